This design comes from an exercise in tuning for small area on the open sky130 flow, not from production work.
At most, simulation tests tie the RTL to the original design; equivalence was not proved.
Runs are listed by start time; runs that overlapped did not see each other's results, and the first one shown may already differ from the original design.
Not every run is shown, and edits may drop behaviour that the tests do not exercise.
Function not checked in runs 1, 4, 5, 12 and 18: the RTL went through the layout flow alone.
Power figures rest on the tool's default switching activity, not on a simulated workload.

[flow/design.v]
module flex_counter
#(
	parameter NUM_CNT_BITS = 4
)
(
	input wire n_rst, clear, count_enable, clk,
	input wire [NUM_CNT_BITS-1:0] rollover_val,
	output wire [NUM_CNT_BITS-1:0] count_out,
	output wire rollover_flag
);
reg [NUM_CNT_BITS-1:0] count_reg;
reg [NUM_CNT_BITS-1:0] next_cnt;
reg roll_reg, next_roll;
always_ff @(posedge clk, negedge n_rst)
begin
	if (n_rst == 1'b0) begin
		count_reg <= '0;
	end
	else begin
		count_reg <= next_cnt;
	end
end
always_ff @(posedge clk, negedge n_rst)
begin
	if (n_rst == 1'b0) begin
		roll_reg <= '0;
	end
	else begin
		roll_reg <= next_roll;
	end
end
always_comb begin
	next_roll = rollover_flag;
	next_cnt = count_out;
	if (clear == 1'b1) begin
		next_cnt = '0;
		next_roll = '0;
	end
	else if (count_enable == 1'b1) begin
		if (count_out == rollover_val - 1) begin
			next_roll = 1'b1;
		end
		else begin
			next_roll = 1'b0;
		end
		if (count_out == rollover_val) begin
			next_cnt = 1'b1;
		end
		else begin
			next_cnt = next_cnt + 1;
		end
	end
	else 
	begin
		if (count_out == rollover_val) begin
			next_roll = 1'b1;
		end
		else begin
			next_roll = 1'b0;
		end
	end
end
assign count_out = count_reg;
assign rollover_flag = roll_reg;
endmodule
module flex_stp_sr
#(
	parameter NUM_BITS = 4,
	parameter SHIFT_MSB = 1
)
(
	input wire clk,
	input wire n_rst,
	input wire shift_enable,
	input wire serial_in,
	output reg [NUM_BITS-1:0] parallel_out
);
reg [NUM_BITS-1:0] next_out;
always_ff @(posedge clk, negedge n_rst)
begin
	if (n_rst == 1'b0) begin
		parallel_out <= '1;
	end
	else begin
		parallel_out <= next_out;
	end
end
always_comb begin
	if (shift_enable == 1'b1) begin
		if (SHIFT_MSB == 1'b1) begin
			next_out = {parallel_out[NUM_BITS-2:0],serial_in};
		end
		else begin
			next_out = {serial_in ,parallel_out[NUM_BITS-1:1]};
		end
	end
	else begin
		next_out = parallel_out;
	end
end
endmodule 
module avalonMasterFSM(
	input wire clk, n_rst,   
	input wire [31:0] readdata,
	input wire readen, writen,
	input [31:0] wdata,
	input [31:0] outaddr,  
	input [31:0] inaddr,  
	output reg read, write, dataready,
	output reg [31:0] address, writedata
);
typedef enum bit [2:0] {IDLE,READ,READDATA1,READDATA2,WRITE,WRITEDATA} stateType;
stateType current;
stateType next;
always_ff @ (posedge clk, negedge n_rst)
begin
	if( n_rst == 1'b0)
        begin
		current <= IDLE;
	end
	else
	begin	
		current <= next;
	end
end
always_comb
begin
	next = current;
	case(current)
	IDLE:
	begin
		if (readen)
		begin
			next = READ;
		end
		else if (writen)
		begin	
			next = WRITE;
		end
	end
	WRITE:
		begin
			next = WRITEDATA;
		end
	READ:
		begin
			next = READDATA1;
		end
	READDATA1:
		begin
			next = READDATA2;
		end
	READDATA2:
		begin
			next = IDLE;
		end
	WRITEDATA:
		begin
			next = IDLE;
		end	
	endcase
end
always_comb
begin
	read = 0;
	write = 0;
	writedata = 0;
	address = 0;
	dataready = 0;
	case(current)
	WRITE:
	begin
		write = 1;
		writedata = wdata;
		address = outaddr;
	end
	READ:
	begin
		read = 1;
		address = inaddr;
	end
	READDATA1:
	begin
		read = 1;
		address = inaddr;
	end
	READDATA2:
	begin
		dataready = 1;
		address = inaddr;
	end
	WRITEDATA:
	begin
		write = 1;
		writedata = wdata;
		address = outaddr;
	end
	endcase
end
endmodule
module avalonSlaveFSM(
	input wire clk, read, write, n_rst,   
	input wire [31:0] address, writedata,
	output reg [31:0] readdata,
	output reg [31:0] startpixel,  
	output reg [31:0] endpixel,   
	output reg [31:0] status,    
	output reg [31:0] control   
);
typedef enum bit [1:0] {IDLE,READ,WRITE} stateType;
stateType current;
stateType next;
reg [31:0] nextstart, nextend;
reg nextstatus, nextcontrol;
always_ff @ (posedge clk, negedge n_rst)
begin
	if( n_rst == 1'b0)
        begin
		current <= IDLE;
		startpixel <= 0;
		endpixel <= 0;
		status <= 0;
		control <= 0;	
	end
	else
	begin	
		current <= next;
		startpixel <= nextstart;
		endpixel <= nextend;
		status <= nextstatus;
		control <= nextcontrol;	
	end
end
always_comb
begin
	next = current;
	case(current)
	IDLE:
		if (write && address == 32'd1)
		begin
			next = WRITE;
		end
		else if (write && address == 32'd2)
		begin
			next = WRITE;
		end
		else if (read && address == 32'd3)
		begin
			next = READ;
		end
		else if (write && address == 32'd3)
		begin
			next = WRITE;
		end
		else if (write && address == 32'd4)
		begin
			next = WRITE;
		end
	WRITE:
		begin
			next = IDLE;
		end
	READ:
		begin
			if (read && address == 32'd3)
			begin
				next = READ;
			end
			else begin
				next = IDLE;
			end
		end
	endcase
end
always_comb
begin
	nextstart = startpixel;
	nextend = endpixel;
	nextcontrol = control;
	nextstatus = status;
	readdata = 0;
	case(current)
	WRITE:
	begin
		if (address == 32'd1)
		begin
			nextstart = writedata;
		end
		else if (address == 32'd2)
		begin	
			nextend = writedata;
		end
		else if (address == 32'd4)
		begin
	 		nextcontrol = writedata;
		end
		else if (address == 32'd3)
		begin
			nextstatus = writedata;
		end
	end
	READ:
	begin
		if (address == 32'd3)
		begin
			readdata = nextstatus;
		end
	end
	endcase
end
endmodule
module preGrayScale 
(
	input wire clk,
	input wire n_rst,
	input wire [31:0]  read_word,
	input wire start_en,
	input wire store_en,
	output reg [3:0][23:0] out_pixels,
	output reg gray_en
);
reg [3:0][23:0] in_pixels;
reg [7:0] temp1, next_temp1;
reg [15:0] temp2, next_temp2;
typedef enum bit [1:0] {IDLE, EXTRACT1, EXTRACT2, EXTRACT3} stateType;
stateType state;
stateType next_state;
always_ff @ (posedge clk, negedge n_rst) begin
	if (n_rst == 1'b0) begin
		state <= IDLE;
		in_pixels <= {24'd0, 24'd0, 24'd0, 24'd0};
		temp1 <= 0;
		temp2 <= 0;
	end
	else begin
		state <= next_state;
		in_pixels <= out_pixels;
		temp1 <= next_temp1;
		temp2 <= next_temp2;
	end
end
always_comb begin
	next_state = state;
	out_pixels = in_pixels;
	gray_en = 0;
	next_temp1 = temp1;
	next_temp2 = temp2;
	case (state) 
		IDLE: begin
			if (start_en == 1) begin
				next_state = EXTRACT1;
			end
		end
		EXTRACT1: begin
			if (store_en == 1) begin
				out_pixels[3] = read_word[31:8];
				next_temp1 = read_word[7:0];
				next_state = EXTRACT2;
			end
		end
		EXTRACT2: begin
			if (store_en == 1) begin
				out_pixels[2] = {next_temp1, read_word[31:16]};
				next_temp2 = read_word[15:0];
				next_state = EXTRACT3;
			end
		end
		EXTRACT3: begin
			if (store_en == 1) begin
				out_pixels[1] = {next_temp2, read_word[31:24]};
				out_pixels[0] = read_word[23:0];
				gray_en = 1;
				next_state = EXTRACT1;
			end
		end
	endcase
end
endmodule
module grayscale
(
	input wire clk,    
	input wire n_rst, 
	input wire [3:0][23:0] in_pixel_buffer,
	input wire gray_en,
	output reg [3:0][7:0] gray_pixel,
	output reg gray_done
);
	typedef enum bit [2:0] {IDLE, GRAY_1, GRAY_2, GRAY_3, GRAY_4, DONE} stateType;
	stateType state;
	stateType nxt_state;
	reg [7:0] gray_pixel_r, gray_pixel_g, gray_pixel_b, gray_1, gray_2;
	reg [8:0] grayscaled_value;
	reg [31:0] tmp_gray_pixel, tmp_gray_pixel_q;
	always_ff @ (posedge clk, negedge n_rst) begin : REG_LOGIC	
		if(n_rst == 1'b0) begin
			state <= IDLE;
			tmp_gray_pixel_q <= 32'd0;
		end else begin
			state <= nxt_state;
			tmp_gray_pixel_q <= tmp_gray_pixel;
		end
	end
	always_comb begin : NXT_LOGIC
		tmp_gray_pixel = tmp_gray_pixel_q;
		gray_pixel = 32'd0;
		gray_done = 1'b0;
		nxt_state = state;
		gray_pixel_r = 8'd0;
		gray_pixel_g = 8'd0;
		gray_pixel_b = 8'd0;
		gray_1 = 8'd0;
		gray_2 = 8'd0;
		grayscaled_value = 9'd0;
		case(state) IDLE: begin
			if(gray_en == 1'b1) begin
				nxt_state = GRAY_1;
				gray_done = 1'b0;
				gray_pixel = 8'd0;
			end else begin
				gray_done = 1'b0;
				gray_pixel = 8'd0;
				nxt_state = IDLE;
			end
			end GRAY_1: begin
				gray_pixel_r = {2'b00, in_pixel_buffer[3][23:18]};   
				gray_pixel_g = {2'b00, in_pixel_buffer[3][15:10]};   
				gray_pixel_b = {4'b0000, in_pixel_buffer[3][7:4]};   
				gray_1 = gray_pixel_r + {gray_pixel_g[6:0], 1'b0};   
				gray_2 = gray_pixel_b + gray_pixel_g;		     
				grayscaled_value = gray_1 + gray_2;		     
				if(grayscaled_value[8] == 1'b1)
					tmp_gray_pixel[31:24] = 8'd255;
				else
					tmp_gray_pixel[31:24] = grayscaled_value[7:0];
				gray_done = 1'b0;
				nxt_state = GRAY_2;
			end GRAY_2: begin
				gray_pixel_r = {2'b00, in_pixel_buffer[2][23:18]};   
				gray_pixel_g = {2'b00, in_pixel_buffer[2][15:10]};   
				gray_pixel_b = {4'b0000, in_pixel_buffer[2][7:4]};   
				gray_1 = gray_pixel_r + {gray_pixel_g[6:0], 1'b0};   
				gray_2 = gray_pixel_b + gray_pixel_g;		     
				grayscaled_value = gray_1 + gray_2;		     
				if(grayscaled_value[8] == 1'b1)
					tmp_gray_pixel[23:16] = 8'd255;
				else
					tmp_gray_pixel[23:16] = grayscaled_value[7:0];
				gray_done = 1'b0;
				nxt_state = GRAY_3;
			end GRAY_3: begin
				gray_pixel_r = {2'b00, in_pixel_buffer[1][23:18]};   
				gray_pixel_g = {2'b00, in_pixel_buffer[1][15:10]};   
				gray_pixel_b = {4'b0000, in_pixel_buffer[1][7:4]};   
				gray_1 = gray_pixel_r + {gray_pixel_g[6:0], 1'b0};   
				gray_2 = gray_pixel_b + gray_pixel_g;		     
				grayscaled_value = gray_1 + gray_2;		     
				if(grayscaled_value[8] == 1'b1)
					tmp_gray_pixel[15:8] = 8'd255;
				else
					tmp_gray_pixel[15:8] = grayscaled_value[7:0];
				gray_done = 1'b0;
				nxt_state = GRAY_4;
			end GRAY_4: begin
				gray_pixel_r = {2'b00, in_pixel_buffer[0][23:18]};   
				gray_pixel_g = {2'b00, in_pixel_buffer[0][15:10]};   
				gray_pixel_b = {4'b0000, in_pixel_buffer[0][7:4]};   
				gray_1 = gray_pixel_r + {gray_pixel_g[6:0], 1'b0};   
				gray_2 = gray_pixel_b + gray_pixel_g;		     
				grayscaled_value = gray_1 + gray_2;		     
				if(grayscaled_value[8] == 1'b1)
					tmp_gray_pixel[7:0] = 8'd255;
				else
					tmp_gray_pixel[7:0] = grayscaled_value[7:0];
				gray_done = 1'b0;
				nxt_state = DONE;
			end DONE: begin
				gray_pixel= tmp_gray_pixel;
				gray_done = 1'b1;
				nxt_state = IDLE;
			end
		endcase
	end
endmodule
module calculateCompBuffer(
	input wire clk,
	input wire n_rst,
	input wire grayed_done,
	input wire [3:0][7:0] grayed_pixels,
	input wire edge_detected,
	input wire getMatrix,
	output reg computeSobel,
	output reg [2:0][7:0][7:0] out_buffer,
	output reg fill,
	output reg [2:0] next_counter
);
typedef enum bit [3:0] {IDLE, FILL1, FILL2, FILL3, FILL4, FILL5, FILL6, FILL7, FILL8, INC, DEC, SHIFT, SHIFTCOMPUTE} stateType;
stateType state;
stateType next_state;
reg shift_en, incdec, next_shift_en, next_incdec, edge_found, next_edge_found;
reg [2:0] counter;
reg [2:0][7:0][7:0] in_buffer;
reg computeSobel_prev;
reg shift_done, next_shift_done;
always_ff @ (posedge clk, negedge n_rst) begin : REG_LOGIC	
	if(n_rst == 1'b0) begin
		state <= IDLE;
		counter <= 0;
		shift_en <= 0;
		incdec <= 1;
		edge_found <= 0;
		shift_done <= 0;
		in_buffer  <= 		   {{8'd0, 8'd0, 8'd0, 8'd0, 8'd0, 8'd0, 8'd0, 8'd0},
					    {8'd0, 8'd0, 8'd0, 8'd0, 8'd0, 8'd0, 8'd0, 8'd0},
					    {8'd0, 8'd0, 8'd0, 8'd0, 8'd0, 8'd0, 8'd0, 8'd0}};
		computeSobel_prev <= 0;
	end else begin
		state <= next_state;
		counter <= next_counter;
		shift_en <= next_shift_en;
		incdec <= next_incdec;
		edge_found <= next_edge_found;
		in_buffer <= out_buffer;
		computeSobel_prev <= computeSobel;
		shift_done <= next_shift_done;
	end
end
always_comb begin: NXT_LOGIC
	next_state = state;
	computeSobel = computeSobel_prev;
	out_buffer  =  in_buffer;
	next_shift_done = shift_done;
 	next_edge_found = edge_found;
	next_counter = counter;
	next_shift_en = shift_en;
	next_incdec = incdec;
	fill = 0;
	case(state)
		IDLE: begin
			next_state = FILL1;
		end
		FILL1: begin	
			computeSobel = 0;
			if (grayed_done == 1) begin
				out_buffer[2][7:4] = grayed_pixels;
				next_state = FILL2;
			end
			else begin
				next_state = FILL1;
			end
		end
		FILL2: begin
			if (grayed_done == 1) begin
				out_buffer[1][7:4] = grayed_pixels;
				next_state = FILL3;
			end
			else begin 
				next_state = FILL2;
			end
		end
		FILL3: begin
			if (grayed_done == 1) begin
				out_buffer[0][7:4] = grayed_pixels;
				if (incdec == 1 && shift_en == 0) 
					next_state = INC;
				else if (incdec == 0 && shift_en == 0) 
					next_state = DEC;
				else if (shift_en == 1) begin
					next_state = FILL6;
				end
				if (edge_detected == 1)
					next_edge_found = 1;
			end
		end
		INC: begin
			if(computeSobel_prev == 1'b1)
				computeSobel = 0;
			else begin
				if (getMatrix == 1) begin
					computeSobel = 1;
					if (counter == 7) 
						next_counter = 0;
					else
						next_counter = counter + 1;
					if(next_counter == 1 && shift_done == 0) begin
						fill = 1;
						next_state = FILL4;
					end else if (next_counter == 5 && edge_found == 0) begin
						fill = 1;
						next_state = FILL1;
					end else if (next_counter == 5 && edge_found== 1) begin
						next_edge_found = 0;
						next_state = SHIFT;
					end else if (shift_done == 1) 
						next_shift_done = 0;
				end
			end
		end
		FILL4: begin
			computeSobel = 0;
			if (grayed_done == 1) begin
				out_buffer[2][3:0] = grayed_pixels;
				next_state = FILL5;
			end
		end
		FILL5: begin
			if (grayed_done == 1) begin
				out_buffer[1][3:0] = grayed_pixels;
				next_state = FILL6;
			end
		end
		FILL6: begin
			if (grayed_done == 1) begin
				out_buffer[0][3:0] = grayed_pixels;
				if (shift_en == 1) begin		
					next_shift_en = 0;
					next_state = SHIFTCOMPUTE;	
				end
				if (edge_detected == 1) 
					next_edge_found = 1;
				if (incdec == 1 && shift_en == 0) 
					next_state = INC;
				else if (incdec == 0 && shift_en == 0) 
					next_state = DEC;
			end
		end
		SHIFTCOMPUTE: begin
			computeSobel = 1;
			next_shift_done = 1;
			if (incdec == 1) 
				next_state = INC;
			else if (incdec == 0) 
				next_state = DEC;
		end
		DEC: begin
			if(computeSobel_prev == 1'b1)
				computeSobel = 0;
			else begin
				if (getMatrix == 1) begin
					computeSobel = 1;
					if (counter == 0) 
						next_counter = 7;
					else
						next_counter = counter - 1;
					if (next_counter == 4 && shift_done == 0) begin
						fill = 1;
						next_state = FILL1;
					end else if (next_counter == 0 && edge_detected == 0) begin
						fill = 1;
						next_state = FILL4;
					end
					else if (next_counter == 0 && edge_detected == 1) begin
						next_state = SHIFT;
						next_edge_found = 0;
					end
					else if (shift_done == 1)
						next_shift_done = 0;
				end		
			end
		end
		SHIFT: begin
			computeSobel = 0;
			next_shift_en = 1;
			fill = 1;
			next_state = FILL3;
			out_buffer[2] = in_buffer[1];
			out_buffer[1] = in_buffer[0];
			if (incdec == 1) begin
				next_incdec = 0;
			end
			else begin
				next_incdec = 1;
			end
		end
	endcase
end
endmodule
module sobel_controller
(
	input wire clk,
	input wire n_rst,
	input wire [2:0] option,
	input wire [2:0][7:0][7:0] in_buffer,
	input wire computeSobel,
	output reg [2:0][2:0][7:0] sobel_matrix,
	output reg sobel_ready
);
typedef enum bit [3:0] {IDLE, COMP_1, COMP_2, COMP_3, COMP_4, COMP_5, COMP_6, COMP_7, COMP_8} stateType;
stateType state;
stateType next_state;
always_ff @ (posedge clk, negedge n_rst) begin : REG_LOGIC	
	if(n_rst == 1'b0) begin
		state <= IDLE;
	end else begin
		state <= next_state;
	end
end
always_comb begin: NXT_LOGIC
	next_state = state;
	sobel_ready = 0;
	sobel_matrix = '0;
	case(state) 
		IDLE: begin
			if (option == 0 && computeSobel == 1)
				next_state = COMP_1;
			else if (option == 1 && computeSobel == 1)
				next_state = COMP_2;
			else if (option == 2 && computeSobel == 1) 
				next_state = COMP_3;
			else if (option == 3 && computeSobel == 1) 
				next_state = COMP_4;
			else if (option == 4 && computeSobel == 1) 
				next_state = COMP_5;
			else if (option == 5 && computeSobel == 1) 
				next_state = COMP_6;
			else if (option == 6 && computeSobel == 1)
				next_state = COMP_7;
			else if (option == 7 && computeSobel == 1) 
				next_state = COMP_8;
		end
		COMP_1: begin
			sobel_matrix[2][2] = in_buffer[2][7];
			sobel_matrix[2][1] = in_buffer[2][6];
			sobel_matrix[2][0] = in_buffer[2][5];
			sobel_matrix[1][2] = in_buffer[1][7];
			sobel_matrix[1][1] = in_buffer[1][6];
			sobel_matrix[1][0] = in_buffer[1][5];
			sobel_matrix[0][2] = in_buffer[0][7];
			sobel_matrix[0][1] = in_buffer[0][6];
			sobel_matrix[0][0] = in_buffer[0][5];
			sobel_ready = 1;
			next_state = IDLE;
		end
		COMP_2: begin
			sobel_matrix[2][2] = in_buffer[2][6];
			sobel_matrix[2][1] = in_buffer[2][5];
			sobel_matrix[2][0] = in_buffer[2][4];
			sobel_matrix[1][2] = in_buffer[1][6];
			sobel_matrix[1][1] = in_buffer[1][5];
			sobel_matrix[1][0] = in_buffer[1][4];
			sobel_matrix[0][2] = in_buffer[0][6];
			sobel_matrix[0][1] = in_buffer[0][5];
			sobel_matrix[0][0] = in_buffer[0][4];
			sobel_ready = 1;
			next_state = IDLE;
		end
		COMP_3: begin
			sobel_matrix[2][2] = in_buffer[2][5];
			sobel_matrix[2][1] = in_buffer[2][4];
			sobel_matrix[2][0] = in_buffer[2][3];
			sobel_matrix[1][2] = in_buffer[1][5];
			sobel_matrix[1][1] = in_buffer[1][4];
			sobel_matrix[1][0] = in_buffer[1][3];
			sobel_matrix[0][2] = in_buffer[0][5];
			sobel_matrix[0][1] = in_buffer[0][4];
			sobel_matrix[0][0] = in_buffer[0][3];
			sobel_ready = 1;
			next_state = IDLE;
		end
		COMP_4: begin
			sobel_matrix[2][2] = in_buffer[2][4];
			sobel_matrix[2][1] = in_buffer[2][3];
			sobel_matrix[2][0] = in_buffer[2][2];
			sobel_matrix[1][2] = in_buffer[1][4];
			sobel_matrix[1][1] = in_buffer[1][3];
			sobel_matrix[1][0] = in_buffer[1][2];
			sobel_matrix[0][2] = in_buffer[0][4];
			sobel_matrix[0][1] = in_buffer[0][3];
			sobel_matrix[0][0] = in_buffer[0][2];
			sobel_ready = 1;
			next_state = IDLE;
		end
		COMP_5: begin
			sobel_matrix[2][2] = in_buffer[2][3];
			sobel_matrix[2][1] = in_buffer[2][2];
			sobel_matrix[2][0] = in_buffer[2][1];
			sobel_matrix[1][2] = in_buffer[1][3];
			sobel_matrix[1][1] = in_buffer[1][2];
			sobel_matrix[1][0] = in_buffer[1][1];
			sobel_matrix[0][2] = in_buffer[0][3];
			sobel_matrix[0][1] = in_buffer[0][2];
			sobel_matrix[0][0] = in_buffer[0][1];
			sobel_ready = 1;
			next_state = IDLE;
		end
		COMP_6: begin
			sobel_matrix[2][2] = in_buffer[2][2];
			sobel_matrix[2][1] = in_buffer[2][1];
			sobel_matrix[2][0] = in_buffer[2][0];
			sobel_matrix[1][2] = in_buffer[1][2];
			sobel_matrix[1][1] = in_buffer[1][1];
			sobel_matrix[1][0] = in_buffer[1][0];
			sobel_matrix[0][2] = in_buffer[0][2];
			sobel_matrix[0][1] = in_buffer[0][1];
			sobel_matrix[0][0] = in_buffer[0][0];
			sobel_ready = 1;
			next_state = IDLE;
		end
		COMP_7: begin
			sobel_matrix[2][2] = in_buffer[2][1];
			sobel_matrix[2][1] = in_buffer[2][0];
			sobel_matrix[2][0] = in_buffer[2][7];
			sobel_matrix[1][2] = in_buffer[1][1];
			sobel_matrix[1][1] = in_buffer[1][0];
			sobel_matrix[1][0] = in_buffer[1][7];
			sobel_matrix[0][2] = in_buffer[0][1];
			sobel_matrix[0][1] = in_buffer[0][0];
			sobel_matrix[0][0] = in_buffer[0][7];
			sobel_ready = 1;
			next_state = IDLE;
		end
		COMP_8: begin
			sobel_matrix[2][2] = in_buffer[2][0];
			sobel_matrix[2][1] = in_buffer[2][7];
			sobel_matrix[2][0] = in_buffer[2][6];
			sobel_matrix[1][2] = in_buffer[1][0];
			sobel_matrix[1][1] = in_buffer[1][7];
			sobel_matrix[1][0] = in_buffer[1][6];
			sobel_matrix[0][2] = in_buffer[0][0];
			sobel_matrix[0][1] = in_buffer[0][7];
			sobel_matrix[0][0] = in_buffer[0][6];
			sobel_ready = 1;
			next_state = IDLE;
		end
	endcase
end
endmodule
module sobel_edge
(
	input wire sobel_en,
	input wire [2:0][2:0][7:0] comp_matrix,
	output reg output_pixel,
	output wire sobel_done
);
	reg signed[15:0] f1_x, f2_x, f3_x, f4_x;
	reg signed [15:0] f1_y, f2_y, f3_y, f4_y;
	reg signed [15:0] g1_x, g2_x, g3_x;
 	reg unsigned [15:0] g_x;
	reg signed [15:0] g1_y, g2_y, g3_y;
	reg unsigned [15:0] g_y;
	reg signed [15:0] gradient;
	reg tmp_done;
	always_comb begin	
		tmp_done = 1'b0;
		f1_x = (comp_matrix[2][0] ^ 16'b1111111111111111) + 1'b1;  
		f2_x = {7'b0000000, comp_matrix[1][2], 1'b0};	 
		f3_x = {7'b0000000, comp_matrix[1][0], 1'b0};	 
		f3_x = (f3_x[15:0] ^ 16'b1111111111111111) + 1'b1;
		f4_x = (comp_matrix[0][0] ^ 16'b1111111111111111) + 1'b1;  
		f1_y = {7'b0000000, comp_matrix[2][1], 1'b0};     
		f2_y = ({8'b00000000, comp_matrix[0][2]} ^ 16'b1111111111111111) + 1'b1;  
		f3_y = {7'b0000000, comp_matrix[0][1], 1'b0};	 
		f3_y = (f3_y[15:0] ^ 16'b1111111111111111) + 1'b1;
		f4_y = ({8'b00000000, comp_matrix[0][0]} ^ 16'b1111111111111111) + 1'b1;  
		g1_x = f1_x + f2_x;
		g2_x = f3_x + f4_x;
		g3_x = comp_matrix[2][2] + comp_matrix[0][2];
		g_x = g1_x + g2_x + g3_x;				 
		if (g_x[15] == 1'b1)
			g_x = (g_x[15:0] ^ 16'b1111111111111111) + 1'b1;
		else
			g_x = g_x[15:0];
		g1_y = f1_y + f2_y;
		g2_y = f3_y + f4_y;
		g3_y = comp_matrix[2][0] + comp_matrix[2][2];
		g_y = g1_y + g2_y + g3_y;				 
		if (g_y[15] == 1'b1)
			g_y = (g_y[15:0] ^ 16'b1111111111111111) + 1'b1;
		else
			g_y = g_y[15:0];
		gradient = g_x + g_y;	
		if (gradient[15] == 1'b1)
			gradient = (gradient[15:0] ^ 16'b1111111111111111) + 1'b1;
		else
			gradient = gradient[15:0];
		if(gradient > 16'd127) begin
			output_pixel = 1'b1;
			tmp_done = 1;
		end else begin
			output_pixel = 1'b0;
			tmp_done = 1;
		end
	end
	assign sobel_done = tmp_done;
endmodule
module window_slider(
	input wire clk,
	input wire n_rst,
	input wire nx_pixel_en,
	input wire [31:0] image_start_addr,
	output reg next_edge_detected,
	output reg addr_done,
	output reg [31:0] next_calc_address,
	output reg next_last_pix_read
);
	reg [7:0] col_cnt;
	reg [8:0] row_cnt;
	reg [1:0] matrix_cnt;
	reg [31:0] calc_address;
	reg [7:0] next_col_cnt;
	reg [8:0] next_row_cnt;
	reg [1:0] next_matrix_cnt;
	typedef enum bit [4:0] {IDLE, CALC1, DONE1, CALC2, DONE2, CALC3, DONE3, INCDEC_COL, DONEINCDEC, NEW_ROW1, DONEN1, NEW_ROW2, DONEN2, INC_ROW, DONEINC_ROW, DONE, ENDDONE} stateType;
	stateType state;
	stateType next_state;
	reg incdec;  
	reg next_incdec;
	reg addr_done_prev;
	reg [31:0] calc_tmp1, calc_tmp2, calc_tmp3, calc_tmp4;
	reg edge_detected, last_pix_read;
	reg getAddr, next_getAddr;
	always_ff @ (posedge clk, negedge n_rst) begin : REG_LOGIC	
		if(n_rst == 1'b0) begin
			state <= IDLE;
			col_cnt <= 0;
			row_cnt <= 0;
			matrix_cnt <= 0;
			calc_address <= 0;
			edge_detected <= 0;
			incdec <= 0;
			last_pix_read <= 0;
			addr_done_prev <= 0;
			getAddr <= 0;
		end else begin
			state <= next_state;
		        col_cnt <= next_col_cnt;
			row_cnt <= next_row_cnt;
			matrix_cnt <= next_matrix_cnt;
			calc_address <= next_calc_address;
			edge_detected <= next_edge_detected;
			incdec <= next_incdec;
			last_pix_read <= next_last_pix_read;
			addr_done_prev <= addr_done;
			getAddr <= next_getAddr;
		end
	end
	always_comb begin: NXT_LOGIC
		next_getAddr = getAddr;
		next_state = state;
		next_col_cnt = col_cnt;
		next_row_cnt = row_cnt;
		next_matrix_cnt = matrix_cnt;
		next_calc_address = calc_address;
		calc_tmp1 = 0;
		calc_tmp2 = 0;
		calc_tmp3 = 0;
		calc_tmp4 = 0;
		addr_done = addr_done_prev;
		next_edge_detected = edge_detected;
		next_incdec = incdec;
		next_last_pix_read = last_pix_read;
		case(state)
			IDLE: begin 	
				if(nx_pixel_en == 1 && edge_detected == 0 ) begin
					next_state = CALC1;
					next_getAddr = 1;
				end else if(nx_pixel_en == 1 && edge_detected == 1) begin
					next_state = NEW_ROW1;
					next_edge_detected = 0;
					next_getAddr = 1;
				end else begin
					next_getAddr = 0;
					next_state = IDLE;
				end
			end CALC1: begin	
				if(addr_done_prev == 1'b1)
					addr_done = 0;
				else if (nx_pixel_en == 1 || getAddr == 1) begin
					next_getAddr = 0;	
					if(matrix_cnt == 0) begin  
						calc_tmp1 = 32'h000001E0 * row_cnt;  
						calc_tmp2 = 32'h00000003 * col_cnt;
						calc_tmp3 = image_start_addr + calc_tmp1;
						next_calc_address = calc_tmp2 + calc_tmp3;
						next_matrix_cnt = matrix_cnt + 2'b01;
						next_state = DONE1;
					end else if(matrix_cnt == 2) begin  
						next_calc_address = calc_address + 32'h00000001;
						next_matrix_cnt = 2'b00;
						next_state = DONE2;
					end else begin  
						next_calc_address = calc_address + 32'h00000001;
						next_matrix_cnt = matrix_cnt + 2'b01;
						next_state = DONE1;
					end				
				end
			end DONE1: begin
				addr_done = 1;
				next_state = CALC1;
			end DONE2: begin
				addr_done = 1;
				next_state = CALC2;
			end DONE3: begin
				addr_done = 1;
				next_state = CALC3;
			end DONEINCDEC: begin
				addr_done = 1;
				next_state = INCDEC_COL;
			end DONEN1: begin
				addr_done = 1;
				next_state = NEW_ROW1;
			end DONEN2: begin
				addr_done = 1;
				next_state = NEW_ROW2;
			end DONEINC_ROW: begin
				addr_done = 1;
				next_state = INC_ROW;
			end CALC2: begin
				if(addr_done_prev == 1'b1)
					addr_done = 1'b0;	
				else if (nx_pixel_en == 1) begin
					if(matrix_cnt == 0) begin  
						next_calc_address = calc_address + 32'd478;
						next_matrix_cnt = matrix_cnt + 2'b01;
						next_state = DONE2;
					end else if(matrix_cnt == 2) begin  
						next_calc_address = calc_address + 32'h00000001;
						next_matrix_cnt = 2'b00;
						next_state = DONE3;
					end else begin  
						next_calc_address = calc_address + 32'h00000001;
						next_matrix_cnt = matrix_cnt + 2'b01;
						next_state = DONE2;
					end
				end	
			end CALC3: begin
				if(addr_done_prev == 1'b1)
					addr_done = 1'b0;
				else if (nx_pixel_en == 1) begin	
					if(matrix_cnt == 0) begin  
						next_calc_address = calc_address + 32'd478;
						next_matrix_cnt = matrix_cnt + 2'b01;
						next_state = DONE3;
					end else if(matrix_cnt == 2) begin  
						next_calc_address = calc_address + 32'h00000001;
						next_matrix_cnt = 2'b00;
						next_state = DONEINCDEC;
					end else begin  
						next_calc_address = calc_address + 32'h00000001;
						next_matrix_cnt = matrix_cnt + 2'b01;
						next_state = DONE3;
					end 
					if(row_cnt == 477 && col_cnt == 0 && matrix_cnt == 2) begin  
						next_state = ENDDONE;
					end
				end	
			end INCDEC_COL: begin
				if (addr_done_prev == 1'b1) 
					addr_done = 1'b0;
				else if(incdec == 0) begin  
					if(col_cnt == 159) begin  
						next_col_cnt = 157; 
						next_incdec = 1;
						next_edge_detected = 1;
						next_state = IDLE;
					end else begin
						next_col_cnt = col_cnt + 1;  
						next_state = IDLE;
					end
				end else begin  
					if(col_cnt == 0) begin   
						next_col_cnt = 2;
						next_incdec = 0;
						next_edge_detected = 1;
						next_state = IDLE;
					end else begin
						next_col_cnt = col_cnt - 1;  
						next_state = IDLE;
					end
				end
			end NEW_ROW1: begin
				if(addr_done_prev == 1'b1)
					addr_done = 1'b0;
				else if (nx_pixel_en == 1 || getAddr == 1) begin	
					next_getAddr = 0;
					if(matrix_cnt == 0 && incdec == 1) begin  
						next_calc_address = calc_address + 32'd475;
						next_matrix_cnt = matrix_cnt + 2'b01;
						next_state = DONEN1;
					end else if(matrix_cnt == 0 && incdec == 0) begin  
						next_calc_address = calc_address + 32'd478;
						next_matrix_cnt = matrix_cnt + 2'b01;
						next_state = DONEN1;
					end else if(matrix_cnt == 2) begin  
						next_calc_address = calc_address + 32'h00000001;
						next_matrix_cnt = 2'b00;
						next_state = DONEN2;
					end else begin  
						next_calc_address = calc_address + 32'h00000001;
						next_matrix_cnt = matrix_cnt + 2'b01;
						next_state = DONEN1;
					end	
				end
			end NEW_ROW2: begin
				if(addr_done_prev == 1'b1)
					addr_done = 1'b0;
				else if (nx_pixel_en == 1) begin	
					if(matrix_cnt == 0) begin  
						next_calc_address = calc_address + 32'd1;
						next_matrix_cnt = matrix_cnt + 2'b01;
						next_state = DONEN2;
					end else if(matrix_cnt == 2) begin  
						next_calc_address = calc_address + 32'h00000001;
						next_matrix_cnt = 2'b00;
						next_state = DONEINC_ROW;
					end else begin  
						next_calc_address = calc_address + 32'h00000001;
						next_matrix_cnt = matrix_cnt + 2'b01;
						next_state = DONEN2;
					end
				end	
			end INC_ROW: begin
				if (addr_done_prev == 1'b1) 
					addr_done = 1'b0;
				else begin	
					next_row_cnt = row_cnt + 1;
					next_state = IDLE;
				end
			end ENDDONE: begin
				addr_done = 1;
				next_last_pix_read = 1;
				next_state = DONE;
			end DONE: begin
				if (addr_done_prev == 1) 
					addr_done = 0;
				next_last_pix_read = 1;
			end
		endcase
	end
endmodule
module outputBuffer(
	input wire clk, n_rst, edge_pixel, out_en, write_out_enable, img_done,
	output reg out_empty, out_full,
	input wire [31:0] endpixel,
	output reg [31:0] out_pixel,
	output wire [31:0] write_addr
);
typedef enum bit [2:0] {IDLE, CHECK_FULL, FULL, WRITE_OUT, DONE} stateType;
stateType current;
stateType next;
reg [5:0] count;
reg full;
reg nextcol;
reg [31:0] currpixel;
reg [5:0] buffcnt;
reg [4:0] ccnt;
reg [8:0] rcnt;
reg [31:0] next_out_pixel;
reg [31:0] next_write_addr;
reg [31:0] curr_addr;
reg [31:0] out_pixel_q;
always_ff @ (posedge clk, negedge n_rst)
begin
	if( n_rst == 1'b0)
        begin
		current <= IDLE;
		curr_addr <= 32'd0;
		out_pixel_q <= 32'd0;
	end
	else
	begin	
		current <= next;
		curr_addr <= next_write_addr;
		out_pixel_q <= out_pixel;
	end
end
flex_stp_sr #(32,0) TXSR(.clk(clk), .n_rst(n_rst), .shift_enable(out_en), .serial_in(edge_pixel), .parallel_out(next_out_pixel));
flex_counter #(6) buffcounter (.clk(clk), .n_rst(n_rst), .clear(1'b0), .count_enable(out_en), .rollover_val(6'd32), .rollover_flag(full), .count_out(buffcnt));
flex_counter #(5) colcnt (.clk(clk), .n_rst(n_rst), .clear(out_en & nextcol), .count_enable(write_out_enable), .rollover_val(5'd19), .rollover_flag(nextcol), .count_out(ccnt));
flex_counter #(9) rowcnt (.clk(clk), .n_rst(n_rst), .clear(1'b0), .count_enable(nextcol), .rollover_val(9'd0), .count_out(rcnt));
always_comb
begin
	next = current;
	case(current)
	IDLE:
	begin
		if (out_en)
		begin
			next = CHECK_FULL;
		end
		if (img_done)
		begin
			next = DONE;
		end
	end
	CHECK_FULL:
	begin
		if (full)
		begin
			next = FULL;
		end
		else
		begin
			next = IDLE;
		end
	end
	FULL:
	begin
		if (write_out_enable)
		begin
			next = WRITE_OUT;
		end
	end
	WRITE_OUT:
	begin
		next = IDLE;
	end
	endcase
end
always_comb
begin
	out_full = 0;
	out_empty = 0;
	out_pixel = out_pixel_q;
	case(current)
	FULL:
	begin
		out_full = 1'b1;
	end
	WRITE_OUT:
	begin
		out_empty = 1'b1;
		if (ccnt <= 18)
		begin
			out_pixel = next_out_pixel;
		end
		else
		begin
			if (rcnt % 2 == 0)
			begin
				out_pixel = {next_out_pixel[31:2], 2'b0};
			end
			else begin
				out_pixel={2'b0, next_out_pixel[29:0]};
			end		
		end
	end
	DONE:
	begin
		out_pixel = 32'd1;
	end
	endcase
end
always_comb
begin
	next_write_addr = curr_addr;
	if (rcnt % 2 == 0 && write_out_enable && !img_done)
	begin
		next_write_addr = endpixel + (ccnt*4) + (rcnt*20);
	end
	else if (rcnt % 2 == 1 && write_out_enable && !img_done)
	begin
		next_write_addr = curr_addr + 20 - (ccnt*4);
	end
end
assign write_addr = img_done ? 32'd4 : curr_addr;
endmodule
module controller(
	input wire clk,
	input wire n_rst,
	input wire start,       
	input wire addr_done, 
	input wire gray_en,
	input wire gray_done,
	input wire computeSobel,
	input wire sobel_ready,
	input wire image_done,
	input wire out_full,
	input wire out_empty,
	input wire data_ready,    
	input wire sobel_pixel,
	input wire compBufferFill,
	output reg getMatrix,
	output reg sobel_complete,
	output reg nx_pixel_en,
	output reg read_enable,  
	output reg pre_gray_start_en,
	output reg pre_gray_store_en,
	output reg out_pixel,
	output reg out_en,
	output reg write_out_enable  
);
	typedef enum bit [4:0] {IDLE, GET_PIX_ADDR, FETCH_DATA, PRE_WAIT, STORE_PIX, WAIT, GRAYSCALE, CALC_BUFF, 
				WAIT2, GET_SOBEL_MATRIX, SOBEL_COMP, WAIT3, WAIT4, CHECK_OUT, STORE_OUT, CHECK_DONE, DONE, ENDDONE} stateType;
	stateType state;
	stateType next_state;
	reg storeOutPixel, storeOutPixel_q;
	reg needFill, needFill_q;
	always_ff @ (posedge clk, negedge n_rst) begin : REG_LOGIC	
		if(n_rst == 1'b0) begin
			state <= IDLE;
			storeOutPixel_q <= 1'b0;
			needFill_q <= 1'b0;
		end else begin
		state <= next_state;
			storeOutPixel_q <= storeOutPixel;
			needFill_q <= needFill;
		end
	end
	always_comb begin: NXT_LOGIC
		next_state = state;
		nx_pixel_en = 1'b0;
		read_enable = 1'b0;
		pre_gray_start_en = 1'b0;
		pre_gray_store_en = 1'b0;
		out_en = 1'b0;
		sobel_complete = 1'b0;
		write_out_enable = 1'b0;
		out_pixel = 0;
		getMatrix = 0;
		storeOutPixel = storeOutPixel_q;
		needFill = needFill_q;
		case(state)
			IDLE: begin
				if(start == 1'b1) 
					next_state = GET_PIX_ADDR;
			end GET_PIX_ADDR: begin
				nx_pixel_en = 1'b1;
				next_state = FETCH_DATA;
			end FETCH_DATA: begin
				if (addr_done == 1'b1) begin
					read_enable = 1'b1;
					pre_gray_start_en = 1;
					next_state = PRE_WAIT;
				end
			end PRE_WAIT: begin
				next_state = STORE_PIX;
			end STORE_PIX: begin
				if (data_ready == 1) begin
					pre_gray_store_en = 1'b1;				
					if(gray_en == 1'b1) 
						next_state = GRAYSCALE;
					else if(gray_en == 1'b0)
						next_state = GET_PIX_ADDR;
				end
			end WAIT: begin
				if(gray_en == 1'b1) 
					next_state = GRAYSCALE;
				else if(gray_en == 1'b0)
					next_state = GET_PIX_ADDR;
			end GRAYSCALE: begin
				if (gray_done == 1'b1) begin
					next_state = WAIT2; 
				end
			end CALC_BUFF: begin 
				next_state = WAIT2;
			end WAIT2: begin
				getMatrix = 1;
				needFill = compBufferFill;
				if(computeSobel == 1'd1)
					next_state = GET_SOBEL_MATRIX;
				else if(computeSobel == 1'b0)
					next_state = GET_PIX_ADDR;
			end GET_SOBEL_MATRIX: begin
				if(sobel_ready == 1'b1)
					storeOutPixel = sobel_pixel; 
					next_state = CHECK_OUT; 
			end SOBEL_COMP: begin
				next_state = WAIT3;
			end WAIT3: begin
				next_state = WAIT4;
			end WAIT4: begin
				next_state = CHECK_OUT;
			end CHECK_OUT: begin
				if (out_full == 0) begin 
					out_en = 1;
					out_pixel = storeOutPixel;
					next_state = CHECK_DONE;
				end
				else begin
					write_out_enable = 1;
					next_state = STORE_OUT;
				end
			end STORE_OUT: begin
				if (out_empty == 1) begin
					out_en = 1;
					out_pixel = storeOutPixel;
					next_state = CHECK_DONE;
				end
			end CHECK_DONE: begin
				if(image_done == 1'b0 && needFill == 1)
					next_state = GET_PIX_ADDR;
				else if (needFill == 0) begin
					next_state = WAIT2;
				end
				if(image_done == 1'b1)
					next_state = DONE;
			end DONE: begin
				if (out_empty == 1) 
					sobel_complete = 1;
				else 
					write_out_enable = 1;
					next_state = ENDDONE;
			end ENDDONE: begin
				sobel_complete = 1;
				if (out_empty == 1) 
					write_out_enable = 1;
			end
		endcase
	end
endmodule
module sobel_edge_detection
(
	input wire clk, 	
	input wire n_rst,
	input wire start,	 
	input wire data_ready,
	input wire [31:0] read_word,	         
	input wire [31:0] image_start_addr,	 
	input wire [31:0] out_start_addr,	 
	output reg [31:0] sobel_pixel,		 
	output reg [31:0] pixAddress,		 
	output wire [31:0] writeAddress,	 
	output reg read_enable,				 
	output reg write_out_enable,		 
	output reg sobel_complete
);
reg start_en;
reg store_en;
reg [3:0][23:0] pixelsBuffer;
reg gray_en;
reg [3:0][7:0] grayedBuffer;
reg gray_done;
reg edge_detected;
reg computeSobel;
reg [2:0][7:0][7:0] computationBuffer;
reg [2:0] counter;
reg [2:0][2:0][7:0] sobel_matrix;
reg sobel_ready;
reg sobel_done;
reg nx_pixel_en;
reg addr_done;
reg image_done;
reg out_en;
reg out_empty;
reg out_full;
reg out_pixel;
reg tempSobel_pixel;
reg fill;
reg getMatrix;
preGrayScale fillBuffer (.clk(clk), .n_rst(n_rst), .read_word(read_word), .start_en(start_en), .store_en(store_en), .out_pixels(pixelsBuffer), .gray_en(gray_en));
grayscale grayBuffer (.clk(clk), .n_rst(n_rst), .in_pixel_buffer(pixelsBuffer), .gray_en(gray_en), .gray_pixel(grayedBuffer), .gray_done(gray_done));
calculateCompBuffer fillCompBuffer (.clk(clk), .n_rst(n_rst), .grayed_done(gray_done), .grayed_pixels(grayedBuffer), .edge_detected(edge_detected), .getMatrix(getMatrix), .computeSobel(computeSobel), .out_buffer(computationBuffer), .fill(fill), .next_counter(counter));
sobel_controller getSobelMatrix (.clk(clk), .n_rst(n_rst), .option(counter), .in_buffer(computationBuffer), .computeSobel(computeSobel), .sobel_matrix(sobel_matrix), .sobel_ready(sobel_ready));
sobel_edge sobelCalc (.sobel_en(sobel_ready), .comp_matrix(sobel_matrix), .output_pixel(out_pixel), .sobel_done(sobel_done));
window_slider window (.clk(clk), .n_rst(n_rst), .nx_pixel_en(nx_pixel_en), .image_start_addr(image_start_addr), .next_edge_detected(edge_detected), .addr_done(addr_done), .next_calc_address(pixAddress), .next_last_pix_read(image_done));
outputBuffer outData (.clk(clk), .n_rst(n_rst), .edge_pixel(tempSobel_pixel), .out_en(out_en), .write_out_enable(write_out_enable), .img_done(sobel_complete), .out_empty(out_empty), .out_full(out_full), .endpixel(out_start_addr), .out_pixel(sobel_pixel), .write_addr(writeAddress));
controller controlUnit (.clk(clk), .n_rst(n_rst), .start(start), .addr_done(addr_done), .gray_en(gray_en), .gray_done(gray_done), .computeSobel(computeSobel), .sobel_ready(sobel_ready), .image_done(image_done), .sobel_complete(sobel_complete), .nx_pixel_en(nx_pixel_en), .read_enable(read_enable), .pre_gray_start_en(start_en), .pre_gray_store_en(store_en), .out_pixel(tempSobel_pixel), .out_en(out_en), .out_full(out_full), .out_empty(out_empty), .data_ready(data_ready), .sobel_pixel(out_pixel), .compBufferFill(fill), .getMatrix(getMatrix), .write_out_enable(write_out_enable));
endmodule
module avalonBus
(
	input wire clk,
	input wire n_rst,
	input wire slave_read,
	input wire slave_write,
	input wire [31:0] slave_writedata,
	input wire [31:0] slave_addr,
	output reg [31:0] slave_readdata,
	input wire [31:0] master_readdata,
	output reg master_read,
	output reg master_write,
	output reg [31:0] master_addr,
	output reg [31:0] master_writedata,
	output reg sobel_complete
);
reg [31:0] startpixel;  
reg [31:0] endpixel;    
reg [31:0] status;     
reg [31:0] control;    
reg dataready;
reg read_en;
reg write_out_en;
reg [31:0] inaddr;
wire [31:0] outaddr;
reg [31:0] sobel_pixel;
avalonMasterFSM master (.clk(clk), .n_rst(n_rst), .readdata(master_readdata), .readen(read_en), .writen(write_out_en), .wdata(sobel_pixel), .inaddr(inaddr), .outaddr(outaddr), .read(master_read), .write(master_write), .dataready(dataready), .address(master_addr), .writedata(master_writedata));
avalonSlaveFSM slave (.clk(clk), .n_rst(n_rst), .read(slave_read), .write(slave_write), .address(slave_addr), .writedata(slave_writedata), .readdata(slave_readdata), .startpixel(startpixel), .endpixel(endpixel), .status(status), .control(control));
sobel_edge_detection sobel (.clk(clk), .n_rst(n_rst), .start(control[0]), .data_ready(dataready), .read_word(master_readdata), .image_start_addr(startpixel), .out_start_addr(endpixel), .sobel_pixel(sobel_pixel), .pixAddress(inaddr), .writeAddress(outaddr), .read_enable(read_en), .write_out_enable(write_out_en), .sobel_complete(sobel_complete)); 
endmodule
[flow/run.sh]
#!/bin/bash
# synth_recipe.tcl (not shown) runs the flow's synth.tcl, then flattens the netlist and writes it again
# the make line also repeats each setting of config.mk as NAME=value (left out here)
make -C /OpenROAD-flow-scripts/flow DESIGN_CONFIG=/design/flow/config.mk WORK_HOME=/design/flow/orfs CLKGATE_MAP_FILE= SYNTH_SCRIPT=/design/flow/synth_recipe.tcl finish
[flow/config.mk]
export PLATFORM = sky130hd
export DESIGN_NAME = avalonBus
export DESIGN_NICKNAME = avalonBus
export VERILOG_FILES = /design/flow/design.v
export SDC_FILE = /design/flow/constraint.sdc
export NUM_CORES = 4
export LEC_CHECK = 0
export CAP_MARGIN = 20
export CORE_MARGIN = 2
export CORE_UTILIZATION = 40
export PLACE_DENSITY = 0.6
export SLEW_MARGIN = 20
[flow/constraint.sdc]
create_clock -name core_clock -period 12.0 [get_ports {clk}]
set_input_delay 2.4000 -clock core_clock [delete_from_list [all_inputs] [get_ports {clk}]]
set_output_delay 2.4000 -clock core_clock [all_outputs]
set_load 0.01 [all_outputs]
==> summary.md, run 1 <==
| Metric | Value |
|---|---|
| Top post-synthesis cells by count | 554 x dfrtp_1, 535 x nand2_1, 468 x inv_1 |
| Worst stage delay on the critical path | 0.64 ns |
| Setup TNS | 0 ns |
| Num CTS Buffers | 74 |
| #FFs+latches synth | 587 |
| Min cycle time layout | 11.34 ns |
| Met1 wire length | 60200 µm |
| Reg area | 14700 µm² |
| Metal2 WL | 65500 µm |
| WS Path Type | reg2reg |
| RSZ-0062 raised after global routing | no |
| Initial Utilization | 40.4% |
| EDFF count, synth | 0 |
| Yosys warnings | 14 |
| Worst Path Required | 12.57 ns |
| Worst skew pair latency | 0.64 ns |
| Core Area | 111000 µm² |
| Cell Rows | 122 |
| Die area | 115000 µm² |
| Post-route insts no fill | 6678 |
| Period utilization | 94.5% |
| Grt total ovfl | 0 |
| Largest regs | sobel.fillCompBuffer.in_buffer: 192 flops, sobel.fillBuffer.in_pixels: 64 flops |
| Number of port buffers | 159 |
| Critical path's top delay family | simple AND/OR/NAND/NOR gates |
| Avg WL per Cell | 21.5 µm |
| Largest register by flop count | sobel.fillCompBuffer.in_buffer |
| CTS tree | done |
| Run status | finished clean |
| Top Layer Used | met4 |
| Pwr Density | 89.8 nW/µm² |
| Max-cap viol count | 0 |
| Crit path DAT | 11.91 ns |
| IO Pins | 199 |
| Clock skew | 0.0155 ns |
| Startpoint types | register |
| Post-route ant nets | 0 |
| Final setup viols | 0 |
| Slew @ Worst Pin | 1.14 ns |
| Synth top area share | 30.9% |
| Initial antenna violation count | 0 |
| Slew margin rel. | 24.1% |
| DR vias | 39000 |
| Drt pass-1 iters | 8 |
| Vias in the first global route | 38400 |
| Worst hold path class | reg2reg |
| Final HPWL DP | 103000 µm |
| Area contributors post-synth | dfrtp_1 31%, ha_1 7.5%, fa_1 5.5%, nand2_1 4.5%, inv_1 3.9% |
| Most common cell in the netlist | dfrtp_1 |
| Mean Syn Cell Area | 8.83 µm² |
| Max reg flops | 192 |
| VDD IR max | 0.109 mV |
| Post-synth top area cell | dfrtp_1 |
| Buffers & Inverters on Critical Path | 2 |
| Pleak | 24.3 nW |
| Area of the multi-input gates | 27200 µm² |
| Routed met3 length | 10000 µm |
| CTS root buffer | clkbuf_16 |
| Clk buf depth | 3 |
| Seq/Total Area, Yosys | 32.9% |
| Final #Nets | 5625 |
| CTS sink count | 587 |
| FFs w/ async S/R, synth | 100% |
| Ys flop type | dfrtp_1 |
| Crit-path slowest cell | or4_1 |
| Synthesized netlist cell count | 5077 |
| Clock transition at the registers of the reported paths | 0.07 ns |
| Crit-path max FO | 14 |
| Vias per std cell | 5.84 |
| Die width | 339 µm |
| Placer Congestion | 0.978 |
| Largest net degree at the start of global routing | 172 |
| Post-Syn Area | 44800 µm² |
| Die Y | 339 µm |
| Cell variety after synth | 103 |
| First-pass GRT wire length | 223000 µm |
| CTS Hold Bufs | 0 |
| GRT Total Usage | 24.5% |
| Pins Over Slew Limit | 0 |
| Post-placement cell count | 6538 |
| Endpoints failing hold | 0 |
| Initial drt markers | 3755 |
| CP Capture Type | register |
| DRC violations left | 0 |
| Layout cell share with drive strength beyond 1 | 9.66% |
| F_max | 0.0882 GHz |
| H-tree depth | 3 |
| WL final | 143000 µm |
| # fillers | 10800 |
| Layout area overhead | 12.7% |
report_power, final:
part	switching (mW)	internal [mW]	total (mW)	leakage (nW)
clock network	0.951	1.37	2.32	1.23
logic	0.132	0.0898	0.222	15.2
registers	0.00331	1.99	1.99	7.82
path summary, 6_finish.rpt:
path	startpoint	to	slack, ns	cells past startpoint
max reg2reg	sobel.grayBuffer.state[1]	sobel.controlUnit.storeOutPixel_q	0.66	42
min in group asynchronous	n_rst	slave.current[0]	1.82	1
max	sobel.grayBuffer.state[1]	sobel.controlUnit.storeOutPixel_q	0.66	42
max in group asynchronous	n_rst	sobel.outData.out_pixel_q[6]	7.81	3
min	sobel.outData.TXSR.parallel_out[30]	sobel.outData.TXSR.parallel_out[29]	0.46	2
min reg2reg	sobel.outData.TXSR.parallel_out[30]	sobel.outData.TXSR.parallel_out[29]	0.46	2
cells in the final DEF, fill, tap and decap left out, types with 95 or more instances in the layout:
master | netlist | routed
a22o_1 | 100 | 100
inv_1 | 468 | 468
o22ai_1 | 107 | 107
o21ai_0 | 251 | 250
dfrtp_1 | 554 | 551
nor3_1 | 103 | 95
a21oi_1 | 296 | 294
nand3_1 | 105 | 105
xnor2_1 | 183 | 183
nand2_1 | 535 | 534
clkdlybuf4s50_1 | 0 | 158
mux2_2 | 145 | 145
a22oi_1 | 118 | 118
ha_1 | 270 | 270
buf_4 | 34 | 111
fa_1 | 124 | 124
nor2_1 | 277 | 270
cells by family after synthesis:
| group | synth area share [%] |
|---|---|
| AND/OR/NAND/NOR | 14.8 |
| AO/OA/AOI/OAI | 21.0 |
| flip-flops | 32.9 |
| adder cells (fa/ha/maj) | 13.4 |
| other | 0.00837 |
| XOR/XNOR | 5.38 |
| buffers and inverters | 7.06 |
| multiplexers | 5.45 |
worst register-to-register path: cells and delay by family (launching register included):
family,cells,cell delay (ns)
XOR/XNOR,5,0.96
flip-flops,1,0.46
adder cells (fa/ha/maj),8,2.75
buffers and inverters,2,0.27
AND/OR/NAND/NOR,13,3.57
AO/OA/AOI/OAI,13,3.20
multiplexers,1,0.08
final cells by class:
| type | instances | area share (%) |
|---|---|---|
| timing repair buffer | 273 | 4.91 |
| sequential | 587 | 29.2 |
| clock buffer | 96 | 4.07 |
| tap | 1488 | 3.68 |
| inverter | 473 | 3.52 |
| antenna | 1 | 0.00495 |
| clock inverter | 38 | 0.849 |
| multi-input combinational | 3722 | 53.8 |
per-layer routing:
metal  vias up  global-route usage [%]
met1     19000                    31.5
met3       355                    4.13
met2      1519                    39.9
met4         0                    12.4
met5         -                       0
li1      18100                       -
metrics by stage:
stage	worst slack, ns	cell area, µm²	hold slack [ns]	util (%)	power, mW
6_report	0.663	50500	0.458	45.5	4.54
5_1_grt	0.0306	50500	0.475	45.5	4.69
4_1_cts	0.235	50400	0.461	45.5	4.59
3_5_place_dp	0.317	48000	0.451	43.2	2.26
3_3_place_gp	0.494	48000	0.448	43.2	2.25
2_1_floorplan	1.30	44900	0.438	-	2.15
timing repair:
| action | CTS | global route |
|---|---|---|
| gates resized for setup | 0 | 11 |
| setup endpoints to repair | 0 | 1 |
| buffers inserted | 0 | 2 |
| endpoints found under the hold margin | 0 | 0 |
==> run 2, diff against run 1 <==
==> flow/design.v (replaced) <==
module avalonBus
(
	input wire clk,
	input wire n_rst,
	input wire slave_read,
	input wire slave_write,
	input wire [31:0] slave_writedata,
	input wire [31:0] slave_addr,
	output reg [31:0] slave_readdata,
	input wire [31:0] master_readdata,
	output reg master_read,
	output reg master_write,
	output reg [31:0] master_addr,
	output reg [31:0] master_writedata,
	output reg sobel_complete
);
function automatic [31:0] add32(input [31:0] x, input [31:0] y, input ci);
	integer i;
	reg c;
	begin
		c = ci;
		for (i = 0; i < 32; i = i + 1) begin
			add32[i] = x[i] ^ y[i] ^ c;
			c = (x[i] & y[i]) | (c & (x[i] ^ y[i]));
		end
	end
endfunction
localparam [1:0] S_IDLE = 2'd0, S_READ = 2'd1, S_WRITE = 2'd2;
reg [1:0] s_state;
reg [31:0] startpixel, endpixel;
reg status, control;
wire a_hi0 = (slave_addr[31:3] == 29'd0);
wire a1 = a_hi0 && slave_addr[2:0] == 3'd1;
wire a2 = a_hi0 && slave_addr[2:0] == 3'd2;
wire a3 = a_hi0 && slave_addr[2:0] == 3'd3;
wire a4 = a_hi0 && slave_addr[2:0] == 3'd4;
always_ff @(posedge clk, negedge n_rst) begin
	if (!n_rst) begin
		s_state <= S_IDLE;
		startpixel <= 32'd0;
		endpixel <= 32'd0;
		status <= 1'b0;
		control <= 1'b0;
	end else begin
		case (s_state)
		S_IDLE: begin
			if (slave_write && (a1 || a2 || a4)) s_state <= S_WRITE;
			else if (slave_read && a3) s_state <= S_READ;
			else if (slave_write && a3) s_state <= S_WRITE;
		end
		S_READ: if (!(slave_read && a3)) s_state <= S_IDLE;
		default: s_state <= S_IDLE;
		endcase
		if (s_state == S_WRITE) begin
			if (a1) startpixel <= slave_writedata;
			if (a2) endpixel <= slave_writedata;
			if (a3) status <= slave_writedata[0];
			if (a4) control <= slave_writedata[0];
		end
	end
end
always_comb begin
	slave_readdata = 32'd0;
	slave_readdata[0] = (s_state == S_READ) && a3 && status;
end
localparam [3:0] C_IDLE = 4'd0, C_GPA = 4'd1, C_FETCH = 4'd2, C_PREWAIT = 4'd3,
	C_STORE = 4'd4, C_GRAY = 4'd5, C_WAIT2 = 4'd6, C_GSM = 4'd7, C_CHKOUT = 4'd8,
	C_STOREOUT = 4'd9, C_CHKDONE = 4'd10, C_DONE = 4'd11, C_ENDDONE = 4'd12;
reg [3:0] c_state;
reg store_out_pix;
reg need_fill;
localparam [2:0] M_IDLE = 3'd0, M_READ = 3'd1, M_RD1 = 3'd2, M_RD2 = 3'd3, M_WRITE = 3'd4, M_WD = 3'd5;
reg [2:0] m_state;
wire data_ready = (m_state == M_RD2);
wire addr_done;
wire image_done;
wire gray_en;
wire gray_done;
wire compute_sobel;
wire fill;
wire sobel_pixel;
wire out_full, out_empty;
wire nx_pixel_en = (c_state == C_GPA);
wire read_enable = (c_state == C_FETCH) && addr_done;
wire store_en = (c_state == C_STORE) && data_ready;
wire get_matrix = (c_state == C_WAIT2);
wire out_en = ((c_state == C_CHKOUT) && !out_full) || ((c_state == C_STOREOUT) && out_empty);
wire write_out_enable = ((c_state == C_CHKOUT) && out_full) || ((c_state == C_DONE) && !out_empty)
	|| ((c_state == C_ENDDONE) && out_empty);
wire img_done = ((c_state == C_DONE) && out_empty) || (c_state == C_ENDDONE);
always_comb sobel_complete = img_done;
always_ff @(posedge clk, negedge n_rst) begin
	if (!n_rst) begin
		c_state <= C_IDLE;
		store_out_pix <= 1'b0;
		need_fill <= 1'b0;
	end else begin
		case (c_state)
		C_IDLE: if (control) c_state <= C_GPA;
		C_GPA: c_state <= C_FETCH;
		C_FETCH: if (addr_done) c_state <= C_PREWAIT;
		C_PREWAIT: c_state <= C_STORE;
		C_STORE: if (data_ready) c_state <= gray_en ? C_GRAY : C_GPA;
		C_GRAY: if (gray_done) c_state <= C_WAIT2;
		C_WAIT2: begin
			need_fill <= fill;
			c_state <= compute_sobel ? C_GSM : C_GPA;
		end
		C_GSM: begin
			store_out_pix <= sobel_pixel;
			c_state <= C_CHKOUT;
		end
		C_CHKOUT: c_state <= out_full ? C_STOREOUT : C_CHKDONE;
		C_STOREOUT: if (out_empty) c_state <= C_CHKDONE;
		C_CHKDONE: begin
			if (image_done) c_state <= C_DONE;
			else if (need_fill) c_state <= C_GPA;
			else c_state <= C_WAIT2;
		end
		C_DONE: c_state <= C_ENDDONE;
		default: c_state <= C_ENDDONE;
		endcase
	end
end
always_ff @(posedge clk, negedge n_rst) begin
	if (!n_rst) m_state <= M_IDLE;
	else begin
		case (m_state)
		M_IDLE: if (read_enable) m_state <= M_READ; else if (write_out_enable) m_state <= M_WRITE;
		M_READ: m_state <= M_RD1;
		M_RD1: m_state <= M_RD2;
		M_WRITE: m_state <= M_WD;
		default: m_state <= M_IDLE;
		endcase
	end
end
wire [31:0] calc_address;
wire [31:0] write_addr;
wire [31:0] out_pixel;
wire m_rd = (m_state == M_READ) || (m_state == M_RD1) || (m_state == M_RD2);
wire m_wr = (m_state == M_WRITE) || (m_state == M_WD);
always_comb begin
	master_read = (m_state == M_READ) || (m_state == M_RD1);
	master_write = m_wr;
	master_addr = m_rd ? calc_address : (m_wr ? write_addr : 32'd0);
	master_writedata = m_wr ? out_pixel : 32'd0;
end
localparam [4:0] W_IDLE = 5'd0, W_CALC1 = 5'd1, W_DONE1 = 5'd2, W_CALC2 = 5'd3, W_DONE2 = 5'd4,
	W_CALC3 = 5'd5, W_DONE3 = 5'd6, W_INCDEC = 5'd7, W_DONEINCDEC = 5'd8, W_NR1 = 5'd9,
	W_DONEN1 = 5'd10, W_NR2 = 5'd11, W_DONEN2 = 5'd12, W_INCROW = 5'd13, W_DONEINCROW = 5'd14,
	W_DONE = 5'd15, W_ENDDONE = 5'd16;
reg [4:0] w_state;
reg [7:0] col_cnt;
reg [8:0] row_cnt;
reg [1:0] matrix_cnt;
reg [31:0] calc_q;
reg w_edge;
reg w_incdec;
reg w_adp;
reg get_addr;
wire w_is_done = (w_state == W_DONE1) || (w_state == W_DONE2) || (w_state == W_DONE3) ||
	(w_state == W_DONEINCDEC) || (w_state == W_DONEN1) || (w_state == W_DONEN2) ||
	(w_state == W_DONEINCROW) || (w_state == W_ENDDONE);
assign addr_done = w_is_done || ((w_state == W_IDLE) && w_adp);
assign image_done = (w_state == W_ENDDONE) || (w_state == W_DONE);
reg next_edge;
always_comb begin
	next_edge = w_edge;
	if (w_state == W_IDLE && nx_pixel_en && w_edge) next_edge = 1'b0;
	if (w_state == W_INCDEC && !w_adp) begin
		if (!w_incdec && col_cnt == 8'd159) next_edge = 1'b1;
		if (w_incdec && col_cnt == 8'd0) next_edge = 1'b1;
	end
end
wire trig = nx_pixel_en || get_addr;
wire upd = !w_adp && (((w_state == W_CALC1 || w_state == W_NR1) && trig) ||
	((w_state == W_CALC2 || w_state == W_CALC3 || w_state == W_NR2) && nx_pixel_en));
wire m0 = (matrix_cnt == 2'd0);
wire first = (w_state == W_CALC1) && m0;
wire big = m0 && (w_state == W_CALC2 || w_state == W_CALC3 || w_state == W_NR1);
wire [31:0] row15 = add32({19'd0, row_cnt, 4'd0}, ~{23'd0, row_cnt}, 1'b1);
wire [31:0] col3 = add32({23'd0, col_cnt, 1'b0}, {24'd0, col_cnt}, 1'b0);
wire [31:0] offs_w = add32({14'd0, row15[12:0], 5'd0}, {22'd0, col3[9:0]}, 1'b0);
wire [17:0] offs = offs_w[17:0];
wire [17:0] incv = big ? ((w_state == W_NR1 && w_incdec) ? 18'd475 : 18'd478) : 18'd1;
wire [31:0] add_a = first ? startpixel : calc_q;
wire [17:0] add_b = first ? offs : incv;
wire [31:0] add_s = add32(add_a, {14'd0, add_b}, 1'b0);
assign calc_address = calc_q;
always_ff @(posedge clk, negedge n_rst) begin
	if (!n_rst) begin
		w_state <= W_IDLE;
		col_cnt <= 8'd0;
		row_cnt <= 9'd0;
		matrix_cnt <= 2'd0;
		calc_q <= 32'd0;
		w_edge <= 1'b0;
		w_incdec <= 1'b0;
		w_adp <= 1'b0;
		get_addr <= 1'b0;
	end else begin
		w_adp <= addr_done;
		w_edge <= next_edge;
		if (upd) begin
			calc_q <= add_s;
			matrix_cnt <= (matrix_cnt == 2'd2) ? 2'd0 : matrix_cnt + 2'd1;
		end
		case (w_state)
		W_IDLE: begin
			if (nx_pixel_en) begin
				w_state <= w_edge ? W_NR1 : W_CALC1;
				get_addr <= 1'b1;
			end else get_addr <= 1'b0;
		end
		W_CALC1: if (upd) begin
			get_addr <= 1'b0;
			w_state <= (matrix_cnt == 2'd2) ? W_DONE2 : W_DONE1;
		end
		W_CALC2: if (upd) w_state <= (matrix_cnt == 2'd2) ? W_DONE3 : W_DONE2;
		W_CALC3: if (upd) begin
			if (row_cnt == 9'd477 && col_cnt == 8'd0 && matrix_cnt == 2'd2) w_state <= W_ENDDONE;
			else w_state <= (matrix_cnt == 2'd2) ? W_DONEINCDEC : W_DONE3;
		end
		W_NR1: if (upd) begin
			get_addr <= 1'b0;
			w_state <= (matrix_cnt == 2'd2) ? W_DONEN2 : W_DONEN1;
		end
		W_NR2: if (upd) w_state <= (matrix_cnt == 2'd2) ? W_DONEINCROW : W_DONEN2;
		W_INCDEC: if (!w_adp) begin
			w_state <= W_IDLE;
			if (!w_incdec) begin
				if (col_cnt == 8'd159) begin col_cnt <= 8'd157; w_incdec <= 1'b1; end
				else col_cnt <= col_cnt + 8'd1;
			end else begin
				if (col_cnt == 8'd0) begin col_cnt <= 8'd2; w_incdec <= 1'b0; end
				else col_cnt <= col_cnt - 8'd1;
			end
		end
		W_INCROW: if (!w_adp) begin
			row_cnt <= row_cnt + 9'd1;
			w_state <= W_IDLE;
		end
		W_DONE1: w_state <= W_CALC1;
		W_DONE2: w_state <= W_CALC2;
		W_DONE3: w_state <= W_CALC3;
		W_DONEINCDEC: w_state <= W_INCDEC;
		W_DONEN1: w_state <= W_NR1;
		W_DONEN2: w_state <= W_NR2;
		W_DONEINCROW: w_state <= W_INCROW;
		W_ENDDONE: w_state <= W_DONE;
		default: ;
		endcase
	end
end
reg [1:0] word_ph;        
reg [7:0] carry;          
reg [2:0] g_cnt;          
assign gray_en = store_en && (word_ph == 2'd2);
assign gray_done = (g_cnt == 3'd5);
wire [31:0] rw = master_readdata;
reg [5:0] gx_r, gx_g;
reg [3:0] gx_b;
always_comb begin
	case (word_ph)
	2'd0: begin gx_r = rw[31:26]; gx_g = rw[23:18]; gx_b = rw[15:12]; end
	2'd1: begin gx_r = carry[5:0]; gx_g = rw[31:26]; gx_b = rw[23:20]; end
	default: begin gx_r = rw[23:18]; gx_g = rw[15:10]; gx_b = rw[7:4]; end
	endcase
end
wire [31:0] g3 = add32({25'd0, gx_g, 1'b0}, {26'd0, gx_g}, 1'b0);
wire [31:0] grb = add32({26'd0, gx_r}, {28'd0, gx_b}, 1'b0);
wire [31:0] gsw = add32({24'd0, g3[7:0]}, {25'd0, grb[6:0]}, 1'b0);
wire [8:0] gsum = gsw[8:0];
wire [7:0] gray_a = gsum[8] ? 8'hFF : gsum[7:0];
wire [31:0] csw = add32({24'd0, carry}, {28'd0, rw[31:28]}, 1'b0);
wire [8:0] csum = csw[8:0];
wire [7:0] gray_c = csum[8] ? 8'hFF : csum[7:0];
wire [31:0] p3 = add32({25'd0, rw[7:2], 1'b0}, {26'd0, rw[7:2]}, 1'b0);
wire [31:0] p1w = add32({24'd0, p3[7:0]}, {26'd0, rw[15:10]}, 1'b0);
wire [7:0] p1 = p1w[7:0];
always_ff @(posedge clk, negedge n_rst) begin
	if (!n_rst) begin
		word_ph <= 2'd0;
		g_cnt <= 3'd0;
	end else begin
		if (store_en) word_ph <= (word_ph == 2'd2) ? 2'd0 : word_ph + 2'd1;
		if (g_cnt == 3'd5) g_cnt <= 3'd0;
		else if (g_cnt != 3'd0 || gray_en) g_cnt <= g_cnt + 3'd1;
	end
end
always_ff @(posedge clk) begin
	if (store_en) begin
		if (word_ph == 2'd0) carry <= {2'b00, rw[7:2]};
		else if (word_ph == 2'd1) carry <= p1;
	end
end
localparam [3:0] B_IDLE = 4'd0, B_FILL1 = 4'd1, B_FILL2 = 4'd2, B_FILL3 = 4'd3, B_FILL4 = 4'd4,
	B_FILL5 = 4'd5, B_FILL6 = 4'd6, B_INC = 4'd7, B_DEC = 4'd8, B_SHIFT = 4'd9, B_SHIFTC = 4'd10;
reg [3:0] b_state;
reg [2:0] counter;
reg shift_en, b_incdec, edge_found, shift_done, cs_prev;
reg cs;
reg fill_r;
reg [3:0] b_next;
reg [2:0] n_counter;
reg n_shift_en, n_incdec, n_edge_found, n_shift_done;
assign compute_sobel = cs;
assign fill = fill_r;
always_comb begin
	b_next = b_state;
	cs = cs_prev;
	n_counter = counter;
	n_shift_en = shift_en;
	n_incdec = b_incdec;
	n_edge_found = edge_found;
	n_shift_done = shift_done;
	fill_r = 1'b0;
	case (b_state)
	B_IDLE: b_next = B_FILL1;
	B_FILL1: begin
		cs = 1'b0;
		if (gray_done) b_next = B_FILL2;
	end
	B_FILL2: if (gray_done) b_next = B_FILL3;
	B_FILL3: if (gray_done) begin
		if (b_incdec && !shift_en) b_next = B_INC;
		else if (!b_incdec && !shift_en) b_next = B_DEC;
		else b_next = B_FILL6;
		if (next_edge) n_edge_found = 1'b1;
	end
	B_INC: begin
		if (cs_prev) cs = 1'b0;
		else if (get_matrix) begin
			cs = 1'b1;
			n_counter = counter + 3'd1;
			if (n_counter == 3'd1 && !shift_done) begin fill_r = 1'b1; b_next = B_FILL4; end
			else if (n_counter == 3'd5 && !edge_found) begin fill_r = 1'b1; b_next = B_FILL1; end
			else if (n_counter == 3'd5 && edge_found) begin n_edge_found = 1'b0; b_next = B_SHIFT; end
			else if (shift_done) n_shift_done = 1'b0;
		end
	end
	B_FILL4: begin
		cs = 1'b0;
		if (gray_done) b_next = B_FILL5;
	end
	B_FILL5: if (gray_done) b_next = B_FILL6;
	B_FILL6: if (gray_done) begin
		if (shift_en) begin n_shift_en = 1'b0; b_next = B_SHIFTC; end
		if (next_edge) n_edge_found = 1'b1;
		if (b_incdec && !shift_en) b_next = B_INC;
		else if (!b_incdec && !shift_en) b_next = B_DEC;
	end
	B_SHIFTC: begin
		cs = 1'b1;
		n_shift_done = 1'b1;
		b_next = b_incdec ? B_INC : B_DEC;
	end
	B_DEC: begin
		if (cs_prev) cs = 1'b0;
		else if (get_matrix) begin
			cs = 1'b1;
			n_counter = counter - 3'd1;
			if (n_counter == 3'd4 && !shift_done) begin fill_r = 1'b1; b_next = B_FILL1; end
			else if (n_counter == 3'd0 && !next_edge) begin fill_r = 1'b1; b_next = B_FILL4; end
			else if (n_counter == 3'd0 && next_edge) begin b_next = B_SHIFT; n_edge_found = 1'b0; end
			else if (shift_done) n_shift_done = 1'b0;
		end
	end
	B_SHIFT: begin
		cs = 1'b0;
		n_shift_en = 1'b1;
		fill_r = 1'b1;
		b_next = B_FILL3;
		n_incdec = !b_incdec;
	end
	default: ;
	endcase
end
always_ff @(posedge clk, negedge n_rst) begin
	if (!n_rst) begin
		b_state <= B_IDLE;
		counter <= 3'd0;
		shift_en <= 1'b0;
		b_incdec <= 1'b1;
		edge_found <= 1'b0;
		shift_done <= 1'b0;
		cs_prev <= 1'b0;
	end else begin
		b_state <= b_next;
		counter <= n_counter;
		shift_en <= n_shift_en;
		b_incdec <= n_incdec;
		edge_found <= n_edge_found;
		shift_done <= n_shift_done;
		cs_prev <= cs;
	end
end
wire [2:0][7:0][7:0] cb;
wire fill_hi = (b_state == B_FILL1) || (b_state == B_FILL2) || (b_state == B_FILL3);
wire fill_lo = (b_state == B_FILL4) || (b_state == B_FILL5) || (b_state == B_FILL6);
wire [2:0] fill_row;
assign fill_row[2] = (b_state == B_FILL1) || (b_state == B_FILL4);
assign fill_row[1] = (b_state == B_FILL2) || (b_state == B_FILL5);
assign fill_row[0] = (b_state == B_FILL3) || (b_state == B_FILL6);
wire do_shift = (b_state == B_SHIFT);
genvar gr, gc;
generate
for (gr = 0; gr < 3; gr = gr + 1) begin : g_row
	for (gc = 0; gc < 8; gc = gc + 1) begin : g_col
		wire half_ok = (gc >= 4) ? fill_hi : fill_lo;
		wire [1:0] ph = (gc % 4 == 3) ? 2'd0 : (gc % 4 == 2) ? 2'd1 : 2'd2;
		wire we = store_en && fill_row[gr] && half_ok && (word_ph == ph);
		wire [7:0] din = (gc % 4 == 1) ? gray_c : gray_a;
		reg [7:0] px;
		always_ff @(posedge clk) begin
			if (gr > 0 && do_shift) px <= cb[(gr > 0) ? gr - 1 : 0][gc];
			else if (we) px <= din;
		end
		assign cb[gr][gc] = px;
	end
end
endgenerate
wire [2:0] c2 = 3'd7 - counter;
wire [2:0] c1 = 3'd6 - counter;
wire [2:0] c0 = 3'd5 - counter;
wire [7:0] r12 = cb[1][c2], r11 = cb[1][c1], r10 = cb[1][c0];
wire [7:0] m02 = cb[0][c2], m01 = cb[0][c1], m00 = cb[0][c0];
wire [7:0] m22 = do_shift ? r12 : cb[2][c2];
wire [7:0] m21 = do_shift ? r11 : cb[2][c1];
wire [7:0] m20 = do_shift ? r10 : cb[2][c0];
wire [7:0] m12 = do_shift ? m02 : r12;
wire [7:0] m10 = do_shift ? m00 : r10;
function automatic [9:0] sum3(input [7:0] x, input [7:0] y, input [7:0] z);
	reg [31:0] t1, t2;
	begin
		t1 = add32({24'd0, x}, {24'd0, y}, 1'b0);
		t2 = add32({23'd0, t1[8:0]}, {24'd0, z}, 1'b0);
		sum3 = t2[9:0];
	end
endfunction
function automatic outside63(input [10:0] x);
	outside63 = !((x[10:6] == 5'd0) || ((x[10:6] == 5'b11111) && (x[5:0] != 6'd0)));
endfunction
wire [9:0] su_p = sum3(m22, m12, m21);
wire [9:0] su_n = sum3(m10, m01, m00);
wire [9:0] sv_p = sum3(m12, m02, m01);
wire [9:0] sv_n = sum3(m20, m10, m21);
wire [31:0] uw = add32({22'd0, su_p}, ~{22'd0, su_n}, 1'b1);
wire [31:0] vw = add32({22'd0, sv_p}, ~{22'd0, sv_n}, 1'b1);
assign sobel_pixel = outside63(uw[10:0]) || outside63(vw[10:0]);
localparam [2:0] O_IDLE = 3'd0, O_CHECK = 3'd1, O_FULL = 3'd2, O_WRITE = 3'd3, O_DONE = 3'd4;
reg [2:0] o_state;
reg [31:0] sr;
reg [5:0] buffcnt;
reg [4:0] ccnt;
reg [8:0] rcnt;
reg [31:0] curr_addr;
reg [31:0] opix_q;
wire full = (buffcnt == 6'd32);
wire nextcol = (ccnt == 5'd19);
wire odd = rcnt[0];
wire [31:0] r5 = add32({21'd0, rcnt, 2'b00}, {23'd0, rcnt}, 1'b0);
wire [31:0] evw = add32({20'd0, r5[11:0]}, {27'd0, ccnt}, 1'b0);
wire [31:0] odw = add32(32'd5, ~{27'd0, ccnt}, 1'b1);
wire [29:0] ob = odd ? odw[29:0] : {18'd0, evw[11:0]};
wire [31:0] oa = odd ? curr_addr : endpixel;
wire [31:0] osw = add32({2'b00, oa[31:2]}, {2'b00, ob}, 1'b0);
wire [31:0] oadd_s = {osw[29:0], oa[1:0]};
assign out_full = (o_state == O_FULL);
assign out_empty = (o_state == O_WRITE);
always_ff @(posedge clk, negedge n_rst) begin
	if (!n_rst) begin
		o_state <= O_IDLE;
		sr <= 32'hFFFFFFFF;
		buffcnt <= 6'd0;
		ccnt <= 5'd0;
		rcnt <= 9'd0;
		curr_addr <= 32'd0;
	end else begin
		case (o_state)
		O_IDLE: begin
			if (img_done) o_state <= O_DONE;
			else if (out_en) o_state <= O_CHECK;
		end
		O_CHECK: o_state <= full ? O_FULL : O_IDLE;
		O_FULL: if (write_out_enable) o_state <= O_WRITE;
		O_WRITE: o_state <= O_IDLE;
		default: ;
		endcase
		if (out_en) begin
			sr <= {store_out_pix, sr[31:1]};
			buffcnt <= full ? 6'd1 : buffcnt + 6'd1;
		end
		if (out_en && nextcol) ccnt <= 5'd0;
		else if (write_out_enable) ccnt <= nextcol ? 5'd1 : ccnt + 5'd1;
		if (nextcol) rcnt <= rcnt + 9'd1;
		if (write_out_enable && !img_done) curr_addr <= oadd_s;
	end
end
reg [31:0] opix;
always_comb begin
	opix = opix_q;
	if (o_state == O_WRITE) begin
		if (ccnt <= 5'd18) opix = sr;
		else if (!odd) opix = {sr[31:2], 2'b00};
		else opix = {2'b00, sr[29:0]};
	end else if (o_state == O_DONE) opix = 32'd1;
end
always_ff @(posedge clk) opix_q <= opix;
assign out_pixel = opix;
assign write_addr = img_done ? 32'd4 : curr_addr;
endmodule
==> summary.md, run 2 <==
| Metric | Value |
|---|---|
| Startpoint types | register |
| Cell variety after synth | 87 (-16%) |
| Slew margin rel. | 27.3% (+3.3 points) |
| Min cycle time layout | 11.56 ns (+0.225 ns) |
| GRT Total Usage | 19.4% (-5.2 points) |
| Yosys warnings | 1 (-13) |
| Worst Hold Slack | 0.457 ns (-0.000583 ns) |
| WL final | 76200 µm (-47%) |
| Pins Over Slew Limit | 0 (unchanged) |
| #FFs+latches synth | 473 (-19%) |
| Max-cap viol count | 0 (unchanged) |
| Synth top area share | 19.4% (-12 points) |
| F_max | 0.0865 GHz (-1.9%) |
| Cell Rows | 102 (-16%) |
| Top post-synthesis cells by count | 343 x nor2_1, 286 x nand2_1, 208 x dfrtp_1 |
| Crit-path max FO | 5 (-9) |
| Seq/Total Area, Yosys | 41.0% (+8.2 points) |
| FFs w/ async S/R, synth | 51.0% (-49 points) |
| Final HPWL DP | 54300 µm (-47%) |
| Worst hold path class | reg2reg |
| Clk buf depth | 3 (unchanged) |
| Layout cell share with drive strength beyond 1 | 16.4% (+6.8 points) |
| H-tree depth | 2 (-1) |
| Max reg flops | 192 (unchanged) |
| Number of setup buffers added after CTS | 0 (unchanged) |
| Drt pass-1 iters | 7 (-1) |
| Clock skew | 0.0148 ns (-0.000681 ns) |
| Post-route insts no fill | 3928 (-41%) |
| Cell area after layout | 35200 µm² (-30%) |
| Avg WL per Cell | 19.4 µm (-9.7%) |
| DR vias | 21200 (-46%) |
| Ys flop type | dfrtp_1 |
| Final core occ | 45.7% (+0.16 points) |
| Slew @ Worst Pin | 1.09 ns (-0.0458 ns) |
| Pwr Density | 106 nW/µm² (+18%) |
| Placed inst area | 33400 µm² (-30%) |
| Worst skew pair latency | 0.60 ns (-0.04 ns) |
| CTS sink count | 473 (-19%) |
| Layout area overhead | 13.6% |
| Endpoints failing hold | 0 (unchanged) |
| Clock transition at the registers of the reported paths | 0.06 ns (about the same) |
| Initial drt markers | 1536 (-59%) |
| Die area | 79800 µm² (-31%) |
| CTS root buffer | clkbuf_16 |
| EDFF count, synth | 200 (+200) |
| Setup TNS | 0 ns (unchanged) |
| Final #Nets | 3214 (-43%) |
| Area contributors post-synth | edfxtp_1 19%, dfrtp_1 17%, fa_1 11%, mux4_2 8.0%, mux2_2 5.7% |
| Fin worst setup slack | 0.438 ns (-0.225 ns) |
| Worst stage delay on the critical path | 0.49 ns (-0.15 ns) |
| Post-place setup slack | 0.455 ns (+0.138 ns) |
| Pleak | 14.2 nW (-41%) |
| Placer Congestion | 0.864 (-12%) |
| Post-synth top area cell | edfxtp_1 |
| VDD IR max | 0.0921 mV (-16%) |
| Number of port buffers | 159 (unchanged) |
| WS Path Type | reg2reg |
| Largest net degree at the start of global routing | 126 (-27%) |
| Power, Total | 3.74 mW (-18%) |
| Die Y | 282 µm (-17%) |
| Worst Path Required | 12.49 ns (-0.08 ns) |
| Mean Syn Cell Area | 11.2 µm² (+27%) |
| Post-placement cell count | 3832 (-41%) |
| CTS tree | done |
| DRC violations left | 0 (unchanged) |
| Post-route ant nets | 0 (unchanged) |
| Crit path DAT | 12.05 ns (+0.14 ns) |
| Initial Utilization | 40.2% (-0.17 points) |
| Core Area | 77100 µm² (-31%) |
| Final setup viols | 0 (unchanged) |
| Die width | 282 µm (-17%) |
| Post-Syn Area | 31000 µm² (-31%) |
| CP Capture Type | register |
| Commonest non-fill, non-tap cell in the layout | nor2_1 |
| Run status | finished clean |
| Grt total ovfl | 0 (unchanged) |
| Synthesized netlist cell count | 2759 (-46%) |
| RSZ-0062 raised after global routing | no |
| Vias in the first global route | 21900 (-43%) |
| Period utilization | 96.4% (+1.9 points) |
| Crit-path slowest cell | fa_1 |
| Largest register by flop count | g_row.g_col.px |
| Most frequent cells in the layout | 340 x nor2_1, 286 x nand2_1, 204 x dfrtp_1 |
| Num CTS Buffers | 51 (-31%) |
| Crit-path most repeated cell | fa_1 |
| Initial antenna violation count | 1 (+1) |
| Vias per std cell | 5.39 (-7.7%) |
| First-pass GRT wire length | 121000 µm (-46%) |
| Most common cell in the netlist | nor2_1 |
| IO Pins | 199 (unchanged) |
## run 2: changes by cell type after synthesis, sizes merged, moves of 109 or more
| cell | delta |
|---|---|
| mux4 | +109 |
| a22oi | -117 |
| nand2 | -248 |
| a21oi | -199 |
| dfrtp | -346 |
| clkbuf | -155 |
| edfxtp | +200 |
| xnor2 | -156 |
| inv | -285 |
| o21ai | -153 |
| ha | -173 |
## run 2: final cells by class
cell class,count,area [µm²]
fillers,7122,41900
multi-input cells,1934,16700
flip-flops and latches,473,12700
repair buffers,199,1920
clock buffers,71,1530
well taps,1040,1300
inverters,187,702
clock inverters,23,308
diodes,1,2.50
## run 2: path summary, 6_finish.rpt
check / from / end / slack, ns / cells past startpoint
worst max-delay path: rcnt[2] / curr_addr[31] / 0.44 / 37
worst min-delay path: opix_q[3] / opix_q[3] / 0.46 / 2
worst max register to register: rcnt[2] / curr_addr[31] / 0.44 / 37
worst min register to register: opix_q[3] / opix_q[3] / 0.46 / 2
max in group asynchronous: n_rst / startpixel[19] / 8.75 / 3
min in group asynchronous: n_rst / store_out_pix / 1.67 / 1
## run 2: cell families (layout without fill, tap and decap cells)
| group | Yosys count | count (layout) | synth area share [%] |
|---|---|---|---|
| AND/OR/NAND/NOR | 852 | 852 | 12.3 |
| other | 1 | 32 | 0.0121 |
| adder cells (fa/ha/maj) | 268 | 268 | 15.0 |
| flip-flops | 473 | 473 | 41.0 |
| buffers and inverters | 382 | 480 | 5.56 |
| multiplexers | 374 | 374 | 17.2 |
| XOR/XNOR | 31 | 31 | 0.936 |
| AO/OA/AOI/OAI | 378 | 378 | 8.01 |
## run 2: metal layers
metal,track usage (%),share of wire [%]
met1,25.0,41
met2,34.1,51
met3,2.70,5.3
met4,5.05,2.3
met5,0,0
## run 2: power breakdown
group,switching (mW),internal [mW]
sequential,0.0000466,1.75
clock,0.671,1.04
combinational,0.168,0.103
total,0.839,2.90
## run 2: timing repair
action	CTS	global route
hold endpoints to repair	0	0
gates resized for setup	0	3
setup endpoints to repair	0	1
hold buffers	0	0
## run 2: worst max-delay path: cells and delay by family (launching register included)
| family | cells | cell delay (ns) |
|---|---|---|
| adder cells (fa/ha/maj) | 29 | 10.22 |
| AND/OR/NAND/NOR | 2 | 0.13 |
| XOR/XNOR | 1 | 0.16 |
| flip-flops | 1 | 0.44 |
| buffers and inverters | 3 | 0.16 |
| AO/OA/AOI/OAI | 2 | 0.34 |
==> run 3, diff against run 2 <==
--- a/flow/design.v
+++ b/flow/design.v
@@ -108,7 +108,7 @@
 		end
-		C_GSM: begin
+		C_GSM: c_state <= C_CHKOUT;
+		C_CHKOUT: begin
 			store_out_pix <= sobel_pixel;
-			c_state <= C_CHKOUT;
+			c_state <= out_full ? C_STOREOUT : C_CHKDONE;
 		end
-		C_CHKOUT: c_state <= out_full ? C_STOREOUT : C_CHKDONE;
 		C_STOREOUT: if (out_empty) c_state <= C_CHKDONE;
@@ -189,2 +189,3 @@
 assign calc_address = calc_q;
+always_ff @(posedge clk) if (upd) calc_q <= add_s;
 always_ff @(posedge clk, negedge n_rst) begin
@@ -195,3 +196,2 @@
 		matrix_cnt <= 2'd0;
-		calc_q <= 32'd0;
 		w_edge <= 1'b0;
@@ -204,3 +204,2 @@
 		if (upd) begin
-			calc_q <= add_s;
 			matrix_cnt <= (matrix_cnt == 2'd2) ? 2'd0 : matrix_cnt + 2'd1;
@@ -398,2 +397,5 @@
 wire [2:0][7:0][7:0] cb;
+reg [1:0] rot;
+reg sv_q;
+wire [1:0] rot_dec = (rot == 2'd0) ? 2'd2 : rot - 2'd1;
 wire fill_hi = (b_state == B_FILL1) || (b_state == B_FILL2) || (b_state == B_FILL3);
@@ -405,2 +407,15 @@
 wire do_shift = (b_state == B_SHIFT);
+always_ff @(posedge clk, negedge n_rst) begin
+	if (!n_rst) begin
+		rot <= 2'd0;
+		sv_q <= 1'b0;
+	end else begin
+		sv_q <= do_shift;
+		if (sv_q) rot <= rot_dec;
+	end
+end
+wire [2:0] fill_phys;
+assign fill_phys[0] = (rot == 2'd0) ? fill_row[0] : (rot == 2'd1) ? fill_row[2] : fill_row[1];
+assign fill_phys[1] = (rot == 2'd0) ? fill_row[1] : (rot == 2'd1) ? fill_row[0] : fill_row[2];
+assign fill_phys[2] = (rot == 2'd0) ? fill_row[2] : (rot == 2'd1) ? fill_row[1] : fill_row[0];
 genvar gr, gc;
@@ -411,3 +426,3 @@
 		wire [1:0] ph = (gc % 4 == 3) ? 2'd0 : (gc % 4 == 2) ? 2'd1 : 2'd2;
-		wire we = store_en && fill_row[gr] && half_ok && (word_ph == ph);
+		wire we = store_en && fill_phys[gr] && half_ok && (word_ph == ph);
 		wire [7:0] din = (gc % 4 == 1) ? gray_c : gray_a;
@@ -415,4 +430,3 @@
 		always_ff @(posedge clk) begin
-			if (gr > 0 && do_shift) px <= cb[(gr > 0) ? gr - 1 : 0][gc];
-			else if (we) px <= din;
+			if (we) px <= din;
 		end
@@ -422,20 +436,40 @@
 endgenerate
-wire [2:0] c2 = 3'd7 - counter;
-wire [2:0] c1 = 3'd6 - counter;
-wire [2:0] c0 = 3'd5 - counter;
-wire [7:0] r12 = cb[1][c2], r11 = cb[1][c1], r10 = cb[1][c0];
-wire [7:0] m02 = cb[0][c2], m01 = cb[0][c1], m00 = cb[0][c0];
-wire [7:0] m22 = do_shift ? r12 : cb[2][c2];
-wire [7:0] m21 = do_shift ? r11 : cb[2][c1];
-wire [7:0] m20 = do_shift ? r10 : cb[2][c0];
-wire [7:0] m12 = do_shift ? m02 : r12;
-wire [7:0] m10 = do_shift ? m00 : r10;
-function automatic [9:0] sum3(input [7:0] x, input [7:0] y, input [7:0] z);
-	reg [31:0] t1, t2;
-	begin
-		t1 = add32({24'd0, x}, {24'd0, y}, 1'b0);
-		t2 = add32({23'd0, t1[8:0]}, {24'd0, z}, 1'b0);
-		sum3 = t2[9:0];
-	end
+wire j0 = (c_state == C_WAIT2);
+wire j1 = (c_state == C_GSM);
+wire j2 = !j0 && !j1;
+wire [2:0] wcol = ~n_counter - {1'b0, j2, j1};
+wire vs = (b_next == B_SHIFT) || (b_state == B_SHIFT) || sv_q;
+wire [2:0] l2, l1, l0;
+assign l2 = vs ? ((rot == 2'd0) ? 3'b010 : (rot == 2'd1) ? 3'b100 : 3'b001)
+               : ((rot == 2'd0) ? 3'b100 : (rot == 2'd1) ? 3'b001 : 3'b010);
+assign l0 = (rot == 2'd0) ? 3'b001 : (rot == 2'd1) ? 3'b010 : 3'b100;
+assign l1 = vs ? l0 : ((rot == 2'd0) ? 3'b010 : (rot == 2'd1) ? 3'b100 : 3'b001);
+wire [2:0][7:0] yq;
+genvar gp;
+generate
+for (gp = 0; gp < 3; gp = gp + 1) begin : g_phys
+	assign yq[gp] = cb[gp][wcol];
+end
+endgenerate
+function automatic [7:0] pick(input [2:0] s, input [2:0][7:0] q);
+	pick = ({8{s[0]}} & q[0]) | ({8{s[1]}} & q[1]) | ({8{s[2]}} & q[2]);
 endfunction
+wire [7:0] x2 = pick(l2, yq), x1 = pick(l1, yq), x0 = pick(l0, yq);
+wire [31:0] pw = add32({24'd0, x2}, {24'd0, x1}, 1'b0);
+wire [31:0] qw = add32({24'd0, x1}, {24'd0, x0}, 1'b0);
+wire [31:0] dw = add32({24'd0, x2}, ~{24'd0, x0}, 1'b1);
+wire [10:0] cp = {2'b00, pw[8:0]};
+wire [10:0] cq = {2'b00, qw[8:0]};
+wire [10:0] cd = {{2{dw[8]}}, dw[8:0]};
+wire [10:0] xu = j0 ? cp : (j1 ? cd : cq);
+wire [10:0] xv = j0 ? cq : (j1 ? cd : cp);
+wire nu = j2;
+wire nv = !j0;
+reg [10:0] acc_u, acc_v;
+wire [31:0] su = add32({21'd0, j0 ? 11'd0 : acc_u}, {21'd0, xu ^ {11{nu}}}, nu);
+wire [31:0] sv = add32({21'd0, j0 ? 11'd0 : acc_v}, {21'd0, xv ^ {11{nv}}}, nv);
+always_ff @(posedge clk) begin
+	acc_u <= su[10:0];
+	acc_v <= sv[10:0];
+end
 function automatic outside63(input [10:0] x);
@@ -443,9 +477,3 @@
 endfunction
-wire [9:0] su_p = sum3(m22, m12, m21);
-wire [9:0] su_n = sum3(m10, m01, m00);
-wire [9:0] sv_p = sum3(m12, m02, m01);
-wire [9:0] sv_n = sum3(m20, m10, m21);
-wire [31:0] uw = add32({22'd0, su_p}, ~{22'd0, su_n}, 1'b1);
-wire [31:0] vw = add32({22'd0, sv_p}, ~{22'd0, sv_n}, 1'b1);
-assign sobel_pixel = outside63(uw[10:0]) || outside63(vw[10:0]);
+assign sobel_pixel = outside63(su[10:0]) || outside63(sv[10:0]);
 localparam [2:0] O_IDLE = 3'd0, O_CHECK = 3'd1, O_FULL = 3'd2, O_WRITE = 3'd3, O_DONE = 3'd4;
@@ -457,3 +485,2 @@
 reg [31:0] curr_addr;
-reg [31:0] opix_q;
 wire full = (buffcnt == 6'd32);
@@ -473,3 +500,2 @@
 		o_state <= O_IDLE;
-		sr <= 32'hFFFFFFFF;
 		buffcnt <= 6'd0;
@@ -477,3 +503,2 @@
 		rcnt <= 9'd0;
-		curr_addr <= 32'd0;
 	end else begin
@@ -490,3 +515,2 @@
 		if (out_en) begin
-			sr <= {store_out_pix, sr[31:1]};
 			buffcnt <= full ? 6'd1 : buffcnt + 6'd1;
@@ -496,15 +520,28 @@
 		if (nextcol) rcnt <= rcnt + 9'd1;
-		if (write_out_enable && !img_done) curr_addr <= oadd_s;
 	end
 end
+always_ff @(posedge clk) begin
+	if (out_en) sr <= {(c_state == C_CHKOUT) ? sobel_pixel : store_out_pix, sr[31:1]};
+	if (write_out_enable && !img_done) curr_addr <= oadd_s;
+end
+wire in_wo = (o_state == O_WRITE);
+reg wo_shift, wo_lost, wo_keep, wo_odd;
+always_ff @(posedge clk) begin
+	if (in_wo) begin
+		wo_shift <= out_en;
+		wo_lost <= sr[0];
+		wo_keep <= (ccnt <= 5'd18);
+		wo_odd <= odd;
+	end
+end
+wire [31:0] obase = (!in_wo && wo_shift) ? {sr[30:0], wo_lost} : sr;
+wire okeep = in_wo ? (ccnt <= 5'd18) : wo_keep;
+wire oodd = in_wo ? odd : wo_odd;
 reg [31:0] opix;
 always_comb begin
-	opix = opix_q;
-	if (o_state == O_WRITE) begin
-		if (ccnt <= 5'd18) opix = sr;
-		else if (!odd) opix = {sr[31:2], 2'b00};
-		else opix = {2'b00, sr[29:0]};
-	end else if (o_state == O_DONE) opix = 32'd1;
+	if (o_state == O_DONE) opix = 32'd1;
+	else if (okeep) opix = obase;
+	else if (!oodd) opix = {obase[31:2], 2'b00};
+	else opix = {2'b00, obase[29:0]};
 end
-always_ff @(posedge clk) opix_q <= opix;
 assign out_pixel = opix;
==> summary.md, run 3 <==
| Metric | Value |
|---|---|
| Cell Rows | 95 (-6.9%) |
| Most frequent cells in the layout | 298 x edfxtp_1, 285 x nand2_1, 182 x inv_1 |
| CTS tree | done |
| Commonest non-fill, non-tap cell in the layout | edfxtp_1 |
| Die width | 264 µm (-6.5%) |
| Mean Syn Cell Area | 12.0 µm² (+6.6%) |
| Synthesized netlist cell count | 2256 (-18%) |
| F_max | 0.0873 GHz (+0.95%) |
| Num CTS Buffers | 52 (+2.0%) |
| Top post-synthesis cells by count | 298 x edfxtp_1, 285 x nand2_1, 182 x inv_1 |
| Number of port buffers | 159 (unchanged) |
| Pwr Density | 116 nW/µm² (+9.5%) |
| Final HPWL DP | 45000 µm (-17%) |
| Initial Utilization | 40.3% (+0.089 points) |
| Internal | 2.84 mW (-2.0%) |
| Crit path to | curr_addr[31] |
| Slew margin rel. | 28.5% (+1.2 points) |
| Setup TNS | 0 ns (unchanged) |
| Clk pwr share | 45.9% (about the same) |
| Sw Pwr | 780 µW (-7.0%) |
| Switching part of the total power | 21.6% (-0.92 points) |
| Ys flop type | edfxtp_1 |
| Hold path cells | 0 (-2) |
| Crit path DAT | 11.80 ns (-0.25 ns) |
| Placer Congestion | 0.823 (-4.8%) |
| Startpoint types | register |
| Run status | finished clean |
| Hold Startpoint | endpixel[0] |
| CTS Hold Bufs | 0 (unchanged) |
| Post-route ant nets | 0 (unchanged) |
| Post-synth top area cell | edfxtp_1 |
| Reg2Reg Setup Slack | 0.55 ns (+0.11 ns) |
| Cell variety after synth | 86 (-1.1%) |
| Cells on worst reg2reg path | 34 (-8.1%) |
| Crit path launch | rcnt[2] |
| Final setup viols | 0 (unchanged) |
| Post-route insts no fill | 3300 (-16%) |
| Layout area overhead | 15.4% |
| Die area | 69700 µm² (-13%) |
| CP Capture Type | register |
| Clock transition at the registers of the reported paths | 0.06 ns (about the same) |
| Max-cap viol count | 0 (unchanged) |
| GRT Total Usage | 18.1% (-1.3 points) |
| EDFF count, synth | 298 (+49%) |
| Yosys warnings | 1 (unchanged) |
| Layout cell share with drive strength beyond 1 | 12.0% (-4.4 points) |
| FFs w/ async S/R, synth | 31.5% (-19 points) |
| End of the worst register-to-register path | curr_addr[31] |
| Vias in the first global route | 17800 (-19%) |
| Largest register by flop count | g_row.g_col.px |
| DR vias | 17500 (-17%) |
| Sequential share of power | 49.4% (+2.4 points) |
| CTS sink count | 470 (-0.63%) |
| Area contributors post-synth | edfxtp_1 33%, dfrtp_1 14%, fa_1 10%, mux2_2 4.5%, ha_1 4.2% |
| #FFs+latches synth | 470 (-0.63%) |
| Clk buf depth | 3 (unchanged) |
| VDD IR max | 0.0941 mV (+2.2%) |
| Worst hold path class | reg2reg |
| Die Y | 264 µm (-6.5%) |
| Core Area | 67000 µm² (-13%) |
| Vias per std cell | 5.30 (-1.8%) |
| Crit-path max FO | 6 (+1) |
| Period utilization | 95.4% (-0.90 points) |
| Pleak | 12.3 nW (-14%) |
| Comb pwr share | 4.7% (-2.6 points) |
| Clock skew | 0.0395 ns (+0.0248 ns) |
| DRC violations left | 0 (unchanged) |
| RSZ-0062 raised after global routing | no |
| Number of setup buffers added after CTS | 0 (unchanged) |
| R2R Path Start | rcnt[2] |
| Largest net degree at the start of global routing | 97 (-23%) |
| Post-placement cell count | 3203 (-16%) |
| Worst path depth | 34 (-8.1%) |
| Final #Nets | 2712 (-16%) |
| # fillers | 6063 (-15%) |
| IO Pins | 199 (unchanged) |
| Drt pass-1 iters | 5 (-2) |
| Pins Over Slew Limit | 0 (unchanged) |
| WL final | 62500 µm (-18%) |
| Initial drt markers | 1311 (-15%) |
| Crit-path most repeated cell | fa_1 |
| Worst skew pair latency | 0.61 ns (about the same) |
| CTS root buffer | clkbuf_16 |
| Worst stage delay on the critical path | 0.48 ns (about the same) |
| H-tree depth | 2 (unchanged) |
| Min cycle time layout | 11.45 ns (-0.108 ns) |
| First-pass GRT wire length | 100000 µm (-17%) |
| Critical path's top delay family | adder cells |
| Slew @ Worst Pin | 1.07 ns (-0.0174 ns) |
| Grt total ovfl | 0 (unchanged) |
| Post-Syn Area | 27000 µm² (-13%) |
| Crit-path slowest cell | fa_1 |
| Worst Hold Slack | 0.450 ns (-0.00699 ns) |
| Seq/Total Area, Yosys | 48.6% (+7.6 points) |
| Power, Total | 3.62 mW (-3.1%) |
| WS Path Type | reg2reg |
| Buffers & Inverters on Critical Path | 3 (unchanged) |
| Synth top area share | 33.1% (+14 points) |
| Max reg flops | 192 (unchanged) |
| Diodes inserted | 0 (-1) |
| Avg WL per Cell | 19.0 µm (-2.3%) |
| Initial antenna violation count | 0 (-1) |
| Final core occ | 46.5% (+0.81 points) |
| Most common cell in the netlist | edfxtp_1 |
| Worst Path Required | 12.35 ns (-0.14 ns) |
| Post-CTS sizing | 0 (unchanged) |
| Endpoints failing hold | 0 (unchanged) |
run 3: changes by cell type in the layout (fill, tap and decap cells not counted), sizes merged, moves of 27 or more:
cell / delta
nor2: -232
o21a: -27
mux2i: -32
edfxtp: +98
fa: -34
mux2: -50
mux4: -62
dfrtp: -61
dfstp: -32
run 3: how the worst min path moves through the flow:
stage	endpoint
after CTS	curr_addr[0]
after global placement	curr_addr[1]
after detailed placement	curr_addr[0]
after floorplan	curr_addr[0]
after global routing	curr_addr[0]
final	curr_addr[0]
run 3: cells by family (layout without fill, tap and decap cells):
kind of cell,count (synthesis),count (layout),share of synthesized area [%]
multiplexers,230,230,11.3
AND/OR/NAND/NOR,607,607,10.4
buffers and inverters,324,465,5.13
AO/OA/AOI/OAI,355,355,8.78
flip-flops,470,470,48.6
other,1,31,0.0139
adder cells (fa/ha/maj),227,227,14.3
XOR/XNOR,42,42,1.42
run 3: through the flow:
stage               instance area, µm²  worst slack (ns)
finish                           31200             0.546
floorplan                        27100              1.16
detailed placement               29400             0.603
global route                     31200             0.146
CTS                              31200             0.547
global placement                 29400             0.676
run 3: power groups by stage:
stage	registers (mW)	clock network, mW	logic, mW
after floorplan	1.82	0	0.0877
after global placement	1.82	0	0.169
after detailed placement	1.82	0	0.177
after CTS	1.79	1.70	0.178
after global routing	1.79	1.77	0.199
final	1.79	1.66	0.171
run 3: cell type report:
cell class | instances | area [µm²] | share of cell area, %
sequential | 470 | 13100 | 42.1
multi-input combinational | 1492 | 12700 | 40.6
timing repair buffer | 187 | 1810 | 5.81
clock buffer | 72 | 1450 | 4.65
tap | 873 | 1090 | 3.50
inverter | 182 | 683 | 2.19
clock inverter | 24 | 349 | 1.12
run 3: metal layers:
| metal | global-route usage, % | routed length, µm |
|---|---|---|
| met1 | 26.3 | 29500 |
| met2 | 28.5 | 28900 |
| met3 | 2.59 | 3030 |
| met4 | 4.44 | 1140 |
| met5 | 0 | 0 |
==> run 4, diff against run 3 <==
--- a/flow/design.v
+++ b/flow/design.v
@@ -481,2 +481,3 @@
 reg [31:0] sr;
+reg sr_pend, sr_bit;
 reg [5:0] buffcnt;
@@ -523,3 +524,5 @@
 always_ff @(posedge clk) begin
-	if (out_en) sr <= {(c_state == C_CHKOUT) ? sobel_pixel : store_out_pix, sr[31:1]};
+	sr_pend <= out_en;
+	sr_bit <= (c_state == C_CHKOUT) ? sobel_pixel : store_out_pix;
+	if (sr_pend) sr <= {sr_bit, sr[31:1]};
 	if (write_out_enable && !img_done) curr_addr <= oadd_s;
@@ -527,7 +530,5 @@
 wire in_wo = (o_state == O_WRITE);
-reg wo_shift, wo_lost, wo_keep, wo_odd;
+reg wo_keep, wo_odd;
 always_ff @(posedge clk) begin
 	if (in_wo) begin
-		wo_shift <= out_en;
-		wo_lost <= sr[0];
 		wo_keep <= (ccnt <= 5'd18);
@@ -536,3 +537,3 @@
 end
-wire [31:0] obase = (!in_wo && wo_shift) ? {sr[30:0], wo_lost} : sr;
+wire [31:0] obase = sr;
 wire okeep = in_wo ? (ccnt <= 5'd18) : wo_keep;
--- a/flow/config.mk
+++ b/flow/config.mk
@@ -10,2 +10,5 @@
 export CORE_UTILIZATION = 40
+export CTS_BUF_LIST = sky130_fd_sc_hd__clkbuf_8
+export CTS_CLUSTER_DIAMETER = 50
+export CTS_CLUSTER_SIZE = 16
 export PLACE_DENSITY = 0.6
==> summary.md, run 4 <==
| Metric | Value |
|---|---|
| Yosys warnings | 1 (unchanged) |
| GRT Total Usage | 18.1% (about the same) |
| Most frequent cells in the layout | 296 x edfxtp_1, 220 x nand2_1, 180 x inv_1 |
| Setup TNS | 0 ns (unchanged) |
| Placer Congestion | 0.861 (+4.7%) |
| Vias per std cell | 5.26 (-0.72%) |
| IO Pins | 199 (unchanged) |
| Crit-path max FO | 9 (+3) |
| Final setup viols | 0 (unchanged) |
| Num CTS Buffers | 53 (+1.9%) |
| Slew margin rel. | 24.6% (-3.8 points) |
| Worst stage delay on the critical path | 0.49 ns (about the same) |
| Crit-path slowest cell | dfrtp_2 |
| CTS root buffer | clkbuf_8 |
| Initial antenna violation count | 1 (+1) |
| CP Capture Type | register |
| Final core occ | 46.0% (-0.50 points) |
| Layout area overhead | 13.9% |
| Slew @ Worst Pin | 1.13 ns (+0.0577 ns) |
| Run status | finished clean |
| Avg WL per Cell | 18.9 µm (-0.12%) |
| Min cycle time layout | 11.48 ns (+0.0303 ns) |
| Seq/Total Area, Yosys | 49.5% (+0.89 points) |
| First-pass GRT wire length | 96900 µm (-3.2%) |
| Placed inst area | 28900 µm² (-1.5%) |
| RSZ-0062 raised after global routing | no |
| Pins Over Slew Limit | 0 (unchanged) |
| Most common cell in the netlist | edfxtp_1 |
| Max-cap viol count | 0 (unchanged) |
| Synth top area share | 33.5% (+0.43 points) |
| Largest net degree at the start of global routing | 104 (+7.2%) |
| WS Path Type | reg2reg |
| Post-route ant nets | 0 (unchanged) |
| Vias in the first global route | 17400 (-2.2%) |
| Pwr Density | 107 nW/µm² (-8.2%) |
| Final HPWL DP | 43300 µm (-3.7%) |
| Initial Utilization | 40.4% (+0.066 points) |
| CTS tree | done |
| Layout cell share with drive strength beyond 1 | 12.6% (+0.59 points) |
| Endpoints failing hold | 0 (unchanged) |
| Ys flop type | edfxtp_1 |
| Core Area | 65600 µm² (-2.1%) |
| Crit path DAT | 11.88 ns (+0.08 ns) |
| Clock transition at the registers of the reported paths | 0.09 ns (+0.03 ns) |
| Post-synth top area cell | edfxtp_1 |
| Number of port buffers | 159 (unchanged) |
| Cell Rows | 94 (-1.1%) |
| Number of setup buffers added after CTS | 0 (unchanged) |
| Die area | 68300 µm² (-1.9%) |
| Largest register by flop count | g_row.g_col.px |
| Initial drt markers | 1272 (-3.0%) |
| Final #Nets | 2639 (-2.7%) |
| Cell variety after synth | 80 (-7.0%) |
| DRC violations left | 0 (unchanged) |
| Period utilization | 95.7% (+0.25 points) |
| Die width | 261 µm (-0.96%) |
| Drt pass-1 iters | 5 (unchanged) |
| CTS sink count | 470 (unchanged) |
| Commonest non-fill, non-tap cell in the layout | edfxtp_1 |
| VDD IR max | 0.0914 mV (-2.8%) |
| H-tree depth | 2 (unchanged) |
| Pleak | 11.8 nW (-3.6%) |
| Mean Syn Cell Area | 12.2 µm² (+2.0%) |
| #FFs+latches synth | 470 (unchanged) |
| Clock skew | 0.0290 ns (-0.0106 ns) |
| Clk buf depth | 3 (unchanged) |
| Post-Syn Area | 26500 µm² (-1.9%) |
| F_max | 0.0871 GHz (-0.26%) |
| Worst Path Required | 12.40 ns (+0.05 ns) |
| Cell area after layout | 30200 µm² (-3.2%) |
| Worst hold path class | reg2reg |
| Grt total ovfl | 0 (unchanged) |
| Top post-synthesis cells by count | 296 x edfxtp_1, 220 x nand2_1, 177 x inv_1 |
| Area contributors post-synth | edfxtp_1 34%, dfrtp_1 14%, fa_1 10%, mux2_2 4.3%, ha_1 4.2% |
| Post-CTS sizing | 0 (unchanged) |
| Startpoint types | register |
| Max reg flops | 192 (unchanged) |
| Die Y | 261 µm (-0.96%) |
| Worst skew pair latency | 0.65 ns (+0.04 ns) |
| DR vias | 16900 (-3.1%) |
| EDFF count, synth | 296 (-0.67%) |
| Crit-path most repeated cell | fa_1 |
| WL final | 60900 µm (-2.5%) |
| CTS Hold Bufs | 0 (unchanged) |
| FFs w/ async S/R, synth | 31.5% (unchanged) |
| Synthesized netlist cell count | 2168 (-3.9%) |
## run 4: changes by cell type in the layout (fill, tap and decap cells not counted), sizes merged, moves of 6 or more
cell	before	now
a21oi	91	72
mux2	112	101
and2	19	48
clkbuf	72	56
a21o	12	5
nor2	111	126
nand2b	31	39
nand3	28	14
nand2	285	220
inv	183	192
o22ai	15	9
## run 4: cells by family after synthesis
logic type	Yosys count	synth area share, %
AOI/OAI and AO/OA	324	8.11
other	1	0.0142
adders and majority gates	227	14.6
and+or+nand+nor	576	10.4
muxes	222	11.1
xor gates and xnor gates	42	1.39
buffers and inverters	306	4.84
DFF	470	49.5
## run 4: final timing paths
kind / endpoint / slack, ns / cells after the start / startpoint
max in group asynchronous: s_state[0] / 8.98 / 2 / n_rst
min in group asynchronous: row_cnt[8] / 1.86 / 1 / n_rst
hold reg to reg: sr[31] / 0.44 / 0 / sr_bit
hold / removal: sr[31] / 0.44 / 0 / sr_bit
setup reg to reg: curr_addr[31] / 0.52 / 34 / rcnt[0]
setup / recovery: curr_addr[31] / 0.52 / 34 / rcnt[0]
## run 4: layout make-up
type                            count  area, µm²
Antenna cell                        2       5.00
Clock buffer                       55        757
Clock inverter                     42        487
Fill cell                        5972      35400
Inverter                          179        672
Multi-Input combinational cell   1422      12300
Sequential cell                   470      13100
Tap cell                          864       1080
Timing Repair Buffer              186       1800
## run 4: power breakdown
part | switching (mW) | total, mW | internal (mW)
sequential | 0.000139 | 1.78 | 1.78
combinational | 0.131 | 0.185 | 0.0541
clock | 0.658 | 1.25 | 0.593
total | 0.789 | 3.22 | 2.43
## run 4: per-stage QoR
step	cells	setup slack, ns	hold WS (ns)	power [mW]
floorplan	2198	1.05	0.386	1.91
global placement	3121	0.662	0.425	2.00
detailed placement	3121	0.548	0.431	2.01
CTS	3218	0.527	0.453	3.27
global route	3219	0.0865	0.467	3.35
finish	3220	0.516	0.442	3.22
## run 4: routing by layer
| layer | share of wire [%] | up-vias | global-route usage [%] |
|---|---|---|---|
| li1 | - | 7926 | - |
| met1 | 45 | 8477 | 24.9 |
| met2 | 47 | 470 | 30.0 |
| met3 | 5.7 | 68 | 2.79 |
| met4 | 1.7 | 0 | 4.43 |
| met5 | 0 | - | 0 |
## run 4: critical path, delay by kind of cell, from the launching register on
kind | cells | cell delay (ns)
XOR/XNOR | 1 | 0.16
adder cells (fa/ha/maj) | 29 | 10.26
flip-flops | 1 | 0.49
AO/OA/AOI/OAI | 1 | 0.15
buffers and inverters | 3 | 0.18
==> run 5, diff against run 4 <==
==> flow/flow/run.sh (new file) <==
#!/bin/bash
# Standard layout, with the port buffers made from the smallest buffer cell.
set -euo pipefail
bash standard.sh "BUFFER_PORTS_ARGS=-buffer_cell sky130_fd_sc_hd__buf_1" finish > standard_flow.log 2>&1
==> flow/standard.sh (new file) <==
#!/bin/bash
# synth_recipe.tcl (not shown) runs the flow's synth.tcl, then flattens the netlist and writes it again
# the make line also repeats each setting of config.mk as NAME=value (left out here)
make -C /OpenROAD-flow-scripts/flow DESIGN_CONFIG=/design/flow/config.mk WORK_HOME=/design/flow/orfs CLKGATE_MAP_FILE= SYNTH_SCRIPT=/design/flow/synth_recipe.tcl "${@:-finish}"
--- a/flow/config.mk
+++ b/flow/config.mk
@@ -10,5 +10,2 @@
 export CORE_UTILIZATION = 40
-export CTS_BUF_LIST = sky130_fd_sc_hd__clkbuf_8
-export CTS_CLUSTER_DIAMETER = 50
-export CTS_CLUSTER_SIZE = 16
 export PLACE_DENSITY = 0.6
removed: flow/run.sh
==> summary.md, run 5 <==
| Metric | Value |
|---|---|
| Sequential share of power | 51.0% (-4.4 points) |
| Hold Crit Endpoint | sr[10] |
| IO Pins | 199 (unchanged) |
| Clock transition at the registers of the reported paths | 0.06 ns (-0.03 ns) |
| F_max | 0.0874 GHz (+0.42%) |
| Placer Congestion | 0.866 (+0.55%) |
| Vias per std cell | 5.26 (about the same) |
| Cell variety after synth | 80 (unchanged) |
| Setup TNS | 0 ns (unchanged) |
| Vias in the first global route | 17000 (-2.2%) |
| Crit path DAT | 11.77 ns (-0.11 ns) |
| Core Area | 65600 µm² (unchanged) |
| Final setup viols | 0 (unchanged) |
| DR vias | 16900 (-0.28%) |
| CTS tree | done |
| Period utilization | 95.3% (-0.40 points) |
| Crit-path max FO | 16 (+7) |
| CTS Hold Bufs | 0 (unchanged) |
| Post-Syn Area | 26500 µm² (unchanged) |
| VDD IR max | 0.178 mV (+95%) |
| H-tree depth | 2 (unchanged) |
| Slew margin rel. | 31.3% (+6.7 points) |
| Slew @ Worst Pin | 1.00 ns (-0.129 ns) |
| Worst Hold Slack | 0.437 ns (-0.00511 ns) |
| Synthesized netlist cell count | 2168 (unchanged) |
| Post-route insts no fill | 3213 (-0.22%) |
| Mean Syn Cell Area | 12.2 µm² (unchanged) |
| Top post-synthesis cells by count | 296 x edfxtp_1, 220 x nand2_1, 177 x inv_1 |
| Run status | finished clean |
| Min cycle time layout | 11.44 ns (-0.0476 ns) |
| Initial antenna violation count | 0 (-1) |
| Comb pwr share | 4.7% (-1.0 points) |
| Crit-path most repeated cell | fa_1 |
| RSZ-0062 raised after global routing | no |
| Reg2Reg Setup Slack | 0.56 ns (+0.05 ns) |
| End of the worst register-to-register path | curr_addr[31] |
| Die area | 68300 µm² (unchanged) |
| Post-CTS sizing | 0 (unchanged) |
| Largest register by flop count | g_row.g_col.px |
| WL final | 60100 µm (-1.4%) |
| Hold Startpoint | sr[11] |
| Final HPWL DP | 43000 µm (-0.78%) |
| Hold path cells | 0 (unchanged) |
| Startpoint types | register |
| Post-route ant nets | 0 (unchanged) |
| Commonest non-fill, non-tap cell in the layout | edfxtp_1 |
| Clk pwr share | 44.3% (+5.5 points) |
| Post-synth top area cell | edfxtp_1 |
| Pwr Density | 118 nW/µm² (+11%) |
| Clock skew | 0.0298 ns (+0.000792 ns) |
| Pleak | 11.6 nW (-1.9%) |
| Largest net degree at the start of global routing | 62 (-40%) |
| Worst skew pair latency | 0.60 ns (-0.05 ns) |
| Cells on worst reg2reg path | 34 (unchanged) |
| Cell area after layout | 29600 µm² (-2.0%) |
| Worst stage delay on the critical path | 0.53 ns (+0.04 ns) |
| First-pass GRT wire length | 95400 µm (-1.6%) |
| Most frequent cells in the layout | 296 x edfxtp_1, 220 x nand2_1, 177 x inv_1 |
| Yosys warnings | 1 (unchanged) |
| Cell Rows | 94 (unchanged) |
| Most common cell in the netlist | edfxtp_1 |
| Clk buf depth | 3 (unchanged) |
| Crit-path slowest cell | dfrtp_2 |
| Worst Path Required | 12.34 ns (-0.06 ns) |
| Worst hold path class | reg2reg |
| Power, Total | 3.50 mW (+8.8%) |
| Area contributors post-synth | edfxtp_1 34%, dfrtp_1 14%, fa_1 10%, mux2_2 4.3%, ha_1 4.2% |
| EDFF count, synth | 296 (unchanged) |
| Sw Pwr | 776 µW (-1.6%) |
| Max reg flops | 192 (unchanged) |
| Seq/Total Area, Yosys | 49.5% (unchanged) |
| Synth top area share | 33.5% (unchanged) |
| Number of port buffers | 159 (unchanged) |
| Max-cap viol count | 0 (unchanged) |
| DRC violations left | 0 (unchanged) |
| Initial Utilization | 40.4% (unchanged) |
| Post-placement cell count | 3120 (-0.032%) |
| Ys flop type | edfxtp_1 |
| Pins Over Slew Limit | 0 (unchanged) |
| Final #Nets | 2636 (-0.11%) |
| Diodes inserted | 0 (-2) |
| CTS sink count | 470 (unchanged) |
| Layout cell share with drive strength beyond 1 | 11.8% (-0.82 points) |
| WS Path Type | reg2reg |
| Grt total ovfl | 0 (unchanged) |
| Num CTS Buffers | 51 (-3.8%) |
| CTS root buffer | clkbuf_16 |
| GRT Total Usage | 17.8% (-0.22 points) |
| Switching part of the total power | 22.2% (-2.3 points) |
| Placed inst area | 27900 µm² (-3.4%) |
| Internal | 2.73 mW (+12%) |
| Initial drt markers | 1253 (-1.5%) |
| Drt pass-1 iters | 5 (unchanged) |
| #FFs+latches synth | 470 (unchanged) |
| CP Capture Type | register |
| FFs w/ async S/R, synth | 31.5% (unchanged) |
| R2R Path Start | rcnt[0] |
| Die width | 261 µm (unchanged) |
| Die Y | 261 µm (unchanged) |
| Number of setup buffers added after CTS | 0 (unchanged) |
| Layout area overhead | 11.7% |
| Avg WL per Cell | 18.7 µm (-1.2%) |
| Endpoints failing hold | 0 (unchanged) |
-- run 5: worst max-delay path, delay by kind of cell, from the launching register on --
kind	cells	cell delay (ns)
AO/OA/AOI/OAI	1	0.13
XOR/XNOR	1	0.16
adder cells (fa/ha/maj)	29	10.20
buffers and inverters	3	0.17
flip-flops	1	0.53
-- run 5: final cells by class --
class	count	area [µm²]
fill	6039	36000
clock inverter	24	273
inverter	179	672
sequential	470	13100
clock buffer	69	1360
tap	864	1080
multi-input combinational	1422	12300
timing repair buffer	185	808
-- run 5: power by group through the flow --
| stage | Sequential, mW | Combinational [mW] | Clock (mW) |
|---|---|---|---|
| finish | 1.79 | 0.164 | 1.55 |
| detailed placement | 1.82 | 0.168 | 0 |
| global placement | 1.82 | 0.158 | 0 |
| CTS | 1.79 | 0.169 | 1.59 |
| floorplan | 1.82 | 0.0905 | 0 |
| global route | 1.79 | 0.189 | 1.66 |
-- run 5: stage by stage --
stage / utilization [%] / worst slack [ns]
2_1_floorplan: - / 1.05
3_3_place_gp: 42.6 / 0.582
3_5_place_dp: 42.6 / 0.603
4_1_cts: 45.1 / 0.564
5_1_grt: 45.1 / 0.0943
6_report: 45.1 / 0.564
-- run 5: worst max path at each step --
stage / start / to / slack [ns]
2_1_floorplan: rcnt[0] / curr_addr[31] / 1.05
3_3_place_gp: rcnt[0] / curr_addr[31] / 0.58
3_5_place_dp: rcnt[0] / curr_addr[31] / 0.60
4_1_cts: rcnt[0] / curr_addr[31] / 0.56
5_1_grt: rcnt[0] / curr_addr[31] / 0.09
6_report: rcnt[0] / curr_addr[31] / 0.56
-- run 5: logic make-up (layout without fill, tap and decap cells) --
| group | count (synthesis) | count (layout) | synth area share, % |
|---|---|---|---|
| XOR/XNOR | 42 | 42 | 1.39 |
| multiplexers | 222 | 222 | 11.1 |
| buffers and inverters | 306 | 457 | 4.84 |
| other | 1 | 31 | 0.0142 |
| adder cells (fa/ha/maj) | 227 | 227 | 14.6 |
| AO/OA/AOI/OAI | 324 | 324 | 8.11 |
| flip-flops | 470 | 470 | 49.5 |
| AND/OR/NAND/NOR | 576 | 576 | 10.4 |
-- run 5: layer usage --
metal / global-route usage (%) / up-vias / share of wire, %
li1: - / 7918 / -
met1: 24.3 / 8445 / 44
met2: 29.6 / 456 / 48
met3: 3.22 / 75 / 5.8
met4: 4.59 / 0 / 1.9
met5: 0 / - / 0
==> run 6, diff against run 5 <==
--- a/flow/design.v
+++ b/flow/design.v
@@ -457,10 +457,8 @@
 wire [7:0] x2 = pick(l2, yq), x1 = pick(l1, yq), x0 = pick(l0, yq);
-wire [31:0] pw = add32({24'd0, x2}, {24'd0, x1}, 1'b0);
-wire [31:0] qw = add32({24'd0, x1}, {24'd0, x0}, 1'b0);
-wire [31:0] dw = add32({24'd0, x2}, ~{24'd0, x0}, 1'b1);
-wire [10:0] cp = {2'b00, pw[8:0]};
-wire [10:0] cq = {2'b00, qw[8:0]};
-wire [10:0] cd = {{2{dw[8]}}, dw[8:0]};
-wire [10:0] xu = j0 ? cp : (j1 ? cd : cq);
-wire [10:0] xv = j0 ? cq : (j1 ? cd : cp);
+wire [31:0] aw = add32({24'd0, x2}, j1 ? ~{24'd0, x0} : {24'd0, x1}, j1);
+wire [31:0] bw = add32({24'd0, x1}, {24'd0, x0}, 1'b0);
+wire [10:0] ca = aw[10:0];
+wire [10:0] cb2 = {2'b00, bw[8:0]};
+wire [10:0] xu = j2 ? cb2 : ca;
+wire [10:0] xv = j0 ? cb2 : ca;
 wire nu = j2;
==> flow/flow/run.sh (replaced) <==
#!/bin/bash
# Standard layout, with the port buffers made from the smallest buffer cell
# and a clock tree of clkbuf_8 without dummy loads.
set -euo pipefail
bash standard.sh "BUFFER_PORTS_ARGS=-buffer_cell sky130_fd_sc_hd__buf_1" \
  "CTS_ARGS=-sink_clustering_enable -repair_clock_nets -dont_use_dummy_load -buf_list sky130_fd_sc_hd__clkbuf_8" \
  finish > standard_flow.log 2>&1
==> summary.md, run 6 <==
| Metric | Value |
|---|---|
| WL final | 60500 µm (+0.66%) |
| Pins Over Slew Limit | 0 (unchanged) |
| VDD IR max | 0.0590 mV (-67%) |
| Setup TNS | 0 ns (unchanged) |
| Initial antenna violation count | 3 (+3) |
| Worst stage delay on the critical path | 0.48 ns (-0.05 ns) |
| CTS tree | done |
| FFs w/ async S/R, synth | 31.5% (unchanged) |
| Min cycle time layout | 11.44 ns (+0.00436 ns) |
| Run status | finished clean |
| #FFs+latches synth | 470 (unchanged) |
| Cell area after layout | 29000 µm² (-2.0%) |
| DRC violations left | 0 (unchanged) |
| Drt pass-1 iters | 5 (unchanged) |
| Seq/Total Area, Yosys | 49.6% (+0.14 points) |
| Crit path DAT | 11.82 ns (+0.05 ns) |
| Synth top area share | 33.6% (+0.097 points) |
| Num CTS Buffers | 83 (+63%) |
| Crit-path slowest cell | fa_1 |
| DR vias | 16900 (+0.11%) |
| Post-Syn Area | 26400 µm² (-0.29%) |
| Pleak | 11.2 nW (-3.3%) |
| # fillers | 6030 (-0.15%) |
| Most frequent cells in the layout | 296 x edfxtp_1, 239 x nand2_1, 165 x inv_1 |
| Core Area | 65600 µm² (unchanged) |
| Top post-synthesis cells by count | 296 x edfxtp_1, 239 x nand2_1, 165 x inv_1 |
| Clock transition at the registers of the reported paths | 0.07 ns (about the same) |
| Vias per std cell | 5.31 (+0.93%) |
| GRT Total Usage | 18.1% (+0.21 points) |
| RSZ-0062 raised after global routing | no |
| Post-route ant nets | 0 (unchanged) |
| Crit path launch | rcnt[2] |
| Die area | 68100 µm² (-0.28%) |
| Layout cell share with drive strength beyond 1 | 12.3% (+0.54 points) |
| Ys flop type | edfxtp_1 |
| Initial drt markers | 1201 (-4.2%) |
| Period utilization | 95.3% (about the same) |
| Crit-path most repeated cell | fa_1 |
| Final setup viols | 0 (unchanged) |
| F_max | 0.0874 GHz (about the same) |
| Reg2Reg Setup Slack | 0.56 ns (about the same) |
| EDFF count, synth | 296 (unchanged) |
| R2R Path Start | rcnt[2] |
| Cell variety after synth | 93 (+16%) |
| Cells on worst reg2reg path | 34 (unchanged) |
| Area contributors post-synth | edfxtp_1 34%, dfrtp_1 14%, fa_1 9.9%, ha_1 4.4%, mux4_2 4.1% |
| Largest net degree at the start of global routing | 72 (+16%) |
| End of the worst register-to-register path | curr_addr[31] |
| Initial Utilization | 40.3% (-0.12 points) |
| Slew @ Worst Pin | 1.04 ns (+0.0399 ns) |
| Crit-path max FO | 6 (-10) |
| Synthesized netlist cell count | 2149 (-0.88%) |
| Most common cell in the netlist | edfxtp_1 |
| WS Path Type | reg2reg |
| Cell Rows | 94 (unchanged) |
| Final #Nets | 2644 (+0.30%) |
| Worst hold path class | reg2reg |
| Clock skew | 0.0851 ns (+0.0553 ns) |
| Max reg flops | 192 (unchanged) |
| Grt total ovfl | 0 (unchanged) |
| Endpoints failing hold | 0 (unchanged) |
| Final HPWL DP | 42000 µm (-2.4%) |
| Max-cap viol count | 0 (unchanged) |
| Layout area overhead | 9.77% |
| Yosys warnings | 1 (unchanged) |
| Commonest non-fill, non-tap cell in the layout | edfxtp_1 |
| H-tree depth | 3 (+1) |
| First-pass GRT wire length | 96600 µm (+1.3%) |
| CTS Hold Bufs | 0 (unchanged) |
| CP Capture Type | register |
| Number of port buffers | 159 (unchanged) |
| Die Y | 261 µm (-0.14%) |
| Clk buf depth | 3 (unchanged) |
| Placed inst area | 27800 µm² (-0.37%) |
| IO Pins | 199 (unchanged) |
| CTS root buffer | clkbuf_8 |
| Pwr Density | 108 nW/µm² (-8.5%) |
| Number of setup buffers added after CTS | 0 (unchanged) |
| Worst Path Required | 12.38 ns (+0.04 ns) |
| Slew margin rel. | 30.5% (-0.83 points) |
| Worst skew pair latency | 0.68 ns (+0.08 ns) |
| Mean Syn Cell Area | 12.3 µm² (+0.59%) |
| Die width | 261 µm (-0.14%) |
| Largest register by flop count | g_row.g_col.px |
| Post-CTS sizing | 0 (unchanged) |
| Startpoint types | register |
| CTS sink count | 470 (unchanged) |
| Avg WL per Cell | 19.0 µm (+1.5%) |
| Post-synth top area cell | edfxtp_1 |
| Vias in the first global route | 17400 (+2.1%) |
| Crit path to | curr_addr[31] |
| Placer Congestion | 0.851 (-1.8%) |
run 6: cell families after synthesis:
group,count (synthesis),synth area share [%]
adder cells (fa/ha/maj),223,14.3
other,1,0.0142
flip-flops,470,49.6
multiplexers,229,11.3
buffers and inverters,298,4.78
XOR/XNOR,39,1.29
AO/OA/AOI/OAI,310,7.99
AND/OR/NAND/NOR,579,10.7
run 6: final cells by class:
| class | instances | area, µm² | area share, % |
|---|---|---|---|
| well taps | 864 | 1080 | 3.73 |
| inverters | 166 | 623 | 2.15 |
| clock buffers | 83 | 1140 | 3.94 |
| flip-flops and latches | 470 | 13100 | 45.2 |
| diodes | 4 | 10.0 | 0.0345 |
| repair buffers | 189 | 823 | 2.84 |
| multi-input cells | 1411 | 12200 | 42.1 |
run 6: critical path, delay by kind of cell, from the launching register on:
kind | cells | cell delay, ns
adders and majority gates | 29 | 10.23
AOI/OAI and AO/OA | 1 | 0.13
xor gates and xnor gates | 1 | 0.17
DFF | 1 | 0.45
buffers and inverters | 3 | 0.18
run 6: per-stage QoR:
stage / total power [mW] / hold WS [ns] / std cells / worst slack, ns / util, %
6_report: 3.14 / 0.415 / 3187 / 0.559 / 44.2
5_1_grt: 3.28 / 0.436 / 3186 / 0.173 / 44.2
4_1_cts: 3.19 / 0.418 / 3182 / 0.581 / 44.2
3_5_place_dp: 1.98 / 0.427 / 3099 / 0.620 / 42.4
3_3_place_gp: 1.97 / 0.425 / 3099 / 0.703 / 42.4
2_1_floorplan: 1.91 / 0.386 / 2179 / 1.05 / -
run 6: how the worst min path moves through the flow:
stage / to / cells after the start / from / slack, ns
global route: sr[8] / 0 / sr[9] / 0.44
detailed placement: sr[8] / 0 / sr[9] / 0.43
global placement: sr[21] / 0 / sr[22] / 0.42
floorplan: sr[31] / 0 / sr_bit / 0.39
CTS: sr[28] / 0 / sr[29] / 0.42
finish: sr[28] / 0 / sr[29] / 0.42
run 6: report_power, final:
part | internal [mW] | switching (mW)
logic | 0.0334 | 0.125
registers | 1.79 | 0.00000000000452
clock network | 0.607 | 0.589
total | 2.43 | 0.714
run 6: metal layers:
metal | global-route usage (%) | part of all wire [%]
met5 | 0 | 0
met4 | 5.84 | 2.5
met3 | 3.42 | 5.1
met2 | 29.1 | 47
met1 | 24.8 | 46
==> run 7, diff against run 6 <==
==> flow/flow/run.sh (replaced) <==
#!/bin/bash
# Standard layout, with the port buffers made from the smallest buffer cell
# and a clock tree of clkbuf_4 in small clusters without dummy loads.
set -euo pipefail
bash standard.sh "BUFFER_PORTS_ARGS=-buffer_cell sky130_fd_sc_hd__buf_1" \
  "CTS_ARGS=-sink_clustering_enable -repair_clock_nets -dont_use_dummy_load -buf_list sky130_fd_sc_hd__clkbuf_4 -sink_clustering_size 8 -sink_clustering_max_diameter 30" \
  finish > standard_flow.log 2>&1
==> summary.md, run 7 <==
| Metric | Value |
|---|---|
| Final HPWL DP | 42000 µm (unchanged) |
| Ys flop type | edfxtp_1 |
| Commonest non-fill, non-tap cell in the layout | edfxtp_1 |
| FFs w/ async S/R, synth | 31.5% (unchanged) |
| WL final | 60200 µm (-0.37%) |
| Layout area overhead | 8.58% |
| Number of setup buffers added after CTS | 0 (unchanged) |
| Placer Congestion | 0.851 (unchanged) |
| Mean Syn Cell Area | 12.3 µm² (unchanged) |
| Die width | 261 µm (unchanged) |
| EDFF count, synth | 296 (unchanged) |
| First-pass GRT wire length | 96200 µm (-0.42%) |
| Fin worst setup slack | 0.580 ns (+0.0203 ns) |
| Vias in the first global route | 17600 (+1.1%) |
| H-tree depth | 3 (unchanged) |
| CTS root buffer | clkbuf_4 |
| CTS tree | done |
| Top post-synthesis cells by count | 296 x edfxtp_1, 239 x nand2_1, 165 x inv_1 |
| Layout cell share with drive strength beyond 1 | 13.3% (+1.0 points) |
| Final setup viols | 0 (unchanged) |
| Die area | 68100 µm² (unchanged) |
| Crit-path most repeated cell | fa_1 |
| Pwr Density | 102 nW/µm² (-6.3%) |
| Post-Syn Area | 26400 µm² (unchanged) |
| IO Pins | 199 (unchanged) |
| Worst stage delay on the critical path | 0.48 ns (about the same) |
| Most frequent cells in the layout | 296 x edfxtp_1, 239 x nand2_1, 165 x inv_1 |
| Area contributors post-synth | edfxtp_1 34%, dfrtp_1 14%, fa_1 9.9%, ha_1 4.4%, mux4_2 4.1% |
| Cell Rows | 94 (unchanged) |
| F_max | 0.0876 GHz (+0.18%) |
| Initial drt markers | 1090 (-9.2%) |
| DRC violations left | 0 (unchanged) |
| Slew margin rel. | 32.6% (+2.1 points) |
| Endpoints failing hold | 0 (unchanged) |
| Synth top area share | 33.6% (unchanged) |
| Largest register by flop count | g_row.g_col.px |
| Mux share of post-synthesis cell area | 11.3% (unchanged) |
| Fraction of the mapped netlist area in simple logic gates | 10.7% (unchanged) |
| Drt pass-1 iters | 5 (unchanged) |
| Synth Area in Adders | 14.3% (unchanged) |
| Clock transition at the registers of the reported paths | 0.06 ns (about the same) |
| Worst skew pair latency | 0.87 ns (+0.19 ns) |
| Avg WL per Cell | 18.7 µm (-1.2%) |
| Clock skew | 0.120 ns (+0.0353 ns) |
| Worst Path Required | 12.58 ns (+0.20 ns) |
| #FFs+latches synth | 470 (unchanged) |
| CP Capture Type | register |
| Vias per std cell | 5.31 (about the same) |
| Max-cap viol count | 0 (unchanged) |
| Post-synth top area cell | edfxtp_1 |
| Die Y | 261 µm (unchanged) |
| CTS Hold Bufs | 0 (unchanged) |
| Core Area | 65600 µm² (unchanged) |
| GRT Total Usage | 17.9% (-0.12 points) |
| Reg area | 13100 µm² (unchanged) |
| Crit-path max FO | 8 (+2) |
| Cell variety after synth | 93 (unchanged) |
| Post-CTS sizing | 0 (unchanged) |
| Pleak | 11.1 nW (-0.81%) |
| Max reg flops | 192 (unchanged) |
| Initial antenna violation count | 3 (unchanged) |
| Xor/xnor share of the synthesized area | 1.29% (unchanged) |
| Seq/Total Area, Yosys | 49.6% (unchanged) |
| CTS sink count | 470 (unchanged) |
| RSZ-0062 raised after global routing | no |
| Slew @ Worst Pin | 1.01 ns (-0.0315 ns) |
| Crit-path slowest cell | fa_1 |
| Area of the multi-input gates | 12200 µm² (unchanged) |
| DR vias | 17100 (+0.87%) |
| # fillers | 6103 (+1.2%) |
| Clk buf depth | 3 (unchanged) |
| Post-synthesis compound-gate area fraction | 7.99% (unchanged) |
| WS Path Type | reg2reg |
| Largest net degree at the start of global routing | 72 (unchanged) |
| Crit path DAT | 12.00 ns (+0.18 ns) |
| Worst Hold Slack | 0.420 ns (+0.00504 ns) |
| Post-place setup slack | 0.620 ns (unchanged) |
| Min cycle time layout | 11.42 ns (-0.0203 ns) |
| Run status | finished clean |
| Number of port buffers | 159 (unchanged) |
| Most common cell in the netlist | edfxtp_1 |
| Num CTS Buffers | 110 (+33%) |
| Startpoint types | register |
| VDD IR max | 0.0768 mV (+30%) |
| Final #Nets | 2671 (+1.0%) |
| Setup TNS | 0 ns (unchanged) |
| Worst hold path class | reg2reg |
| Period utilization | 95.2% (-0.17 points) |
| Grt total ovfl | 0 (unchanged) |
| Pins Over Slew Limit | 0 (unchanged) |
| Synthesized netlist cell count | 2149 (unchanged) |
| Largest family of logic cells by synthesized area | adder cells |
| Yosys warnings | 1 (unchanged) |
| Post-route ant nets | 0 (unchanged) |
| Initial Utilization | 40.3% (unchanged) |
==> run 7: cell counts after synthesis <==
No cell type changed its count.
==> run 7: final cells by class <==
cell class / count / share of cell area (%)
diodes: 4 / 0.0349
clock buffers: 110 / 2.88
inverters: 166 / 2.17
multi-input cells: 1411 / 42.6
flip-flops and latches: 470 / 45.7
well taps: 864 / 3.77
repair buffers: 189 / 2.87
==> run 7: layer usage <==
| metal | GRT usage (%) | share of wire, % |
|---|---|---|
| met5 | 0 | 0 |
| met4 | 6.17 | 2.8 |
| met3 | 3.85 | 5.9 |
| met2 | 28.7 | 47 |
| met1 | 24.3 | 45 |
==> run 7: logic make-up after synthesis <==
family                   after synthesis
AND/OR/NAND/NOR                      579
flip-flops                           470
AO/OA/AOI/OAI                        310
buffers and inverters                298
multiplexers                         229
adder cells (fa/ha/maj)              223
XOR/XNOR                              39
other                                  1
==> run 7: worst max-delay path: cells and delay by family (launching register included) <==
family,cells,cell delay [ns]
XOR/XNOR,1,0.17
flip-flops,1,0.47
adder cells (fa/ha/maj),29,10.20
buffers and inverters,3,0.18
AO/OA/AOI/OAI,1,0.13
==> run 7: worst paths after layout <==
path / end / start / slack (ns) / cells after the start
worst min-delay path: sr[27] / sr[28] / 0.42 / 0
max in group asynchronous: edge_found / n_rst / 8.37 / 3
min in group asynchronous: word_ph[1] / n_rst / 1.52 / 1
worst max-delay path: curr_addr[31] / rcnt[0] / 0.58 / 34
worst max register to register: curr_addr[31] / rcnt[0] / 0.58 / 34
worst min register to register: sr[27] / sr[28] / 0.42 / 0
==> run 7: stage by stage <==
| step | total power [mW] | util, % | cells | instance area [µm²] |
|---|---|---|---|---|
| 2_1_floorplan | 1.91 | - | 2179 | 26500 |
| 3_3_place_gp | 1.97 | 42.4 | 3099 | 27800 |
| 3_5_place_dp | 1.98 | 42.4 | 3099 | 27800 |
| 4_1_cts | 2.97 | 43.7 | 3209 | 28700 |
| 5_1_grt | 3.05 | 43.7 | 3213 | 28700 |
| 6_report | 2.91 | 43.7 | 3214 | 28700 |
==> run 7: where the power goes <==
group,switching (mW),internal [mW]
Combinational,0.124,0.0334
Clock,0.559,0.412
Sequential,0.00000000000478,1.79
Total,0.683,2.23
==> run 8, diff against run 7 <==
==> flow/flow/run.sh (replaced) <==
#!/bin/bash
set -euo pipefail
bash standard.sh "BUFFER_PORTS_ARGS=-buffer_cell sky130_fd_sc_hd__buf_1" \
  "CTS_ARGS=-sink_clustering_enable -repair_clock_nets -dont_use_dummy_load -buf_list sky130_fd_sc_hd__clkbuf_2 -sink_clustering_size 6 -sink_clustering_max_diameter 25" \
  finish > standard_flow.log 2>&1
==> summary.md, run 8 <==
| Metric | Value |
|---|---|
| Run status | finished clean |
| Synth Area in Adders | 14.3% (unchanged) |
| Placer Congestion | 0.851 (unchanged) |
| Initial drt markers | 1147 (+5.2%) |
| Ys flop type | edfxtp_1 |
| CP Capture Type | register |
| Post-Syn Area | 26400 µm² (unchanged) |
| Crit-path slowest cell | fa_1 |
| Grt total ovfl | 0 (unchanged) |
| Worst Path Required | 12.96 ns (+0.38 ns) |
| CTS sink count | 470 (unchanged) |
| Post-synthesis compound-gate area fraction | 7.99% (unchanged) |
| Hold Crit Endpoint | sr[27] |
| Crit-path most repeated cell | fa_1 |
| CTS Hold Bufs | 0 (unchanged) |
| Clock skew | 0.202 ns (+0.0820 ns) |
| R2R Path Start | rcnt[2] |
| Post-CTS sizing | 0 (unchanged) |
| Synth top area share | 33.6% (unchanged) |
| Initial antenna violation count | 4 (+1) |
| WL final | 60800 µm (+0.94%) |
| IO Pins | 199 (unchanged) |
| Hold Startpoint | sr[28] |
| DR vias | 17300 (+1.4%) |
| Cell Rows | 94 (unchanged) |
| Clock transition at the registers of the reported paths | 0.08 ns (+0.02 ns) |
| Post-synth top area cell | edfxtp_1 |
| Layout cell share with drive strength beyond 1 | 14.6% (+1.3 points) |
| Setup TNS | 0 ns (unchanged) |
| Worst hold path class | reg2reg |
| Hold path cells | 0 (unchanged) |
| Number of port buffers | 159 (unchanged) |
| F_max | 0.0877 GHz (+0.18%) |
| Max-cap viol count | 0 (unchanged) |
| Drt pass-1 iters | 7 (+2) |
| Num CTS Buffers | 145 (+32%) |
| Post-route ant nets | 0 (unchanged) |
| Pleak | 11.2 nW (+0.86%) |
| Endpoints failing hold | 0 (unchanged) |
| Xor/xnor share of the synthesized area | 1.29% (unchanged) |
| #FFs+latches synth | 470 (unchanged) |
| Period utilization | 95.0% (-0.17 points) |
| Cells on worst reg2reg path | 34 (unchanged) |
| Mux share of post-synthesis cell area | 11.3% (unchanged) |
| VDD IR max | 0.0626 mV (-19%) |
| Die Y | 261 µm (unchanged) |
| Cell variety after synth | 93 (unchanged) |
| Slew margin rel. | 30.9% (-1.7 points) |
| Yosys warnings | 1 (unchanged) |
| Mean Syn Cell Area | 12.3 µm² (unchanged) |
| CTS tree | done |
| Vias in the first global route | 17900 (+1.9%) |
| First-pass GRT wire length | 96900 µm (+0.77%) |
| Die area | 68100 µm² (unchanged) |
| Area contributors post-synth | edfxtp_1 34%, dfrtp_1 14%, fa_1 9.9%, ha_1 4.4%, mux4_2 4.1% |
| RSZ-0062 raised after global routing | no |
| DRC violations left | 0 (unchanged) |
| Final #Nets | 2706 (+1.3%) |
| H-tree depth | 4 (+1) |
| Largest register by flop count | g_row.g_col.px |
| End of the worst register-to-register path | curr_addr[31] |
| Final HPWL DP | 42000 µm (unchanged) |
| Layout area overhead | 8.23% |
| Die width | 261 µm (unchanged) |
| Top post-synthesis cells by count | 296 x edfxtp_1, 239 x nand2_1, 165 x inv_1 |
| WS Path Type | reg2reg |
| GRT Total Usage | 18.2% (+0.28 points) |
| Worst stage delay on the critical path | 0.48 ns (about the same) |
| Avg WL per Cell | 18.7 µm (-0.27%) |
| Max reg flops | 192 (unchanged) |
| Reg area | 13100 µm² (unchanged) |
| FFs w/ async S/R, synth | 31.5% (unchanged) |
| Area of the multi-input gates | 12200 µm² (unchanged) |
| Pins Over Slew Limit | 0 (unchanged) |
| Most common cell in the netlist | edfxtp_1 |
| Fraction of the mapped netlist area in simple logic gates | 10.7% (unchanged) |
| Synthesized netlist cell count | 2149 (unchanged) |
| Pwr Density | 99.9 nW/µm² (-1.7%) |
| Slew @ Worst Pin | 1.03 ns (+0.0250 ns) |
| Final core occ | 43.6% (-0.14 points) |
| Final setup viols | 0 (unchanged) |
| Core Area | 65600 µm² (unchanged) |
| Reg2Reg Setup Slack | 0.60 ns (+0.02 ns) |
| Largest net degree at the start of global routing | 72 (unchanged) |
| Commonest non-fill, non-tap cell in the layout | edfxtp_1 |
| Clk buf depth | 3 (unchanged) |
| Seq/Total Area, Yosys | 49.6% (unchanged) |
| Critical path's top delay family | adder cells |
| Buffers & Inverters on Critical Path | 3 (unchanged) |
| Initial Utilization | 40.3% (unchanged) |
| EDFF count, synth | 296 (unchanged) |
| Vias per std cell | 5.32 (+0.20%) |
| Worst skew pair latency | 1.29 ns (+0.42 ns) |
| Number of setup buffers added after CTS | 0 (unchanged) |
| CTS root buffer | clkbuf_2 |
| Crit path DAT | 12.36 ns (+0.36 ns) |
| Startpoint types | register |
| Min cycle time layout | 11.40 ns (-0.0203 ns) |
| # fillers | 6141 (+0.62%) |
| Largest family of logic cells by synthesized area | adder cells |
| Most frequent cells in the layout | 296 x edfxtp_1, 239 x nand2_1, 165 x inv_1 |
| Crit-path max FO | 6 (-2) |
## run 8: cell counts after synthesis
No cell type changed its count.
## run 8: worst max-delay path by stage
stage                       start       endpoint  slack [ns]  cells after the start
after global placement    rcnt[2]  curr_addr[31]        0.70                     34
after global routing      rcnt[0]  curr_addr[31]        0.19                     38
after CTS                 rcnt[2]  curr_addr[31]        0.61                     34
after detailed placement  rcnt[2]  curr_addr[31]        0.62                     34
final                     rcnt[2]  curr_addr[31]        0.60                     34
after floorplan           rcnt[0]  curr_addr[31]        1.05                     36
## run 8: layout make-up
class	instances	share of cell area [%]
clock buffers	145	2.54
repair buffers	189	2.88
inverters	166	2.18
flip-flops and latches	470	45.9
well taps	864	3.78
multi-input cells	1411	42.7
diodes	8	0.0700
## run 8: where the power goes
part,total (mW),leakage [nW],switching [mW],internal (mW)
clock network,0.911,0.602,0.599,0.313
logic,0.160,5.95,0.126,0.0334
registers,1.79,4.69,0.00000000000487,1.79
## run 8: routing by layer
layer  track usage, %  vias to the layer above  part of all wire [%]
met5                0                        -                     0
met4             7.56                        0                   2.7
met3             4.25                      111                   5.9
met2             28.8                      535                    47
met1             24.3                     8601                    45
li1                 -                     8055                     -
## run 8: through the flow
step | worst slack (ns) | cells | total power [mW] | hold WS [ns] | cell area (µm²)
4_1_cts | 0.611 | 3244 | 2.91 | 0.393 | 28600
5_1_grt | 0.187 | 3250 | 3.00 | 0.409 | 28600
3_5_place_dp | 0.620 | 3099 | 1.98 | 0.427 | 27800
2_1_floorplan | 1.05 | 2179 | 1.91 | 0.386 | 26500
3_3_place_gp | 0.703 | 3099 | 1.97 | 0.425 | 27800
6_report | 0.600 | 3253 | 2.86 | 0.411 | 28600
## run 8: cells by family after synthesis
family,Yosys count
compound gates,310
xor+xnor,39
fa+ha+maj,223
buf+inv,298
flops,470
mux,229
other cells,1
simple gates,579
==> run 9, diff against run 8 <==
==> flow/flow/run.sh (replaced) <==
#!/bin/bash
set -euo pipefail
bash standard.sh "BUFFER_PORTS_ARGS=-buffer_cell sky130_fd_sc_hd__buf_1" \
  "CTS_ARGS=-sink_clustering_enable -repair_clock_nets -dont_use_dummy_load -buf_list sky130_fd_sc_hd__clkbuf_4 -sink_clustering_size 10 -sink_clustering_max_diameter 40" \
  finish > standard_flow.log 2>&1
--- a/flow/config.mk
+++ b/flow/config.mk
@@ -7,3 +7,3 @@
 export LEC_CHECK = 0
-export CAP_MARGIN = 20
+export CAP_MARGIN = 0
 export CORE_MARGIN = 2
@@ -11,2 +11,2 @@
 export PLACE_DENSITY = 0.6
-export SLEW_MARGIN = 20
+export SLEW_MARGIN = 0
==> summary.md, run 9 <==
| Metric | Value |
|---|---|
| Core Area | 65600 µm² (unchanged) |
| Placed inst area | 27800 µm² (unchanged) |
| Final #Nets | 2645 (-2.3%) |
| EDFF count, synth | 296 (unchanged) |
| Startpoint types | register |
| Post-Syn Area | 26400 µm² (unchanged) |
| H-tree depth | 3 (-1) |
| FFs w/ async S/R, synth | 31.5% (unchanged) |
| Cell variety after synth | 93 (unchanged) |
| CTS tree | done |
| WL final | 60100 µm (-1.2%) |
| CP Capture Type | register |
| Period utilization | 95.1% (+0.12 points) |
| Slew margin rel. | 29.1% (-1.9 points) |
| RSZ-0062 raised after global routing | no |
| DRC violations left | 0 (unchanged) |
| Num CTS Buffers | 85 (-41%) |
| Avg WL per Cell | 18.8 µm (+0.73%) |
| Worst path depth | 34 (unchanged) |
| Grt total ovfl | 0 (unchanged) |
| CTS root buffer | clkbuf_4 |
| Min cycle time layout | 11.41 ns (+0.0141 ns) |
| Pins Over Slew Limit | 0 (unchanged) |
| Crit-path most repeated cell | fa_1 |
| Area contributors post-synth | edfxtp_1 34%, dfrtp_1 14%, fa_1 9.9%, ha_1 4.4%, mux4_2 4.1% |
| Setup TNS | 0 ns (unchanged) |
| Worst Path Required | 12.57 ns (-0.39 ns) |
| Ys flop type | edfxtp_1 |
| Worst skew pair latency | 0.86 ns (-0.43 ns) |
| Number of setup buffers added after CTS | 0 (unchanged) |
| Pleak | 11.0 nW (-1.9%) |
| CTS Hold Bufs | 0 (unchanged) |
| Die area | 68100 µm² (unchanged) |
| WS Path Type | reg2reg |
| Cell Rows | 94 (unchanged) |
| Fin worst setup slack | 0.586 ns (-0.0141 ns) |
| Post-synth top area cell | edfxtp_1 |
| Max-cap viol count | 0 (unchanged) |
| Largest net degree at the start of global routing | 72 (unchanged) |
| Layout cell share with drive strength beyond 1 | 12.3% (-2.3 points) |
| Die width | 261 µm (unchanged) |
| DR vias | 16900 (-2.4%) |
| Endpoints failing hold | 0 (unchanged) |
| IO Pins | 199 (unchanged) |
| Mean Syn Cell Area | 12.3 µm² (unchanged) |
| VDD IR max | 0.0622 mV (-0.68%) |
| Number of port buffers | 159 (unchanged) |
| CTS sink count | 470 (unchanged) |
| Synthesized netlist cell count | 2149 (unchanged) |
| Cell area after layout | 28500 µm² (-0.36%) |
| Clk buf depth | 3 (unchanged) |
| Commonest non-fill, non-tap cell in the layout | edfxtp_1 |
| Post-CTS sizing | 0 (unchanged) |
| Yosys warnings | 1 (unchanged) |
| Seq/Total Area, Yosys | 49.6% (unchanged) |
| Top post-synthesis cells by count | 296 x edfxtp_1, 239 x nand2_1, 165 x inv_1 |
| Most frequent cells in the layout | 296 x edfxtp_1, 239 x nand2_1, 165 x inv_1 |
| Cells on worst reg2reg path | 34 (unchanged) |
| F_max | 0.0876 GHz (-0.12%) |
| Worst stage delay on the critical path | 0.48 ns (about the same) |
| Crit path DAT | 11.98 ns (-0.38 ns) |
| Crit-path max FO | 6 (unchanged) |
| Worst hold path class | reg2reg |
| Synth top area share | 33.6% (unchanged) |
| First-pass GRT wire length | 96100 µm (-0.92%) |
| Post-place setup slack | 0.620 ns (unchanged) |
| Final HPWL DP | 42000 µm (unchanged) |
| Slew @ Worst Pin | 1.05 ns (+0.0196 ns) |
| Initial Utilization | 40.3% (unchanged) |
| Final setup viols | 0 (unchanged) |
| Pwr Density | 98.2 nW/µm² (-1.6%) |
| Drt pass-1 iters | 5 (-2) |
| Largest register by flop count | g_row.g_col.px |
| Layout area overhead | 7.84% |
| Most common cell in the netlist | edfxtp_1 |
| Die Y | 261 µm (unchanged) |
| Critical path's top delay family | adder cells |
| Initial drt markers | 1207 (+5.2%) |
| Vias per std cell | 5.29 (-0.51%) |
| Post-route ant nets | 0 (unchanged) |
| Crit-path slowest cell | fa_1 |
| Clock transition at the registers of the reported paths | 0.08 ns (about the same) |
| GRT Total Usage | 17.9% (-0.29 points) |
| Max reg flops | 192 (unchanged) |
| Hold path cells | 0 (unchanged) |
| #FFs+latches synth | 470 (unchanged) |
| Placer Congestion | 0.851 (unchanged) |
| Buffers & Inverters on Critical Path | 3 (unchanged) |
| Initial antenna violation count | 4 (unchanged) |
| Run status | finished clean |
| Vias in the first global route | 17400 (-3.1%) |
| Clock skew | 0.122 ns (-0.0803 ns) |
## run 9: cell counts after synthesis
Identical to the previous run, type by type.
## run 9: final timing paths
check | slack [ns] | from | to
min in group asynchronous | 1.48 | n_rst | w_edge
max in group asynchronous | 8.38 | n_rst | counter[2]
worst min register to register | 0.41 | sr[12] | sr[11]
worst max-delay path | 0.59 | rcnt[2] | curr_addr[31]
worst min-delay path | 0.41 | sr[12] | sr[11]
worst max register to register | 0.59 | rcnt[2] | curr_addr[31]
## run 9: layout make-up
cell class	count	area, µm²
diodes	6	15.0
multi-input cells	1411	12200
repair buffers	188	818
flip-flops and latches	470	13100
well taps	864	1080
fillers	6090	37100
inverters	166	623
clock buffers	85	638
## run 9: power by group
part	switching (mW)	internal, mW	total (mW)
Combinational	0.124	0.0334	0.158
Clock	0.534	0.322	0.856
Sequential	0.00000000000460	1.79	1.79
## run 9: stage by stage
stage	instances	power [mW]	hold slack (ns)	util, %
finish	3190	2.80	0.406	43.4
floorplan	2179	1.91	0.386	-
CTS	3184	2.85	0.407	43.4
detailed placement	3099	1.98	0.427	42.4
global placement	3099	1.97	0.425	42.4
global route	3189	2.93	0.421	43.4
## run 9: per-layer routing
metal	part of all wire, %	vias up	track usage [%]
met3	5.5	103	3.47
li1	-	7919	-
met1	45	8426	24.6
met4	2.9	0	6.06
met2	47	433	28.7
met5	0	-	0
## run 9: logic make-up (layout without fill, tap and decap cells)
| family | Yosys count | in the layout | synth area share, % |
|---|---|---|---|
| other | 1 | 37 | 0.0142 |
| flip-flops | 470 | 470 | 49.6 |
| adder cells (fa/ha/maj) | 223 | 223 | 14.3 |
| multiplexers | 229 | 229 | 11.3 |
| buffers and inverters | 298 | 439 | 4.78 |
| AND/OR/NAND/NOR | 579 | 579 | 10.7 |
| AO/OA/AOI/OAI | 310 | 310 | 7.99 |
| XOR/XNOR | 39 | 39 | 1.29 |
## run 9: worst register-to-register path, delay by kind of cell, from the launching register on
| family | cells | cell delay (ns) |
|---|---|---|
| buffers and inverters | 3 | 0.18 |
| flip-flops | 1 | 0.46 |
| AO/OA/AOI/OAI | 1 | 0.13 |
| adder cells (fa/ha/maj) | 29 | 10.26 |
| XOR/XNOR | 1 | 0.17 |
==> run 10, diff against run 9 <==
--- a/flow/design.v
+++ b/flow/design.v
@@ -147,6 +147,6 @@
 end
-localparam [4:0] W_IDLE = 5'd0, W_CALC1 = 5'd1, W_DONE1 = 5'd2, W_CALC2 = 5'd3, W_DONE2 = 5'd4,
-	W_CALC3 = 5'd5, W_DONE3 = 5'd6, W_INCDEC = 5'd7, W_DONEINCDEC = 5'd8, W_NR1 = 5'd9,
-	W_DONEN1 = 5'd10, W_NR2 = 5'd11, W_DONEN2 = 5'd12, W_INCROW = 5'd13, W_DONEINCROW = 5'd14,
-	W_DONE = 5'd15, W_ENDDONE = 5'd16;
+localparam [4:0] W_IDLE = 5'd0, W_CALC1 = 5'd1, W_CALC2 = 5'd2, W_CALC3 = 5'd3, W_INCDEC = 5'd4,
+	W_NR1 = 5'd5, W_NR2 = 5'd6, W_INCROW = 5'd7, W_DONE = 5'd8,
+	W_DONE1 = 5'd17, W_DONE2 = 5'd18, W_DONE3 = 5'd19, W_DONEINCDEC = 5'd20,
+	W_DONEN1 = 5'd21, W_DONEN2 = 5'd22, W_DONEINCROW = 5'd23, W_ENDDONE = 5'd24;
 reg [4:0] w_state;
@@ -160,5 +160,3 @@
 reg get_addr;
-wire w_is_done = (w_state == W_DONE1) || (w_state == W_DONE2) || (w_state == W_DONE3) ||
-	(w_state == W_DONEINCDEC) || (w_state == W_DONEN1) || (w_state == W_DONEN2) ||
-	(w_state == W_DONEINCROW) || (w_state == W_ENDDONE);
+wire w_is_done = w_state[4];
 assign addr_done = w_is_done || ((w_state == W_IDLE) && w_adp);
@@ -241,11 +239,3 @@
 		end
-		W_DONE1: w_state <= W_CALC1;
-		W_DONE2: w_state <= W_CALC2;
-		W_DONE3: w_state <= W_CALC3;
-		W_DONEINCDEC: w_state <= W_INCDEC;
-		W_DONEN1: w_state <= W_NR1;
-		W_DONEN2: w_state <= W_NR2;
-		W_DONEINCROW: w_state <= W_INCROW;
-		W_ENDDONE: w_state <= W_DONE;
-		default: ;
+		default: w_state[4] <= 1'b0;
 		endcase
--- a/flow/flow/run.sh
+++ b/flow/flow/run.sh
@@ -1,2 +1,6 @@
 #!/bin/bash
+# The standard layout (standard.sh, standard synthesis unchanged), with:
+#  - port buffers made from the smallest buffer cell (buf_1);
+#  - a clock tree of clkbuf_4 in clusters of at most 10 sinks, without dummy loads.
+# make's full output goes to standard_flow.log; ORFS keeps each step's log under orfs/logs.
 set -euo pipefail
==> summary.md, run 10 <==
| Metric | Value |
|---|---|
| Run status | finished clean |
| Initial drt markers | 1064 (-12%) |
| Pwr Density | 98.1 nW/µm² (-0.11%) |
| Pleak | 11.2 nW (+1.5%) |
| Post-synth top area cell | edfxtp_1 |
| Cell area after layout | 28300 µm² (-0.66%) |
| Largest register by flop count | g_row.g_col.px |
| Final #Nets | 2608 (-1.4%) |
| Placed inst area | 27700 µm² (-0.62%) |
| R2R Path Start | rcnt[2] |
| CTS Hold Bufs | 0 (unchanged) |
| Mean Syn Cell Area | 12.5 µm² (+1.3%) |
| DRC violations left | 0 (unchanged) |
| Number of port buffers | 159 (unchanged) |
| Post-route ant nets | 0 (unchanged) |
| CTS root buffer | clkbuf_4 |
| Initial Utilization | 40.6% (+0.33 points) |
| Placer Congestion | 0.843 (-0.91%) |
| EDFF count, synth | 296 (unchanged) |
| F_max | 0.0882 GHz (+0.67%) |
| Yosys warnings | 1 (unchanged) |
| Area contributors post-synth | edfxtp_1 34%, dfrtp_1 14%, fa_1 10%, ha_1 4.4%, mux4_2 4.1% |
| Final setup viols | 0 (unchanged) |
| Largest net degree at the start of global routing | 73 (+1.4%) |
| Switching part of the total power | 23.4% (-0.18 points) |
| Die Y | 260 µm (-0.30%) |
| #FFs+latches synth | 470 (unchanged) |
| Number of setup buffers added after CTS | 0 (unchanged) |
| Cell Rows | 93 (-1.1%) |
| Grt total ovfl | 0 (unchanged) |
| Worst Path Required | 12.56 ns (about the same) |
| WS Path Type | reg2reg |
| Crit-path max FO | 5 (-1) |
| Die width | 260 µm (-0.30%) |
| Vias per std cell | 5.28 (-0.27%) |
| Synth top area share | 33.8% (+0.21 points) |
| Worst hold path class | reg2reg |
| Vias in the first global route | 16800 (-3.5%) |
| Cells on worst reg2reg path | 34 (unchanged) |
| Most frequent cells in the layout | 296 x edfxtp_1, 216 x nand2_1, 172 x inv_1 |
| Drt pass-1 iters | 5 (unchanged) |
| Hold Startpoint | sr[27] |
| Commonest non-fill, non-tap cell in the layout | edfxtp_1 |
| End of the worst register-to-register path | curr_addr[31] |
| Comb pwr share | 5.5% (about the same) |
| Synthesized netlist cell count | 2109 (-1.9%) |
| Clk pwr share | 30.2% (-0.4 points) |
| Startpoint types | register |
| Slew margin rel. | 21.7% (-7.4 points) |
| Sw Pwr | 649 µW (-1.5%) |
| Crit path DAT | 11.90 ns (-0.08 ns) |
| Cell variety after synth | 90 (-3.2%) |
| Worst stage delay on the critical path | 0.48 ns (about the same) |
| IO Pins | 199 (unchanged) |
| GRT Total Usage | 17.3% (-0.62 points) |
| RSZ-0062 raised after global routing | no |
| Die area | 67700 µm² (-0.60%) |
| Max-cap viol count | 0 (unchanged) |
| First-pass GRT wire length | 92100 µm (-4.1%) |
| Reg2Reg Setup Slack | 0.66 ns (+0.08 ns) |
| Post-place setup slack | 0.703 ns (+0.0833 ns) |
| WL final | 57900 µm (-3.5%) |
| Period utilization | 94.5% (-0.63 points) |
| Most common cell in the netlist | edfxtp_1 |
| FFs w/ async S/R, synth | 31.5% (unchanged) |
| Post-Syn Area | 26300 µm² (-0.61%) |
| Final HPWL DP | 41500 µm (-1.2%) |
| DR vias | 16600 (-1.6%) |
| Post-CTS sizing | 0 (unchanged) |
| Setup TNS | 0 ns (unchanged) |
| Avg WL per Cell | 18.4 µm (-2.2%) |
| Endpoints failing hold | 0 (unchanged) |
| H-tree depth | 3 (unchanged) |
| Sequential share of power | 64.3% (+0.5 points) |
| Max reg flops | 192 (unchanged) |
| Clock transition at the registers of the reported paths | 0.08 ns (about the same) |
| Fin worst setup slack | 0.662 ns (+0.0760 ns) |
| Crit-path most repeated cell | fa_1 |
| Internal | 2.13 mW (-0.54%) |
| VDD IR max | 0.0441 mV (-29%) |
| Clk buf depth | 3 (unchanged) |
| Core Area | 64700 µm² (-1.4%) |
| # fillers | 6021 (-1.1%) |
| CP Capture Type | register |
| Min cycle time layout | 11.34 ns (-0.0760 ns) |
| Slew @ Worst Pin | 1.16 ns (+0.104 ns) |
| Hold path cells | 0 (unchanged) |
| Hold Crit Endpoint | sr[26] |
| Seq/Total Area, Yosys | 49.9% (+0.31 points) |
| Layout area overhead | 7.79% (about the same) |
| CTS tree | done |
| Initial antenna violation count | 4 (unchanged) |
| Num CTS Buffers | 82 (-3.5%) |
| Layout cell share with drive strength beyond 1 | 12.4% (+0.11 points) |
| Crit-path slowest cell | fa_1 |
| Ys flop type | edfxtp_1 |
| CTS sink count | 470 (unchanged) |
| Top post-synthesis cells by count | 296 x edfxtp_1, 216 x nand2_1, 172 x inv_1 |
| Pins Over Slew Limit | 0 (unchanged) |
| Clock skew | 0.118 ns (-0.00433 ns) |
| Worst skew pair latency | 0.86 ns (about the same) |
## run 10: cell count changes after synthesis, sizes merged, moves of 7 or more
cell | before | now
clkbuf | 86 | 74
o21ai | 88 | 78
inv | 165 | 172
nand4 | 20 | 11
nand2 | 239 | 216
buf | 46 | 56
## run 10: logic make-up after synthesis
logic type               count (synthesis)  share of synthesized area (%)
flip-flops                             470                           49.9
other                                    1                         0.0143
adder cells (fa/ha/maj)                224                           14.4
XOR/XNOR                                43                           1.52
buffers and inverters                  303                           4.98
AO/OA/AOI/OAI                          306                           8.03
multiplexers                           229                           11.4
AND/OR/NAND/NOR                        533                           9.67
## run 10: area by class of cell
cell class | count | area, µm² | area share, %
sequential | 470 | 13100 | 46.3
multi-input combinational | 1366 | 12000 | 42.3
tap | 855 | 1070 | 3.78
timing repair buffer | 192 | 848 | 3.00
inverter | 173 | 649 | 2.29
clock buffer | 82 | 616 | 2.17
antenna | 8 | 20.0 | 0.0707
## run 10: how the worst max path moves through the flow
| stage | start | endpoint | slack (ns) | depth (start not counted) |
|---|---|---|---|---|
| after global placement | rcnt[2] | curr_addr[31] | 0.71 | 34 |
| after global routing | ccnt[0] | curr_addr[31] | 0.25 | 36 |
| final | rcnt[2] | curr_addr[31] | 0.66 | 34 |
| after CTS | rcnt[2] | curr_addr[31] | 0.65 | 34 |
| after floorplan | rcnt[2] | curr_addr[31] | 1.18 | 34 |
| after detailed placement | rcnt[2] | curr_addr[31] | 0.70 | 34 |
## run 10: through the flow
step | hold slack (ns) | utilization (%) | instances | power (mW)
5_1_grt | 0.380 | 43.7 | 3146 | 2.92
2_1_floorplan | 0.386 | - | 2139 | 1.91
3_3_place_gp | 0.423 | 42.8 | 3056 | 1.97
6_report | 0.371 | 43.7 | 3146 | 2.78
4_1_cts | 0.369 | 43.7 | 3138 | 2.83
3_5_place_dp | 0.425 | 42.8 | 3056 | 1.98
## run 10: per-layer routing
metal | vias to the layer above | track usage [%] | part of all wire (%) | wire [µm]
li1 | 7776 | - | - | -
met1 | 8275 | 24.7 | 47 | 27100
met2 | 465 | 26.7 | 45 | 26300
met3 | 88 | 3.57 | 5.8 | 3380
met4 | 0 | 5.02 | 2.1 | 1210
met5 | - | 0 | 0 | 0
## run 10: critical path, delay by kind of cell, from the launching register on
family / cells / cell delay, ns
compound gates: 1 / 0.13
buf+inv: 3 / 0.16
xor+xnor: 1 / 0.17
flops: 1 / 0.42
fa+ha+maj: 29 / 10.21
## run 10: power by group through the flow
stage	Sequential (mW)	Clock (mW)	Combinational, mW
finish	1.78	0.839	0.154
global route	1.79	0.953	0.180
CTS	1.78	0.886	0.159
detailed placement	1.82	0	0.158
global placement	1.82	0	0.149
floorplan	1.82	0	0.0877
==> run 11, diff against run 10 <==
--- a/flow/design.v
+++ b/flow/design.v
@@ -29,3 +29,6 @@
 reg [1:0] s_state;
-reg [31:0] startpixel, endpixel;
+reg [31:0] start_q, end_q;
+reg start_set, end_set;
+wire [31:0] startpixel = start_set ? start_q : 32'd0;
+wire [31:0] endpixel = end_set ? end_q : 32'd0;
 reg status, control;
@@ -39,4 +42,4 @@
 		s_state <= S_IDLE;
-		startpixel <= 32'd0;
-		endpixel <= 32'd0;
+		start_set <= 1'b0;
+		end_set <= 1'b0;
 		status <= 1'b0;
@@ -54,4 +57,4 @@
 		if (s_state == S_WRITE) begin
-			if (a1) startpixel <= slave_writedata;
-			if (a2) endpixel <= slave_writedata;
+			if (a1) start_set <= 1'b1;
+			if (a2) end_set <= 1'b1;
 			if (a3) status <= slave_writedata[0];
@@ -61,2 +64,6 @@
 end
+always_ff @(posedge clk) begin
+	if (s_state == S_WRITE && a1) start_q <= slave_writedata;
+	if (s_state == S_WRITE && a2) end_q <= slave_writedata;
+end
 always_comb begin
@@ -185,3 +192,3 @@
 wire [17:0] add_b = first ? offs : incv;
-wire [31:0] add_s = add32(add_a, {14'd0, add_b}, 1'b0);
+wire [31:0] add_s;   
 assign calc_address = calc_q;
@@ -289,3 +296,4 @@
 reg [2:0] counter;
-reg shift_en, b_incdec, edge_found, shift_done, cs_prev;
+reg shift_en, b_incdec, edge_found, shift_done;
+wire cs_prev = (c_state == C_GSM);
 reg cs;
@@ -375,3 +383,2 @@
 		shift_done <= 1'b0;
-		cs_prev <= 1'b0;
 	end else begin
@@ -383,3 +390,2 @@
 		shift_done <= n_shift_done;
-		cs_prev <= cs;
 	end
@@ -388,3 +394,3 @@
 reg [1:0] rot;
-reg sv_q;
+wire sv_q = (c_state == C_CHKOUT) && shift_en;
 wire [1:0] rot_dec = (rot == 2'd0) ? 2'd2 : rot - 2'd1;
@@ -400,5 +406,3 @@
 		rot <= 2'd0;
-		sv_q <= 1'b0;
 	end else begin
-		sv_q <= do_shift;
 		if (sv_q) rot <= rot_dec;
@@ -482,4 +486,7 @@
 wire [31:0] oa = odd ? curr_addr : endpixel;
-wire [31:0] osw = add32({2'b00, oa[31:2]}, {2'b00, ob}, 1'b0);
-wire [31:0] oadd_s = {osw[29:0], oa[1:0]};
+wire [31:0] sh_a = upd ? add_a : oa;
+wire [31:0] sh_b = upd ? {14'd0, add_b} : {ob, 2'b00};
+wire [31:0] sh_s = add32(sh_a, sh_b, 1'b0);
+assign add_s = sh_s;
+wire [31:0] oadd_s = sh_s;
 assign out_full = (o_state == O_FULL);
==> summary.md, run 11 <==
| Metric | Value |
|---|---|
| Run status | finished clean |
| # fillers | 5796 (-3.7%) |
| Most frequent cells in the layout | 360 x edfxtp_1, 170 x nand2_1, 161 x inv_1 |
| Clk pwr share | 30.5% (+0.3 points) |
| Startpoint types | register |
| Slew margin rel. | 19.9% (-1.9 points) |
| Fin worst setup slack | 0.277 ns (-0.385 ns) |
| Worst Hold Slack | 0.411 ns (+0.0397 ns) |
| CTS Hold Bufs | 0 (unchanged) |
| Post-synth top area cell | edfxtp_1 |
| Power, Total | 2.83 mW (+1.7%) |
| Crit-path max FO | 3 (-2) |
| Max-cap viol count | 0 (unchanged) |
| Synthesized netlist cell count | 2078 (-1.5%) |
| #FFs+latches synth | 470 (unchanged) |
| Yosys warnings | 1 (unchanged) |
| Crit-path most repeated cell | fa_2 |
| Largest net degree at the start of global routing | 60 (-18%) |
| Post-route insts no fill | 3139 (-0.22%) |
| Die area | 66300 µm² (-2.2%) |
| Seq/Total Area, Yosys | 52.3% (+2.4 points) |
| M2 GR Usage | 31.7% (+4.9 points) |
| Largest register by flop count | g_row.g_col.px |
| Die Y | 257 µm (-1.1%) |
| Post-placement cell count | 3049 (-0.23%) |
| EDFF count, synth | 360 (+22%) |
| Pleak | 10.5 nW (-5.8%) |
| DRC violations left | 0 (unchanged) |
| Mux share of post-synthesis cell area | 7.72% (-3.7 points) |
| IO Pins | 199 (unchanged) |
| Vias in the first global route | 17600 (+5.3%) |
| Worst stage delay on the critical path | 0.54 ns (+0.06 ns) |
| Top post-synthesis cells by count | 360 x edfxtp_1, 170 x nand2_1, 168 x inv_1 |
| Ys flop type | edfxtp_1 |
| Worst hold path class | reg2reg |
| Setup TNS | 0 ns (unchanged) |
| Comb pwr share | 5.3% (-0.2 points) |
| Internal | 2.17 mW (+1.8%) |
| Xor/xnor share of the synthesized area | 1.37% (-0.15 points) |
| Post-route ant nets | 0 (unchanged) |
| Pins Over Slew Limit | 0 (unchanged) |
| Crit-path slowest cell | fa_2 |
| Clk buf depth | 3 (unchanged) |
| Initial drt markers | 1446 (+36%) |
| Fraction of the mapped netlist area in simple logic gates | 10.4% (+0.75 points) |
| Mean Syn Cell Area | 12.4 µm² (-0.74%) |
| Worst skew pair latency | 0.84 ns (-0.02 ns) |
| Cell variety after synth | 92 (+2.2%) |
| Area contributors post-synth | edfxtp_1 42%, fa_1 9.0%, dfrtp_1 8.1%, mux4_2 4.2%, ha_1 3.7% |
| VDD IR max | 0.0701 mV (+59%) |
| Grt total ovfl | 0 (unchanged) |
| DR vias | 16900 (+1.9%) |
| Sw Pwr | 659 µW (+1.6%) |
| Switching part of the total power | 23.3% (about the same) |
| F_max | 0.0853 GHz (-3.3%) |
| WL final | 62000 µm (+7.0%) |
| Met1 Track Usage GR | 24.8% (+0.14 points) |
| Most common cell in the netlist | edfxtp_1 |
| Final HPWL DP | 43000 µm (+3.8%) |
| Layout area overhead | 9.62% |
| Cell Rows | 92 (-1.1%) |
| Largest family of logic cells by synthesized area | adder cells |
| Placed inst area | 27400 µm² (-1.0%) |
| Placer Congestion | 0.842 (about the same) |
| Commonest non-fill, non-tap cell in the layout | edfxtp_1 |
| Period utilization | 97.7% (+3.2 points) |
| Met3 usage | 3.17% (-0.40 points) |
| Number of port buffers | 159 (unchanged) |
| Grt peak-use layer | met2 |
| Post-Syn Area | 25700 µm² (-2.2%) |
| H-tree depth | 3 (unchanged) |
| Avg WL per Cell | 19.7 µm (+7.2%) |
| GRT Total Usage | 18.7% (+1.4 points) |
| Synth top area share | 42.1% (+8.2 points) |
| Cell area after layout | 28200 µm² (-0.53%) |
| Core Area | 63300 µm² (-2.1%) |
| Max reg flops | 192 (unchanged) |
| Final setup viols | 0 (unchanged) |
| Crit path DAT | 12.34 ns (+0.44 ns) |
| Post-synthesis compound-gate area fraction | 10.3% (+2.2 points) |
| First-pass GRT wire length | 98200 µm (+6.5%) |
| Initial antenna violation count | 3 (-1) |
| Final #Nets | 2581 (-1.0%) |
| Drt pass-1 iters | 5 (unchanged) |
| Die width | 257 µm (-1.1%) |
| Synth Area in Adders | 12.7% (-1.7 points) |
| Num CTS Buffers | 84 (+2.4%) |
| Final core occ | 44.5% (+0.72 points) |
| Post-place setup slack | -0.337 ns (-1.04 ns) |
| CTS root buffer | clkbuf_4 |
| WS Path Type | reg2reg |
| Clock skew | 0.0991 ns (-0.0187 ns) |
| FFs w/ async S/R, synth | 17.9% (-14 points) |
| CTS tree | done |
| Vias per std cell | 5.39 (+2.1%) |
| Initial Utilization | 40.6% (about the same) |
| Clock transition at the registers of the reported paths | 0.09 ns (about the same) |
| Slew @ Worst Pin | 1.20 ns (+0.0397 ns) |
| Sequential share of power | 64.2% (about the same) |
| Layout cell share with drive strength beyond 1 | 15.0% (+2.6 points) |
| Pwr Density | 100 nW/µm² (+2.3%) |
| Min cycle time layout | 11.72 ns (+0.385 ns) |
| CTS sink count | 470 (unchanged) |
| Worst Path Required | 12.62 ns (+0.06 ns) |
| Endpoints failing hold | 0 (unchanged) |
| CP Capture Type | register |
-- run 11: metal layers --
| metal | vias up | wire [µm] |
|---|---|---|
| li1 | 7891 | - |
| met1 | 8452 | 27100 |
| met2 | 473 | 30700 |
| met3 | 95 | 2890 |
| met4 | 2 | 1310 |
| met5 | - | 13 |
-- run 11: critical path, delay by kind of cell, from the launching register on --
| kind | cells | cell delay [ns] |
|---|---|---|
| flops | 1 | 0.39 |
| simple gates | 3 | 0.95 |
| compound gates | 3 | 0.32 |
| buf+inv | 7 | 0.37 |
| fa+ha+maj | 31 | 9.46 |
-- run 11: cells by family (layout without fill, tap and decap cells) --
logic type / Yosys count / count (layout)
and+or+nand+nor: 553 / 553
DFF: 470 / 470
AOI/OAI and AO/OA: 385 / 385
buffers and inverters: 305 / 485
adders and majority gates: 191 / 191
muxes: 135 / 135
xor gates and xnor gates: 38 / 38
other: 1 / 36
-- run 11: repair_timing --
item	in CTS	in global routing
gates resized for setup	18	31
buffers inserted	0	1
hold endpoints to repair	0	0
pin swaps	1	5
setup endpoints to repair	6	6
-- run 11: power groups by stage --
stage | logic, mW | clock network (mW) | registers [mW]
finish | 0.151 | 0.861 | 1.81
global route | 0.176 | 0.964 | 1.81
CTS | 0.156 | 0.902 | 1.81
detailed placement | 0.156 | 0 | 1.85
global placement | 0.146 | 0 | 1.85
floorplan | 0.0873 | 0 | 1.85
-- run 11: cell type report --
type / instances / area, µm² / share of cell area, %
diodes: 5 / 12.5 / 0.0444
repair buffers: 232 / 1150 / 4.08
clock buffers: 84 / 631 / 2.24
inverters: 169 / 637 / 2.26
multi-input cells: 1333 / 11200 / 39.9
well taps: 846 / 1060 / 3.76
flip-flops and latches: 470 / 13400 / 47.7
-- run 11: final timing paths --
kind,startpoint,to,slack (ns),cells after the start
worst max register to register,w_state[3],calc_q[30],0.28,44
max in group asynchronous,n_rst,col_cnt[2],9.24,2
worst min-delay path,sr_bit,sr[31],0.41,0
worst max-delay path,w_state[3],calc_q[30],0.28,44
worst min register to register,sr_bit,sr[31],0.41,0
min in group asynchronous,n_rst,rcnt[8],1.50,1
==> run 12, diff against run 11 <==
--- a/flow/design.v
+++ b/flow/design.v
@@ -192,3 +192,3 @@
 wire [17:0] add_b = first ? offs : incv;
-wire [31:0] add_s;   
+wire [31:0] add_s = add32(add_a, {14'd0, add_b}, 1'b0);
 assign calc_address = calc_q;
@@ -486,7 +486,4 @@
 wire [31:0] oa = odd ? curr_addr : endpixel;
-wire [31:0] sh_a = upd ? add_a : oa;
-wire [31:0] sh_b = upd ? {14'd0, add_b} : {ob, 2'b00};
-wire [31:0] sh_s = add32(sh_a, sh_b, 1'b0);
-assign add_s = sh_s;
-wire [31:0] oadd_s = sh_s;
+wire [31:0] osw = add32({2'b00, oa[31:2]}, {2'b00, ob}, 1'b0);
+wire [31:0] oadd_s = {osw[29:0], oa[1:0]};
 assign out_full = (o_state == O_FULL);
==> summary.md, run 12 <==
| Metric | Value |
|---|---|
| Max-cap viol count | 0 (unchanged) |
| RSZ-0062 raised after global routing | no |
| Hold Startpoint | sr[18] |
| Pleak | 10.4 nW (-1.2%) |
| Number of port buffers | 159 (unchanged) |
| Die Y | 259 µm (+0.76%) |
| Layout cell share with drive strength beyond 1 | 9.67% (-5.3 points) |
| Setup TNS | 0 ns (unchanged) |
| Worst hold path class | reg2reg |
| Grt peak-use layer | met2 |
| Met1 Track Usage GR | 25.4% (+0.57 points) |
| Cell variety after synth | 95 (+3.3%) |
| R2R Path Start | rcnt[0] |
| Initial drt markers | 1281 (-11%) |
| Num CTS Buffers | 74 (-12%) |
| Post-CTS sizing | 0 (-18) |
| Worst skew pair latency | 0.86 ns (+0.02 ns) |
| GRT Total Usage | 18.2% (-0.59 points) |
| Pwr Density | 98.5 nW/µm² (-1.9%) |
| Die area | 67300 µm² (+1.5%) |
| FFs w/ async S/R, synth | 17.9% (unchanged) |
| DR vias | 16900 (-0.22%) |
| Vias in the first global route | 17000 (-3.9%) |
| Core Area | 64500 µm² (+1.8%) |
| First-pass GRT wire length | 95400 µm (-2.8%) |
| IO Pins | 199 (unchanged) |
| VDD IR max | 0.0541 mV (-23%) |
| CTS Hold Bufs | 0 (unchanged) |
| Layout area overhead | 7.70% |
| F_max | 0.0866 GHz (+1.6%) |
| Avg WL per Cell | 19.2 µm (-2.7%) |
| Final HPWL DP | 43100 µm (about the same) |
| Min cycle time layout | 11.54 ns (-0.180 ns) |
| Number of setup buffers added after CTS | 0 (unchanged) |
| Crit-path most repeated cell | fa_1 |
| Clk buf depth | 3 (unchanged) |
| Synth top area share | 41.4% (-0.65 points) |
| Crit path DAT | 12.12 ns (-0.22 ns) |
| WL final | 60400 µm (-2.5%) |
| Slew margin rel. | 30.9% (+11 points) |
| Power, Total | 2.77 mW (-2.1%) |
| Largest net degree at the start of global routing | 54 (-10%) |
| Final setup viols | 0 (unchanged) |
| Clock skew | 0.145 ns (+0.0459 ns) |
| DRC violations left | 0 (unchanged) |
| CTS sink count | 470 (unchanged) |
| Crit-path slowest cell | dfrtp_2 |
| CTS tree | done |
| Largest register by flop count | g_row.g_col.px |
| Commonest non-fill, non-tap cell in the layout | edfxtp_1 |
| Final core occ | 43.6% (-0.89 points) |
| Most common cell in the netlist | edfxtp_1 |
| Worst Path Required | 12.57 ns (-0.05 ns) |
| Cell Rows | 93 (+1.1%) |
| Max reg flops | 192 (unchanged) |
| Period utilization | 96.2% (-1.5 points) |
| Vias per std cell | 5.37 (-0.42%) |
| Top post-synthesis cells by count | 360 x edfxtp_1, 207 x nand2_1, 171 x inv_1 |
| Grt total ovfl | 0 (unchanged) |
| Area contributors post-synth | edfxtp_1 41%, fa_1 10%, dfrtp_1 8.0%, ha_1 4.4%, mux4_2 4.1% |
| #FFs+latches synth | 470 (unchanged) |
| Post-Syn Area | 26100 µm² (+1.6%) |
| Slew @ Worst Pin | 1.03 ns (-0.172 ns) |
| Fin worst setup slack | 0.457 ns (+0.180 ns) |
| Drt pass-1 iters | 8 (+3) |
| EDFF count, synth | 360 (unchanged) |
| Crit path launch | rcnt[0] |
| Clock transition at the registers of the reported paths | 0.10 ns (about the same) |
| Crit-path max FO | 15 (+12) |
| Pins Over Slew Limit | 0 (unchanged) |
| H-tree depth | 3 (unchanged) |
| Mean Syn Cell Area | 12.3 µm² (-0.36%) |
| CTS root buffer | clkbuf_4 |
| CP Capture Type | register |
| M2 GR Usage | 28.7% (-3.0 points) |
| Seq/Total Area, Yosys | 51.5% (-0.80 points) |
| Initial antenna violation count | 2 (-1) |
| Most frequent cells in the layout | 360 x edfxtp_1, 207 x nand2_1, 171 x inv_1 |
| Die width | 259 µm (+0.76%) |
| Final #Nets | 2611 (+1.2%) |
| Post-route ant nets | 0 (unchanged) |
| Endpoints failing hold | 0 (unchanged) |
| Run status | finished clean |
| Post-synth top area cell | edfxtp_1 |
| Ys flop type | edfxtp_1 |
| Initial Utilization | 40.5% (-0.10 points) |
| Synthesized netlist cell count | 2118 (+1.9%) |
| Yosys warnings | 1 (unchanged) |
| Placer Congestion | 0.831 (-1.3%) |
| Post-place setup slack | 0.565 ns (+0.902 ns) |
| WS Path Type | reg2reg |
| Met3 usage | 3.65% (+0.48 points) |
| Worst Hold Slack | 0.401 ns (-0.0100 ns) |
| Startpoint types | register |
| Worst stage delay on the critical path | 0.54 ns (about the same) |
-- run 12: final timing paths --
check                           endpoint  slack [ns]  cells after the start
setup / recovery           curr_addr[31]        0.46                     34
hold / removal                    sr[17]        0.40                      0
setup reg to reg           curr_addr[31]        0.46                     34
hold reg to reg                   sr[17]        0.40                      0
max in group asynchronous     col_cnt[3]        9.26                      2
min in group asynchronous        ccnt[1]        1.55                      1
-- run 12: area by class of cell --
cell class	count	area [µm²]
Antenna cell	4	10.0
Clock buffer	74	556
Fill cell	5949	36400
Inverter	172	646
Multi-Input combinational cell	1377	11500
Sequential cell	470	13400
Tap cell	855	1070
Timing Repair Buffer	193	856
-- run 12: logic make-up after synthesis --
group	Yosys count	share of synthesized area [%]
adders and majority gates	223	14.5
AOI/OAI and AO/OA	389	10.2
and+or+nand+nor	588	11.1
DFF	470	51.5
muxes	107	6.49
buffers and inverters	301	4.95
xor gates and xnor gates	39	1.31
other	1	0.0144
-- run 12: worst max-delay path: cells and delay by family (launching register included) --
kind,cells,cell delay [ns]
adder cells (fa/ha/maj),29,10.27
flip-flops,1,0.54
XOR/XNOR,1,0.17
buffers and inverters,3,0.16
AO/OA/AOI/OAI,1,0.14
-- run 12: per-stage QoR --
step,instance area (µm²),cells
after floorplan,26200,2148
after global placement,27500,3067
after detailed placement,27500,3067
after CTS,28100,3141
after global routing,28100,3143
final,28100,3145
-- run 12: power by group --
part | internal (mW) | leakage [nW] | switching, mW
logic | 0.0324 | 5.55 | 0.122
clock network | 0.283 | 0.340 | 0.515
registers | 1.81 | 4.52 | 0.00000393
total | 2.13 | 10.4 | 0.637
-- run 12: routing by layer --
metal	part of all wire [%]	vias to the layer above	wire (µm)
met5	0.030	-	18
met4	2.3	2	1400
met3	6.4	84	3880
met2	46	543	27800
met1	45	8353	27300
li1	-	7893	-
==> run 13, diff against run 12 <==
--- a/flow/design.v
+++ b/flow/design.v
@@ -192,3 +192,3 @@
 wire [17:0] add_b = first ? offs : incv;
-wire [31:0] add_s = add32(add_a, {14'd0, add_b}, 1'b0);
+wire [31:0] add_s;   
 assign calc_address = calc_q;
@@ -486,4 +486,8 @@
 wire [31:0] oa = odd ? curr_addr : endpixel;
-wire [31:0] osw = add32({2'b00, oa[31:2]}, {2'b00, ob}, 1'b0);
-wire [31:0] oadd_s = {osw[29:0], oa[1:0]};
+wire winsel = (c_state == C_GPA) || (c_state == C_FETCH);
+wire [31:0] sh_a = winsel ? add_a : oa;
+wire [31:0] sh_b = winsel ? {14'd0, add_b} : {ob, 2'b00};
+wire [31:0] sh_s = add32(sh_a, sh_b, 1'b0);
+assign add_s = sh_s;
+wire [31:0] oadd_s = sh_s;
 assign out_full = (o_state == O_FULL);
==> summary.md, run 13 <==
| Metric | Value |
|---|---|
| Run status | finished clean |
| CTS sink count | 470 (unchanged) |
| Pwr Density | 99.2 nW/µm² (+0.70%) |
| Largest register by flop count | g_row.g_col.px |
| Clock skew | 0.0928 ns (-0.0521 ns) |
| Clk buf depth | 3 (unchanged) |
| Crit-path slowest cell | fa_2 |
| Area contributors post-synth | edfxtp_1 42%, fa_1 9.1%, dfrtp_1 8.1%, mux4_2 4.2%, ha_1 3.7% |
| Crit path DAT | 12.30 ns (+0.18 ns) |
| Largest net degree at the start of global routing | 65 (+20%) |
| Reg2Reg Setup Slack | 0.24 ns (-0.22 ns) |
| Post-synth top area cell | edfxtp_1 |
| Top post-synthesis cells by count | 360 x edfxtp_1, 191 x nand2_1, 157 x inv_1 |
| Core Area | 63100 µm² (-2.1%) |
| End of the worst register-to-register path | calc_q[31] |
| Max-cap viol count | 0 (unchanged) |
| Initial Utilization | 40.5% (+0.070 points) |
| Pleak | 10.4 nW (-0.44%) |
| RSZ-0062 raised after global routing | yes |
| Placer Congestion | 0.875 (+5.3%) |
| R2R Path Start | col_cnt[1] |
| Synth top area share | 42.3% (+0.84 points) |
| Clock transition at the registers of the reported paths | 0.10 ns (about the same) |
| Slew @ Worst Pin | 0.966 ns (-0.0599 ns) |
| Worst Hold Slack | 0.407 ns (+0.00633 ns) |
| WL final | 60800 µm (+0.52%) |
| Crit-path max FO | 2 (-13) |
| Sw Pwr | 644 µW (+1.1%) |
| Worst Path Required | 12.54 ns (-0.03 ns) |
| Number of port buffers | 159 (unchanged) |
| Met3 usage | 3.13% (-0.52 points) |
| Met1 Track Usage GR | 23.9% (-1.5 points) |
| Crit path to | calc_q[31] |
| WS Path Type | reg2reg |
| Comb pwr share | 5.6% (about the same) |
| First-pass GRT wire length | 95800 µm (+0.42%) |
| Avg WL per Cell | 19.5 µm (+1.6%) |
| CTS root buffer | clkbuf_4 |
| Initial drt markers | 1220 (-4.8%) |
| Min cycle time layout | 11.76 ns (+0.216 ns) |
| Startpoint types | register |
| Endpoints failing hold | 0 (unchanged) |
| Grt total ovfl | 0 (unchanged) |
| M2 GR Usage | 30.4% (+1.7 points) |
| Yosys warnings | 1 (unchanged) |
| Worst skew pair latency | 0.83 ns (-0.03 ns) |
| Cells on worst reg2reg path | 41 (+21%) |
| GRT Total Usage | 18.5% (+0.34 points) |
| Hold Startpoint | sr[28] |
| Final #Nets | 2553 (-2.2%) |
| Period utilization | 98.0% (+1.8 points) |
| Switching part of the total power | 23.2% (+0.13 points) |
| Final core occ | 44.5% (+0.87 points) |
| Worst hold path class | reg2reg |
| #FFs+latches synth | 470 (unchanged) |
| Final setup viols | 0 (unchanged) |
| EDFF count, synth | 360 (unchanged) |
| Commonest non-fill, non-tap cell in the layout | edfxtp_1 |
| FFs w/ async S/R, synth | 17.9% (unchanged) |
| IO Pins | 199 (unchanged) |
| Vias in the first global route | 17200 (+1.6%) |
| Post-Syn Area | 25600 µm² (-2.0%) |
| Setup TNS | 0 ns (unchanged) |
| CP Capture Type | register |
| Initial antenna violation count | 7 (+5) |
| Internal | 2.14 mW (+0.36%) |
| Synthesized netlist cell count | 2054 (-3.0%) |
| Final HPWL DP | 42700 µm (-0.89%) |
| Pins Over Slew Limit | 0 (unchanged) |
| Die Y | 257 µm (-0.98%) |
| DR vias | 16900 (+0.36%) |
| F_max | 0.0850 GHz (-1.8%) |
| Drt pass-1 iters | 7 (-1) |
| Vias per std cell | 5.44 (+1.4%) |
| Slew margin rel. | 35.3% (+4.5 points) |
| Crit path launch | col_cnt[1] |
| Most common cell in the netlist | edfxtp_1 |
| Num CTS Buffers | 76 (+2.7%) |
| H-tree depth | 3 (unchanged) |
| Sequential share of power | 65.3% (-0.3 points) |
| Ys flop type | edfxtp_1 |
| VDD IR max | 0.112 mV (+110%) |
| Worst stage delay on the critical path | 0.55 ns (about the same) |
| Most frequent cells in the layout | 360 x edfxtp_1, 190 x nand2_1, 158 x buf_1 |
| DRC violations left | 0 (unchanged) |
| Post-route ant nets | 0 (unchanged) |
| Cell variety after synth | 88 (-7.4%) |
| Layout area overhead | 9.67% |
| Cell Rows | 92 (-1.1%) |
| Die area | 66000 µm² (-1.9%) |
| Layout cell share with drive strength beyond 1 | 14.1% (+4.4 points) |
| Seq/Total Area, Yosys | 52.5% (+1.0 points) |
| Crit-path most repeated cell | fa_2 |
| Die width | 257 µm (-0.98%) |
| CTS tree | done |
| Mean Syn Cell Area | 12.4 µm² (+1.1%) |
| Clk pwr share | 29.1% (+0.3 points) |
| Max reg flops | 192 (unchanged) |
| Grt peak-use layer | met2 |
| Power, Total | 2.78 mW (+0.52%) |
## run 13: cell count changes in the layout (fill, tap and decap cells not counted), moves of 19 or more
| cell | before | now |
|---|---|---|
| fa_1 | 130 | 82 |
| buf_4 | 34 | 73 |
| a221oi_1 | 3 | 36 |
| fa_2 | 1 | 34 |
| mux2i_1 | 41 | 72 |
| a31o_2 | 2 | 23 |
| o211ai_1 | 21 | 1 |
| ha_1 | 91 | 72 |
## run 13: final cells by class
cell class | instances | area (µm²)
fill | 5924 | 35000
timing repair buffer | 234 | 1170
inverter | 160 | 601
tap | 846 | 1060
multi-input combinational | 1320 | 11200
clock buffer | 76 | 571
sequential | 470 | 13400
antenna | 7 | 17.5
## run 13: power by group through the flow
stage	clock network (mW)	logic (mW)	registers (mW)
floorplan	0	0.0873	1.85
global placement	0	0.151	1.85
detailed placement	0	0.163	1.85
CTS	0.848	0.163	1.82
global route	0.905	0.181	1.82
finish	0.810	0.157	1.81
## run 13: worst min path at each step
stage | end | slack [ns] | cells after the start
floorplan | sr[31] | 0.39 | 0
global placement | sr[11] | 0.43 | 0
detailed placement | sr[31] | 0.42 | 0
CTS | sr[27] | 0.42 | 0
global route | sr[4] | 0.43 | 0
finish | sr[27] | 0.41 | 0
## run 13: what timing repair did
| item | CTS | global route |
|---|---|---|
| resized for setup | 20 | 25 |
| hold buffers | 0 | 0 |
| gates cloned | 0 | 0 |
| endpoints found under the setup margin | 4 | 4 |
| pin swaps | 6 | 7 |
| setup buffers | 0 | 1 |
| hold endpoints to repair | 0 | 0 |
## run 13: through the flow
stage / cell area [µm²] / setup WS [ns] / cells
CTS: 27900 / 0.0133 / 3105
floorplan: 25800 / 0.0195 / 2084
detailed placement: 27300 / -0.436 / 3029
finish: 28000 / 0.241 / 3113
global placement: 27300 / -0.305 / 3029
global route: 28000 / -0.0757 / 3113
## run 13: cell families after synthesis
| logic type | count (synthesis) | synth area share, % |
|---|---|---|
| flip-flops | 470 | 52.5 |
| adder cells (fa/ha/maj) | 191 | 12.8 |
| AO/OA/AOI/OAI | 380 | 10.1 |
| AND/OR/NAND/NOR | 550 | 10.6 |
| other | 1 | 0.0147 |
| XOR/XNOR | 37 | 1.37 |
| buffers and inverters | 294 | 5.12 |
| multiplexers | 131 | 7.53 |
## run 13: worst max-delay path, delay by kind of cell (launching register included)
family	cells	cell delay (ns)
fa+ha+maj	32	10.15
buf+inv	5	0.27
compound gates	2	0.29
xor+xnor	2	0.36
flops	1	0.42
## run 13: routing by layer
layer	part of all wire, %	wire [µm]
met5	0	0
met4	4.2	2570
met3	4.8	2950
met2	49	29500
met1	42	25700
==> run 14, diff against run 13 <==
--- a/flow/flow/run.sh
+++ b/flow/flow/run.sh
@@ -7,3 +7,3 @@
 bash standard.sh "BUFFER_PORTS_ARGS=-buffer_cell sky130_fd_sc_hd__buf_1" \
-  "CTS_ARGS=-sink_clustering_enable -repair_clock_nets -dont_use_dummy_load -buf_list sky130_fd_sc_hd__clkbuf_4 -sink_clustering_size 10 -sink_clustering_max_diameter 40" \
-  finish > standard_flow.log 2>&1
+  "CTS_ARGS=-sink_clustering_enable -repair_clock_nets -dont_use_dummy_load -buf_list sky130_fd_sc_hd__clkbuf_8 -sink_clustering_size 18 -sink_clustering_max_diameter 50" \
+  SKIP_REPAIR_TIE_FANOUT=1 finish > standard_flow.log 2>&1
==> summary.md, run 14 <==
| Metric | Value |
|---|---|
| GRT Total Usage | 18.3% (-0.21 points) |
| Period utilization | 98.4% (+0.37 points) |
| H-tree depth | 2 (-1) |
| M2 GR Usage | 31.4% (+1.1 points) |
| IO Pins | 199 (unchanged) |
| CTS tree | done |
| Layout area overhead | 9.56% |
| Synthesized netlist cell count | 2054 (unchanged) |
| Grt peak-use layer | met2 |
| Slew margin rel. | 33.5% (-1.8 points) |
| CTS Hold Bufs | 0 (unchanged) |
| Endpoints failing hold | 0 (unchanged) |
| Layout cell share with drive strength beyond 1 | 13.1% (-0.95 points) |
| CP Capture Type | register |
| Initial drt markers | 1333 (+9.3%) |
| Crit-path most repeated cell | fa_2 |
| Placed inst area | 27200 µm² (-0.49%) |
| VDD IR max | 0.0956 mV (-15%) |
| Largest net degree at the start of global routing | 58 (-11%) |
| Die Y | 257 µm (unchanged) |
| Synth top area share | 42.3% (unchanged) |
| CTS sink count | 470 (unchanged) |
| Commonest non-fill, non-tap cell in the layout | edfxtp_1 |
| Cell variety after synth | 88 (unchanged) |
| Pleak | 10.3 nW (-0.92%) |
| F_max | 0.0847 GHz (-0.38%) |
| #FFs+latches synth | 470 (unchanged) |
| Min cycle time layout | 11.80 ns (+0.0447 ns) |
| Top post-synthesis cells by count | 360 x edfxtp_1, 191 x nand2_1, 157 x inv_1 |
| Seq/Total Area, Yosys | 52.5% (unchanged) |
| Clk buf depth | 3 (unchanged) |
| EDFF count, synth | 360 (unchanged) |
| Startpoint types | register |
| CTS root buffer | clkbuf_8 |
| Final HPWL DP | 41800 µm (-2.0%) |
| Worst skew pair latency | 0.67 ns (-0.16 ns) |
| Post-synth top area cell | edfxtp_1 |
| Worst hold path class | reg2reg |
| Final core occ | 44.4% (-0.048 points) |
| DRC violations left | 0 (unchanged) |
| DR vias | 16700 (-1.7%) |
| Met3 usage | 2.43% (-0.70 points) |
| Most frequent cells in the layout | 360 x edfxtp_1, 190 x nand2_1, 158 x buf_1 |
| Post-route ant nets | 0 (unchanged) |
| Die width | 257 µm (unchanged) |
| Largest register by flop count | g_row.g_col.px |
| Grt total ovfl | 0 (unchanged) |
| Crit path DAT | 12.22 ns (-0.08 ns) |
| Cell Rows | 92 (unchanged) |
| Drt pass-1 iters | 5 (-2) |
| FFs w/ async S/R, synth | 17.9% (unchanged) |
| Crit-path slowest cell | fa_2 |
| Worst Hold Slack | 0.409 ns (+0.00189 ns) |
| Mean Syn Cell Area | 12.4 µm² (unchanged) |
| Max reg flops | 192 (unchanged) |
| Initial antenna violation count | 2 (-5) |
| Core Area | 63100 µm² (unchanged) |
| Vias in the first global route | 17100 (-0.99%) |
| Most common cell in the netlist | edfxtp_1 |
| Num CTS Buffers | 50 (-34%) |
| Placer Congestion | 0.844 (-3.5%) |
| Area contributors post-synth | edfxtp_1 42%, fa_1 9.1%, dfrtp_1 8.1%, mux4_2 4.2%, ha_1 3.7% |
| Crit-path max FO | 2 (unchanged) |
| Worst Path Required | 12.42 ns (-0.12 ns) |
| Final setup viols | 0 (unchanged) |
| Die area | 66000 µm² (unchanged) |
| Cell area after layout | 28000 µm² (-0.11%) |
| Final #Nets | 2495 (-2.3%) |
| Reg2Reg Setup Slack | 0.20 ns (-0.04 ns) |
| Vias per std cell | 5.46 (+0.37%) |
| Number of port buffers | 159 (unchanged) |
| Critical path's top delay family | adder cells |
| Max-cap viol count | 0 (unchanged) |
| Clock skew | 0.106 ns (+0.0136 ns) |
| Post-Syn Area | 25600 µm² (unchanged) |
| Yosys warnings | 1 (unchanged) |
| Pins Over Slew Limit | 0 (unchanged) |
| Avg WL per Cell | 19.7 µm (+1.2%) |
| Pwr Density | 102 nW/µm² (+2.9%) |
| First-pass GRT wire length | 95700 µm (-0.11%) |
| Worst stage delay on the critical path | 0.55 ns (about the same) |
| WL final | 60200 µm (-0.88%) |
| Slew @ Worst Pin | 0.993 ns (+0.0270 ns) |
| Clock transition at the registers of the reported paths | 0.10 ns (about the same) |
| WS Path Type | reg2reg |
| Met1 Track Usage GR | 24.2% (+0.30 points) |
| Buffers & Inverters on Critical Path | 5 (unchanged) |
| Run status | finished clean |
| Ys flop type | edfxtp_1 |
| Initial Utilization | 40.5% (unchanged) |
| RSZ-0062 raised after global routing | yes |
run 14: cell counts after synthesis:
Identical to the previous run, type by type.
run 14: cell families after synthesis:
kind of cell / count (synthesis) / share of synthesized area [%]
buf+inv: 294 / 5.12
simple gates: 550 / 10.6
xor+xnor: 37 / 1.37
mux: 131 / 7.53
flops: 470 / 52.5
other cells: 1 / 0.0147
fa+ha+maj: 191 / 12.8
compound gates: 380 / 10.1
run 14: worst reg2reg max path: cells and delay by family (launching register included):
family                   cells  cell delay, ns
AO/OA/AOI/OAI                2            0.26
XOR/XNOR                     2            0.35
adder cells (fa/ha/maj)     32           10.32
buffers and inverters        5            0.32
flip-flops                   1            0.35
run 14: final cells by class:
| cell class | instances | area [µm²] |
|---|---|---|
| fill | 5816 | 35100 |
| sequential | 470 | 13400 |
| multi-input combinational | 1290 | 11100 |
| timing repair buffer | 232 | 1150 |
| tap | 846 | 1060 |
| clock buffer | 50 | 688 |
| inverter | 160 | 601 |
| antenna | 2 | 5.00 |
run 14: final timing paths:
kind | start | end | cells after the start
min in group asynchronous | n_rst | end_set | 1
max in group asynchronous | n_rst | edge_found | 2
hold / removal | sr[28] | sr[27] | 0
setup reg to reg | col_cnt[0] | calc_q[31] | 41
setup / recovery | col_cnt[0] | calc_q[31] | 41
hold reg to reg | sr[28] | sr[27] | 0
run 14: power breakdown:
part / switching, mW / internal (mW)
Sequential: 0.000000000339 / 1.82
Combinational: 0.123 / 0.0325
Clock: 0.520 / 0.368
Total: 0.643 / 2.22
run 14: metrics by stage:
step	std cells	power, mW	setup TNS [ns]	setup WS [ns]
5_1_grt	3050	2.98	-0.275	-0.133
3_3_place_gp	2996	2.00	-0.880	-0.347
6_report	3050	2.86	0	0.197
4_1_cts	3046	2.90	0	0.00883
3_5_place_dp	2996	2.01	-1.36	-0.452
2_1_floorplan	2054	1.94	0	0.0195
run 14: layer usage:
metal	routed length (µm)	up-vias
met5	0	-
met1	26300	8390
met4	1210	0
met3	2800	89
li1	-	7709
met2	30000	466
run 14: repair_timing:
action                                  CTS  global route
endpoints found under the setup margin    4             4
gates resized for setup                  19            26
buffers inserted                          0             1
pin swaps                                 7            14
==> run 15, diff against run 14 <==
--- a/flow/flow/run.sh
+++ b/flow/flow/run.sh
@@ -7,3 +7,3 @@
 bash standard.sh "BUFFER_PORTS_ARGS=-buffer_cell sky130_fd_sc_hd__buf_1" \
-  "CTS_ARGS=-sink_clustering_enable -repair_clock_nets -dont_use_dummy_load -buf_list sky130_fd_sc_hd__clkbuf_8 -sink_clustering_size 18 -sink_clustering_max_diameter 50" \
+  "CTS_ARGS=-sink_clustering_enable -repair_clock_nets -dont_use_dummy_load -buf_list sky130_fd_sc_hd__clkbuf_4 -sink_clustering_size 10 -sink_clustering_max_diameter 40" \
   SKIP_REPAIR_TIE_FANOUT=1 finish > standard_flow.log 2>&1
==> summary.md, run 15 <==
| Metric | Value |
|---|---|
| Vias in the first global route | 17300 (+1.4%) |
| Clock transition at the registers of the reported paths | 0.10 ns (about the same) |
| Synthesized netlist cell count | 2054 (unchanged) |
| Die width | 257 µm (unchanged) |
| Crit path launch | col_cnt[0] |
| Mean Syn Cell Area | 12.4 µm² (unchanged) |
| Commonest non-fill, non-tap cell in the layout | edfxtp_1 |
| Worst path depth | 41 (unchanged) |
| Largest family of logic cells by synthesized area | adder cells |
| Area contributors post-synth | edfxtp_1 42%, fa_1 9.1%, dfrtp_1 8.1%, mux4_2 4.2%, ha_1 3.7% |
| Worst hold path class | reg2reg |
| Crit-path slowest cell | fa_2 |
| Worst Path Required | 12.60 ns (+0.18 ns) |
| Die Y | 257 µm (unchanged) |
| Initial Utilization | 40.5% (unchanged) |
| Buffers & Inverters on Critical Path | 5 (unchanged) |
| Crit-path max FO | 2 (unchanged) |
| Worst stage delay on the critical path | 0.53 ns (-0.02 ns) |
| IO Pins | 199 (unchanged) |
| Period utilization | 97.9% (-0.46 points) |
| Initial drt markers | 1283 (-3.8%) |
| Clk buf depth | 3 (unchanged) |
| First-pass GRT wire length | 96400 µm (+0.79%) |
| R2R Path Start | col_cnt[0] |
| Post-place setup slack | -0.452 ns (unchanged) |
| Crit path to | calc_q[31] |
| Reg2Reg Setup Slack | 0.25 ns (+0.05 ns) |
| Crit path DAT | 12.35 ns (+0.13 ns) |
| Layout cell share with drive strength beyond 1 | 14.2% (+1.1 points) |
| Setup TNS | 0 ns (unchanged) |
| CTS root buffer | clkbuf_4 |
| Critical path's top delay family | adder cells |
| Yosys warnings | 1 (unchanged) |
| Min cycle time layout | 11.75 ns (-0.0547 ns) |
| H-tree depth | 3 (+1) |
| CTS Hold Bufs | 0 (unchanged) |
| Worst skew pair latency | 0.87 ns (+0.20 ns) |
| Endpoints failing hold | 0 (unchanged) |
| Grt total ovfl | 0 (unchanged) |
| Synth Area in Adders | 12.8% (unchanged) |
| Top post-synthesis cells by count | 360 x edfxtp_1, 191 x nand2_1, 157 x inv_1 |
| Cell variety after synth | 88 (unchanged) |
| Avg WL per Cell | 19.7 µm (-0.35%) |
| Mux share of post-synthesis cell area | 7.53% (unchanged) |
| Most frequent cells in the layout | 360 x edfxtp_1, 190 x nand2_1, 158 x buf_1 |
| #FFs+latches synth | 470 (unchanged) |
| WL final | 60700 µm (+0.76%) |
| Cell area after layout | 27900 µm² (-0.30%) |
| Max reg flops | 192 (unchanged) |
| Initial antenna violation count | 2 (unchanged) |
| Xor/xnor share of the synthesized area | 1.37% (unchanged) |
| VDD IR max | 0.0733 mV (-23%) |
| CP Capture Type | register |
| Seq/Total Area, Yosys | 52.5% (unchanged) |
| WS Path Type | reg2reg |
| Final HPWL DP | 41800 µm (unchanged) |
| Most common cell in the netlist | edfxtp_1 |
| Fraction of the mapped netlist area in simple logic gates | 10.6% (unchanged) |
| Startpoint types | register |
| RSZ-0062 raised after global routing | yes |
| Post-Syn Area | 25600 µm² (unchanged) |
| Number of port buffers | 159 (unchanged) |
| GRT Total Usage | 18.5% (+0.26 points) |
| Pwr Density | 101 nW/µm² (-1.5%) |
| Num CTS Buffers | 79 (+58%) |
| Post-route ant nets | 0 (unchanged) |
| DR vias | 16800 (+1.1%) |
| Vias per std cell | 5.46 (about the same) |
| F_max | 0.0851 GHz (+0.47%) |
| Core Area | 63100 µm² (unchanged) |
| Slew @ Worst Pin | 0.969 ns (-0.0240 ns) |
| Clock skew | 0.134 ns (+0.0277 ns) |
| CTS tree | done |
| Synth top area share | 42.3% (unchanged) |
| Run status | finished clean |
| Fin worst setup slack | 0.251 ns (+0.0547 ns) |
| End of the worst register-to-register path | calc_q[31] |
| Max-cap viol count | 0 (unchanged) |
| Drt pass-1 iters | 5 (unchanged) |
| Pins Over Slew Limit | 0 (unchanged) |
| Post-synthesis compound-gate area fraction | 10.1% (unchanged) |
| Final setup viols | 0 (unchanged) |
| Placer Congestion | 0.844 (unchanged) |
| Post-synth top area cell | edfxtp_1 |
| Die area | 66000 µm² (unchanged) |
| DRC violations left | 0 (unchanged) |
| Crit-path most repeated cell | fa_2 |
| EDFF count, synth | 360 (unchanged) |
| CTS sink count | 470 (unchanged) |
| Layout area overhead | 9.22% |
| Ys flop type | edfxtp_1 |
| Placed inst area | 27200 µm² (unchanged) |
| Final #Nets | 2524 (+1.2%) |
| Cell Rows | 92 (unchanged) |
| FFs w/ async S/R, synth | 17.9% (unchanged) |
| Pleak | 10.3 nW (about the same) |
| Cells on worst reg2reg path | 41 (unchanged) |
| Slew margin rel. | 35.1% (+1.6 points) |
| Largest register by flop count | g_row.g_col.px |
| Largest net degree at the start of global routing | 58 (unchanged) |
-- run 15: cell counts after synthesis --
No cell type changed its count.
-- run 15: layer usage --
layer	track usage, %	wire length (µm)
met1	24.1	26100
met2	31.6	29900
met3	3.23	3050
met4	5.85	1620
met5	0	0
-- run 15: cell type report --
cell class                 instances  area [µm²]
fill                            5861       35200
sequential                       470       13400
inverter                         160         601
multi-input combinational       1290       11100
timing repair buffer             232        1150
antenna                            7        17.5
tap                              846        1060
clock buffer                      79         593
-- run 15: kinds of logic after synthesis --
kind of cell             count (synthesis)
AND/OR/NAND/NOR                        550
AO/OA/AOI/OAI                          380
multiplexers                           131
other                                    1
buffers and inverters                  294
adder cells (fa/ha/maj)                191
XOR/XNOR                                37
flip-flops                             470
-- run 15: where the power goes --
| part | switching (mW) | leakage [nW] | total [mW] | internal [mW] |
|---|---|---|---|---|
| combinational | 0.123 | 5.51 | 0.156 | 0.0324 |
| sequential | 0.000000000346 | 4.40 | 1.81 | 1.81 |
| clock | 0.537 | 0.364 | 0.838 | 0.301 |
| total | 0.661 | 10.3 | 2.81 | 2.15 |
-- run 15: per-stage QoR --
stage,hold WS (ns),power (mW),util (%),std cells
finish,0.423,2.81,44.3,3084
global route,0.433,2.93,44.3,3084
CTS,0.432,2.85,44.1,3075
detailed placement,0.426,2.01,43.1,2996
global placement,0.427,2.00,43.1,2996
floorplan,0.386,1.94,-,2054
-- run 15: repair_timing --
action                                  in CTS  in global routing
pin swaps                                    8                 13
buffers inserted                             0                  1
gates cloned                                 0                  0
gates resized for setup                     21                 23
endpoints found under the setup margin       4                  4
endpoints found under the hold margin        0                  0
-- run 15: how the worst min path moves through the flow --
stage | depth (start not counted) | slack [ns] | start | end
after floorplan | 0 | 0.39 | sr_bit | sr[31]
after global routing | 0 | 0.43 | sr[6] | sr[5]
after CTS | 0 | 0.43 | sr[18] | sr[17]
final | 0 | 0.42 | sr[6] | sr[5]
after global placement | 0 | 0.43 | sr[11] | sr[10]
after detailed placement | 0 | 0.43 | sr[15] | sr[14]
==> run 16, diff against run 15 <==
--- a/flow/flow/run.sh
+++ b/flow/flow/run.sh
@@ -3,3 +3,4 @@
 #  - port buffers made from the smallest buffer cell (buf_1);
-#  - a clock tree of clkbuf_4 in clusters of at most 10 sinks, without dummy loads.
+#  - a clock tree of clkbuf_4 in clusters of at most 10 sinks, without dummy loads;
+#  - the synthesized tie cell kept as one cell (no per-load tie cells).
 # make's full output goes to standard_flow.log; ORFS keeps each step's log under orfs/logs.
==> summary.md, run 16 <==
| Metric | Value |
|---|---|
| Worst hold path class | reg2reg |
| Number of port buffers | 159 (unchanged) |
| IO Pins | 199 (unchanged) |
| Crit-path max FO | 2 (unchanged) |
| Initial drt markers | 1283 (unchanged) |
| Cell variety after synth | 88 (unchanged) |
| R2R Path Start | col_cnt[0] |
| Max reg flops | 192 (unchanged) |
| FFs w/ async S/R, synth | 17.9% (unchanged) |
| Period utilization | 97.9% (unchanged) |
| CTS sink count | 470 (unchanged) |
| Post-Syn Area | 25600 µm² (unchanged) |
| Num CTS Buffers | 79 (unchanged) |
| GRT Total Usage | 18.5% (unchanged) |
| Synth top area share | 42.3% (unchanged) |
| Yosys warnings | 1 (unchanged) |
| Slew margin rel. | 35.1% (unchanged) |
| # fillers | 5861 (unchanged) |
| Post-synth top area cell | edfxtp_1 |
| Vias per std cell | 5.46 (unchanged) |
| Initial antenna violation count | 2 (unchanged) |
| RSZ-0062 raised after global routing | yes |
| Commonest non-fill, non-tap cell in the layout | edfxtp_1 |
| Initial Utilization | 40.5% (unchanged) |
| Final HPWL DP | 41800 µm (unchanged) |
| Area of the multi-input gates | 11100 µm² (unchanged) |
| Placed inst area | 27200 µm² (unchanged) |
| Crit path DAT | 12.35 ns (about the same) |
| CP Capture Type | register |
| Layout cell share with drive strength beyond 1 | 14.2% (unchanged) |
| Top post-synthesis cells by count | 360 x edfxtp_1, 191 x nand2_1, 157 x inv_1 |
| Die area | 66000 µm² (unchanged) |
| Grt total ovfl | 0 (unchanged) |
| Synthesized netlist cell count | 2054 (unchanged) |
| Cell Rows | 92 (unchanged) |
| Drt pass-1 iters | 5 (unchanged) |
| WS Path Type | reg2reg |
| Area contributors post-synth | edfxtp_1 42%, fa_1 9.1%, dfrtp_1 8.1%, mux4_2 4.2%, ha_1 3.7% |
| Mean Syn Cell Area | 12.4 µm² (unchanged) |
| Worst stage delay on the critical path | 0.53 ns (about the same) |
| Final #Nets | 2524 (unchanged) |
| Largest net degree at the start of global routing | 58 (unchanged) |
| Most frequent cells in the layout | 360 x edfxtp_1, 190 x nand2_1, 158 x buf_1 |
| Crit-path most repeated cell | fa_2 |
| Most common cell in the netlist | edfxtp_1 |
| Clock transition at the registers of the reported paths | 0.10 ns (about the same) |
| Post-route ant nets | 0 (unchanged) |
| Reg area | 13400 µm² (unchanged) |
| Ys flop type | edfxtp_1 |
| #FFs+latches synth | 470 (unchanged) |
| Seq/Total Area, Yosys | 52.5% (unchanged) |
| Largest register by flop count | g_row.g_col.px |
| Power, Total | 2.81 mW (unchanged) |
| Placer Congestion | 0.844 (unchanged) |
| Die width | 257 µm (unchanged) |
| Layout area overhead | 9.22% (unchanged) |
| Vias in the first global route | 17300 (unchanged) |
| Worst Path Required | 12.60 ns (about the same) |
| F_max | 0.0851 GHz (unchanged) |
| Fin worst setup slack | 0.251 ns (unchanged) |
| Avg WL per Cell | 19.7 µm (unchanged) |
| Final setup viols | 0 (unchanged) |
| CTS Hold Bufs | 0 (unchanged) |
| Startpoint types | register |
| Worst skew pair latency | 0.87 ns (about the same) |
| Clk buf depth | 3 (unchanged) |
| WL final | 60700 µm (unchanged) |
| CTS root buffer | clkbuf_4 |
| Slew @ Worst Pin | 0.969 ns (unchanged) |
| DRC violations left | 0 (unchanged) |
| First-pass GRT wire length | 96400 µm (unchanged) |
| Pins Over Slew Limit | 0 (unchanged) |
| H-tree depth | 3 (unchanged) |
| Pleak | 10.3 nW (unchanged) |
| Clock skew | 0.134 ns (unchanged) |
| Die Y | 257 µm (unchanged) |
| Core Area | 63100 µm² (unchanged) |
| Cell area after layout | 27900 µm² (unchanged) |
| DR vias | 16800 (unchanged) |
| EDFF count, synth | 360 (unchanged) |
| Crit path launch | col_cnt[0] |
| VDD IR max | 0.0733 mV (unchanged) |
| Min cycle time layout | 11.75 ns (unchanged) |
| Pwr Density | 101 nW/µm² (unchanged) |
| CTS tree | done |
| Run status | finished clean |
| Hold Startpoint | sr[6] |
| Endpoints failing hold | 0 (unchanged) |
| Crit-path slowest cell | fa_2 |
| Post-place setup slack | -0.452 ns (unchanged) |
| Max-cap viol count | 0 (unchanged) |
## run 16: cell counts in the layout (fill, tap and decap cells not counted)
No cell type changed its count.
## run 16: power breakdown
group          total, mW  internal, mW  switching (mW)
clock network      0.838         0.301           0.537
registers           1.81          1.81  0.000000000346
logic              0.156        0.0324           0.123
total               2.81          2.15           0.661
## run 16: cell families after synthesis
logic type | synth area share (%)
flip-flops | 52.5
AND/OR/NAND/NOR | 10.6
buffers and inverters | 5.12
AO/OA/AOI/OAI | 10.1
adder cells (fa/ha/maj) | 12.8
XOR/XNOR | 1.37
multiplexers | 7.53
other | 0.0147
## run 16: per-stage QoR
stage / TNS, ns / util (%) / hold WS, ns / cells
after floorplan: 0 / - / 0.386 / 2054
after global placement: -0.880 / 43.1 / 0.427 / 2996
after detailed placement: -1.36 / 43.1 / 0.426 / 2996
after CTS: 0 / 44.1 / 0.432 / 3075
after global routing: -0.120 / 44.3 / 0.433 / 3084
final: 0 / 44.3 / 0.423 / 3084
## run 16: what timing repair did
item,4_1_cts,5_1_grt
pin swaps,8,13
gates resized for setup,21,23
buffers inserted,0,1
endpoints found under the setup margin,4,4
## run 16: metal layers
| layer | part of all wire [%] | GRT usage [%] | up-vias |
|---|---|---|---|
| met2 | 49 | 31.6 | 506 |
| met1 | 43 | 24.1 | 8398 |
| li1 | - | - | 7803 |
| met5 | 0 | 0 | - |
| met4 | 2.7 | 5.85 | 0 |
| met3 | 5.0 | 3.23 | 122 |
## run 16: final cells by class
cell class / instances / share of cell area, %
antenna: 7 / 0.0627
inverter: 160 / 2.15
multi-input combinational: 1290 / 39.7
timing repair buffer: 232 / 4.11
clock buffer: 79 / 2.12
sequential: 470 / 48.1
tap: 846 / 3.79
## run 16: critical path: cells and delay by family, from the launching register on
family                     cells  cell delay (ns)
buffers and inverters          5             0.32
adders and majority gates     32            10.22
AOI/OAI and AO/OA              2             0.26
xor gates and xnor gates       2             0.35
DFF                            1             0.35
## run 16: path summary, 6_finish.rpt
path / to / slack (ns) / cells past startpoint
max in group asynchronous: b_state[1] / 9.26 / 2
min in group asynchronous: ccnt[0] / 1.65 / 1
worst max register to register: calc_q[31] / 0.25 / 41
worst min register to register: sr[5] / 0.42 / 0
worst min-delay path: sr[5] / 0.42 / 0
worst max-delay path: calc_q[31] / 0.25 / 41
==> run 17, diff against run 16 <==
--- a/flow/config.mk
+++ b/flow/config.mk
@@ -9,4 +9,4 @@
 export CORE_MARGIN = 2
-export CORE_UTILIZATION = 40
-export PLACE_DENSITY = 0.6
+export CORE_UTILIZATION = 55
+export PLACE_DENSITY = 0.75
 export SLEW_MARGIN = 0
==> summary.md, run 17 <==
| Metric | Value |
|---|---|
| Post-route insts no fill | 2835 (-8.1%) |
| Power, Total | 2.74 mW (-2.3%) |
| Vias in the first global route | 17500 (+0.94%) |
| Pwr Density | 99.6 nW/µm² (-1.0%) |
| Avg WL per Cell | 20.7 µm (+5.1%) |
| GRT Total Usage | 25.0% (+6.5 points) |
| Slew @ Worst Pin | 1.16 ns (+0.187 ns) |
| Layout area overhead | 7.75% |
| Initial antenna violation count | 3 (+1) |
| Synth top area share | 42.3% (unchanged) |
| Die Y | 220 µm (-14%) |
| Min cycle time layout | 11.73 ns (-0.0206 ns) |
| Crit-path slowest cell | fa_1 |
| WL final | 58600 µm (-3.4%) |
| Pleak | 10.2 nW (-0.47%) |
| Max-cap viol count | 0 (unchanged) |
| H-tree depth | 3 (unchanged) |
| Num CTS Buffers | 70 (-11%) |
| Placed inst area | 26900 µm² (-1.1%) |
| F_max | 0.0853 GHz (+0.18%) |
| Synthesized netlist cell count | 2054 (unchanged) |
| Largest net degree at the start of global routing | 47 (-19%) |
| Initial Utilization | 55.3% (+15 points) |
| #FFs+latches synth | 470 (unchanged) |
| CTS root buffer | clkbuf_4 |
| Most frequent cells in the layout | 360 x edfxtp_1, 189 x nand2_1, 158 x buf_1 |
| Placer Congestion | 0.913 (+8.2%) |
| Crit-path max FO | 2 (unchanged) |
| Ys flop type | edfxtp_1 |
| Fin worst setup slack | 0.272 ns (+0.0206 ns) |
| Post-place setup slack | -0.362 ns (+0.0904 ns) |
| Top post-synthesis cells by count | 360 x edfxtp_1, 191 x nand2_1, 157 x inv_1 |
| IO Pins | 199 (unchanged) |
| WS Path Type | reg2reg |
| First-pass GRT wire length | 93400 µm (-3.1%) |
| Crit path DAT | 12.29 ns (-0.06 ns) |
| Worst Hold Slack | 0.445 ns (+0.0212 ns) |
| Commonest non-fill, non-tap cell in the layout | edfxtp_1 |
| Pins Over Slew Limit | 0 (unchanged) |
| Final setup viols | 0 (unchanged) |
| Initial drt markers | 1372 (+6.9%) |
| Clk buf depth | 3 (unchanged) |
| CTS sink count | 470 (unchanged) |
| Buffers & Inverters on Critical Path | 4 (-1) |
| Most common cell in the netlist | edfxtp_1 |
| VDD IR max | 0.102 mV (+39%) |
| Layout cell share with drive strength beyond 1 | 13.8% (-0.44 points) |
| Clock transition at the registers of the reported paths | 0.10 ns (about the same) |
| CP Capture Type | register |
| Run status | finished clean |
| Period utilization | 97.7% (-0.17 points) |
| Area contributors post-synth | edfxtp_1 42%, fa_1 9.1%, dfrtp_1 8.1%, mux4_2 4.2%, ha_1 3.7% |
| Worst hold path class | reg2reg |
| Worst stage delay on the critical path | 0.50 ns (-0.03 ns) |
| Final core occ | 59.6% (+15 points) |
| Cell area after layout | 27600 µm² (-1.3%) |
| EDFF count, synth | 360 (unchanged) |
| Setup TNS | 0 ns (unchanged) |
| Core Area | 46300 µm² (-27%) |
| CTS tree | done |
| Final HPWL DP | 41500 µm (-0.89%) |
| Die area | 48200 µm² (-27%) |
| Number of port buffers | 159 (unchanged) |
| Crit-path most repeated cell | fa_2 |
| Endpoints failing hold | 0 (unchanged) |
| Largest register by flop count | g_row.g_col.px |
| Mean Syn Cell Area | 12.4 µm² (unchanged) |
| Post-route ant nets | 0 (unchanged) |
| Final #Nets | 2515 (-0.36%) |
| Post-synth top area cell | edfxtp_1 |
| Clock skew | 0.0949 ns (-0.0392 ns) |
| Startpoint types | register |
| Grt total ovfl | 0 (unchanged) |
| Max reg flops | 192 (unchanged) |
| FFs w/ async S/R, synth | 17.9% (unchanged) |
| Cell Rows | 79 (-14%) |
| Slew margin rel. | 22.7% (-12 points) |
| Cell variety after synth | 88 (unchanged) |
| DRC violations left | 0 (unchanged) |
| Post-placement cell count | 2758 (-7.9%) |
| Seq/Total Area, Yosys | 52.5% (unchanged) |
| Worst Path Required | 12.56 ns (-0.04 ns) |
| Drt pass-1 iters | 5 (unchanged) |
| Worst skew pair latency | 0.82 ns (-0.05 ns) |
| Post-Syn Area | 25600 µm² (unchanged) |
| Die width | 220 µm (-14%) |
| DR vias | 16900 (+0.70%) |
| Yosys warnings | 1 (unchanged) |
| Critical path's top delay family | adder cells |
| Vias per std cell | 5.98 (+9.5%) |
==> run 17: cell counts after synthesis <==
No cell type changed its count.
==> run 17: layer usage <==
layer / GRT usage [%] / vias up / wire length (µm)
met5: 0 / - / 0
met4: 9.66 / 0 / 1990
met3: 4.43 / 121 / 3590
met2: 42.3 / 639 / 29000
met1: 32.3 / 8413 / 24000
li1: - / 7773 / -
==> run 17: area by class of cell <==
class | count | area [µm²]
inverters | 160 | 601
multi-input cells | 1290 | 11100
well taps | 607 | 759
repair buffers | 232 | 1150
fillers | 3602 | 18700
diodes | 6 | 15.0
clock buffers | 70 | 526
flip-flops and latches | 470 | 13400
==> run 17: power by group <==
group | internal, mW | switching [mW] | total [mW]
combinational | 0.0333 | 0.119 | 0.152
clock | 0.269 | 0.508 | 0.777
sequential | 1.81 | 0.000000000338 | 1.81
total | 2.12 | 0.627 | 2.74
==> run 17: cells by family after synthesis <==
logic type / after synthesis / synth area share, %
AO/OA/AOI/OAI: 380 / 10.1
other: 1 / 0.0147
multiplexers: 131 / 7.53
AND/OR/NAND/NOR: 550 / 10.6
flip-flops: 470 / 52.5
buffers and inverters: 294 / 5.12
adder cells (fa/ha/maj): 191 / 12.8
XOR/XNOR: 37 / 1.37
==> run 17: what timing repair did <==
action                     in CTS  in global routing
hold buffers                    0                  0
resized for setup              19                 19
pin swaps                       2                  2
setup endpoints to repair       4                  4
setup buffers                   0                  1
==> run 17: final timing paths <==
| path | from | to | slack [ns] | depth (start not counted) |
|---|---|---|---|---|
| min | sr[24] | sr[23] | 0.44 | 0 |
| max in group asynchronous | n_rst | buffcnt[1] | 9.25 | 2 |
| max reg2reg | col_cnt[0] | curr_addr[31] | 0.27 | 41 |
| max | col_cnt[0] | curr_addr[31] | 0.27 | 41 |
| min reg2reg | sr[24] | sr[23] | 0.44 | 0 |
| min in group asynchronous | n_rst | row_cnt[3] | 1.63 | 1 |
==> run 18, diff against run 17 <==
--- a/flow/design.v
+++ b/flow/design.v
@@ -159,4 +159,4 @@
 reg [4:0] w_state;
-reg [7:0] col_cnt;
-reg [8:0] row_cnt;
+reg [8:0] col3;
+reg [12:0] row15;
 reg [1:0] matrix_cnt;
@@ -175,4 +175,4 @@
 	if (w_state == W_INCDEC && !w_adp) begin
-		if (!w_incdec && col_cnt == 8'd159) next_edge = 1'b1;
-		if (w_incdec && col_cnt == 8'd0) next_edge = 1'b1;
+		if (!w_incdec && col3 == 9'd477) next_edge = 1'b1;
+		if (w_incdec && col3 == 9'd0) next_edge = 1'b1;
 	end
@@ -185,5 +185,5 @@
 wire big = m0 && (w_state == W_CALC2 || w_state == W_CALC3 || w_state == W_NR1);
-wire [31:0] row15 = add32({19'd0, row_cnt, 4'd0}, ~{23'd0, row_cnt}, 1'b1);
-wire [31:0] col3 = add32({23'd0, col_cnt, 1'b0}, {24'd0, col_cnt}, 1'b0);
-wire [31:0] offs_w = add32({14'd0, row15[12:0], 5'd0}, {22'd0, col3[9:0]}, 1'b0);
+wire [31:0] offs_w = add32({14'd0, row15, 5'd0}, {23'd0, col3}, 1'b0);
+wire [31:0] col3_step = add32({23'd0, col3}, w_incdec ? 32'hFFFFFFFD : 32'd3, 1'b0);
+wire [31:0] row15_inc = add32({19'd0, row15}, 32'd15, 1'b0);
 wire [17:0] offs = offs_w[17:0];
@@ -198,4 +198,4 @@
 		w_state <= W_IDLE;
-		col_cnt <= 8'd0;
-		row_cnt <= 9'd0;
+		col3 <= 9'd0;
+		row15 <= 13'd0;
 		matrix_cnt <= 2'd0;
@@ -224,3 +224,3 @@
 		W_CALC3: if (upd) begin
-			if (row_cnt == 9'd477 && col_cnt == 8'd0 && matrix_cnt == 2'd2) w_state <= W_ENDDONE;
+			if (row15 == 13'd7155 && col3 == 9'd0 && matrix_cnt == 2'd2) w_state <= W_ENDDONE;
 			else w_state <= (matrix_cnt == 2'd2) ? W_DONEINCDEC : W_DONE3;
@@ -235,7 +235,7 @@
 			if (!w_incdec) begin
-				if (col_cnt == 8'd159) begin col_cnt <= 8'd157; w_incdec <= 1'b1; end
-				else col_cnt <= col_cnt + 8'd1;
+				if (col3 == 9'd477) begin col3 <= 9'd471; w_incdec <= 1'b1; end
+				else col3 <= col3_step[8:0];
 			end else begin
-				if (col_cnt == 8'd0) begin col_cnt <= 8'd2; w_incdec <= 1'b0; end
-				else col_cnt <= col_cnt - 8'd1;
+				if (col3 == 9'd0) begin col3 <= 9'd6; w_incdec <= 1'b0; end
+				else col3 <= col3_step[8:0];
 			end
@@ -243,3 +243,3 @@
 		W_INCROW: if (!w_adp) begin
-			row_cnt <= row_cnt + 9'd1;
+			row15 <= row15_inc[12:0];
 			w_state <= W_IDLE;
--- a/flow/config.mk
+++ b/flow/config.mk
@@ -9,4 +9,4 @@
 export CORE_MARGIN = 2
-export CORE_UTILIZATION = 55
-export PLACE_DENSITY = 0.75
+export CORE_UTILIZATION = 40
+export PLACE_DENSITY = 0.6
 export SLEW_MARGIN = 0
==> summary.md, run 18 <==
| Metric | Value |
|---|---|
| Crit-path slowest cell | fa_2 |
| Clock skew | 0.122 ns (+0.0270 ns) |
| Switching part of the total power | 23.1% (+0.27 points) |
| Core Area | 63000 µm² (+36%) |
| Run status | finished clean |
| Clk buf depth | 3 (unchanged) |
| CTS tree | done |
| EDFF count, synth | 360 (unchanged) |
| Clock transition at the registers of the reported paths | 0.08 ns (-0.02 ns) |
| Max-cap viol count | 0 (unchanged) |
| Yosys warnings | 1 (unchanged) |
| RSZ-0062 raised after global routing | no |
| Most common cell in the netlist | edfxtp_1 |
| Placer Congestion | 0.838 (-8.2%) |
| Area contributors post-synth | edfxtp_1 43%, fa_1 8.7%, dfrtp_1 8.7%, mux4_2 4.3%, ha_1 3.1% |
| Vias per std cell | 5.50 (-8.0%) |
| Layout area overhead | 8.73% |
| Slew @ Worst Pin | 1.06 ns (-0.101 ns) |
| Number of setup buffers added after CTS | 0 (unchanged) |
| Worst stage delay on the critical path | 0.43 ns (-0.07 ns) |
| Largest register by flop count | g_row.g_col.px |
| Vias in the first global route | 17500 (+0.38%) |
| Slew margin rel. | 29.4% (+6.7 points) |
| Period utilization | 96.9% (-0.88 points) |
| Post-Syn Area | 25400 µm² (-0.65%) |
| CTS Hold Bufs | 0 (unchanged) |
| H-tree depth | 3 (unchanged) |
| Worst Path Required | 12.59 ns (+0.03 ns) |
| Crit path DAT | 12.21 ns (-0.08 ns) |
| Internal | 2.16 mW (+2.1%) |
| CP Capture Type | register |
| Max reg flops | 192 (unchanged) |
| Largest net degree at the start of global routing | 68 (+45%) |
| Pwr Density | 102 nW/µm² (+2.2%) |
| Die area | 65500 µm² (+36%) |
| Initial Utilization | 40.3% (-15 points) |
| VDD IR max | 0.0901 mV (-11%) |
| First-pass GRT wire length | 96500 µm (+3.3%) |
| Ys flop type | edfxtp_1 |
| IO Pins | 199 (unchanged) |
| # fillers | 5817 (+61%) |
| Die Y | 256 µm (+17%) |
| Comb pwr share | 5.2% (-0.4 points) |
| Seq/Total Area, Yosys | 53.4% (+0.83 points) |
| Worst Hold Slack | 0.382 ns (-0.0629 ns) |
| Pleak | 10.3 nW (+0.26%) |
| Final setup viols | 0 (unchanged) |
| Sequential share of power | 65.1% (-1.0 points) |
| Post-route ant nets | 0 (unchanged) |
| #FFs+latches synth | 475 (+1.1%) |
| DR vias | 16800 (-0.68%) |
| Number of port buffers | 159 (unchanged) |
| WL final | 60900 µm (+3.9%) |
| Final #Nets | 2483 (-1.3%) |
| Sw Pwr | 650 µW (+3.7%) |
| Mean Syn Cell Area | 12.4 µm² (-0.16%) |
| Fin worst setup slack | 0.377 ns (+0.105 ns) |
| Clk pwr share | 29.6% (+1.3 points) |
| FFs w/ async S/R, synth | 18.7% (+0.86 points) |
| Top post-synthesis cells by count | 360 x edfxtp_1, 202 x nand2_1, 148 x inv_1 |
| Initial antenna violation count | 5 (+2) |
| Final HPWL DP | 42400 µm (+2.2%) |
| Die width | 256 µm (+17%) |
| CTS root buffer | clkbuf_4 |
| Cell variety after synth | 92 (+4.5%) |
| Most frequent cells in the layout | 360 x edfxtp_1, 202 x nand2_1, 158 x buf_1 |
| Commonest non-fill, non-tap cell in the layout | edfxtp_1 |
| Num CTS Buffers | 78 (+11%) |
| Startpoint types | register |
| Worst skew pair latency | 0.86 ns (+0.04 ns) |
| Min cycle time layout | 11.62 ns (-0.105 ns) |
| Endpoints failing hold | 0 (unchanged) |
| F_max | 0.0860 GHz (+0.90%) |
| Layout cell share with drive strength beyond 1 | 13.9% (+0.13 points) |
| Pins Over Slew Limit | 0 (unchanged) |
| Initial drt markers | 1245 (-9.3%) |
| Avg WL per Cell | 19.9 µm (-3.8%) |
| Crit-path most repeated cell | fa_2 |
| Post-synth top area cell | edfxtp_1 |
| GRT Total Usage | 18.6% (-6.4 points) |
| Grt total ovfl | 0 (unchanged) |
| Crit-path max FO | 5 (+3) |
| CTS sink count | 475 (+1.1%) |
| DRC violations left | 0 (unchanged) |
| Worst hold path class | reg2reg |
| Drt pass-1 iters | 7 (+2) |
| WS Path Type | reg2reg |
| Synthesized netlist cell count | 2044 (-0.49%) |
| Synth top area share | 42.6% (+0.27 points) |
| Post-place setup slack | -0.334 ns (+0.0279 ns) |
| Cell Rows | 92 (+16%) |
run 18: cell count changes in the layout (fill, tap and decap cells not counted), moves of 7 or more:
| cell | delta |
|---|---|
| a21oi_1 | -12 |
| clkbuf_4 | +8 |
| ha_1 | -12 |
| inv_1 | -8 |
| mux2i_1 | -14 |
| nand2_1 | +13 |
| nand4_1 | -10 |
| nor2_1 | +11 |
| o221ai_1 | +7 |
| xnor2_1 | -12 |
run 18: cells by family after synthesis:
family	share of synthesized area, %
DFF	53.4
other	0.0148
adders and majority gates	11.8
buffers and inverters	5.01
muxes	7.25
AOI/OAI and AO/OA	10.8
xor gates and xnor gates	0.931
and+or+nand+nor	10.9
run 18: routing by layer:
metal	track usage, %	wire, µm
met3	3.26	2930
met4	7.89	2520
met5	0	0
met1	23.7	25600
met2	31.3	29800
run 18: critical path: cells and delay by family (launching register included):
family / cells / cell delay [ns]
AO/OA/AOI/OAI: 2 / 0.25
adder cells (fa/ha/maj): 31 / 9.50
AND/OR/NAND/NOR: 3 / 0.74
flip-flops: 1 / 0.39
XOR/XNOR: 2 / 0.35
buffers and inverters: 3 / 0.19
run 18: through the flow:
stage	std cells	utilization [%]	cell area, µm²	setup TNS (ns)	power [mW]
after floorplan	2044	-	25500	0	1.95
after global placement	2976	42.8	27000	-0.557	2.01
after detailed placement	2976	42.8	27000	-0.895	2.02
after CTS	3054	43.8	27600	0	2.85
after global routing	3060	43.9	27600	0	2.94
final	3060	43.9	27600	0	2.81
run 18: cell type report:
type / count / area, µm² / share of cell area, %
repair buffers: 226 / 1100 / 4.00
diodes: 6 / 15.0 / 0.0544
well taps: 846 / 1060 / 3.83
clock buffers: 78 / 586 / 2.12
multi-input cells: 1280 / 10700 / 38.9
inverters: 149 / 559 / 2.02
flip-flops and latches: 475 / 13600 / 49.1
run 18: power groups by stage:
stage,sequential [mW],combinational (mW),clock [mW]
2_1_floorplan,1.87,0.0875,0
3_3_place_gp,1.87,0.143,0
6_report,1.83,0.147,0.833
4_1_cts,1.83,0.153,0.868
3_5_place_dp,1.87,0.153,0
5_1_grt,1.83,0.172,0.932
run 18: worst paths after layout:
path,depth (start not counted),endpoint,slack [ns],from
min,0,sr[24],0.38,sr[25]
min reg2reg,0,sr[24],0.38,sr[25]
max reg2reg,41,calc_q[31],0.38,c_state[0]
max in group asynchronous,2,store_out_pix,9.19,n_rst
max,41,calc_q[31],0.38,c_state[0]
min in group asynchronous,1,rcnt[7],1.48,n_rst
run 18: what timing repair did:
item | in CTS | in global routing
pin swaps | 2 | 5
gates resized for setup | 7 | 14
endpoints found under the setup margin | 4 | 4
==> run 19, diff against run 18 <==
--- a/flow/design.v
+++ b/flow/design.v
@@ -476,3 +476,3 @@
 reg [4:0] ccnt;
-reg [8:0] rcnt;
+reg [11:0] rcnt5;    
 reg [31:0] curr_addr;
@@ -480,4 +480,5 @@
 wire nextcol = (ccnt == 5'd19);
-wire odd = rcnt[0];
-wire [31:0] r5 = add32({21'd0, rcnt, 2'b00}, {23'd0, rcnt}, 1'b0);
+wire odd = rcnt5[0];
+wire [11:0] r5 = rcnt5;
+wire [31:0] r5_inc = add32({20'd0, rcnt5}, 32'd5, 1'b0);
 wire [31:0] evw = add32({20'd0, r5[11:0]}, {27'd0, ccnt}, 1'b0);
@@ -499,3 +500,3 @@
 		ccnt <= 5'd0;
-		rcnt <= 9'd0;
+		rcnt5 <= 12'd0;
 	end else begin
@@ -516,3 +517,3 @@
 		else if (write_out_enable) ccnt <= nextcol ? 5'd1 : ccnt + 5'd1;
-		if (nextcol) rcnt <= rcnt + 9'd1;
+		if (nextcol) rcnt5 <= r5_inc[11:0];
 	end
--- a/flow/config.mk
+++ b/flow/config.mk
@@ -9,4 +9,4 @@
 export CORE_MARGIN = 2
-export CORE_UTILIZATION = 40
-export PLACE_DENSITY = 0.6
+export CORE_UTILIZATION = 55
+export PLACE_DENSITY = 0.75
 export SLEW_MARGIN = 0
==> summary.md, run 19 <==
| Metric | Value |
|---|---|
| Run status | finished clean |
| Most common cell in the netlist | edfxtp_1 |
| Core Area | 45200 µm² (-28%) |
| Yosys warnings | 1 (unchanged) |
| Synth top area share | 43.1% (+0.52 points) |
| Clk buf depth | 3 (unchanged) |
| Die width | 218 µm (-15%) |
| Layout area overhead | 7.13% |
| CTS tree | done |
| Post-Syn Area | 25100 µm² (-1.2%) |
| Sequential share of power | 66.2% (+1.1 points) |
| Reg2Reg Setup Slack | 0.22 ns (-0.16 ns) |
| Placed inst area | 26300 µm² (-2.6%) |
| Setup TNS | 0 ns (unchanged) |
| Hold Crit Endpoint | sr[31] |
| Power, Total | 2.78 mW (-1.1%) |
| Final HPWL DP | 39800 µm (-6.0%) |
| Die area | 47400 µm² (-28%) |
| Initial drt markers | 1481 (+19%) |
| Cell area after layout | 26900 µm² (-2.7%) |
| Sw Pwr | 634 µW (-2.4%) |
| RSZ-0062 raised after global routing | yes |
| Endpoints failing hold | 0 (unchanged) |
| Mean Syn Cell Area | 12.6 µm² (+1.3%) |
| Worst Hold Slack | 0.401 ns (+0.0195 ns) |
| Area of the multi-input gates | 10400 µm² (-3.2%) |
| DR vias | 16400 (-2.8%) |
| Clock skew | 0.107 ns (-0.0149 ns) |
| VDD IR max | 0.0972 mV (+7.9%) |
| WL final | 55800 µm (-8.3%) |
| Pleak | 10.1 nW (-2.0%) |
| Largest register by flop count | g_row.g_col.px |
| R2R Path Start | w_state[4] |
| Final #Nets | 2419 (-2.6%) |
| DRC violations left | 0 (unchanged) |
| Slew margin rel. | 32.8% (+3.5 points) |
| Pins Over Slew Limit | 0 (unchanged) |
| Post-placement cell count | 2671 (-10%) |
| Max reg flops | 192 (unchanged) |
| Avg WL per Cell | 20.3 µm (+2.1%) |
| Ys flop type | edfxtp_1 |
| IO Pins | 199 (unchanged) |
| Hold path cells | 0 (unchanged) |
| Max-cap viol count | 0 (unchanged) |
| Placer Congestion | 0.921 (+9.9%) |
| Seq/Total Area, Yosys | 54.3% (+0.95 points) |
| Startpoint types | register |
| Internal | 2.15 mW (-0.69%) |
| Cells on worst reg2reg path | 41 (unchanged) |
| Slew @ Worst Pin | 0.982 ns (-0.0733 ns) |
| Clk pwr share | 28.3% (-1.3 points) |
| Final setup viols | 0 (unchanged) |
| Vias per std cell | 5.95 (+8.2%) |
| H-tree depth | 3 (unchanged) |
| Largest net degree at the start of global routing | 70 (+2.9%) |
| Post-synth top area cell | edfxtp_1 |
| Num CTS Buffers | 71 (-9.0%) |
| Clock transition at the registers of the reported paths | 0.10 ns (+0.02 ns) |
| Top post-synthesis cells by count | 360 x edfxtp_1, 213 x nand2_1, 140 x inv_1 |
| Crit-path most repeated cell | fa_2 |
| Worst stage delay on the critical path | 0.40 ns (-0.03 ns) |
| Pwr Density | 103 nW/µm² (+1.6%) |
| Post-route insts no fill | 2749 (-10%) |
| Drt pass-1 iters | 6 (-1) |
| GRT Total Usage | 24.1% (+5.5 points) |
| Switching part of the total power | 22.8% (-0.31 points) |
| Worst skew pair latency | 0.82 ns (-0.04 ns) |
| Layout cell share with drive strength beyond 1 | 14.2% (+0.28 points) |
| Commonest non-fill, non-tap cell in the layout | edfxtp_1 |
| Initial Utilization | 55.5% (+15 points) |
| # fillers | 3545 (-39%) |
| WS Path Type | reg2reg |
| Post-route ant nets | 0 (unchanged) |
| Worst Path Required | 12.57 ns (-0.02 ns) |
| Area contributors post-synth | edfxtp_1 43%, dfrtp_1 9.1%, fa_1 8.3%, mux4_2 4.3%, ha_1 3.4% |
| EDFF count, synth | 360 (unchanged) |
| #FFs+latches synth | 478 (+0.63%) |
| Reg area | 13600 µm² (+0.54%) |
| F_max | 0.0849 GHz (-1.4%) |
| Hold Startpoint | sr_bit |
| First-pass GRT wire length | 88700 µm (-8.0%) |
| End of the worst register-to-register path | curr_addr[31] |
| Crit-path max FO | 4 (-1) |
| Period utilization | 98.2% (+1.3 points) |
| CTS sink count | 478 (+0.63%) |
| FFs w/ async S/R, synth | 19.2% (+0.51 points) |
| CP Capture Type | register |
| Comb pwr share | 5.5% (+0.3 points) |
| Number of port buffers | 159 (unchanged) |
| Initial antenna violation count | 2 (-3) |
| Die Y | 218 µm (-15%) |
| Worst hold path class | reg2reg |
| Min cycle time layout | 11.78 ns (+0.161 ns) |
| Crit-path slowest cell | or3_4 |
| Synthesized netlist cell count | 1994 (-2.4%) |
| Crit path DAT | 12.36 ns (+0.15 ns) |
| Most frequent cells in the layout | 360 x edfxtp_1, 213 x nand2_1, 158 x buf_1 |
| Grt total ovfl | 0 (unchanged) |
| Vias in the first global route | 16600 (-5.5%) |
| Cell Rows | 78 (-15%) |
| CTS root buffer | clkbuf_4 |
| Cell variety after synth | 85 (-7.6%) |
==> run 19: cell types whose count changed in the layout (fill, tap and decap cells not counted), sizes merged, moves of 8 or more <==
| cell | previous run | this run |
|---|---|---|
| inv | 148 | 140 |
| mux2 | 16 | 35 |
| nand2 | 204 | 214 |
| mux2i | 58 | 27 |
| buf | 225 | 214 |
| a222oi | 1 | 9 |
| nor2 | 115 | 102 |
==> run 19: cell families (layout without fill, tap and decap cells) <==
group | after synthesis | count (layout) | share of synthesized area [%]
compound gates | 360 | 360 | 10.2
xor+xnor | 27 | 27 | 0.942
fa+ha+maj | 174 | 174 | 11.8
buf+inv | 279 | 429 | 4.90
flops | 478 | 478 | 54.3
mux | 110 | 110 | 6.98
other cells | 1 | 6 | 0.0149
simple gates | 565 | 565 | 10.9
==> run 19: power by group through the flow <==
stage / sequential (mW) / clock (mW) / combinational (mW)
floorplan: 1.88 / 0 / 0.0876
global placement: 1.88 / 0 / 0.146
detailed placement: 1.88 / 0 / 0.156
CTS: 1.84 / 0.811 / 0.155
global route: 1.84 / 0.869 / 0.177
finish: 1.84 / 0.788 / 0.152
==> run 19: layout make-up <==
| type | count | area share (%) |
|---|---|---|
| clock buffers | 71 | 1.98 |
| well taps | 600 | 2.79 |
| repair buffers | 215 | 3.81 |
| diodes | 5 | 0.0465 |
| flip-flops and latches | 478 | 50.7 |
| multi-input cells | 1237 | 38.7 |
| inverters | 143 | 2.00 |
==> run 19: timing repair <==
action	4_1_cts	5_1_grt
endpoints found under the setup margin	4	4
resized for setup	8	18
buffers inserted	1	1
pin swaps	2	2
hold buffers	0	0
==> run 19: through the flow <==
| stage | util [%] | setup slack (ns) |
|---|---|---|
| finish | 59.5 | 0.216 |
| global route | 59.5 | -0.101 |
| CTS | 59.4 | 0.000507 |
| detailed placement | 58.1 | -0.366 |
| global placement | 58.1 | -0.140 |
| floorplan | - | 0.00648 |
==> run 19: worst max path at each step <==
stage | from | to | slack [ns]
after floorplan | w_state[3] | calc_q[31] | 0.006
after global placement | w_state[3] | calc_q[31] | -0.14
after detailed placement | w_state[3] | curr_addr[31] | -0.37
after CTS | w_state[4] | curr_addr[31] | 0.0005
after global routing | w_state[4] | calc_q[31] | -0.10
final | w_state[4] | curr_addr[31] | 0.22
==> run 19: worst max-delay path: cells and delay by family, from the launching register on <==
kind,cells,cell delay (ns)
buf+inv,3,0.15
flops,1,0.38
xor+xnor,2,0.31
fa+ha+maj,31,9.54
compound gates,1,0.19
simple gates,4,0.98
==> run 19: routing by layer <==
metal | vias to the layer above | track usage, % | part of all wire (%)
met5 | - | 0 | 0
met4 | 0 | 7.72 | 2.7
met3 | 111 | 4.32 | 6.4
met2 | 639 | 40.9 | 50
met1 | 8082 | 31.6 | 41
li1 | 7535 | - | -
==> run 20, diff against run 19 <==
--- a/flow/flow/run.sh
+++ b/flow/flow/run.sh
@@ -8,3 +8,3 @@
 bash standard.sh "BUFFER_PORTS_ARGS=-buffer_cell sky130_fd_sc_hd__buf_1" \
-  "CTS_ARGS=-sink_clustering_enable -repair_clock_nets -dont_use_dummy_load -buf_list sky130_fd_sc_hd__clkbuf_4 -sink_clustering_size 10 -sink_clustering_max_diameter 40" \
+  "CTS_ARGS=-sink_clustering_enable -repair_clock_nets -dont_use_dummy_load -buf_list sky130_fd_sc_hd__clkbuf_4 -sink_clustering_size 12 -sink_clustering_max_diameter 35" \
   SKIP_REPAIR_TIE_FANOUT=1 finish > standard_flow.log 2>&1
==> summary.md, run 20 <==
| Metric | Value |
|---|---|
| WS Path Type | reg2reg |
| Period utilization | 98.6% (+0.38 points) |
| Largest net degree at the start of global routing | 70 (unchanged) |
| Synth top area share | 43.1% (unchanged) |
| Area contributors post-synth | edfxtp_1 43%, dfrtp_1 9.1%, fa_1 8.3%, mux4_2 4.3%, ha_1 3.4% |
| Crit path launch | w_state[4] |
| Buffers & Inverters on Critical Path | 3 (unchanged) |
| Layout cell share with drive strength beyond 1 | 14.5% (+0.36 points) |
| Clock transition at the registers of the reported paths | 0.10 ns (about the same) |
| Startpoint types | register |
| Metal2 WL | 28200 µm (+0.13%) |
| R2R Path Start | w_state[4] |
| Synthesized netlist cell count | 1994 (unchanged) |
| Top Layer Used | met4 |
| Max reg flops | 192 (unchanged) |
| Initial drt markers | 1587 (+7.2%) |
| Worst hold path class | reg2reg |
| Worst skew pair latency | 0.86 ns (+0.04 ns) |
| Sequential share of power | 65.3% (-0.9 points) |
| CTS root buffer | clkbuf_4 |
| Clk buf depth | 3 (unchanged) |
| Max-cap viol count | 0 (unchanged) |
| Worst Path Required | 12.57 ns (about the same) |
| Placer Congestion | 0.921 (unchanged) |
| Initial antenna violation count | 2 (unchanged) |
| H-tree depth | 3 (unchanged) |
| Critical path's top delay family | adder cells |
| Yosys warnings | 1 (unchanged) |
| Grt total ovfl | 0 (unchanged) |
| Pleak | 10.1 nW (+0.42%) |
| Die width | 218 µm (unchanged) |
| Post-place setup slack | -0.366 ns (unchanged) |
| Routed met3 length | 3650 µm (+3.0%) |
| Post-route insts no fill | 2758 (+0.33%) |
| Final HPWL DP | 39800 µm (unchanged) |
| Final setup viols | 0 (unchanged) |
| Sw Pwr | 642 µW (+1.3%) |
| Most common cell in the netlist | edfxtp_1 |
| WL final | 56000 µm (+0.37%) |
| Ys flop type | edfxtp_1 |
| Cell Rows | 78 (unchanged) |
| Cell variety after synth | 85 (unchanged) |
| Commonest non-fill, non-tap cell in the layout | edfxtp_1 |
| Number of port buffers | 159 (unchanged) |
| RSZ-0062 raised after global routing | yes |
| GRT Total Usage | 24.1% (about the same) |
| Pwr Density | 105 nW/µm² (+1.1%) |
| # fillers | 3539 (-0.17%) |
| Avg WL per Cell | 20.3 µm (about the same) |
| Crit-path most repeated cell | fa_2 |
| Most frequent cells in the layout | 360 x edfxtp_1, 213 x nand2_1, 158 x buf_1 |
| Slew @ Worst Pin | 1.00 ns (+0.0190 ns) |
| First-pass GRT wire length | 88700 µm (about the same) |
| Crit-path max FO | 4 (unchanged) |
| Met1 wire length | 22700 µm (about the same) |
| Layout area overhead | 7.40% |
| Run status | finished clean |
| Clk pwr share | 29.2% (+0.9 points) |
| Crit-path slowest cell | or3_4 |
| VDD IR max | 0.0990 mV (+1.8%) |
| Post-placement cell count | 2671 (unchanged) |
| Core Area | 45200 µm² (unchanged) |
| Internal | 2.18 mW (+1.4%) |
| DR vias | 16500 (+0.94%) |
| CTS tree | done |
| Seq/Total Area, Yosys | 54.3% (unchanged) |
| CTS Hold Bufs | 0 (unchanged) |
| Hold Startpoint | sr_bit |
| CTS sink count | 478 (unchanged) |
| Worst stage delay on the critical path | 0.40 ns (about the same) |
| F_max | 0.0845 GHz (-0.38%) |
| Clock skew | 0.129 ns (+0.0217 ns) |
| Post-route ant nets | 0 (unchanged) |
| Final #Nets | 2428 (+0.37%) |
| Pins Over Slew Limit | 0 (unchanged) |
| Num CTS Buffers | 79 (+11%) |
| FFs w/ async S/R, synth | 19.2% (unchanged) |
| Worst Hold Slack | 0.394 ns (-0.00708 ns) |
| Comb pwr share | 5.4% (about the same) |
| #FFs+latches synth | 478 (unchanged) |
| Vias per std cell | 5.99 (+0.61%) |
| IO Pins | 199 (unchanged) |
| CP Capture Type | register |
| DRC violations left | 0 (unchanged) |
| EDFF count, synth | 360 (unchanged) |
| Mean Syn Cell Area | 12.6 µm² (unchanged) |
| Initial Utilization | 55.5% (unchanged) |
| Fin worst setup slack | 0.171 ns (-0.0452 ns) |
| Largest register by flop count | g_row.g_col.px |
| Die area | 47400 µm² (unchanged) |
| Die Y | 218 µm (unchanged) |
| Slew margin rel. | 31.5% (-1.3 points) |
| Top post-synthesis cells by count | 360 x edfxtp_1, 213 x nand2_1, 140 x inv_1 |
| Min cycle time layout | 11.83 ns (+0.0452 ns) |
| Drt pass-1 iters | 6 (unchanged) |
| Crit path DAT | 12.39 ns (+0.03 ns) |
| Endpoints failing hold | 0 (unchanged) |
| Final core occ | 59.7% (+0.15 points) |
| Post-synth top area cell | edfxtp_1 |
| Switching part of the total power | 22.8% (about the same) |
| Vias in the first global route | 16600 (+0.078%) |
| Post-Syn Area | 25100 µm² (unchanged) |
run 20: cell counts after synthesis:
Identical to the previous run, type by type.
run 20: routing by layer:
layer | track usage, % | up-vias
li1 | - | 7572
met5 | 0 | -
met4 | 8.15 | 0
met2 | 41.1 | 642
met3 | 4.59 | 115
met1 | 31.1 | 8192
run 20: what timing repair did:
action	CTS	global route
setup buffers	1	2
resized for setup	9	17
pin swaps	2	2
hold endpoints to repair	0	0
setup endpoints to repair	4	4
run 20: cell families after synthesis:
logic type | synth area share (%)
xor gates and xnor gates | 0.942
buffers and inverters | 4.90
DFF | 54.3
and+or+nand+nor | 10.9
adders and majority gates | 11.8
muxes | 6.98
other | 0.0149
AOI/OAI and AO/OA | 10.2
run 20: path summary, 6_finish.rpt:
| kind | to | cells after the start | slack (ns) |
|---|---|---|---|
| setup / recovery | calc_q[31] | 41 | 0.17 |
| hold / removal | sr[31] | 0 | 0.39 |
| setup reg to reg | calc_q[31] | 41 | 0.17 |
| hold reg to reg | sr[31] | 0 | 0.39 |
| max in group asynchronous | s_state[1] | 2 | 9.16 |
| min in group asynchronous | ccnt[3] | 1 | 1.50 |
run 20: through the flow:
step	setup TNS (ns)	power [mW]	area, µm²
after floorplan	0	1.96	25200
after global placement	-0.281	2.02	26300
after detailed placement	-1.12	2.03	26300
after CTS	0	2.84	26900
after global routing	-0.294	2.93	27000
final	0	2.82	27000
run 20: power groups by stage:
| stage | logic (mW) | registers (mW) | clock network [mW] |
|---|---|---|---|
| 6_report | 0.153 | 1.84 | 0.823 |
| 5_1_grt | 0.177 | 1.84 | 0.908 |
| 4_1_cts | 0.155 | 1.84 | 0.846 |
| 3_5_place_dp | 0.156 | 1.88 | 0 |
| 3_3_place_gp | 0.146 | 1.88 | 0 |
| 2_1_floorplan | 0.0876 | 1.88 | 0 |
run 20: cell type report:
| type | instances | area (µm²) | share of cell area (%) |
|---|---|---|---|
| Sequential cell | 478 | 13600 | 50.6 |
| Clock buffer | 79 | 593 | 2.20 |
| Inverter | 143 | 537 | 1.99 |
| Multi-Input combinational cell | 1237 | 10400 | 38.6 |
| Tap cell | 600 | 751 | 2.79 |
| Timing Repair Buffer | 216 | 1030 | 3.83 |
| Antenna cell | 5 | 12.5 | 0.0464 |
run 20: worst register-to-register path: cells and delay by family, from the launching register on:
kind	cells	cell delay [ns]
AOI/OAI and AO/OA	1	0.19
buffers and inverters	3	0.15
and+or+nand+nor	4	0.98
DFF	1	0.37
xor gates and xnor gates	2	0.31
adders and majority gates	31	9.58
==> run 21, diff against run 20 <==
--- a/flow/flow/run.sh
+++ b/flow/flow/run.sh
@@ -8,3 +8,3 @@
 bash standard.sh "BUFFER_PORTS_ARGS=-buffer_cell sky130_fd_sc_hd__buf_1" \
-  "CTS_ARGS=-sink_clustering_enable -repair_clock_nets -dont_use_dummy_load -buf_list sky130_fd_sc_hd__clkbuf_4 -sink_clustering_size 12 -sink_clustering_max_diameter 35" \
+  "CTS_ARGS=-sink_clustering_enable -repair_clock_nets -dont_use_dummy_load -buf_list sky130_fd_sc_hd__clkbuf_4 -sink_clustering_size 10 -sink_clustering_max_diameter 40" \
   SKIP_REPAIR_TIE_FANOUT=1 finish > standard_flow.log 2>&1
--- a/flow/config.mk
+++ b/flow/config.mk
@@ -9,4 +9,4 @@
 export CORE_MARGIN = 2
-export CORE_UTILIZATION = 55
-export PLACE_DENSITY = 0.75
+export CORE_UTILIZATION = 65
+export PLACE_DENSITY = 0.85
 export SLEW_MARGIN = 0
==> summary.md, run 21 <==
| Metric | Value |
|---|---|
| Top post-synthesis cells by count | 360 x edfxtp_1, 213 x nand2_1, 140 x inv_1 |
| Crit path DAT | 12.29 ns (-0.10 ns) |
| Placer Congestion | 0.921 (about the same) |
| #FFs+latches synth | 478 (unchanged) |
| Die width | 201 µm (-7.9%) |
| Die area | 40200 µm² (-15%) |
| Most frequent cells in the layout | 360 x edfxtp_1, 213 x nand2_1, 158 x buf_1 |
| Crit-path max FO | 4 (unchanged) |
| Post-Syn Area | 25100 µm² (unchanged) |
| Cell area after layout | 26700 µm² (-0.90%) |
| Slew margin rel. | 25.4% (-6.1 points) |
| Clock transition at the registers of the reported paths | 0.09 ns (about the same) |
| Final #Nets | 2411 (-0.70%) |
| Vias in the first global route | 17300 (+4.6%) |
| Worst hold path class | reg2reg |
| Post-route ant nets | 0 (unchanged) |
| Final setup viols | 0 (unchanged) |
| Cell Rows | 71 (-9.0%) |
| Post-synth top area cell | edfxtp_1 |
| Area contributors post-synth | edfxtp_1 43%, dfrtp_1 9.1%, fa_1 8.3%, mux4_2 4.3%, ha_1 3.4% |
| Layout cell share with drive strength beyond 1 | 13.7% (-0.87 points) |
| Pins Over Slew Limit | 0 (unchanged) |
| Mean Syn Cell Area | 12.6 µm² (unchanged) |
| Largest register by flop count | g_row.g_col.px |
| Max-cap viol count | 0 (unchanged) |
| Grt total ovfl | 0 (unchanged) |
| Avg WL per Cell | 21.6 µm (+6.4%) |
| EDFF count, synth | 360 (unchanged) |
| Core Area | 37800 µm² (-16%) |
| Crit-path slowest cell | or3_4 |
| Worst skew pair latency | 0.78 ns (-0.08 ns) |
| Max reg flops | 192 (unchanged) |
| GRT Total Usage | 29.1% (+5.0 points) |
| Most common cell in the netlist | edfxtp_1 |
| CTS root buffer | clkbuf_4 |
| Worst Path Required | 12.49 ns (-0.08 ns) |
| Synthesized netlist cell count | 1994 (unchanged) |
| Yosys warnings | 1 (unchanged) |
| FFs w/ async S/R, synth | 19.2% (unchanged) |
| Initial Utilization | 66.3% (+11 points) |
| Slew @ Worst Pin | 1.09 ns (+0.0894 ns) |
| Endpoints failing hold | 0 (unchanged) |
| F_max | 0.0847 GHz (+0.24%) |
| DRC violations left | 0 (unchanged) |
| Min cycle time layout | 11.80 ns (-0.0284 ns) |
| Initial antenna violation count | 1 (-1) |
| CTS tree | done |
| WS Path Type | reg2reg |
| Period utilization | 98.3% (-0.24 points) |
| Final HPWL DP | 40000 µm (+0.36%) |
| RSZ-0062 raised after global routing | yes |
| Num CTS Buffers | 69 (-13%) |
| Placed inst area | 26100 µm² (-0.53%) |
| CTS Hold Bufs | 0 (unchanged) |
| Crit-path most repeated cell | fa_2 |
| DR vias | 16900 (+2.3%) |
| Vias per std cell | 6.38 (+6.6%) |
| Run status | finished clean |
| VDD IR max | 0.103 mV (+3.8%) |
| Power, Total | 2.78 mW (-1.5%) |
| H-tree depth | 3 (unchanged) |
| Clk buf depth | 3 (unchanged) |
| Ys flop type | edfxtp_1 |
| CTS sink count | 478 (unchanged) |
| Drt pass-1 iters | 7 (+1) |
| Die Y | 201 µm (-7.9%) |
| Commonest non-fill, non-tap cell in the layout | edfxtp_1 |
| IO Pins | 199 (unchanged) |
| CP Capture Type | register |
| Clock skew | 0.103 ns (-0.0256 ns) |
| Worst stage delay on the critical path | 0.40 ns (about the same) |
| Largest net degree at the start of global routing | 64 (-8.6%) |
| Initial drt markers | 1587 (unchanged) |
| WL final | 57300 µm (+2.2%) |
| Number of port buffers | 159 (unchanged) |
| Pwr Density | 104 nW/µm² (-0.61%) |
| Seq/Total Area, Yosys | 54.3% (unchanged) |
| Synth top area share | 43.1% (unchanged) |
| Cell variety after synth | 85 (unchanged) |
| Startpoint types | register |
| Pleak | 10.0 nW (-0.76%) |
| Layout area overhead | 6.43% |
| First-pass GRT wire length | 92300 µm (+4.1%) |
-- run 21: cell count changes in the layout (fill, tap and decap cells not counted), sizes merged --
cell,change
buf,-7
clkbuf,-10
diode,-4
-- run 21: layout make-up --
type	instances	area [µm²]
timing repair buffer	209	988
inverter	143	537
fill	2514	11100
multi-input combinational	1237	10400
antenna	1	2.50
tap	511	639
sequential	478	13600
clock buffer	69	518
-- run 21: kinds of logic (layout without fill, tap and decap cells) --
family	Yosys count	in the layout	share of synthesized area [%]
DFF	478	478	54.3
muxes	110	110	6.98
buffers and inverters	279	421	4.90
xor gates and xnor gates	27	27	0.942
adders and majority gates	174	174	11.8
and+or+nand+nor	565	565	10.9
AOI/OAI and AO/OA	360	360	10.2
other	1	2	0.0149
-- run 21: critical path: cells and delay by family (launching register included) --
family / cells / cell delay [ns]
xor+xnor: 2 / 0.30
buf+inv: 3 / 0.16
simple gates: 4 / 1.01
fa+ha+maj: 31 / 9.52
flops: 1 / 0.39
compound gates: 1 / 0.19
-- run 21: final timing paths --
kind | endpoint | slack, ns | depth (start not counted) | from
max | calc_q[31] | 0.20 | 41 | w_state[3]
min reg2reg | sr[23] | 0.43 | 0 | sr[24]
min in group asynchronous | buffcnt[3] | 1.56 | 1 | n_rst
min | sr[23] | 0.43 | 0 | sr[24]
max reg2reg | calc_q[31] | 0.20 | 41 | w_state[3]
max in group asynchronous | row15[0] | 9.14 | 2 | n_rst
-- run 21: per-layer routing --
metal / share of wire [%] / global-route usage, % / vias to the layer above
met5: 0 / 0 / -
met4: 4.0 / 11.9 / 0
met3: 8.0 / 5.19 / 195
met2: 50 / 48.7 / 903
met1: 38 / 38.1 / 8265
li1: - / - / 7542
-- run 21: stage by stage --
stage	util (%)	TNS (ns)	std cells	hold WS, ns	worst slack (ns)
6_report	70.6	0	2648	0.433	0.199
3_5_place_dp	69.0	-0.438	2576	0.417	-0.212
3_3_place_gp	69.0	-0.140	2576	0.422	-0.0701
4_1_cts	70.5	0	2646	0.440	0.0494
5_1_grt	70.6	-0.187	2648	0.453	-0.109
2_1_floorplan	-	0	1994	0.386	0.00648
-- run 21: power by group --
group | leakage [nW] | internal (mW) | switching, mW | total [mW]
clock | 0.317 | 0.265 | 0.510 | 0.775
sequential | 4.52 | 1.84 | 0.00000476 | 1.84
combinational | 5.19 | 0.0338 | 0.126 | 0.160
-- run 21: repair_timing --
action / in CTS / in global routing
setup buffers: 1 / 1
pin swaps: 1 / 7
endpoints found under the setup margin: 3 / 4
resized for setup: 5 / 16
==> run 22, diff against run 21 <==
--- a/flow/flow/run.sh
+++ b/flow/flow/run.sh
@@ -8,3 +8,3 @@
 bash standard.sh "BUFFER_PORTS_ARGS=-buffer_cell sky130_fd_sc_hd__buf_1" \
-  "CTS_ARGS=-sink_clustering_enable -repair_clock_nets -dont_use_dummy_load -buf_list sky130_fd_sc_hd__clkbuf_4 -sink_clustering_size 10 -sink_clustering_max_diameter 40" \
+  "CTS_ARGS=-sink_clustering_enable -repair_clock_nets -dont_use_dummy_load -buf_list sky130_fd_sc_hd__clkbuf_8 -sink_clustering_size 20 -sink_clustering_max_diameter 40" \
   SKIP_REPAIR_TIE_FANOUT=1 finish > standard_flow.log 2>&1
==> summary.md, run 22 <==
| Metric | Value |
|---|---|
| Setup TNS | 0 ns (unchanged) |
| Most frequent cells in the layout | 360 x edfxtp_1, 213 x nand2_1, 158 x buf_1 |
| Worst hold path class | reg2reg |
| WS Path Type | reg2reg |
| Layout cell share with drive strength beyond 1 | 13.4% (-0.26 points) |
| Clock skew | 0.110 ns (+0.00686 ns) |
| Largest register by flop count | g_row.g_col.px |
| Clock transition at the registers of the reported paths | 0.07 ns (-0.02 ns) |
| First-pass GRT wire length | 92000 µm (-0.37%) |
| Seq/Total Area, Yosys | 54.3% (unchanged) |
| CTS sink count | 478 (unchanged) |
| F_max | 0.0848 GHz (about the same) |
| Cell area after layout | 27000 µm² (+1.1%) |
| Slew @ Worst Pin | 1.09 ns (-0.00192 ns) |
| Ys flop type | edfxtp_1 |
| DR vias | 16800 (-0.35%) |
| Top post-synthesis cells by count | 360 x edfxtp_1, 213 x nand2_1, 140 x inv_1 |
| CP Capture Type | register |
| Avg WL per Cell | 21.6 µm (about the same) |
| Power, Total | 2.95 mW (+6.4%) |
| Largest net degree at the start of global routing | 64 (unchanged) |
| Period utilization | 98.3% (about the same) |
| Run status | finished clean |
| Cell variety after synth | 85 (unchanged) |
| Post-synth top area cell | edfxtp_1 |
| Reg2Reg Setup Slack | 0.21 ns (about the same) |
| Startpoint types | register |
| Post-place setup slack | -0.212 ns (unchanged) |
| Final #Nets | 2400 (-0.46%) |
| Synth top area share | 43.1% (unchanged) |
| Layout area overhead | 7.58% |
| Clk buf depth | 3 (unchanged) |
| Final setup viols | 0 (unchanged) |
| Max reg flops | 192 (unchanged) |
| Fin worst setup slack | 0.209 ns (+0.00924 ns) |
| Worst skew pair latency | 0.68 ns (-0.10 ns) |
| Pleak | 10.1 nW (+0.99%) |
| Die width | 201 µm (unchanged) |
| # fillers | 2459 (-2.2%) |
| Final HPWL DP | 40000 µm (unchanged) |
| Synthesized netlist cell count | 1994 (unchanged) |
| Endpoints failing hold | 0 (unchanged) |
| Number of port buffers | 159 (unchanged) |
| Crit-path most repeated cell | fa_2 |
| CTS Hold Bufs | 0 (unchanged) |
| Yosys warnings | 1 (unchanged) |
| H-tree depth | 2 (-1) |
| VDD IR max | 0.117 mV (+14%) |
| Initial Utilization | 66.3% (unchanged) |
| FFs w/ async S/R, synth | 19.2% (unchanged) |
| WL final | 57000 µm (-0.48%) |
| Post-route ant nets | 0 (unchanged) |
| Crit path DAT | 12.19 ns (-0.10 ns) |
| Drt pass-1 iters | 6 (-1) |
| Pwr Density | 109 nW/µm² (+5.2%) |
| Placed inst area | 26100 µm² (unchanged) |
| CTS tree | done |
| R2R Path Start | w_state[3] |
| Num CTS Buffers | 58 (-16%) |
| Commonest non-fill, non-tap cell in the layout | edfxtp_1 |
| Post-Syn Area | 25100 µm² (unchanged) |
| EDFF count, synth | 360 (unchanged) |
| Max-cap viol count | 0 (unchanged) |
| CTS root buffer | clkbuf_8 |
| Pins Over Slew Limit | 0 (unchanged) |
| Core Area | 37800 µm² (unchanged) |
| Grt total ovfl | 0 (unchanged) |
| GRT Total Usage | 28.9% (-0.17 points) |
| Initial drt markers | 1557 (-1.9%) |
| Area contributors post-synth | edfxtp_1 43%, dfrtp_1 9.1%, fa_1 8.3%, mux4_2 4.3%, ha_1 3.4% |
| Vias per std cell | 6.39 (+0.10%) |
| Min cycle time layout | 11.79 ns (-0.00924 ns) |
| DRC violations left | 0 (unchanged) |
| #FFs+latches synth | 478 (unchanged) |
| Crit-path max FO | 4 (unchanged) |
| Cell Rows | 71 (unchanged) |
| End of the worst register-to-register path | calc_q[31] |
| Cells on worst reg2reg path | 41 (unchanged) |
| Hold Crit Endpoint | sr[31] |
| Slew margin rel. | 25.6% (+0.13 points) |
| Most common cell in the netlist | edfxtp_1 |
| Initial antenna violation count | 0 (-1) |
| Vias in the first global route | 17300 (-0.21%) |
| Worst stage delay on the critical path | 0.40 ns (about the same) |
| Hold Startpoint | sr_bit |
| Worst Hold Slack | 0.408 ns (-0.0258 ns) |
| Worst Path Required | 12.40 ns (-0.09 ns) |
| Crit-path slowest cell | or3_4 |
| Diodes inserted | 0 (-1) |
| RSZ-0062 raised after global routing | yes |
| Hold path cells | 0 (unchanged) |
| Placer Congestion | 0.921 (unchanged) |
| IO Pins | 199 (unchanged) |
| Mean Syn Cell Area | 12.6 µm² (unchanged) |
| Die Y | 201 µm (unchanged) |
| Die area | 40200 µm² (unchanged) |
run 22: cell counts after synthesis:
Identical to the previous run, type by type.
run 22: power breakdown:
group          leakage (nW)  switching [mW]  internal (mW)  total, mW
clock                 0.417           0.526          0.424      0.950
combinational          5.19           0.126         0.0338      0.159
sequential             4.52      0.00000478           1.84       1.84
total                  10.1           0.652           2.30       2.95
run 22: worst max-delay path: cells and delay by family (launching register included):
| family | cells | cell delay, ns |
|---|---|---|
| fa+ha+maj | 31 | 9.59 |
| simple gates | 4 | 0.98 |
| flops | 1 | 0.38 |
| xor+xnor | 2 | 0.30 |
| compound gates | 1 | 0.18 |
| buf+inv | 3 | 0.15 |
run 22: how the worst max path moves through the flow:
stage | cells past startpoint | to | from | slack [ns]
after floorplan | 44 | calc_q[31] | w_state[3] | 0.006
after global placement | 41 | calc_q[31] | w_state[3] | -0.07
after detailed placement | 41 | calc_q[31] | w_state[3] | -0.21
after CTS | 41 | calc_q[31] | w_state[3] | 0.007
after global routing | 41 | calc_q[31] | w_state[3] | -0.1
final | 41 | calc_q[31] | w_state[3] | 0.21
run 22: stage by stage:
step	util (%)	std cells
after detailed placement	69.0	2576
final	71.3	2636
after global routing	71.3	2636
after CTS	71.2	2635
after global placement	69.0	2576
after floorplan	-	1994
run 22: layout make-up:
class	count	area [µm²]	area share, %
timing repair buffer	209	988	3.66
tap	511	639	2.37
inverter	143	537	1.99
multi-input combinational	1237	10400	38.5
clock buffer	58	798	2.96
sequential	478	13600	50.5
run 22: repair_timing:
item                                    in CTS  in global routing
pin swaps                                    1                  7
cloned                                       0                  0
gates resized for setup                      5                 20
endpoints found under the setup margin       4                  4
setup buffers                                1                  1
run 22: logic make-up after synthesis:
| family | share of synthesized area (%) |
|---|---|
| flops | 54.3 |
| other cells | 0.0149 |
| compound gates | 10.2 |
| fa+ha+maj | 11.8 |
| buf+inv | 4.90 |
| simple gates | 10.9 |
| mux | 6.98 |
| xor+xnor | 0.942 |
run 22: per-layer routing:
metal	share of wire, %	GRT usage, %	vias up
li1	-	-	7477
met5	0	0	-
met3	8.3	4.66	172
met2	50	49.0	887
met1	38	38.0	8310
met4	3.5	11.0	0

-- separate check: timing with driven ports --
The results above use ideal ports. As a check the final layouts listed here were re-extracted and re-timed, cells and wires unchanged. Step 1 (the two cells are an assumption about what drives the block):
set clk [get_ports {clk}]
set_driving_cell -lib_cell sky130_fd_sc_hd__clkbuf_16 $clk
set_driving_cell -lib_cell sky130_fd_sc_hd__buf_2 [delete_from_list [all_inputs] $clk]
Step 2 moves the port delays by t, midway between the first and last clock arrival at a register: inputs arrive t later, outputs are due t later. That takes back most of the time a late clock gives input paths. a / b / c = no drivers / after step 1 / after step 2; a / b = the first two.
run | shift t [ns] | setup WS [ns] | worst setup path at the end
run 1 | 0.703 | 0.663 / 0.663 / 0.663 | register to register
run 2 | 0.652 | 0.438 / 0.438 / 0.438 | register to register
run 3 | 0.648 | 0.546 / 0.546 / 0.546 | register to register
run 4 | 0.697 | 0.516 / 0.516 / 0.516 | register to register
run 5 | 0.646 | 0.564 / 0.564 / 0.564 | register to register
run 6 | 0.692 | 0.559 / 0.559 / 0.559 | register to register
run 7 | 0.863 | 0.580 / 0.580 / 0.580 | register to register
run 8 | 1.248 | 0.600 / 0.600 / 0.600 | register to register
run 9 | 0.852 | 0.586 / 0.586 / 0.586 | register to register
run 10 | 0.855 | 0.662 / 0.662 / 0.662 | register to register
run 11 | 0.853 | 0.277 / 0.277 / 0.277 | register to register
run 12 | 0.843 | 0.457 / 0.457 / 0.457 | register to register
run 13 | 0.847 | 0.241 / 0.241 / 0.241 | register to register
run 14 | 0.684 | 0.197 / 0.197 / 0.197 | register to register
run 15 | 0.859 | 0.251 / 0.251 / 0.251 | register to register
run 16 | 0.859 | 0.251 / 0.251 / 0.251 | register to register
run 17 | 0.820 | 0.272 / 0.272 / 0.272 | register to register
run 18 | 0.856 | 0.377 / 0.377 / 0.377 | register to register
run 19 | 0.829 | 0.216 / 0.216 / 0.216 | register to register
run 20 | 0.844 | 0.171 / 0.171 / 0.171 | register to register
run 21 | 0.785 | 0.199 / 0.199 / 0.199 | register to register
run 22 | 0.683 | 0.209 / 0.209 / 0.209 | register to register
After both steps every run listed still meets setup and hold.
